What follows belongs to an exercise in optimizing a design on an open flow for small area and a short achievable clock period; a production flow would make more cautious choices. Where RTL was checked, it was by simulation tests only, not by an equivalence proof against the original. Order is by start time. A run may have started before the one above it ended, and the first run may already hold edits. The series may have gaps, and a smaller design here may also do less where the tests do not look. Only the layout flow was run in run 18; the RTL was not checked for function there. In runs 8 and 10 to 18 the design's own scripts or RTL, not TritonCTS, make the clock network. No driver is modelled on the clock port, so clock power and skew are understated where the tree is cut down; a real chip needs a root buffer or a tree. Power and IR drop assume default switching activity.

<file path="design/flow/design.v">
module buffer
(
	input clk,
	input rst,
	input [31:0] in,
	output [31:0] out
);
	reg [6:0] row1_r;
	reg [2:0] slot1_r;
	reg [1:0] wr_r;
	reg oen_r, ozero_r;
	reg [0:0] osel_r;
	reg [1:0] wr_d;
	reg oen_d, ozero_d;
	reg [0:0] osel_d;
	reg [31:0] ring [0:255];
	reg [31:0] buffer_out;
	assign out = buffer_out;
	always @(*) begin
		case ({row1_r, slot1_r})
			{7'd0, 3'd0}, {7'd0, 3'd1}, {7'd0, 3'd2}, {7'd0, 3'd3}, {7'd0, 3'd4}: {wr_d, oen_d, ozero_d, osel_d} = {2'b00, 1'b1, 1'b0, 1'd1};
			{7'd0, 3'd5}, {7'd1, 3'd5}, {7'd2, 3'd5}, {7'd3, 3'd5}, {7'd4, 3'd5}, {7'd5, 3'd5}, {7'd6, 3'd5}, {7'd7, 3'd5}, {7'd8, 3'd5}, {7'd9, 3'd5}, {7'd10, 3'd5}, {7'd11, 3'd5}, {7'd12, 3'd5}, {7'd13, 3'd5}, {7'd14, 3'd5}, {7'd15, 3'd5}, {7'd16, 3'd5}, {7'd17, 3'd5}, {7'd18, 3'd5}, {7'd19, 3'd5}, {7'd20, 3'd5}, {7'd21, 3'd5}, {7'd22, 3'd5}, {7'd23, 3'd5}, {7'd24, 3'd5}, {7'd25, 3'd5}, {7'd26, 3'd5}, {7'd27, 3'd5}, {7'd28, 3'd5}, {7'd29, 3'd5}, {7'd30, 3'd5}, {7'd31, 3'd5}, {7'd32, 3'd5}, {7'd33, 3'd5}, {7'd34, 3'd5}, {7'd35, 3'd5}, {7'd36, 3'd5}, {7'd37, 3'd5}, {7'd38, 3'd5}, {7'd39, 3'd5}, {7'd40, 3'd5}, {7'd41, 3'd5}, {7'd42, 3'd5}, {7'd43, 3'd5}, {7'd44, 3'd5}, {7'd45, 3'd5}, {7'd46, 3'd5}, {7'd47, 3'd5}, {7'd48, 3'd5}: {wr_d, oen_d, ozero_d, osel_d} = {2'b00, 1'b1, 1'b1, 1'd0};
			{7'd1, 3'd0}, {7'd1, 3'd2}, {7'd1, 3'd3}, {7'd1, 3'd4}, {7'd2, 3'd0}, {7'd2, 3'd2}, {7'd2, 3'd3}, {7'd2, 3'd4}, {7'd3, 3'd0}, {7'd3, 3'd2}, {7'd3, 3'd3}, {7'd3, 3'd4}, {7'd4, 3'd0}, {7'd4, 3'd2}, {7'd4, 3'd3}, {7'd4, 3'd4}, {7'd5, 3'd0}, {7'd5, 3'd2}, {7'd5, 3'd3}, {7'd5, 3'd4}, {7'd6, 3'd0}, {7'd20, 3'd4}, {7'd21, 3'd4}, {7'd22, 3'd4}, {7'd23, 3'd4}, {7'd24, 3'd4}, {7'd25, 3'd4}, {7'd26, 3'd3}, {7'd26, 3'd4}, {7'd27, 3'd3}, {7'd27, 3'd4}, {7'd28, 3'd3}, {7'd28, 3'd4}, {7'd29, 3'd3}, {7'd29, 3'd4}, {7'd30, 3'd3}, {7'd30, 3'd4}, {7'd31, 3'd3}, {7'd31, 3'd4}, {7'd32, 3'd2}, {7'd32, 3'd3}, {7'd32, 3'd4}, {7'd33, 3'd2}, {7'd33, 3'd3}, {7'd33, 3'd4}, {7'd34, 3'd2}, {7'd34, 3'd3}, {7'd34, 3'd4}, {7'd35, 3'd2}, {7'd35, 3'd3}, {7'd35, 3'd4}, {7'd36, 3'd2}, {7'd36, 3'd3}, {7'd36, 3'd4}, {7'd37, 3'd2}, {7'd37, 3'd3}, {7'd38, 3'd1}, {7'd38, 3'd2}, {7'd38, 3'd3}, {7'd39, 3'd1}, {7'd39, 3'd2}, {7'd39, 3'd3}, {7'd40, 3'd1}, {7'd40, 3'd2}, {7'd40, 3'd3}, {7'd41, 3'd1}, {7'd41, 3'd2}, {7'd41, 3'd3}, {7'd42, 3'd1}, {7'd42, 3'd2}, {7'd42, 3'd3}: {wr_d, oen_d, ozero_d, osel_d} = {2'b10, 1'b1, 1'b0, 1'd1};
			{7'd1, 3'd1}, {7'd6, 3'd2}, {7'd6, 3'd3}, {7'd6, 3'd4}, {7'd7, 3'd0}, {7'd14, 3'd4}, {7'd20, 3'd3}, {7'd26, 3'd2}, {7'd32, 3'd1}, {7'd37, 3'd4}, {7'd38, 3'd0}, {7'd43, 3'd1}, {7'd43, 3'd2}, {7'd43, 3'd3}: {wr_d, oen_d, ozero_d, osel_d} = {2'b10, 1'b1, 1'b0, 1'd0};
			{7'd2, 3'd1}, {7'd3, 3'd1}, {7'd4, 3'd1}, {7'd5, 3'd1}, {7'd6, 3'd1}, {7'd7, 3'd1}, {7'd7, 3'd2}, {7'd7, 3'd3}, {7'd7, 3'd4}, {7'd8, 3'd0}, {7'd8, 3'd1}, {7'd8, 3'd2}, {7'd8, 3'd3}, {7'd8, 3'd4}, {7'd9, 3'd0}, {7'd9, 3'd1}, {7'd9, 3'd2}, {7'd9, 3'd3}, {7'd9, 3'd4}, {7'd10, 3'd0}, {7'd10, 3'd1}, {7'd10, 3'd2}, {7'd10, 3'd3}, {7'd10, 3'd4}, {7'd11, 3'd0}, {7'd11, 3'd1}, {7'd11, 3'd2}, {7'd11, 3'd3}, {7'd11, 3'd4}, {7'd12, 3'd0}, {7'd12, 3'd1}, {7'd12, 3'd2}, {7'd12, 3'd3}, {7'd12, 3'd4}, {7'd13, 3'd0}, {7'd13, 3'd1}, {7'd13, 3'd2}, {7'd13, 3'd3}, {7'd14, 3'd0}, {7'd14, 3'd1}, {7'd14, 3'd2}, {7'd14, 3'd3}, {7'd15, 3'd0}, {7'd15, 3'd1}, {7'd15, 3'd2}, {7'd15, 3'd3}, {7'd15, 3'd4}, {7'd16, 3'd0}, {7'd16, 3'd1}, {7'd16, 3'd2}, {7'd16, 3'd3}, {7'd16, 3'd4}, {7'd17, 3'd0}, {7'd17, 3'd1}, {7'd17, 3'd2}, {7'd17, 3'd3}, {7'd17, 3'd4}, {7'd18, 3'd0}, {7'd18, 3'd1}, {7'd18, 3'd2}, {7'd18, 3'd3}, {7'd18, 3'd4}, {7'd19, 3'd0}, {7'd19, 3'd1}, {7'd19, 3'd2}, {7'd20, 3'd0}, {7'd20, 3'd1}, {7'd20, 3'd2}, {7'd21, 3'd0}, {7'd21, 3'd1}, {7'd21, 3'd2}, {7'd21, 3'd3}, {7'd22, 3'd0}, {7'd22, 3'd1}, {7'd22, 3'd2}, {7'd22, 3'd3}, {7'd23, 3'd0}, {7'd23, 3'd1}, {7'd23, 3'd2}, {7'd23, 3'd3}, {7'd24, 3'd0}, {7'd24, 3'd1}, {7'd24, 3'd2}, {7'd24, 3'd3}, {7'd25, 3'd0}, {7'd25, 3'd1}, {7'd26, 3'd0}, {7'd26, 3'd1}, {7'd27, 3'd0}, {7'd27, 3'd1}, {7'd27, 3'd2}, {7'd28, 3'd0}, {7'd28, 3'd1}, {7'd28, 3'd2}, {7'd29, 3'd0}, {7'd29, 3'd1}, {7'd29, 3'd2}, {7'd30, 3'd0}, {7'd30, 3'd1}, {7'd30, 3'd2}, {7'd31, 3'd0}, {7'd32, 3'd0}, {7'd33, 3'd0}, {7'd33, 3'd1}, {7'd34, 3'd0}, {7'd34, 3'd1}, {7'd35, 3'd0}, {7'd35, 3'd1}, {7'd36, 3'd0}, {7'd36, 3'd1}, {7'd38, 3'd4}, {7'd39, 3'd0}, {7'd39, 3'd4}, {7'd40, 3'd0}, {7'd40, 3'd4}, {7'd41, 3'd0}, {7'd41, 3'd4}, {7'd42, 3'd0}, {7'd42, 3'd4}, {7'd43, 3'd0}, {7'd43, 3'd4}, {7'd44, 3'd0}, {7'd44, 3'd1}, {7'd44, 3'd2}, {7'd44, 3'd3}, {7'd44, 3'd4}, {7'd45, 3'd0}, {7'd45, 3'd1}, {7'd45, 3'd2}, {7'd45, 3'd3}, {7'd45, 3'd4}, {7'd46, 3'd0}, {7'd46, 3'd1}, {7'd46, 3'd2}, {7'd46, 3'd3}, {7'd46, 3'd4}, {7'd47, 3'd0}, {7'd47, 3'd1}, {7'd47, 3'd2}, {7'd47, 3'd3}, {7'd47, 3'd4}, {7'd48, 3'd0}, {7'd48, 3'd1}, {7'd48, 3'd2}, {7'd48, 3'd3}, {7'd48, 3'd4}: {wr_d, oen_d, ozero_d, osel_d} = {2'b01, 1'b1, 1'b0, 1'd0};
			{7'd13, 3'd4}, {7'd19, 3'd3}, {7'd19, 3'd4}, {7'd25, 3'd2}, {7'd25, 3'd3}, {7'd31, 3'd1}, {7'd31, 3'd2}, {7'd37, 3'd0}, {7'd37, 3'd1}: {wr_d, oen_d, ozero_d, osel_d} = {2'b01, 1'b1, 1'b0, 1'd1};
			{7'd49, 3'd0}, {7'd49, 3'd1}, {7'd49, 3'd2}, {7'd49, 3'd3}, {7'd49, 3'd4}: {wr_d, oen_d, ozero_d, osel_d} = {2'b01, 1'b0, 1'b0, 1'd0};
			{7'd49, 3'd5}, {7'd50, 3'd5}, {7'd51, 3'd5}, {7'd52, 3'd5}, {7'd53, 3'd5}, {7'd54, 3'd5}, {7'd55, 3'd5}, {7'd56, 3'd5}, {7'd57, 3'd5}, {7'd58, 3'd5}, {7'd59, 3'd5}, {7'd60, 3'd5}, {7'd61, 3'd5}, {7'd62, 3'd5}, {7'd63, 3'd5}, {7'd64, 3'd5}, {7'd65, 3'd5}, {7'd66, 3'd5}, {7'd67, 3'd5}, {7'd68, 3'd5}, {7'd69, 3'd5}, {7'd70, 3'd5}, {7'd71, 3'd5}, {7'd72, 3'd5}, {7'd73, 3'd5}, {7'd74, 3'd5}, {7'd75, 3'd5}, {7'd76, 3'd5}, {7'd77, 3'd5}, {7'd78, 3'd5}, {7'd79, 3'd5}, {7'd80, 3'd5}, {7'd81, 3'd5}, {7'd82, 3'd5}, {7'd83, 3'd5}, {7'd84, 3'd5}, {7'd85, 3'd5}, {7'd86, 3'd5}, {7'd87, 3'd5}, {7'd88, 3'd5}, {7'd89, 3'd5}, {7'd90, 3'd5}, {7'd91, 3'd5}, {7'd92, 3'd5}, {7'd93, 3'd5}, {7'd94, 3'd5}, {7'd95, 3'd5}, {7'd96, 3'd5}, {7'd97, 3'd5}, {7'd98, 3'd5}, {7'd99, 3'd5}, {7'd100, 3'd5}, {7'd101, 3'd5}, {7'd102, 3'd5}, {7'd103, 3'd5}, {7'd104, 3'd5}, {7'd105, 3'd5}, {7'd106, 3'd5}, {7'd107, 3'd5}, {7'd108, 3'd5}, {7'd109, 3'd5}, {7'd110, 3'd5}, {7'd111, 3'd5}, {7'd112, 3'd5}, {7'd113, 3'd5}, {7'd114, 3'd5}, {7'd115, 3'd5}, {7'd116, 3'd5}, {7'd117, 3'd5}, {7'd118, 3'd5}, {7'd119, 3'd5}, {7'd120, 3'd5}, {7'd121, 3'd5}, {7'd122, 3'd5}, {7'd123, 3'd5}, {7'd124, 3'd5}, {7'd125, 3'd5}, {7'd126, 3'd5}, {7'd127, 3'd5}: {wr_d, oen_d, ozero_d, osel_d} = {2'b00, 1'b0, 1'b1, 1'd0};
			{7'd50, 3'd0}, {7'd50, 3'd1}, {7'd50, 3'd2}, {7'd50, 3'd3}, {7'd50, 3'd4}, {7'd51, 3'd0}, {7'd51, 3'd1}, {7'd51, 3'd2}, {7'd51, 3'd3}, {7'd51, 3'd4}, {7'd52, 3'd0}, {7'd52, 3'd1}, {7'd52, 3'd2}, {7'd52, 3'd3}, {7'd52, 3'd4}, {7'd53, 3'd0}, {7'd53, 3'd1}, {7'd53, 3'd2}, {7'd53, 3'd3}, {7'd53, 3'd4}, {7'd54, 3'd0}, {7'd54, 3'd1}, {7'd54, 3'd2}, {7'd54, 3'd3}, {7'd54, 3'd4}, {7'd55, 3'd0}, {7'd55, 3'd1}, {7'd55, 3'd2}, {7'd55, 3'd3}, {7'd55, 3'd4}, {7'd56, 3'd0}, {7'd56, 3'd1}, {7'd56, 3'd2}, {7'd56, 3'd3}, {7'd56, 3'd4}, {7'd57, 3'd0}, {7'd57, 3'd1}, {7'd57, 3'd2}, {7'd57, 3'd3}, {7'd57, 3'd4}, {7'd58, 3'd0}, {7'd58, 3'd1}, {7'd58, 3'd2}, {7'd58, 3'd3}, {7'd58, 3'd4}, {7'd59, 3'd0}, {7'd59, 3'd1}, {7'd59, 3'd2}, {7'd59, 3'd3}, {7'd59, 3'd4}, {7'd60, 3'd0}, {7'd60, 3'd1}, {7'd60, 3'd2}, {7'd60, 3'd3}, {7'd60, 3'd4}, {7'd61, 3'd0}, {7'd61, 3'd1}, {7'd61, 3'd2}, {7'd61, 3'd3}, {7'd61, 3'd4}, {7'd62, 3'd0}, {7'd62, 3'd1}, {7'd62, 3'd2}, {7'd62, 3'd3}, {7'd62, 3'd4}, {7'd63, 3'd0}, {7'd63, 3'd1}, {7'd63, 3'd2}, {7'd63, 3'd3}, {7'd63, 3'd4}, {7'd64, 3'd0}, {7'd64, 3'd1}, {7'd64, 3'd2}, {7'd64, 3'd3}, {7'd64, 3'd4}, {7'd65, 3'd0}, {7'd65, 3'd1}, {7'd65, 3'd2}, {7'd65, 3'd3}, {7'd65, 3'd4}, {7'd66, 3'd0}, {7'd66, 3'd1}, {7'd66, 3'd2}, {7'd66, 3'd3}, {7'd66, 3'd4}, {7'd67, 3'd0}, {7'd67, 3'd1}, {7'd67, 3'd2}, {7'd67, 3'd3}, {7'd67, 3'd4}, {7'd68, 3'd0}, {7'd68, 3'd1}, {7'd68, 3'd2}, {7'd68, 3'd3}, {7'd68, 3'd4}, {7'd69, 3'd0}, {7'd69, 3'd1}, {7'd69, 3'd2}, {7'd69, 3'd3}, {7'd69, 3'd4}, {7'd70, 3'd0}, {7'd70, 3'd1}, {7'd70, 3'd2}, {7'd70, 3'd3}, {7'd70, 3'd4}, {7'd71, 3'd0}, {7'd71, 3'd1}, {7'd71, 3'd2}, {7'd71, 3'd3}, {7'd71, 3'd4}, {7'd72, 3'd0}, {7'd72, 3'd1}, {7'd72, 3'd2}, {7'd72, 3'd3}, {7'd72, 3'd4}, {7'd73, 3'd0}, {7'd73, 3'd1}, {7'd73, 3'd2}, {7'd73, 3'd3}, {7'd73, 3'd4}, {7'd74, 3'd0}, {7'd74, 3'd1}, {7'd74, 3'd2}, {7'd74, 3'd3}, {7'd74, 3'd4}, {7'd75, 3'd0}, {7'd75, 3'd1}, {7'd75, 3'd2}, {7'd75, 3'd3}, {7'd75, 3'd4}, {7'd76, 3'd0}, {7'd76, 3'd1}, {7'd76, 3'd2}, {7'd76, 3'd3}, {7'd76, 3'd4}, {7'd77, 3'd0}, {7'd77, 3'd1}, {7'd77, 3'd2}, {7'd77, 3'd3}, {7'd77, 3'd4}, {7'd78, 3'd0}, {7'd78, 3'd1}, {7'd78, 3'd2}, {7'd78, 3'd3}, {7'd78, 3'd4}, {7'd79, 3'd0}, {7'd79, 3'd1}, {7'd79, 3'd2}, {7'd79, 3'd3}, {7'd79, 3'd4}, {7'd80, 3'd0}, {7'd80, 3'd1}, {7'd80, 3'd2}, {7'd80, 3'd3}, {7'd80, 3'd4}, {7'd81, 3'd0}, {7'd81, 3'd1}, {7'd81, 3'd2}, {7'd81, 3'd3}, {7'd81, 3'd4}, {7'd82, 3'd0}, {7'd82, 3'd1}, {7'd82, 3'd2}, {7'd82, 3'd3}, {7'd82, 3'd4}, {7'd83, 3'd0}, {7'd83, 3'd1}, {7'd83, 3'd2}, {7'd83, 3'd3}, {7'd83, 3'd4}, {7'd84, 3'd0}, {7'd84, 3'd1}, {7'd84, 3'd2}, {7'd84, 3'd3}, {7'd84, 3'd4}, {7'd85, 3'd0}, {7'd85, 3'd1}, {7'd85, 3'd2}, {7'd85, 3'd3}, {7'd85, 3'd4}, {7'd86, 3'd0}, {7'd86, 3'd1}, {7'd86, 3'd2}, {7'd86, 3'd3}, {7'd86, 3'd4}, {7'd87, 3'd0}, {7'd87, 3'd1}, {7'd87, 3'd2}, {7'd87, 3'd3}, {7'd87, 3'd4}, {7'd88, 3'd0}, {7'd88, 3'd1}, {7'd88, 3'd2}, {7'd88, 3'd3}, {7'd88, 3'd4}, {7'd89, 3'd0}, {7'd89, 3'd1}, {7'd89, 3'd2}, {7'd89, 3'd3}, {7'd89, 3'd4}, {7'd90, 3'd0}, {7'd90, 3'd1}, {7'd90, 3'd2}, {7'd90, 3'd3}, {7'd90, 3'd4}, {7'd91, 3'd0}, {7'd91, 3'd1}, {7'd91, 3'd2}, {7'd91, 3'd3}, {7'd91, 3'd4}, {7'd92, 3'd0}, {7'd92, 3'd1}, {7'd92, 3'd2}, {7'd92, 3'd3}, {7'd92, 3'd4}, {7'd93, 3'd0}, {7'd93, 3'd1}, {7'd93, 3'd2}, {7'd93, 3'd3}, {7'd93, 3'd4}, {7'd94, 3'd0}, {7'd94, 3'd1}, {7'd94, 3'd2}, {7'd94, 3'd3}, {7'd94, 3'd4}, {7'd95, 3'd0}, {7'd95, 3'd1}, {7'd95, 3'd2}, {7'd95, 3'd3}, {7'd95, 3'd4}, {7'd96, 3'd0}, {7'd96, 3'd1}, {7'd96, 3'd2}, {7'd96, 3'd3}, {7'd96, 3'd4}, {7'd97, 3'd0}, {7'd97, 3'd1}, {7'd97, 3'd2}, {7'd97, 3'd3}, {7'd97, 3'd4}, {7'd98, 3'd0}, {7'd98, 3'd1}, {7'd98, 3'd2}, {7'd98, 3'd3}, {7'd98, 3'd4}, {7'd99, 3'd0}, {7'd99, 3'd1}, {7'd99, 3'd2}, {7'd99, 3'd3}, {7'd99, 3'd4}, {7'd100, 3'd0}, {7'd100, 3'd1}, {7'd100, 3'd2}, {7'd100, 3'd3}, {7'd100, 3'd4}, {7'd101, 3'd0}, {7'd101, 3'd1}, {7'd101, 3'd2}, {7'd101, 3'd3}, {7'd101, 3'd4}, {7'd102, 3'd0}, {7'd102, 3'd1}, {7'd102, 3'd2}, {7'd102, 3'd3}, {7'd102, 3'd4}, {7'd103, 3'd0}, {7'd103, 3'd1}, {7'd103, 3'd2}, {7'd103, 3'd3}, {7'd103, 3'd4}, {7'd104, 3'd0}, {7'd104, 3'd1}, {7'd104, 3'd2}, {7'd104, 3'd3}, {7'd104, 3'd4}, {7'd105, 3'd0}, {7'd105, 3'd1}, {7'd105, 3'd2}, {7'd105, 3'd3}, {7'd105, 3'd4}, {7'd106, 3'd0}, {7'd106, 3'd1}, {7'd106, 3'd2}, {7'd106, 3'd3}, {7'd106, 3'd4}, {7'd107, 3'd0}, {7'd107, 3'd1}, {7'd107, 3'd2}, {7'd107, 3'd3}, {7'd107, 3'd4}, {7'd108, 3'd0}, {7'd108, 3'd1}, {7'd108, 3'd2}, {7'd108, 3'd3}, {7'd108, 3'd4}, {7'd109, 3'd0}, {7'd109, 3'd1}, {7'd109, 3'd2}, {7'd109, 3'd3}, {7'd109, 3'd4}, {7'd110, 3'd0}, {7'd110, 3'd1}, {7'd110, 3'd2}, {7'd110, 3'd3}, {7'd110, 3'd4}, {7'd111, 3'd0}, {7'd111, 3'd1}, {7'd111, 3'd2}, {7'd111, 3'd3}, {7'd111, 3'd4}, {7'd112, 3'd0}, {7'd112, 3'd1}, {7'd112, 3'd2}, {7'd112, 3'd3}, {7'd112, 3'd4}, {7'd113, 3'd0}, {7'd113, 3'd1}, {7'd113, 3'd2}, {7'd113, 3'd3}, {7'd113, 3'd4}, {7'd114, 3'd0}, {7'd114, 3'd1}, {7'd114, 3'd2}, {7'd114, 3'd3}, {7'd114, 3'd4}, {7'd115, 3'd0}, {7'd115, 3'd1}, {7'd115, 3'd2}, {7'd115, 3'd3}, {7'd115, 3'd4}, {7'd116, 3'd0}, {7'd116, 3'd1}, {7'd116, 3'd2}, {7'd116, 3'd3}, {7'd116, 3'd4}, {7'd117, 3'd0}, {7'd117, 3'd1}, {7'd117, 3'd2}, {7'd117, 3'd3}, {7'd117, 3'd4}, {7'd118, 3'd0}, {7'd118, 3'd1}, {7'd118, 3'd2}, {7'd118, 3'd3}, {7'd118, 3'd4}, {7'd119, 3'd0}, {7'd119, 3'd1}, {7'd119, 3'd2}, {7'd119, 3'd3}, {7'd119, 3'd4}, {7'd120, 3'd0}, {7'd120, 3'd1}, {7'd120, 3'd2}, {7'd120, 3'd3}, {7'd120, 3'd4}, {7'd121, 3'd0}, {7'd121, 3'd1}, {7'd121, 3'd2}, {7'd121, 3'd3}, {7'd121, 3'd4}, {7'd122, 3'd0}, {7'd122, 3'd1}, {7'd122, 3'd2}, {7'd122, 3'd3}, {7'd122, 3'd4}, {7'd123, 3'd0}, {7'd123, 3'd1}, {7'd123, 3'd2}, {7'd123, 3'd3}, {7'd123, 3'd4}, {7'd124, 3'd0}, {7'd124, 3'd1}, {7'd124, 3'd2}, {7'd124, 3'd3}, {7'd124, 3'd4}, {7'd125, 3'd0}, {7'd125, 3'd1}, {7'd125, 3'd2}, {7'd125, 3'd3}, {7'd125, 3'd4}, {7'd126, 3'd0}, {7'd126, 3'd1}, {7'd126, 3'd2}, {7'd126, 3'd3}, {7'd126, 3'd4}, {7'd127, 3'd0}, {7'd127, 3'd1}, {7'd127, 3'd2}, {7'd127, 3'd3}, {7'd127, 3'd4}: {wr_d, oen_d, ozero_d, osel_d} = {2'b00, 1'b0, 1'b0, 1'd0};
			default: {wr_d, oen_d, ozero_d, osel_d} = 5'b0;
		endcase
	end
	always @(posedge clk) begin
		if (rst) begin
			row1_r <= 7'd0;
			slot1_r <= 3'd1;
			wr_r <= 2'b00;
			oen_r <= 1'b1;
			ozero_r <= 1'b0;
			osel_r <= 1'd1;
		end else begin
			row1_r <= slot1_r == 3'd5 ? row1_r + 7'd1 : row1_r;
			slot1_r <= slot1_r == 3'd5 ? 3'd0 : slot1_r + 3'd1;
			wr_r <= wr_d;
			oen_r <= oen_d;
			ozero_r <= ozero_d;
			osel_r <= osel_d;
		end
	end
	integer j;
	always @(posedge clk) begin
		for (j = 1; j < 256; j = j + 1)
			ring[j] <= ring[j-1];
		ring[0] <= ring[255];
		if (wr_r[0]) ring[0] <= in;
		if (wr_r[1]) ring[35] <= in;
	end
	reg [31:0] tap;
	always @(*) begin
		case (osel_r)
			1'd0: tap = ring[249];
			1'd1: tap = ring[28];
			default: tap = 32'b0;
		endcase
	end
	always @(posedge clk) begin
		if (oen_r)
			buffer_out <= ozero_r ? 32'b0 : tap;
	end
endmodule
</file>
<file path="design/flow/run.sh">
#!/bin/bash
# synth_recipe.tcl (not shown) runs the flow's synth.tcl, then flattens the netlist and writes it again
# the make line also repeats each setting of config.mk as NAME=value (left out here)
make -C /OpenROAD-flow-scripts/flow DESIGN_CONFIG=/design/flow/config.mk WORK_HOME=/design/flow/orfs CLKGATE_MAP_FILE= SYNTH_SCRIPT=/design/flow/synth_recipe.tcl finish
</file>
<file path="design/flow/config.mk">
export PLATFORM = sky130hd
export DESIGN_NAME = buffer
export DESIGN_NICKNAME = buffer
export VERILOG_FILES = /design/flow/design.v
export SDC_FILE = /design/flow/constraint.sdc
export NUM_CORES = 4
export LEC_CHECK = 0
export CAP_MARGIN = 40
export CORE_MARGIN = 2
export CORE_UTILIZATION = 30
export PLACE_DENSITY = 0.35
export SLEW_MARGIN = 20
export SYNTH_MEMORY_MAX_BITS = 16384
</file>
<file path="design/flow/constraint.sdc">
create_clock -name core_clock -period 8.0 [get_ports {clk}]
set_input_delay 1.6000 -clock core_clock [delete_from_list [all_inputs] [get_ports {clk}]]
set_output_delay 1.6000 -clock core_clock [all_outputs]
set_load 0.01 [all_outputs]
</file>
==> summary.md, run 1 <==
| Metric | Value |
|---|---|
| Max-Cap Viols | 0 |
| Required time worst endpoint | ~6.4 ns |
| Top cells by area, synth | dfxtp_1 (98%), edfxtp_1 (0.57%), mux2_2 (0.38%) |
| Commonest cells post-synth | dfxtp_1 (8,207), mux2_2 (57), nor2_1 (51) |
| Final Util | 0.368 |
| Root Buffer | clkbuf_16 |
| Total GRT Usage | 0.0684 |
| Vias | roughly 57,000 |
| P_leak | 81.4 nW |
| Yosys cell types | 50 |
| Register area share after synthesis | 0.987 |
| Total setup buffers inserted after CTS | 0 |
| Skew-Pair Late Insertion Delay | roughly 1.0 ns |
| Hold WC Path Type | register to register |
| GR Overflow Total | 0 |
| Crit end category | output pin |
| Final Hold Fails | 0 |
| Starting density of the core | 0.301 |
| Num rows | 274 |
| Syn Area/Cell | slightly below 20 um2 |
| CP bufs+invs | 1 |
| DRC violations left | 0 |
| Post-Syn Area | 167,000 um2 |
| Largest net degree at the start of global routing | 33 |
| Detail Route Antenna Nets | 0 |
| WL per Instance | 11.0 um |
| Vias in the first global route | 60,600 |
| Pwr dens | 387 nW/um2 |
| Post-CTS Resized | 0 |
| Setup violators final | 0 |
| Nets | 9,421 |
| Worst-Margin Slew | roughly 0.92 ns |
| Power share of the clock group | 0.477 |
| Yosys warnings | 2 |
| WP data arrival | 1.96 ns |
| Crit path max-delay family | buffers and inverters |
| Net Switching | around 15 mW |
| Post-synth top area cell | dfxtp_1 |
| Fin crit period | about 3.6 ns |
| Drt first pass iters | 22 |
| H-tree levels | 6 |
| Share of synthesized flip-flops with an asynchronous set or reset | 0 |
| Post-Syn Instances | between 8,000 and 9,000 |
| Sum of negative setup slack | 0 ns |
| First-pass GRT wire length | roughly 320,000 um |
| Post-synth EDFFs | 32 |
| # port buffers | 65 |
| Initial drt markers | 2,299 |
| Sequential Power Share | 0.522 |
| Crit path kind | register to output pin |
| Worst-path clk slew | about 0.06 ns |
| Layout cell share with drive strength beyond 1 | 0.138 |
| Crit-path cells | clkdlybuf4s50_1 |
| Max-slew headroom | 0.386 |
| Slew Limit Fails | 0 |
| Post-CTS Hold Buffers | 0 |
| Die Height | 751 um |
| CTS tree | built |
| Clock Skew | roughly 0.045 ns |
| Maximum vdd ir drop | approximately 0.0002 V |
| CP max FO | 1 |
| Num CTS Buffers | 804 |
| FF+latch count, synth | around 8,200 |
| Initial antenna violation count | 12 |
| Area added between synthesis and finish | 22.4% |
| Die outline width | about 750 um |
| Sw frac | 0.193 |
| Status | timing/DRC/antenna clean |
| Routed vias/inst | about 3.3 |
| Syn_nets | 8,572 |
| Critical path launch point type | register |
| Io pins | 66 |
| P_int | around 64 mW |
| GPL Wtd Cong | 0.690 |
| Fmax | ~0.28 GHz |
| Clock buffer depth | 4 |
| RSZ-0062 raised after global routing | false |
| Critical path's largest stage delay | 0.55 ns |
| Most common cell in the netlist | dfxtp_1 |
| Fin crit share | 0.445 |
| Post-DP HPWL | ~83,000 um |
| Die area | approximately 560,000 um2 |
| Core footprint | approximately 560,000 um2 |
| Synth top area share | 0.981 |
| Most used DFF post-synth | dfxtp_1 |
| Slowest CP cell | clkdlybuf4s50_1 |
| Total wire length | between 150,000 and 200,000 um |
| CTS Sinks | 8,239 |
| Gate power share | 0.002 |
| Total Power | around 79 mW |
==> flip-flops by register name (all words and copies together), names as in the netlist <==
register	count
slot1_r	3
osel_r	1
ozero_r	1
row1_r	7
ring	8192
oen_r	1
wr_r	2
buffer_out	32
==> layout make-up <==
class / instances / area (um2)
Sequential cell: 8239 / 165000
Antenna cell: 9 / 22.5
Tap cell: 7452 / 9320
Fill cell: 51000 / 351000
Timing Repair Buffer: 71 / 723
Multi-Input combinational cell: 257 / 2020
Clock buffer: 1184 / 23800
Clock inverter: 295 / 3750
Inverter: 8 / 30.0
==> placed cells by master, fill, tap and decap left out, types with 12 or more instances in the layout <==
| cell | netlist | routed |
|---|---|---|
| mux2i_1 | 33 | 33 |
| clkinvlp_4 | 0 | 20 |
| mux2_2 | 57 | 57 |
| clkinv_16 | 0 | 12 |
| inv_6 | 0 | 15 |
| nor2_1 | 51 | 51 |
| clkbuf_1 | 9 | 168 |
| clkbuf_8 | 0 | 201 |
| nand2_1 | 14 | 14 |
| edfxtp_1 | 32 | 32 |
| dfxtp_1 | 8207 | 8202 |
| clkdlybuf4s50_1 | 0 | 65 |
| clkinv_2 | 0 | 157 |
| clkbuf_16 | 0 | 815 |
| bufinv_16 | 0 | 63 |
==> power groups by stage <==
stage | combinational (mW) | sequential [mW] | clock, mW
after global routing | 0.126 | 41.4 | 41.1
final | 0.119 | 41.4 | 37.8
after detailed placement | 0.108 | 42.3 | 0
after global placement | 0.0981 | 42.3 | 0
after CTS | 0.109 | 41.4 | 39.5
after floorplan | 0.0625 | 42.2 | 0
==> per-layer routing <==
| metal | vias to the layer above | routed length, um | track usage | share of wire |
|---|---|---|---|---|
| met2 | 1224 | 70600 | 0.0887 | 0.37 |
| met3 | 829 | 13400 | 0.0247 | 0.070 |
| met4 | 0 | 9910 | 0.0374 | 0.051 |
| met5 | - | 0 | 0 | 0 |
| li1 | 28400 | - | - | - |
| met1 | 26900 | 98600 | 0.0974 | 0.51 |
==> cell families (layout without fill, tap and decap cells) <==
group | count (synthesis) | in the layout | share of synthesized area
muxes | 99 | 99 | 0.00641
buffers and inverters | 36 | 1558 | 0.000994
AOI/OAI and AO/OA | 51 | 51 | 0.00223
xor gates and xnor gates | 5 | 5 | 0.000262
other | 0 | 9 | 0
DFF | 8239 | 8239 | 0.987
adders and majority gates | 6 | 6 | 0.000448
and+or+nand+nor | 96 | 96 | 0.00270
==> path summary, 6_finish.rpt <==
path | slack [ns] | startpoint | to | depth (start not counted)
worst max-delay path | 4.44 | buffer_out[14]$_SDFFCE_PP0P_ | out[14] | 1
worst min-delay path | 0.28 | ring[193][20]$_DFF_P_ | ring[194][20]$_DFF_P_ | 0
worst max register to register | 5.35 | slot1_r[1]$_SDFF_PP0_ | wr_r[1]$_SDFF_PP0_ | 7
worst min register to register | 0.28 | ring[193][20]$_DFF_P_ | ring[194][20]$_DFF_P_ | 0
==> stage by stage <==
stage	instance area, um2	setup WS, ns	hold WS, ns	cells
floorplan	167000	5.60	0.310	8532
global placement	177000	4.53	0.310	16000
detailed placement	177000	4.46	0.312	16000
CTS	205000	4.25	0.280	17500
global route	205000	4.27	0.285	17500
finish	205000	4.44	0.282	17500
==> worst register-to-register path, delay by kind of cell (launching register included) <==
kind | cells | cell delay [ns]
compound gates | 3 | 0.73
simple gates | 2 | 0.69
buf+inv | 1 | 0.18
flops | 1 | 0.59
fa+ha+maj | 1 | 0.33
==> run 2, diff against run 1 <==
--- a/design/flow/config.mk
+++ b/design/flow/config.mk
@@ -7,7 +7,7 @@
 export LEC_CHECK = 0
 export CAP_MARGIN = 40
 export CORE_MARGIN = 2
-export CORE_UTILIZATION = 30
-export PLACE_DENSITY = 0.35
+export CORE_UTILIZATION = 55
+export PLACE_DENSITY = 0.65
 export SLEW_MARGIN = 20
 export SYNTH_MEMORY_MAX_BITS = 16384
==> summary.md, run 2 <==
| Metric | Value |
|---|---|
| Status | timing/DRC/antenna clean |
| Post-DP HPWL | 82,600 um (about the same) |
| Clock Skew | 0.0490 ns (+0.00433 ns) |
| Leading cell type in the layout, fill and taps excluded | dfxtp_1 |
| Slew Limit Fails | 0 (unchanged) |
| Syn Area/Cell | 19.6 um2 (unchanged) |
| Post-Syn Instances | 8,532 (unchanged) |
| Pwr dens | 383 nW/um2 (-1.1%) |
| Critical path's largest stage delay | 0.54 ns (about the same) |
| Detail Route Antenna Nets | 0 (unchanged) |
| RSZ-0062 raised after global routing | false |
| CP max FO | 1 (unchanged) |
| Fin crit share | 0.435 (-0.0101) |
| WL per Instance | 12.9 um (+17%) |
| Total wire length | 178,000 um (-7.5%) |
| Starting density of the core | 0.553 (+0.252) |
| Drt first pass iters | 6 (-73%) |
| Num rows | 202 (-26%) |
| FF+latch count, synth | 8,239 (unchanged) |
| Die outline width | 556 um (-26%) |
| Vias in the first global route | 58,000 (-4.3%) |
| P_leak | 79.8 nW (-2.0%) |
| Crit end category | output pin |
| Post-route cell area | 197,000 um2 (-3.7%) |
| CTS tree | built |
| DRC violations left | 0 (unchanged) |
| Initial antenna violation count | 8 (-4) |
| GR Overflow Total | 0 (unchanged) |
| Slowest CP cell | clkdlybuf4s50_1 |
| Worst-path clk slew | 0.06 ns (about the same) |
| Post-synth EDFFs | 32 (unchanged) |
| Vias | 55,500 (-3.2%) |
| Net Switching | 14.2 mW (-7.0%) |
| Root Buffer | clkbuf_16 |
| Most used DFF post-synth | dfxtp_1 |
| Critical path launch point type | register |
| Post-CTS Hold Buffers | 0 (unchanged) |
| Register area share after synthesis | 0.987 (unchanged) |
| Max-Cap Viols | 0 (unchanged) |
| Die Height | 556 um (-26%) |
| Hold WC Path Type | register to register |
| Area added between synthesis and finish | 17.8% |
| Worst-Margin Slew | 0.811 ns (-0.109 ns) |
| Skew-Pair Late Insertion Delay | 1.01 ns (-0.03 ns) |
| Crit-path cells | clkdlybuf4s50_1 |
| # port buffers | 65 (unchanged) |
| H-tree levels | 6 (unchanged) |
| Crit path max-delay family | buffers and inverters |
| Synth top area share | 0.981 (unchanged) |
| Yosys cell types | 50 (unchanged) |
| First-pass GRT wire length | 298,000 um (-7.2%) |
| Filler cell count | 20,200 (-60%) |
| GPL Wtd Cong | 0.731 (+6.0%) |
| Post-synth top area cell | dfxtp_1 |
| Initial drt markers | 2,320 (+0.91%) |
| Max reg flops | 8,192 (unchanged) |
| Die area | 309,000 um2 (-45%) |
| Biggest register | ring |
| Post-Syn Area | 167,000 um2 (unchanged) |
| Max-slew headroom | 0.459 (+0.0732) |
| Maximum vdd ir drop | 0.000300 V (+47%) |
| Power share of the clock group | 0.451 (-0.026) |
| Yosys warnings | 2 (unchanged) |
| WP data arrival | 1.88 ns (-0.08 ns) |
| Core footprint | 303,000 um2 (-46%) |
| Post-CTS Resized | 0 (unchanged) |
| Nets | 9,321 (-1.1%) |
| Sw frac | 0.188 (-0.00447) |
| Crit path kind | register to output pin |
| Most common cell in the netlist | dfxtp_1 |
| Largest net degree at the start of global routing | 28 (-15%) |
| Io pins | 66 (unchanged) |
| Sequential Power Share | 0.548 (+0.026) |
| Commonest cells post-synth | dfxtp_1 (8,207), mux2_2 (57), nor2_1 (51) |
| CTS Sinks | 8,239 (unchanged) |
| Top cells by area, synth | dfxtp_1 (98%), edfxtp_1 (0.57%), mux2_2 (0.38%) |
| Num CTS Buffers | 702 (-13%) |
| Dpl cell area | 173,000 um2 (-2.4%) |
| Layout cell share with drive strength beyond 1 | 0.123 (-0.0150) |
| P_int | 61.3 mW (-4.3%) |
| Share of synthesized flip-flops with an asynchronous set or reset | 0 (unchanged) |
| Gate power share | 0.001 (about the same) |
| Final Hold Fails | 0 (unchanged) |
| Top Registers | ring (8192), buffer_out (32), row1_r (7) |
| Clock buffer depth | 4 (unchanged) |
| Routed vias/inst | 4.01 (+23%) |
| Sum of negative setup slack | 0 ns (unchanged) |
| Syn_nets | 8,572 (unchanged) |
| Setup violators final | 0 (unchanged) |
| Fin crit period | 3.48 ns (-0.0808 ns) |
| Fmax | 0.287 GHz (+2.3%) |
| Total GRT Usage | 0.117 (+0.0484) |
| Total setup buffers inserted after CTS | 0 (unchanged) |
| Required time worst endpoint | 6.40 ns (about the same) |
| Commonest cells after routing, fill and taps aside | dfxtp_1 (8,202), clkbuf_16 (709), clkbuf_8 (181) |
| CP bufs+invs | 1 (unchanged) |
==> run 2: cell counts after synthesis <==
No cell type changed its count.
==> run 2: final timing paths <==
path	startpoint	end	slack, ns	cells past startpoint
worst min-delay path	ring[76][2]$_DFF_P_	ring[77][2]$_DFF_P_	0.28	0
worst min register to register	ring[76][2]$_DFF_P_	ring[77][2]$_DFF_P_	0.28	0
worst max-delay path	buffer_out[17]$_SDFFCE_PP0P_	out[17]	4.52	1
worst max register to register	slot1_r[1]$_SDFF_PP0_	osel_r$_SDFF_PP1_	5.63	7
==> run 2: kinds of logic after synthesis <==
group                    synth area share
AO/OA/AOI/OAI                     0.00223
XOR/XNOR                         0.000262
adder cells (fa/ha/maj)          0.000448
buffers and inverters            0.000994
flip-flops                          0.987
multiplexers                      0.00641
AND/OR/NAND/NOR                   0.00270
==> run 2: through the flow <==
stage	total power, mW	instances	setup slack (ns)	util	hold WS (ns)
floorplan	42.3	8532	5.60	-	0.310
global placement	42.4	12600	4.50	0.571	0.310
detailed placement	42.4	12600	4.63	0.571	0.312
CTS	76.5	13800	4.38	0.652	0.273
global route	78.2	13800	4.40	0.652	0.285
finish	75.5	13800	4.52	0.652	0.277
==> run 2: routing by layer <==
metal | track usage | wire length (um)
met1 | 0.174 | 93800
met2 | 0.161 | 70300
met3 | 0.0293 | 8290
met4 | 0.0515 | 5730
met5 | 0 | 0
==> run 2: power groups by stage <==
stage               Combinational, mW  Clock (mW)  Sequential (mW)
finish                          0.103        34.0             41.4
global route                    0.112        36.7             41.4
CTS                             0.104        35.0             41.4
detailed placement              0.104           0             42.3
global placement               0.0993           0             42.3
floorplan                      0.0625           0             42.2
==> run 2: area by class of cell <==
class	instances	area [um2]	area share
inverters	8	30.0	0.000152
repair buffers	73	746	0.00378
flip-flops and latches	8239	165000	0.838
clock buffers	1030	20800	0.105
diodes	8	20.0	0.000101
clock inverters	243	3500	0.0177
multi-input cells	257	2020	0.0102
well taps	3978	4980	0.0252
==> run 3, diff against run 2 <==
--- a/design/flow/config.mk
+++ b/design/flow/config.mk
@@ -8,6 +8,9 @@
 export CAP_MARGIN = 40
 export CORE_MARGIN = 2
 export CORE_UTILIZATION = 55
+export CTS_CLUSTER_DIAMETER = 100
+export CTS_CLUSTER_SIZE = 30
 export PLACE_DENSITY = 0.65
+export SETUP_SLACK_MARGIN = 5
 export SLEW_MARGIN = 20
 export SYNTH_MEMORY_MAX_BITS = 16384
==> summary.md, run 3 <==
| Metric | Value |
|---|---|
| Status | timing/DRC/antenna clean |
| Crit end category | output pin |
| Most common cell in the netlist | dfxtp_1 |
| Setup violators final | 0 (unchanged) |
| Drt first pass iters | 7 (+1) |
| R2R cell count | 7 (unchanged) |
| Nets | 8,932 (-4.2%) |
| Clock Skew | 0.0409 ns (-0.00814 ns) |
| Total GRT Usage | 0.108 (-0.00887) |
| Share of synthesized flip-flops with an asynchronous set or reset | 0 (unchanged) |
| Post-Syn Instances | 8,532 (unchanged) |
| Hold WC Path Type | register to register |
| DRC violations left | 0 (unchanged) |
| Critical path launch point type | register |
| GPL Wtd Cong | 0.731 (unchanged) |
| Initial drt markers | 2,626 (+13%) |
| Post-synth EDFFs | 32 (unchanged) |
| CP bufs+invs | 1 (unchanged) |
| WL per Instance | 12.9 um (-0.16%) |
| Layout cell share with drive strength beyond 1 | 0.0502 (-0.0726) |
| Flop2flop setup slack | 5.63 ns (about the same) |
| Storage cell area | 165,000 um2 (unchanged) |
| Critical path's largest stage delay | 0.39 ns (-0.15 ns) |
| Die area | 309,000 um2 (unchanged) |
| Die Height | 556 um (unchanged) |
| P_leak | 72.0 nW (-9.7%) |
| Io pins | 66 (unchanged) |
| Area of the multi-input gates | 2020 um2 (unchanged) |
| Biggest register | ring |
| Root Buffer | clkbuf_16 |
| Post-DP HPWL | 82,600 um (unchanged) |
| Num CTS Buffers | 313 (-55%) |
| GR Overflow Total | 0 (unchanged) |
| H-tree levels | 5 (-1) |
| Tightest hold margin | 0.301 ns (+0.0245 ns) |
| Commonest cells after routing, fill and taps aside | dfxtp_1 (8,202), clkbuf_16 (324), mux2_2 (57) |
| Post-CTS Hold Buffers | 0 (unchanged) |
| Commonest cells post-synth | dfxtp_1 (8,207), mux2_2 (57), nor2_1 (51) |
| Area added between synthesis and finish | 8.28% |
| Most used DFF post-synth | dfxtp_1 |
| Crit-path cells | buf_2 |
| Initial antenna violation count | 6 (-2) |
| Syn_nets | 8,572 (unchanged) |
| # port buffers | 65 (unchanged) |
| Worst Hold End | ring[227][26]$_DFF_P_ |
| Synth top area share | 0.981 (unchanged) |
| Final Hold Fails | 0 (unchanged) |
| Worst R2R Start | slot1_r[1]$_SDFF_PP0_ |
| Starting density of the core | 0.553 (unchanged) |
| Total wire length | 166,000 um (-6.8%) |
| Routed vias/inst | 4.05 (+0.87%) |
| Yosys cell types | 50 (unchanged) |
| Required time worst endpoint | 6.40 ns (about the same) |
| Pwr dens | 330 nW/um2 (-14%) |
| Leading cell type in the layout, fill and taps excluded | dfxtp_1 |
| Hold Crit Start | ring[226][26]$_DFF_P_ |
| First-pass GRT wire length | 275,000 um (-7.7%) |
| Worst-path clk slew | 0.11 ns (+0.05 ns) |
| Largest net degree at the start of global routing | 32 (+14%) |
| Worst-Margin Slew | 0.802 ns (-0.00913 ns) |
| Crit path kind | register to output pin |
| Syn Area/Cell | 19.6 um2 (unchanged) |
| Top Registers | ring (8192), buffer_out (32), row1_r (7) |
| Crit path max-delay family | flip-flops |
| Met3 routed WL | 5840 um (-30%) |
| CP max FO | 1 (unchanged) |
| Worst r2r dst | osel_r$_SDFF_PP1_ |
| Clock buffer depth | 4 (unchanged) |
| WP data arrival | 1.43 ns (-0.45 ns) |
| Die outline width | 556 um (unchanged) |
| Total length of routed met2 wires | 63,100 um (-10%) |
| CTS Sinks | 8,239 (unchanged) |
| RSZ-0062 raised after global routing | true |
| Register area share after synthesis | 0.987 (unchanged) |
| Num rows | 202 (unchanged) |
| Yosys warnings | 2 (unchanged) |
| Highest Signal Layer | met4 |
| Post-Syn Area | 167,000 um2 (unchanged) |
| Total setup buffers inserted after CTS | 0 (unchanged) |
| FF+latch count, synth | 8,239 (unchanged) |
| CTS tree | built |
| Max-slew headroom | 0.465 (+0.00608) |
| Max-Cap Viols | 0 (unchanged) |
| Slowest CP cell | edfxtp_1 |
| Detail Route Antenna Nets | 0 (unchanged) |
| Metal-1 WL | 91,600 um (-2.4%) |
| Fin crit share | 0.379 (-0.0560) |
| Slew Limit Fails | 0 (unchanged) |
| Vias | 52,300 (-5.8%) |
| Vias in the first global route | 52,600 (-9.3%) |
| Max reg flops | 8,192 (unchanged) |
| Core footprint | 303,000 um2 (unchanged) |
| Fmax | 0.330 GHz (+15%) |
| Sum of negative setup slack | 0 ns (unchanged) |
| WHS Path Cells | 0 (unchanged) |
| Top cells by area, synth | dfxtp_1 (98%), edfxtp_1 (0.57%), mux2_2 (0.38%) |
| Filler cell count | 21,700 (+7.7%) |
| Maximum vdd ir drop | 0.000204 V (-32%) |
| Skew-Pair Late Insertion Delay | 0.90 ns (-0.11 ns) |
| Post-synth top area cell | dfxtp_1 |
| Fin crit period | 3.03 ns (-0.448 ns) |
-- run 3: cell counts after synthesis --
No cell type changed its count.
-- run 3: logic make-up (layout without fill, tap and decap cells) --
family / Yosys count / count (layout) / synth area share
AOI/OAI and AO/OA: 51 / 51 / 0.00223
xor gates and xnor gates: 5 / 5 / 0.000262
adders and majority gates: 6 / 6 / 0.000448
buffers and inverters: 36 / 434 / 0.000994
DFF: 8239 / 8239 / 0.987
muxes: 99 / 99 / 0.00641
other: 0 / 7 / 0
and+or+nand+nor: 96 / 96 / 0.00270
-- run 3: area by class of cell --
| class | count | area share |
|---|---|---|
| sequential | 8239 | 0.912 |
| clock buffer | 338 | 0.0451 |
| tap | 3978 | 0.0275 |
| multi-input combinational | 257 | 0.0111 |
| timing repair buffer | 73 | 0.00323 |
| clock inverter | 15 | 0.00135 |
| inverter | 8 | 0.000166 |
| antenna | 7 | 0.0000966 |
-- run 3: power by group --
part,switching (mW),leakage (nW),internal (mW)
Sequential,0.0834,66.5,41.3
Combinational,0.0499,1.40,0.0494
Clock,10.9,4.12,7.43
-- run 3: metrics by stage --
stage / total power [mW] / area, um2 / setup WS (ns) / std cells / util
floorplan: 42.3 / 167000 / 5.60 / 8532 / -
global placement: 42.4 / 173000 / 4.50 / 12600 / 0.571
detailed placement: 42.4 / 173000 / 4.63 / 12600 / 0.571
CTS: 60.6 / 181000 / 4.84 / 12900 / 0.599
global route: 62.0 / 181000 / 4.87 / 12900 / 0.599
finish: 59.8 / 181000 / 4.97 / 12900 / 0.599
-- run 3: routing by layer --
layer / track usage / vias up
met1: 0.170 / 24700
met5: 0 / -
met2: 0.148 / 494
li1: - / 26700
met4: 0.0401 / 0
met3: 0.0197 / 366
-- run 3: how the worst max path moves through the flow --
| stage | start | end | cells past startpoint |
|---|---|---|---|
| after floorplan | rst | wr_r[1]$_SDFF_PP0_ | 5 |
| after global placement | rst | wr_r[1]$_SDFF_PP0_ | 6 |
| after detailed placement | rst | wr_r[1]$_SDFF_PP0_ | 6 |
| after CTS | buffer_out[17]$_SDFFCE_PP0P_ | out[17] | 1 |
| after global routing | buffer_out[17]$_SDFFCE_PP0P_ | out[17] | 1 |
| final | buffer_out[17]$_SDFFCE_PP0P_ | out[17] | 1 |
-- run 3: what timing repair did --
action / CTS / global route
endpoints found under the setup margin: 32 / 32
gates resized for setup: 128 / 0
gates cloned: 0 / 0
==> run 4, diff against run 3 <==
==> design/flow/design.v (replaced) <==
module buffer
(
	input clk,
	input rst,
	input [31:0] in,
	output [31:0] out
);
	reg [6:0] row1_r;
	reg [2:0] slot1_r;
	reg [1:0] wr_r, rd_r;
	reg [1:0] wr_d, rd_d;
	reg [31:0] ring [0:255];
	reg [31:0] buffer_out;
	assign out = buffer_out;
	always @(*) begin
		case ({row1_r, slot1_r})
			{7'd0, 3'd0}, {7'd0, 3'd1}, {7'd0, 3'd2}, {7'd0, 3'd3}, {7'd0, 3'd4}: {wr_d, rd_d} = {2'b00, 2'b10};
			{7'd1, 3'd0}, {7'd1, 3'd2}, {7'd1, 3'd3}, {7'd1, 3'd4}, {7'd2, 3'd0}, {7'd2, 3'd2}, {7'd2, 3'd3}, {7'd2, 3'd4}, {7'd3, 3'd0}, {7'd3, 3'd2}, {7'd3, 3'd3}, {7'd3, 3'd4}, {7'd4, 3'd0}, {7'd4, 3'd2}, {7'd4, 3'd3}, {7'd4, 3'd4}, {7'd5, 3'd0}, {7'd5, 3'd2}, {7'd5, 3'd3}, {7'd5, 3'd4}, {7'd6, 3'd0}, {7'd20, 3'd4}, {7'd21, 3'd4}, {7'd22, 3'd4}, {7'd23, 3'd4}, {7'd24, 3'd4}, {7'd25, 3'd4}, {7'd26, 3'd3}, {7'd26, 3'd4}, {7'd27, 3'd3}, {7'd27, 3'd4}, {7'd28, 3'd3}, {7'd28, 3'd4}, {7'd29, 3'd3}, {7'd29, 3'd4}, {7'd30, 3'd3}, {7'd30, 3'd4}, {7'd31, 3'd3}, {7'd31, 3'd4}, {7'd32, 3'd2}, {7'd32, 3'd3}, {7'd32, 3'd4}, {7'd33, 3'd2}, {7'd33, 3'd3}, {7'd33, 3'd4}, {7'd34, 3'd2}, {7'd34, 3'd3}, {7'd34, 3'd4}, {7'd35, 3'd2}, {7'd35, 3'd3}, {7'd35, 3'd4}, {7'd36, 3'd2}, {7'd36, 3'd3}, {7'd36, 3'd4}, {7'd37, 3'd2}, {7'd37, 3'd3}, {7'd38, 3'd1}, {7'd38, 3'd2}, {7'd38, 3'd3}, {7'd39, 3'd1}, {7'd39, 3'd2}, {7'd39, 3'd3}, {7'd40, 3'd1}, {7'd40, 3'd2}, {7'd40, 3'd3}, {7'd41, 3'd1}, {7'd41, 3'd2}, {7'd41, 3'd3}, {7'd42, 3'd1}, {7'd42, 3'd2}, {7'd42, 3'd3}: {wr_d, rd_d} = {2'b10, 2'b10};
			{7'd1, 3'd1}, {7'd6, 3'd2}, {7'd6, 3'd3}, {7'd6, 3'd4}, {7'd7, 3'd0}, {7'd14, 3'd4}, {7'd20, 3'd3}, {7'd26, 3'd2}, {7'd32, 3'd1}, {7'd37, 3'd4}, {7'd38, 3'd0}, {7'd43, 3'd1}, {7'd43, 3'd2}, {7'd43, 3'd3}: {wr_d, rd_d} = {2'b10, 2'b01};
			{7'd2, 3'd1}, {7'd3, 3'd1}, {7'd4, 3'd1}, {7'd5, 3'd1}, {7'd6, 3'd1}, {7'd7, 3'd1}, {7'd7, 3'd2}, {7'd7, 3'd3}, {7'd7, 3'd4}, {7'd8, 3'd0}, {7'd8, 3'd1}, {7'd8, 3'd2}, {7'd8, 3'd3}, {7'd8, 3'd4}, {7'd9, 3'd0}, {7'd9, 3'd1}, {7'd9, 3'd2}, {7'd9, 3'd3}, {7'd9, 3'd4}, {7'd10, 3'd0}, {7'd10, 3'd1}, {7'd10, 3'd2}, {7'd10, 3'd3}, {7'd10, 3'd4}, {7'd11, 3'd0}, {7'd11, 3'd1}, {7'd11, 3'd2}, {7'd11, 3'd3}, {7'd11, 3'd4}, {7'd12, 3'd0}, {7'd12, 3'd1}, {7'd12, 3'd2}, {7'd12, 3'd3}, {7'd12, 3'd4}, {7'd13, 3'd0}, {7'd13, 3'd1}, {7'd13, 3'd2}, {7'd13, 3'd3}, {7'd14, 3'd0}, {7'd14, 3'd1}, {7'd14, 3'd2}, {7'd14, 3'd3}, {7'd15, 3'd0}, {7'd15, 3'd1}, {7'd15, 3'd2}, {7'd15, 3'd3}, {7'd15, 3'd4}, {7'd16, 3'd0}, {7'd16, 3'd1}, {7'd16, 3'd2}, {7'd16, 3'd3}, {7'd16, 3'd4}, {7'd17, 3'd0}, {7'd17, 3'd1}, {7'd17, 3'd2}, {7'd17, 3'd3}, {7'd17, 3'd4}, {7'd18, 3'd0}, {7'd18, 3'd1}, {7'd18, 3'd2}, {7'd18, 3'd3}, {7'd18, 3'd4}, {7'd19, 3'd0}, {7'd19, 3'd1}, {7'd19, 3'd2}, {7'd20, 3'd0}, {7'd20, 3'd1}, {7'd20, 3'd2}, {7'd21, 3'd0}, {7'd21, 3'd1}, {7'd21, 3'd2}, {7'd21, 3'd3}, {7'd22, 3'd0}, {7'd22, 3'd1}, {7'd22, 3'd2}, {7'd22, 3'd3}, {7'd23, 3'd0}, {7'd23, 3'd1}, {7'd23, 3'd2}, {7'd23, 3'd3}, {7'd24, 3'd0}, {7'd24, 3'd1}, {7'd24, 3'd2}, {7'd24, 3'd3}, {7'd25, 3'd0}, {7'd25, 3'd1}, {7'd26, 3'd0}, {7'd26, 3'd1}, {7'd27, 3'd0}, {7'd27, 3'd1}, {7'd27, 3'd2}, {7'd28, 3'd0}, {7'd28, 3'd1}, {7'd28, 3'd2}, {7'd29, 3'd0}, {7'd29, 3'd1}, {7'd29, 3'd2}, {7'd30, 3'd0}, {7'd30, 3'd1}, {7'd30, 3'd2}, {7'd31, 3'd0}, {7'd32, 3'd0}, {7'd33, 3'd0}, {7'd33, 3'd1}, {7'd34, 3'd0}, {7'd34, 3'd1}, {7'd35, 3'd0}, {7'd35, 3'd1}, {7'd36, 3'd0}, {7'd36, 3'd1}, {7'd38, 3'd4}, {7'd39, 3'd0}, {7'd39, 3'd4}, {7'd40, 3'd0}, {7'd40, 3'd4}, {7'd41, 3'd0}, {7'd41, 3'd4}, {7'd42, 3'd0}, {7'd42, 3'd4}, {7'd43, 3'd0}, {7'd43, 3'd4}, {7'd44, 3'd0}, {7'd44, 3'd1}, {7'd44, 3'd2}, {7'd44, 3'd3}, {7'd44, 3'd4}, {7'd45, 3'd0}, {7'd45, 3'd1}, {7'd45, 3'd2}, {7'd45, 3'd3}, {7'd45, 3'd4}, {7'd46, 3'd0}, {7'd46, 3'd1}, {7'd46, 3'd2}, {7'd46, 3'd3}, {7'd46, 3'd4}, {7'd47, 3'd0}, {7'd47, 3'd1}, {7'd47, 3'd2}, {7'd47, 3'd3}, {7'd47, 3'd4}, {7'd48, 3'd0}, {7'd48, 3'd1}, {7'd48, 3'd2}, {7'd48, 3'd3}, {7'd48, 3'd4}: {wr_d, rd_d} = {2'b01, 2'b01};
			{7'd13, 3'd4}, {7'd19, 3'd3}, {7'd19, 3'd4}, {7'd25, 3'd2}, {7'd25, 3'd3}, {7'd31, 3'd1}, {7'd31, 3'd2}, {7'd37, 3'd0}, {7'd37, 3'd1}: {wr_d, rd_d} = {2'b01, 2'b10};
			{7'd49, 3'd0}, {7'd49, 3'd1}, {7'd49, 3'd2}, {7'd49, 3'd3}, {7'd49, 3'd4}: {wr_d, rd_d} = {2'b01, 2'b00};
			default: {wr_d, rd_d} = 4'b0;
		endcase
	end
	always @(posedge clk) begin
		if (rst) begin
			row1_r <= 7'd0;
			slot1_r <= 3'd1;
			wr_r <= 2'b00;
			rd_r <= 2'b10;
		end else begin
			row1_r <= slot1_r == 3'd5 ? row1_r + 7'd1 : row1_r;
			slot1_r <= slot1_r == 3'd5 ? 3'd0 : slot1_r + 3'd1;
			wr_r <= wr_d;
			rd_r <= rd_d;
		end
	end
	integer j;
	always @(posedge clk) begin
		for (j = 1; j < 256; j = j + 1)
			ring[j] <= ring[j-1];
		ring[0] <= ring[255];
		if (wr_r[0]) ring[0] <= in;
		if (wr_r[1]) ring[35] <= in;
	end
	always @(posedge clk)
		buffer_out <= ({32{rd_r[0]}} & ring[249]) | ({32{rd_r[1]}} & ring[28]);
endmodule
==> summary.md, run 4 <==
| Metric | Value |
|---|---|
| Yosys cell types | 48 (-4.0%) |
| Largest net degree at the start of global routing | 31 (-3.1%) |
| DRC violations left | 0 (unchanged) |
| RSZ-0062 raised after global routing | true |
| Post-Syn Instances | 8,538 (+0.070%) |
| Power share of the clock group | 0.306 (about the same) |
| Clock Skew | 0.0426 ns (+0.00175 ns) |
| Routed vias/inst | 4.03 (-0.41%) |
| Synth top area share | 0.987 (+0.00586) |
| Syn_nets | 8,578 (+0.070%) |
| Slew Limit Fails | 0 (unchanged) |
| # port buffers | 65 (unchanged) |
| Die area | 308,000 um2 (-0.22%) |
| Status | timing/DRC/antenna clean |
| Fmax | 0.337 GHz (+2.0%) |
| Crit path kind | register to output pin |
| Max-slew headroom | 0.442 (-0.0238) |
| Critical path launch point type | register |
| Fin crit period | 2.97 ns (-0.0597 ns) |
| Vias | 52,000 (-0.54%) |
| P_int | 48.6 mW (-0.32%) |
| Top Registers | ring (8192), buffer_out (32), row1_r (7) |
| Max-Cap Viols | 0 (unchanged) |
| Initial antenna violation count | 8 (+2) |
| Biggest register | ring |
| CTS tree | built |
| Share of synthesized flip-flops with an asynchronous set or reset | 0 (unchanged) |
| Clock buffer depth | 4 (unchanged) |
| Crit path max-delay family | flip-flops |
| Max reg flops | 8,192 (unchanged) |
| CTS Sinks | 8,238 (-0.012%) |
| Fin crit share | 0.371 (-0.00746) |
| Layout cell share with drive strength beyond 1 | 0.0515 (+0.00135) |
| Post-synth top area cell | dfxtp_1 |
| Final Hold Fails | 0 (unchanged) |
| Dpl cell area | 173,000 um2 (-0.25%) |
| Sum of negative setup slack | 0 ns (unchanged) |
| Sequential Power Share | 0.692 (about the same) |
| Die Height | 555 um (-0.11%) |
| First-pass GRT wire length | 273,000 um (-0.75%) |
| Syn Area/Cell | 19.6 um2 (-0.29%) |
| Vias in the first global route | 52,300 (-0.42%) |
| Post-DP HPWL | 77,200 um (-6.5%) |
| P_leak | 71.5 nW (-0.68%) |
| Commonest cells post-synth | dfxtp_1 (8,238), mux2_2 (64), a22o_1 (32) |
| Top cells by area, synth | dfxtp_1 (99%), mux2_2 (0.43%), a22o_1 (0.17%) |
| Crit-path cells | buf_2 |
| Most common cell in the netlist | dfxtp_1 |
| Skew-Pair Late Insertion Delay | 0.91 ns (about the same) |
| FF+latch count, synth | 8,238 (-0.012%) |
| Final Non-Filler Cells | 12,900 (-0.13%) |
| GR Overflow Total | 0 (unchanged) |
| Slowest CP cell | dfxtp_1 |
| Total GRT Usage | 0.106 (-0.00178) |
| Post-Syn Area | 167,000 um2 (-0.22%) |
| Gate power share | 0.001 (about the same) |
| Critical path's largest stage delay | 0.33 ns (-0.06 ns) |
| Core footprint | 303,000 um2 (about the same) |
| Starting density of the core | 0.552 (-0.000746) |
| CP max FO | 1 (unchanged) |
| Io pins | 66 (unchanged) |
| Drt first pass iters | 5 (-2) |
| Post-synth EDFFs | 0 (-100%) |
| Commonest cells after routing, fill and taps aside | dfxtp_1 (8,219), clkbuf_16 (320), mux2_2 (64) |
| H-tree levels | 5 (unchanged) |
| Num rows | 202 (unchanged) |
| Total wire length | 164,000 um (-1.3%) |
| Maximum vdd ir drop | 0.000212 V (+3.9%) |
| Leading cell type in the layout, fill and taps excluded | dfxtp_1 |
| Total setup buffers inserted after CTS | 0 (unchanged) |
| Required time worst endpoint | 6.40 ns (about the same) |
| Num CTS Buffers | 313 (unchanged) |
| Worst-path clk slew | 0.11 ns (about the same) |
| Sw frac | 0.186 (+0.000593) |
| Yosys warnings | 2 (unchanged) |
| Area added between synthesis and finish | 8.27% (about the same) |
| Die outline width | 555 um (-0.11%) |
| Post-route cell area | 181,000 um2 (-0.23%) |
| Crit end category | output pin |
| Most used DFF post-synth | dfxtp_1 |
| Pwr dens | 330 nW/um2 (about the same) |
| Initial drt markers | 2,643 (+0.65%) |
| Worst-Margin Slew | 0.836 ns (+0.0345 ns) |
| Net Switching | 11.1 mW (about the same) |
| Register area share after synthesis | 0.987 (about the same) |
| Filler cell count | 21,900 (+0.65%) |
| WP data arrival | 1.37 ns (-0.06 ns) |
| Root Buffer | clkbuf_16 |
| GPL Wtd Cong | 0.720 (-1.5%) |
| WL per Instance | 12.7 um (-1.2%) |
| Nets | 8,929 (-0.034%) |
| Detail Route Antenna Nets | 0 (unchanged) |
| Total Power | 59.7 mW (-0.25%) |
| Cells after DPL | 12,600 (-0.032%) |
| CP bufs+invs | 1 (unchanged) |
| Setup violators final | 0 (unchanged) |
| Hold WC Path Type | register to register |
==> run 4: path summary, 6_finish.rpt <==
| kind | from | endpoint | slack (ns) | depth (start not counted) |
|---|---|---|---|---|
| max reg2reg | slot1_r[1]$_SDFF_PP0_ | rd_r[0]$_SDFF_PP0_ | 5.48 | 7 |
| max | buffer_out[24]$_DFF_P_ | out[24] | 5.03 | 1 |
| min reg2reg | ring[195][12]$_DFF_P_ | ring[196][12]$_DFF_P_ | 0.31 | 0 |
| min | ring[195][12]$_DFF_P_ | ring[196][12]$_DFF_P_ | 0.31 | 0 |
==> run 4: worst reg2reg max path, cell delays in order, from the launching register on <==
cell and delay, ns:
dfxtp_1 0.59, inv_1 0.18, ha_1 0.39, and2_4 0.25
or4_1 0.51, o2111ai_1 0.12, o211ai_1 0.13, a32o_1 0.24
==> run 4: cell families after synthesis <==
kind of cell    synth area share
flops                      0.987
compound gates           0.00394
simple gates             0.00274
mux                      0.00449
buf+inv                  0.00103
fa+ha+maj               0.000449
xor+xnor                0.000262
==> run 4: area by class of cell <==
type,count,area [um2],area share
flip-flops and latches,8238,165000,0.912
clock buffers,321,8010,0.0443
well taps,3978,4980,0.0275
multi-input cells,258,1990,0.0110
repair buffers,71,644,0.00356
clock inverters,15,274,0.00151
inverters,7,26.3,0.000145
diodes,10,25.0,0.000138
==> run 4: power groups by stage <==
stage,sequential [mW],combinational [mW],clock (mW)
2_1_floorplan,42.2,0.0538,0
3_3_place_gp,42.2,0.0841,0
3_5_place_dp,42.2,0.0846,0
4_1_cts,41.3,0.0849,19.0
5_1_grt,41.3,0.0958,20.4
6_report,41.3,0.0877,18.3
==> run 4: timing repair <==
item / 4_1_cts / 5_1_grt
endpoints found under the setup margin: 32 / 27
hold buffers: 0 / 0
gates resized for setup: 140 / 18
==> run 4: metal layers <==
metal  up-vias  GRT usage  wire [um]
met3       382     0.0185       5750
met1     24400      0.172      92400
li1      26700          -          -
met4         0     0.0421       5840
met2       523      0.139      59900
met5         -          0          0
==> run 4: stage by stage <==
stage | util | setup WS (ns) | hold slack, ns
2_1_floorplan | - | 5.70 | 0.310
4_1_cts | 0.598 | 4.91 | 0.306
6_report | 0.598 | 5.03 | 0.306
3_3_place_gp | 0.570 | 4.57 | 0.310
5_1_grt | 0.598 | 4.94 | 0.304
3_5_place_dp | 0.571 | 4.65 | 0.312
==> run 5, diff against run 4 <==
==> design/flow/flow/run.sh (new file) <==
#!/bin/bash
bash standard.sh CTS_ARGS="-sink_clustering_enable -repair_clock_nets -sink_clustering_size 30 -sink_clustering_max_diameter 100 -num_static_layers 1 -balance_levels" finish > standard.log 2>&1
==> design/flow/standard.sh (new file) <==
#!/bin/bash
# synth_recipe.tcl (not shown) runs the flow's synth.tcl, then flattens the netlist and writes it again
# the make line also repeats each setting of config.mk as NAME=value (left out here)
make -C /OpenROAD-flow-scripts/flow DESIGN_CONFIG=/design/flow/config.mk WORK_HOME=/design/flow/orfs CLKGATE_MAP_FILE= SYNTH_SCRIPT=/design/flow/synth_recipe.tcl "${@:-finish}"
removed: design/flow/run.sh
==> summary.md, run 5 <==
| Metric | Value |
|---|---|
| Final Non-Filler Cells | 12,900 (+0.016%) |
| RSZ-0062 raised after global routing | true |
| Num CTS Buffers | 313 (unchanged) |
| Die Height | 555 um (unchanged) |
| Drt first pass iters | 5 (unchanged) |
| Pwr dens | 330 nW/um2 (about the same) |
| Worst-Margin Slew | 0.837 ns (+0.00103 ns) |
| Power share of the clock group | 0.307 (about the same) |
| Flop2flop setup slack | 5.47 ns (about the same) |
| Final Hold Fails | 0 (unchanged) |
| GRT Max-Usage Layer | met1 |
| GPL Wtd Cong | 0.720 (unchanged) |
| Gate power share | 0.001 (about the same) |
| Initial antenna violation count | 8 (unchanged) |
| Crit path kind | register to output pin |
| Maximum vdd ir drop | 0.000209 V (-1.3%) |
| Area added between synthesis and finish | 8.29% (about the same) |
| Post-synth top area cell | dfxtp_1 |
| Post-Syn Instances | 8,538 (unchanged) |
| Die outline width | 555 um (unchanged) |
| Max-slew headroom | 0.441 (-0.000687) |
| Die area | 308,000 um2 (unchanged) |
| CP max FO | 1 (unchanged) |
| Fin crit share | 0.374 (+0.00245) |
| Crit end category | output pin |
| CP bufs+invs | 1 (unchanged) |
| Post-DP HPWL | 77,200 um (unchanged) |
| WL per Instance | 12.7 um (about the same) |
| Met2 Use GR | 0.139 (-0.000174) |
| Worst-path clk slew | 0.11 ns (about the same) |
| Post-Syn Area | 167,000 um2 (unchanged) |
| Biggest register | ring |
| Vias | 52,000 (+0.0096%) |
| P_int | 48.6 mW (about the same) |
| GRT met3 Usage | 0.0184 (-0.000146) |
| Yosys warnings | 2 (unchanged) |
| Syn Area/Cell | 19.6 um2 (unchanged) |
| Top cells by area, synth | dfxtp_1 (99%), mux2_2 (0.43%), a22o_1 (0.17%) |
| WHS Path Cells | 0 (unchanged) |
| Top Registers | ring (8192), buffer_out (32), row1_r (7) |
| Tightest hold margin | 0.292 ns (-0.0141 ns) |
| Max-Cap Viols | 0 (unchanged) |
| Worst Hold End | ring[196][12]$_DFF_P_ |
| Layout cell share with drive strength beyond 1 | 0.0518 (+0.000319) |
| Routed vias/inst | 4.03 (about the same) |
| Sum of negative setup slack | 0 ns (unchanged) |
| Slowest CP cell | dfxtp_1 |
| Critical path launch point type | register |
| Total Power | 59.7 mW (about the same) |
| Dpl cell area | 173,000 um2 (unchanged) |
| Syn_nets | 8,578 (unchanged) |
| Post-route cell area | 181,000 um2 (about the same) |
| Largest net degree at the start of global routing | 31 (unchanged) |
| Worst r2r dst | rd_r[0]$_SDFF_PP0_ |
| GR Overflow Total | 0 (unchanged) |
| Core footprint | 303,000 um2 (unchanged) |
| Final Util | 0.598 (about the same) |
| Initial drt markers | 2,630 (-0.49%) |
| Hold Crit Start | ring[195][12]$_DFF_P_ |
| Slew Limit Fails | 0 (unchanged) |
| Register area share after synthesis | 0.987 (unchanged) |
| Cells after DPL | 12,600 (unchanged) |
| Setup violators final | 0 (unchanged) |
| Nets | 8,929 (unchanged) |
| Crit-path cells | buf_2 |
| Leading cell type in the layout, fill and taps excluded | dfxtp_1 |
| Sw frac | 0.186 (+0.000815) |
| R2R cell count | 7 (unchanged) |
| Hold WC Path Type | register to register |
| Detail Route Antenna Nets | 0 (unchanged) |
| DRC violations left | 0 (unchanged) |
| CTS tree | built |
| H-tree levels | 5 (unchanged) |
| Skew-Pair Late Insertion Delay | 0.93 ns (+0.02 ns) |
| Clock buffer depth | 4 (unchanged) |
| Vias in the first global route | 52,400 (+0.048%) |
| Total wire length | 164,000 um (about the same) |
| Critical path's largest stage delay | 0.33 ns (about the same) |
| First-pass GRT wire length | 273,000 um (about the same) |
| Post-synth EDFFs | 0 (unchanged) |
| Met1 Use GR | 0.172 (about the same) |
| Final WS setup | 5.01 ns (-0.0196 ns) |
| Sequential Power Share | 0.692 (about the same) |
| P_leak | 71.6 nW (about the same) |
| Commonest cells post-synth | dfxtp_1 (8,238), mux2_2 (64), a22o_1 (32) |
| Max reg flops | 8,192 (unchanged) |
| Fin crit period | 2.99 ns (+0.0196 ns) |
| Yosys cell types | 48 (unchanged) |
| Worst R2R Start | slot1_r[1]$_SDFF_PP0_ |
| Setup Slack @ Placement | 4.65 ns (unchanged) |
| Status | timing/DRC/antenna clean |
| # port buffers | 65 (unchanged) |
| Root Buffer | clkbuf_16 |
| Required time worst endpoint | 6.40 ns (about the same) |
| Crit path max-delay family | flip-flops |
| Clock Skew | 0.0588 ns (+0.0162 ns) |
| Share of synthesized flip-flops with an asynchronous set or reset | 0 (unchanged) |
| FF+latch count, synth | 8,238 (unchanged) |
| CTS Sinks | 8,238 (unchanged) |
| Synth top area share | 0.987 (unchanged) |
| Net Switching | 11.1 mW (+0.51%) |
| Io pins | 66 (unchanged) |
| Commonest cells after routing, fill and taps aside | dfxtp_1 (8,219), clkbuf_16 (318), mux2_2 (64) |
| Post-CTS Hold Buffers | 0 (unchanged) |
| WP data arrival | 1.39 ns (+0.02 ns) |
| Most used DFF post-synth | dfxtp_1 |
| Fmax | 0.334 GHz (-0.66%) |
| Starting density of the core | 0.552 (unchanged) |
| Most common cell in the netlist | dfxtp_1 |
| Total GRT Usage | 0.106 (about the same) |
| Num rows | 202 (unchanged) |
-- run 5: cell type report --
| class | count | area [um2] |
|---|---|---|
| sequential | 8238 | 165000 |
| clock buffer | 319 | 7960 |
| clock inverter | 20 | 363 |
| timing repair buffer | 71 | 644 |
| multi-input combinational | 258 | 1990 |
| fill | 21900 | 122000 |
| antenna | 9 | 22.5 |
| tap | 3978 | 4980 |
| inverter | 7 | 26.3 |
-- run 5: worst register-to-register path: cells and delay by family, from the launching register on --
| kind | cells | cell delay, ns |
|---|---|---|
| simple gates | 2 | 0.75 |
| fa+ha+maj | 1 | 0.39 |
| flops | 1 | 0.59 |
| compound gates | 3 | 0.49 |
| buf+inv | 1 | 0.18 |
-- run 5: per-layer routing --
metal	routed length [um]	vias to the layer above	part of all wire
li1	-	26700	-
met1	92600	24300	0.56
met2	59800	538	0.37
met3	5590	388	0.034
met4	5920	0	0.036
met5	0	-	0
-- run 5: how the worst max path moves through the flow --
| stage | to | cells after the start | start | slack (ns) |
|---|---|---|---|---|
| 5_1_grt | out[19] | 1 | buffer_out[19]$_DFF_P_ | 4.92 |
| 3_5_place_dp | wr_r[1]$_SDFF_PP0_ | 5 | rst | 4.65 |
| 4_1_cts | out[24] | 1 | buffer_out[24]$_DFF_P_ | 4.88 |
| 2_1_floorplan | wr_r[1]$_SDFF_PP0_ | 4 | rst | 5.70 |
| 3_3_place_gp | wr_r[1]$_SDFF_PP0_ | 5 | rst | 4.57 |
| 6_report | out[24] | 1 | buffer_out[24]$_DFF_P_ | 5.01 |
-- run 5: power by group through the flow --
stage	clock, mW	combinational (mW)	sequential [mW]
after detailed placement	0	0.0846	42.2
final	18.3	0.0875	41.3
after floorplan	0	0.0538	42.2
after global placement	0	0.0841	42.2
after global routing	20.4	0.0958	41.3
after CTS	19.1	0.0849	41.3
-- run 5: repair_timing --
item | CTS | global route
buffers inserted | 0 | 0
resized for setup | 142 | 16
setup endpoints to repair | 32 | 30
-- run 5: cell families after synthesis --
kind of cell    share of synthesized area
buf+inv                           0.00103
xor+xnor                         0.000262
compound gates                    0.00394
simple gates                      0.00274
flops                               0.987
mux                               0.00449
fa+ha+maj                        0.000449
==> run 6, diff against run 5 <==
==> design/flow/flow/run.sh (replaced) <==
#!/bin/bash
bash standard.sh CTS_ARGS="-sink_clustering_enable -repair_clock_nets -sink_clustering_size 30 -sink_clustering_max_diameter 100 -sink_clustering_levels 2" finish > standard.log 2>&1
==> summary.md, run 6 <==
| Metric | Value |
|---|---|
| Status | timing/DRC/antenna clean |
| Die area | 308,000 um2 (unchanged) |
| Max-Cap Viols | 0 (unchanged) |
| Critical path's largest stage delay | 0.33 ns (about the same) |
| Crit path kind | register to output pin |
| DRC violations left | 0 (unchanged) |
| Initial antenna violation count | 8 (unchanged) |
| Area of the multi-input gates | 1990 um2 (unchanged) |
| Max-slew headroom | 0.442 (+0.000687) |
| Die Height | 555 um (unchanged) |
| Clock buffer depth | 4 (unchanged) |
| Total setup buffers inserted after CTS | 0 (unchanged) |
| WP data arrival | 1.37 ns (-0.02 ns) |
| Area added between synthesis and finish | 8.27% (about the same) |
| GR Overflow Total | 0 (unchanged) |
| Post-synth top area cell | dfxtp_1 |
| Max reg flops | 8,192 (unchanged) |
| Sum of negative setup slack | 0 ns (unchanged) |
| Routed vias/inst | 4.03 (about the same) |
| # port buffers | 65 (unchanged) |
| Worst Hold End | ring[196][12]$_DFF_P_ |
| Final Hold Fails | 0 (unchanged) |
| Crit-path cells | buf_2 |
| Storage cell area | 165,000 um2 (unchanged) |
| Io pins | 66 (unchanged) |
| Num rows | 202 (unchanged) |
| Worst-Margin Slew | 0.836 ns (-0.00103 ns) |
| Crit path max-delay family | flip-flops |
| Hold WC Path Type | register to register |
| Vias in the first global route | 52,300 (-0.048%) |
| Worst-path clk slew | 0.11 ns (about the same) |
| Top Registers | ring (8192), buffer_out (32), row1_r (7) |
| Post-DP HPWL | 77,200 um (unchanged) |
| Critical path launch point type | register |
| CP max FO | 1 (unchanged) |
| Setup Slack @ Placement | 4.65 ns (unchanged) |
| Fmax | 0.337 GHz (+0.66%) |
| Total wire length | 164,000 um (about the same) |
| Core footprint | 303,000 um2 (unchanged) |
| Final WS setup | 5.03 ns (+0.0196 ns) |
| Commonest cells post-synth | dfxtp_1 (8,238), mux2_2 (64), a22o_1 (32) |
| Post-Syn Area | 167,000 um2 (unchanged) |
| Post-route cell area | 181,000 um2 (about the same) |
| Register area share after synthesis | 0.987 (unchanged) |
| Yosys cell types | 48 (unchanged) |
| Pwr dens | 330 nW/um2 (about the same) |
| Biggest register | ring |
| Post-CTS Hold Buffers | 0 (unchanged) |
| Filler cell count | 21,900 (+0.023%) |
| Setup violators final | 0 (unchanged) |
| Maximum vdd ir drop | 0.000212 V (+1.3%) |
| WHS Path Cells | 0 (unchanged) |
| Die outline width | 555 um (unchanged) |
| Hold Crit Start | ring[195][12]$_DFF_P_ |
| Leading cell type in the layout, fill and taps excluded | dfxtp_1 |
| Yosys warnings | 2 (unchanged) |
| Slew Limit Fails | 0 (unchanged) |
| Total GRT Usage | 0.106 (about the same) |
| Clock Skew | 0.0426 ns (-0.0162 ns) |
| P_leak | 71.5 nW (about the same) |
| Syn Area/Cell | 19.6 um2 (unchanged) |
| Required time worst endpoint | 6.40 ns (about the same) |
| Most used DFF post-synth | dfxtp_1 |
| Fin crit period | 2.97 ns (-0.0196 ns) |
| Synth top area share | 0.987 (unchanged) |
| Fin crit share | 0.371 (-0.00245) |
| CP bufs+invs | 1 (unchanged) |
| Layout cell share with drive strength beyond 1 | 0.0515 (-0.000319) |
| CTS tree | built |
| Slowest CP cell | dfxtp_1 |
| R2R cell count | 7 (unchanged) |
| Num CTS Buffers | 313 (unchanged) |
| Post-Syn Instances | 8,538 (unchanged) |
| H-tree levels | 5 (unchanged) |
| Largest net degree at the start of global routing | 31 (unchanged) |
| Detail Route Antenna Nets | 0 (unchanged) |
| Top cells by area, synth | dfxtp_1 (99%), mux2_2 (0.43%), a22o_1 (0.17%) |
| Worst R2R Start | slot1_r[1]$_SDFF_PP0_ |
| First-pass GRT wire length | 273,000 um (about the same) |
| Most common cell in the netlist | dfxtp_1 |
| Starting density of the core | 0.552 (unchanged) |
| Crit end category | output pin |
| WL per Instance | 12.7 um (about the same) |
| Skew-Pair Late Insertion Delay | 0.91 ns (-0.02 ns) |
| Syn_nets | 8,578 (unchanged) |
| FF+latch count, synth | 8,238 (unchanged) |
| RSZ-0062 raised after global routing | true |
| Root Buffer | clkbuf_16 |
| Initial drt markers | 2,643 (+0.49%) |
| Worst r2r dst | rd_r[0]$_SDFF_PP0_ |
| Vias | 52,000 (-0.0096%) |
| GPL Wtd Cong | 0.720 (unchanged) |
| CTS Sinks | 8,238 (unchanged) |
| Dpl cell area | 173,000 um2 (unchanged) |
| Commonest cells after routing, fill and taps aside | dfxtp_1 (8,219), clkbuf_16 (320), mux2_2 (64) |
| Post-synth EDFFs | 0 (unchanged) |
| Nets | 8,929 (unchanged) |
| Drt first pass iters | 5 (unchanged) |
| Share of synthesized flip-flops with an asynchronous set or reset | 0 (unchanged) |
| Flop2flop setup slack | 5.48 ns (about the same) |
-- run 6: worst max-delay path by stage --
stage	startpoint	endpoint	slack, ns	cells after the start
after global routing	buffer_out[19]$_DFF_P_	out[19]	4.94	1
after CTS	buffer_out[24]$_DFF_P_	out[24]	4.91	1
final	buffer_out[24]$_DFF_P_	out[24]	5.03	1
after floorplan	rst	wr_r[1]$_SDFF_PP0_	5.70	4
after global placement	rst	wr_r[1]$_SDFF_PP0_	4.57	5
after detailed placement	rst	wr_r[1]$_SDFF_PP0_	4.65	5
-- run 6: where the power goes --
group | switching [mW] | total (mW) | internal, mW
clock | 11.0 | 18.3 | 7.32
sequential | 0.0770 | 41.3 | 41.2
combinational | 0.0483 | 0.0877 | 0.0394
-- run 6: final cells by class --
cell class	instances	area share
Sequential cell	8238	0.912
Tap cell	3978	0.0275
Inverter	7	0.000145
Clock buffer	321	0.0443
Multi-Input combinational cell	258	0.0110
Antenna cell	10	0.000138
Clock inverter	15	0.00151
Timing Repair Buffer	71	0.00356
-- run 6: timing repair --
action / CTS / global route
resized for setup: 140 / 18
cloned: 0 / 0
setup endpoints to repair: 32 / 27
-- run 6: kinds of logic after synthesis --
logic type               share of synthesized area
adder cells (fa/ha/maj)                   0.000449
flip-flops                                   0.987
multiplexers                               0.00449
buffers and inverters                      0.00103
AND/OR/NAND/NOR                            0.00274
XOR/XNOR                                  0.000262
AO/OA/AOI/OAI                              0.00394
-- run 6: worst register-to-register path, cell delays in order, from the launching register on --
cell and delay [ns]:
dfxtp_1 0.59, inv_1 0.18, ha_1 0.39, and2_4 0.25, or4_1 0.51, o2111ai_1 0.12, o211ai_1 0.13, a32o_1 0.24
-- run 6: per-stage QoR --
stage	hold WS [ns]	power (mW)	utilization	std cells
2_1_floorplan	0.310	42.3	-	8538
3_3_place_gp	0.310	42.3	0.570	12600
3_5_place_dp	0.312	42.3	0.571	12600
4_1_cts	0.306	60.4	0.598	12900
5_1_grt	0.304	61.8	0.598	12900
6_report	0.306	59.7	0.598	12900
-- run 6: layer usage --
layer,part of all wire,vias up,wire length (um),GRT usage
met5,0,-,0,0
met4,0.036,0,5840,0.0421
li1,-,26700,-,-
met2,0.37,523,59900,0.139
met3,0.035,382,5750,0.0185
met1,0.56,24400,92400,0.172
==> run 7, diff against run 6 <==
==> design/flow/design.v (replaced) <==
module buffer
(
	input clk,
	input rst,
	input [31:0] in,
	output [31:0] out
);
	reg [6:0] row1_r;
	reg [2:0] slot1_r;
	reg [1:0] wr_r, rd_r;
	reg [1:0] wr_d, rd_d;
	reg [31:0] ring [0:253];
	reg [31:0] buffer_out;
	assign out = buffer_out;
	always @(*) begin
		case ({row1_r, slot1_r})
			{7'd0, 3'd0}, {7'd0, 3'd2}: {wr_d, rd_d} = {2'b00, 2'b01};
			{7'd0, 3'd1}, {7'd0, 3'd3}, {7'd0, 3'd4}: {wr_d, rd_d} = {2'b00, 2'b10};
			{7'd1, 3'd0}, {7'd1, 3'd2}, {7'd2, 3'd0}, {7'd2, 3'd2}, {7'd3, 3'd0}, {7'd3, 3'd2}, {7'd4, 3'd0}, {7'd4, 3'd2}, {7'd5, 3'd0}, {7'd5, 3'd2}, {7'd6, 3'd0}, {7'd6, 3'd2}, {7'd7, 3'd2}, {7'd8, 3'd2}, {7'd9, 3'd1}, {7'd9, 3'd2}, {7'd10, 3'd1}, {7'd10, 3'd2}, {7'd11, 3'd1}, {7'd11, 3'd2}, {7'd12, 3'd1}, {7'd12, 3'd2}, {7'd13, 3'd1}, {7'd13, 3'd2}, {7'd14, 3'd1}, {7'd14, 3'd2}, {7'd15, 3'd1}, {7'd15, 3'd2}, {7'd16, 3'd1}, {7'd16, 3'd2}, {7'd17, 3'd1}, {7'd17, 3'd2}, {7'd17, 3'd4}, {7'd18, 3'd1}, {7'd18, 3'd2}, {7'd18, 3'd3}, {7'd18, 3'd4}, {7'd19, 3'd1}, {7'd19, 3'd2}, {7'd19, 3'd3}, {7'd19, 3'd4}, {7'd20, 3'd1}, {7'd20, 3'd2}, {7'd20, 3'd3}, {7'd20, 3'd4}, {7'd21, 3'd1}, {7'd21, 3'd2}, {7'd21, 3'd3}, {7'd21, 3'd4}, {7'd22, 3'd1}, {7'd22, 3'd2}, {7'd22, 3'd3}, {7'd22, 3'd4}, {7'd23, 3'd1}, {7'd23, 3'd2}, {7'd23, 3'd3}, {7'd23, 3'd4}, {7'd24, 3'd2}, {7'd24, 3'd3}, {7'd24, 3'd4}, {7'd25, 3'd4}, {7'd26, 3'd4}, {7'd27, 3'd4}, {7'd28, 3'd4}, {7'd29, 3'd4}, {7'd30, 3'd4}, {7'd31, 3'd4}, {7'd32, 3'd4}, {7'd33, 3'd4}, {7'd34, 3'd4}, {7'd35, 3'd0}, {7'd35, 3'd1}, {7'd35, 3'd4}, {7'd36, 3'd0}, {7'd36, 3'd1}, {7'd36, 3'd4}, {7'd37, 3'd0}, {7'd37, 3'd1}, {7'd37, 3'd4}, {7'd38, 3'd0}, {7'd38, 3'd1}, {7'd38, 3'd4}, {7'd39, 3'd0}, {7'd39, 3'd1}, {7'd39, 3'd4}, {7'd40, 3'd0}, {7'd40, 3'd1}, {7'd40, 3'd4}, {7'd41, 3'd0}, {7'd41, 3'd1}, {7'd41, 3'd4}, {7'd42, 3'd0}, {7'd42, 3'd1}, {7'd43, 3'd0}, {7'd43, 3'd1}, {7'd43, 3'd3}, {7'd44, 3'd0}, {7'd44, 3'd1}, {7'd44, 3'd3}, {7'd45, 3'd0}, {7'd45, 3'd1}, {7'd45, 3'd3}, {7'd46, 3'd0}, {7'd46, 3'd1}, {7'd46, 3'd3}, {7'd47, 3'd0}, {7'd47, 3'd1}, {7'd47, 3'd3}, {7'd48, 3'd0}, {7'd48, 3'd1}, {7'd48, 3'd3}: {wr_d, rd_d} = {2'b01, 2'b01};
			{7'd1, 3'd1}, {7'd1, 3'd3}, {7'd1, 3'd4}, {7'd2, 3'd1}, {7'd2, 3'd3}, {7'd2, 3'd4}, {7'd3, 3'd1}, {7'd3, 3'd3}, {7'd3, 3'd4}, {7'd4, 3'd1}, {7'd4, 3'd3}, {7'd4, 3'd4}, {7'd5, 3'd1}, {7'd5, 3'd3}, {7'd5, 3'd4}, {7'd6, 3'd1}, {7'd6, 3'd3}, {7'd6, 3'd4}, {7'd7, 3'd1}, {7'd7, 3'd3}, {7'd7, 3'd4}, {7'd8, 3'd0}, {7'd8, 3'd3}, {7'd8, 3'd4}, {7'd9, 3'd0}, {7'd9, 3'd3}, {7'd9, 3'd4}, {7'd10, 3'd0}, {7'd10, 3'd3}, {7'd10, 3'd4}, {7'd11, 3'd0}, {7'd11, 3'd3}, {7'd11, 3'd4}, {7'd12, 3'd0}, {7'd12, 3'd3}, {7'd12, 3'd4}, {7'd13, 3'd0}, {7'd13, 3'd3}, {7'd13, 3'd4}, {7'd14, 3'd0}, {7'd14, 3'd3}, {7'd14, 3'd4}, {7'd15, 3'd0}, {7'd15, 3'd3}, {7'd15, 3'd4}, {7'd16, 3'd0}, {7'd16, 3'd3}, {7'd17, 3'd0}, {7'd18, 3'd0}, {7'd19, 3'd0}, {7'd20, 3'd0}, {7'd21, 3'd0}, {7'd22, 3'd0}, {7'd23, 3'd0}, {7'd24, 3'd0}, {7'd25, 3'd0}, {7'd25, 3'd1}, {7'd26, 3'd0}, {7'd26, 3'd1}, {7'd26, 3'd2}, {7'd26, 3'd3}, {7'd27, 3'd0}, {7'd27, 3'd1}, {7'd27, 3'd2}, {7'd27, 3'd3}, {7'd28, 3'd0}, {7'd28, 3'd1}, {7'd28, 3'd2}, {7'd28, 3'd3}, {7'd29, 3'd0}, {7'd29, 3'd1}, {7'd29, 3'd2}, {7'd29, 3'd3}, {7'd30, 3'd0}, {7'd30, 3'd1}, {7'd30, 3'd2}, {7'd30, 3'd3}, {7'd31, 3'd0}, {7'd31, 3'd1}, {7'd31, 3'd2}, {7'd31, 3'd3}, {7'd32, 3'd0}, {7'd32, 3'd1}, {7'd32, 3'd2}, {7'd32, 3'd3}, {7'd33, 3'd0}, {7'd33, 3'd1}, {7'd33, 3'd2}, {7'd33, 3'd3}, {7'd34, 3'd2}, {7'd34, 3'd3}, {7'd35, 3'd2}, {7'd35, 3'd3}, {7'd36, 3'd2}, {7'd36, 3'd3}, {7'd37, 3'd2}, {7'd37, 3'd3}, {7'd38, 3'd2}, {7'd38, 3'd3}, {7'd39, 3'd2}, {7'd39, 3'd3}, {7'd40, 3'd2}, {7'd40, 3'd3}, {7'd41, 3'd2}, {7'd41, 3'd3}, {7'd42, 3'd2}, {7'd43, 3'd2}, {7'd43, 3'd4}, {7'd44, 3'd2}, {7'd44, 3'd4}, {7'd45, 3'd2}, {7'd45, 3'd4}, {7'd46, 3'd2}, {7'd46, 3'd4}, {7'd47, 3'd2}, {7'd47, 3'd4}, {7'd48, 3'd2}, {7'd48, 3'd4}: {wr_d, rd_d} = {2'b10, 2'b10};
			{7'd7, 3'd0}, {7'd24, 3'd1}, {7'd25, 3'd2}, {7'd25, 3'd3}, {7'd42, 3'd4}: {wr_d, rd_d} = {2'b01, 2'b10};
			{7'd8, 3'd1}, {7'd16, 3'd4}, {7'd17, 3'd3}, {7'd34, 3'd0}, {7'd34, 3'd1}, {7'd42, 3'd3}: {wr_d, rd_d} = {2'b10, 2'b01};
			{7'd49, 3'd0}, {7'd49, 3'd1}, {7'd49, 3'd3}: {wr_d, rd_d} = {2'b01, 2'b00};
			{7'd49, 3'd2}, {7'd49, 3'd4}: {wr_d, rd_d} = {2'b10, 2'b00};
			default: {wr_d, rd_d} = 4'b0;
		endcase
	end
	always @(posedge clk) begin
		if (rst) begin
			row1_r <= 7'd0;
			slot1_r <= 3'd1;
			wr_r <= 2'b00;
			rd_r <= 2'b01;
		end else begin
			row1_r <= slot1_r == 3'd5 ? row1_r + 7'd1 : row1_r;
			slot1_r <= slot1_r == 3'd5 ? 3'd0 : slot1_r + 3'd1;
			wr_r <= wr_d;
			rd_r <= rd_d;
		end
	end
	integer j;
	always @(posedge clk) begin
		for (j = 1; j < 254; j = j + 1)
			ring[j] <= ring[j-1];
		ring[0] <= ring[253];
		if (wr_r[0]) ring[0] <= in;
		if (wr_r[1]) ring[105] <= in;
	end
	always @(posedge clk)
		buffer_out <= ({32{rd_r[0]}} & ring[253]) | ({32{rd_r[1]}} & ring[104]);
endmodule
==> design/flow/run.sh (new file) <==
#!/bin/bash
# synth_recipe.tcl (not shown) runs the flow's synth.tcl, then flattens the netlist and writes it again
# the make line also repeats each setting of config.mk as NAME=value (left out here)
make -C /OpenROAD-flow-scripts/flow DESIGN_CONFIG=/design/flow/config.mk WORK_HOME=/design/flow/orfs CLKGATE_MAP_FILE= SYNTH_SCRIPT=/design/flow/synth_recipe.tcl finish
removed: design/flow/flow/run.sh
removed: design/flow/standard.sh
==> summary.md, run 7 <==
| Metric | Value |
|---|---|
| Vias | 52,100 (+0.28%) |
| Fmax | 0.339 GHz (+0.71%) |
| Critical path's largest stage delay | 0.34 ns (about the same) |
| Area of the multi-input gates | 1790 um2 (-10%) |
| Area added between synthesis and finish | 8.38% |
| Total wire length | 159,000 um (-2.9%) |
| Syn_nets | 8,455 (-1.4%) |
| Slew Limit Fails | 0 (unchanged) |
| H-tree levels | 5 (unchanged) |
| Gate power share | 0.002 (about the same) |
| Nets | 8,815 (-1.3%) |
| Post-synth top area cell | dfxtp_1 |
| Biggest register | ring |
| Flop2flop setup slack | 5.51 ns (+0.03 ns) |
| Crit path kind | register to output pin |
| Max-Cap Viols | 0 (unchanged) |
| Filler cell count | 21,700 (-0.81%) |
| Vias in the first global route | 53,100 (+1.4%) |
| Top cells by area, synth | dfxtp_1 (99%), mux2_2 (0.38%), a22o_1 (0.17%) |
| P_leak | 71.1 nW (-0.69%) |
| GPL Wtd Cong | 0.793 (+10%) |
| R2R cell count | 7 (unchanged) |
| Die area | 305,000 um2 (-0.91%) |
| Largest net degree at the start of global routing | 31 (unchanged) |
| Sequential Power Share | 0.692 (about the same) |
| Commonest cells after routing, fill and taps aside | dfxtp_1 (8,154), clkbuf_16 (322), mux2_2 (56) |
| Most common cell in the netlist | dfxtp_1 |
| Hold WC Path Type | register to register |
| Fin crit share | 0.369 (-0.00262) |
| Final Hold Fails | 0 (unchanged) |
| Clock buffer depth | 4 (unchanged) |
| Clock Skew | 0.0215 ns (-0.0211 ns) |
| Post-CTS Hold Buffers | 0 (unchanged) |
| Critical path launch point type | register |
| Die Height | 553 um (-0.45%) |
| Maximum vdd ir drop | 0.000239 V (+13%) |
| Top Registers | ring (8128), buffer_out (32), row1_r (7) |
| P_int | 48.3 mW (-0.59%) |
| Critical path endpoint | out[23] |
| Io pins | 66 (unchanged) |
| Final WS setup | 5.05 ns (+0.0210 ns) |
| Max-slew headroom | 0.548 (+0.107) |
| Worst-Margin Slew | 0.673 ns (-0.163 ns) |
| Post-DP HPWL | 76,100 um (-1.4%) |
| CTS tree | built |
| Routed vias/inst | 4.08 (+1.3%) |
| WL per Instance | 12.5 um (-1.9%) |
| GR Overflow Total | 0 (unchanged) |
| Core footprint | 300,000 um2 (-0.91%) |
| Crit end category | output pin |
| Root Buffer | clkbuf_16 |
| CP bufs+invs | 1 (unchanged) |
| Detail Route Antenna Nets | 0 (unchanged) |
| Initial drt markers | 2,701 (+2.2%) |
| Slowest CP cell | dfxtp_2 |
| CP max FO | 1 (unchanged) |
| Die outline width | 553 um (-0.45%) |
| Worst Setup SP | buffer_out[23]$_DFF_P_ |
| Required time worst endpoint | 6.40 ns (about the same) |
| Starting density of the core | 0.552 (about the same) |
| DRC violations left | 0 (unchanged) |
| RSZ-0062 raised after global routing | true |
| Most used DFF post-synth | dfxtp_1 |
| Crit-path cells | buf_6 |
| Synth top area share | 0.988 (+0.00135) |
| Power share of the clock group | 0.306 (about the same) |
| Commonest cells post-synth | dfxtp_1 (8,174), mux2_2 (56), a22o_1 (32) |
| First-pass GRT wire length | 271,000 um (-0.54%) |
| Sum of negative setup slack | 0 ns (unchanged) |
| Fin crit period | 2.95 ns (-0.0210 ns) |
| Layout cell share with drive strength beyond 1 | 0.0520 (+0.000518) |
| # port buffers | 65 (unchanged) |
| Initial antenna violation count | 6 (-2) |
| Drt first pass iters | 9 (+4) |
| Max reg flops | 8,128 (-0.78%) |
| Post-Syn Area | 166,000 um2 (-0.91%) |
| Yosys warnings | 2 (unchanged) |
| Post-Syn Instances | 8,414 (-1.5%) |
| Num CTS Buffers | 311 (-0.64%) |
| Num rows | 201 (-0.50%) |
| Setup Slack @ Placement | 4.58 ns (-0.0649 ns) |
| FF+latch count, synth | 8,174 (-0.78%) |
| Status | timing/DRC/antenna clean |
| Skew-Pair Late Insertion Delay | 0.89 ns (-0.02 ns) |
| Setup violators final | 0 (unchanged) |
| Worst r2r dst | wr_r[1]$_SDFF_PP0_ |
| Total GRT Usage | 0.105 (-0.00107) |
| Pwr dens | 330 nW/um2 (about the same) |
| Syn Area/Cell | 19.7 um2 (+0.55%) |
| Register area share after synthesis | 0.988 (+0.00135) |
| Worst path depth | 1 (unchanged) |
| Post-synth EDFFs | 0 (unchanged) |
| Worst R2R Start | slot1_r[0]$_SDFF_PP1_ |
| CTS Sinks | 8,174 (-0.78%) |
| Crit path max-delay family | flip-flops |
| Total setup buffers inserted after CTS | 0 (unchanged) |
| Share of synthesized flip-flops with an asynchronous set or reset | 0 (unchanged) |
| Yosys cell types | 47 (-2.1%) |
| WP data arrival | 1.35 ns (-0.02 ns) |
| Net Switching | 10.9 mW (-1.3%) |
| Storage cell area | 164,000 um2 (-0.78%) |
| Sw frac | 0.185 (-0.00112) |
| Leading cell type in the layout, fill and taps excluded | dfxtp_1 |
| Worst-path clk slew | 0.11 ns (about the same) |
-- run 7: through the flow --
| stage | cells | utilization | hold WS, ns | power [mW] | area [um2] |
|---|---|---|---|---|---|
| finish | 12800 | 0.599 | 0.314 | 59.2 | 179000 |
| global route | 12800 | 0.598 | 0.319 | 61.4 | 179000 |
| CTS | 12800 | 0.598 | 0.307 | 60.0 | 179000 |
| detailed placement | 12400 | 0.571 | 0.312 | 42.0 | 171000 |
| global placement | 12400 | 0.571 | 0.310 | 42.0 | 171000 |
| floorplan | 8414 | - | 0.310 | 42.0 | 166000 |
-- run 7: kinds of logic after synthesis --
group / count (synthesis) / share of synthesized area
AOI/OAI and AO/OA: 69 / 0.00327
xor gates and xnor gates: 6 / 0.000317
adders and majority gates: 7 / 0.000529
buffers and inverters: 27 / 0.000771
DFF: 8174 / 0.988
muxes: 70 / 0.00472
and+or+nand+nor: 61 / 0.00197
-- run 7: layout make-up --
| class | instances | area share |
|---|---|---|
| diodes | 8 | 0.000112 |
| repair buffers | 71 | 0.00391 |
| multi-input cells | 213 | 0.00997 |
| inverters | 3 | 0.0000628 |
| flip-flops and latches | 8174 | 0.912 |
| clock buffers | 323 | 0.0449 |
| well taps | 3958 | 0.0276 |
| clock inverters | 18 | 0.00126 |
-- run 7: worst min-delay path by stage --
stage,from,to,slack (ns),depth (start not counted)
2_1_floorplan,ring[99][0]$_DFF_P_,ring[100][0]$_DFF_P_,0.31,0
3_3_place_gp,ring[102][26]$_DFF_P_,ring[103][26]$_DFF_P_,0.31,0
3_5_place_dp,ring[99][17]$_DFF_P_,ring[100][17]$_DFF_P_,0.31,0
4_1_cts,ring[165][31]$_DFF_P_,ring[166][31]$_DFF_P_,0.31,0
5_1_grt,ring[173][11]$_DFF_P_,ring[174][11]$_DFF_P_,0.32,0
6_report,ring[165][31]$_DFF_P_,ring[166][31]$_DFF_P_,0.31,0
-- run 7: power by group through the flow --
stage	combinational [mW]	clock (mW)	sequential, mW
after floorplan	0.0536	0	41.9
after global placement	0.0617	0	42.0
after detailed placement	0.0895	0	41.9
after CTS	0.0900	18.9	41.0
after global routing	0.103	20.3	41.1
final	0.0974	18.1	41.0
-- run 7: what timing repair did --
action                     4_1_cts  5_1_grt
resized for setup              150       11
setup endpoints to repair       32       32
cloned                           0        0
-- run 7: per-layer routing --
| metal | global-route usage | vias up | routed length, um |
|---|---|---|---|
| met5 | 0 | - | 0 |
| met4 | 0.0379 | 0 | 5520 |
| met3 | 0.0220 | 427 | 6320 |
| met2 | 0.143 | 582 | 60200 |
| met1 | 0.165 | 24800 | 87100 |
| li1 | - | 26300 | - |
==> run 8, diff against run 7 <==
==> design/flow/flow/run.sh (new file) <==
#!/bin/bash
# Standard layout, except that the clock tree is built by flow/cts_hook.tcl.
set -e
here=$(pwd)
V=sky130_fd_sc_hd__inv_16
export CTREE_DIR=$here/flow
export CTREE_FANOUTS="36 5 4 3 3 100"
export CTREE_CELLS="$V $V $V $V $V $V"
bash standard.sh PRE_CTS_TCL=$here/flow/cts_hook.tcl finish > standard.log 2>&1
==> design/flow/flow/ctree.tcl (new file) <==
# Build a balanced clock tree by recursive bisection.
# Globals: TREE_FANOUTS (list, leaf level first), TREE_CELLS (list of masters per level, leaf first)
proc ctree_split {items nclus} {
  # items: list of {x y payload}; returns list of nclus groups
  if {$nclus <= 1} { return [list $items] }
  set xs [lmap it $items {lindex $it 0}]
  set ys [lmap it $items {lindex $it 1}]
  set dx [expr {[tcl::mathfunc::max {*}$xs] - [tcl::mathfunc::min {*}$xs]}]
  set dy [expr {[tcl::mathfunc::max {*}$ys] - [tcl::mathfunc::min {*}$ys]}]
  set ax [expr {$dx >= $dy ? 0 : 1}]
  set sorted [lsort -integer -index $ax $items]
  set c1 [expr {$nclus / 2}]
  set n1 [expr {int(round(double([llength $items]) * $c1 / $nclus))}]
  set a [lrange $sorted 0 [expr {$n1 - 1}]]
  set b [lrange $sorted $n1 end]
  return [concat [ctree_split $a $c1] [ctree_split $b [expr {$nclus - $c1}]]]
}
proc ctree_build {fanouts cells} {
  set db [ord::get_db]
  set block [ord::get_db_block]
  set clk [$block findNet clk]
  # sinks: every iterm on clk
  set items {}
  foreach it [$clk getITerms] {
    set inst [$it getInst]
    set bb [$inst getBBox]
    lappend items [list [expr {([$bb xMin] + [$bb xMax]) / 2}] [expr {([$bb yMin] + [$bb yMax]) / 2}] $it]
  }
  set level 0
  set core [$block getCoreArea]
  while {1} {
    set fo [lindex $fanouts $level]
    set cellname [lindex $cells $level]
    set master [$db findMaster $cellname]
    set n [llength $items]
    set nclus [expr {($n + $fo - 1) / $fo}]
    if {$level == [llength $fanouts] - 1} { set nclus 1 }
    set groups [ctree_split $items $nclus]
    set next {}
    set gi 0
    foreach g $groups {
      set sx 0; set sy 0
      foreach it $g { incr sx [lindex $it 0]; incr sy [lindex $it 1] }
      set cx [expr {$sx / [llength $g]}]
      set cy [expr {$sy / [llength $g]}]
      set name "ctree_L${level}_$gi"
      set inst [odb::dbInst_create $block $master $name]
      set w [$master getWidth]; set h [$master getHeight]
      set x [expr {max([$core xMin], min([$core xMax] - $w, $cx - $w / 2))}]
      set y [expr {max([$core yMin], min([$core yMax] - $h, $cy - $h / 2))}]
      $inst setLocation $x $y
      $inst setPlacementStatus PLACED
      set net [odb::dbNet_create $block "ctree_net_L${level}_$gi"]
      $net setSigType CLOCK
      foreach it $g {
        set p [lindex $it 2]
        $p disconnect
        $p connect $net
      }
      set out ""; set inp ""
      foreach t [$inst getITerms] {
        if {[$t isOutputSignal]} { set out $t } elseif {[$t isInputSignal]} { set inp $t }
      }
      $out connect $net
      lappend next [list $cx $cy $inp]
      incr gi
    }
    puts "ctree level $level: [llength $groups] x $cellname"
    set items $next
    incr level
    if {[llength $items] == 1} { break }
  }
  # root input to clk
  [lindex [lindex $items 0] 2] connect $clk
}
==> design/flow/flow/cts_hook.tcl (new file) <==
# Sourced by ORFS cts.tcl (PRE_CTS_TCL) before clock_tree_synthesis: replace TritonCTS by a
# balanced inverter tree built by recursive bisection of the flip-flops (flow/ctree.tcl).
source $::env(CTREE_DIR)/ctree.tcl
rename clock_tree_synthesis _tritoncts_unused
proc clock_tree_synthesis {args} {
  ctree_build $::env(CTREE_FANOUTS) $::env(CTREE_CELLS)
  set_propagated_clock [all_clocks]
}
==> design/flow/standard.sh (new file) <==
#!/bin/bash
# synth_recipe.tcl (not shown) runs the flow's synth.tcl, then flattens the netlist and writes it again
# the make line also repeats each setting of config.mk as NAME=value (left out here)
make -C /OpenROAD-flow-scripts/flow DESIGN_CONFIG=/design/flow/config.mk WORK_HOME=/design/flow/orfs CLKGATE_MAP_FILE= SYNTH_SCRIPT=/design/flow/synth_recipe.tcl "${@:-finish}"
removed: design/flow/run.sh
==> summary.md, run 8 <==
| Metric | Value |
|---|---|
| Status | timing/DRC/antenna clean |
| Hold WC Path Type | register to register |
| Critical path's largest stage delay | 0.65 ns (+0.31 ns) |
| GR Overflow Total | 0 (unchanged) |
| Biggest register | ring |
| Core footprint | 300,000 um2 (unchanged) |
| Sum of negative setup slack | 0 ns (unchanged) |
| Crit path max-delay family | simple AND/OR/NAND/NOR gates |
| Post-DP HPWL | 76,100 um (unchanged) |
| Detail Route Antenna Nets | 0 (unchanged) |
| # port buffers | 65 (unchanged) |
| Synth top area share | 0.988 (unchanged) |
| Fmax | 0.334 GHz (-1.4%) |
| Layout cell share with drive strength beyond 1 | 0.0415 (-0.0106) |
| Commonest cells post-synth | dfxtp_1 (8,174), mux2_2 (56), a22o_1 (32) |
| Top cells by area, synth | dfxtp_1 (99%), mux2_2 (0.38%), a22o_1 (0.17%) |
| Setup Slack @ Placement | 4.58 ns (unchanged) |
| Register area share after synthesis | 0.988 (unchanged) |
| Yosys cell types | 47 (unchanged) |
| Critical path launch point type | input pin |
| Leading cell type in the layout, fill and taps excluded | dfxtp_1 |
| Num rows | 201 (unchanged) |
| WL per Instance | 12.3 um (-0.97%) |
| Most used DFF post-synth | dfxtp_1 |
| P_leak | 69.9 nW (-1.6%) |
| Setup violators final | 0 (unchanged) |
| RSZ-0062 raised after global routing | false |
| Total setup buffers inserted after CTS | 0 (unchanged) |
| Crit end category | register |
| Commonest cells after routing, fill and taps aside | dfxtp_1 (8,170), inv_16 (293), mux2_2 (56) |
| Slew Limit Fails | 0 (unchanged) |
| Die outline width | 553 um (unchanged) |
| Crit path kind | input pin to register |
| Most common cell in the netlist | dfxtp_1 |
| Flop2flop setup slack | 5.42 ns (-0.09 ns) |
| Worst R2R Start | slot1_r[0]$_SDFF_PP1_ |
| Required time worst endpoint | 8.55 ns (+2.15 ns) |
| Max-slew headroom | 0.611 (+0.0627) |
| Final Hold Fails | 0 (unchanged) |
| Total Power | 57.2 mW (-3.4%) |
| Pwr dens | 323 nW/um2 (-2.0%) |
| Syn Area/Cell | 19.7 um2 (unchanged) |
| Maximum vdd ir drop | 0.000209 V (-13%) |
| Vias | 51,900 (-0.53%) |
| Total wire length | 157,000 um (-1.4%) |
| Total GRT Usage | 0.101 (-0.00387) |
| Yosys warnings | 2 (unchanged) |
| Initial antenna violation count | 6 (unchanged) |
| Fin crit period | 2.99 ns (+0.0422 ns) |
| Final WS setup | 5.01 ns (-0.0422 ns) |
| DRC violations left | 0 (unchanged) |
| Clock Skew | 0.0675 ns (+0.0460 ns) |
| Worst-Margin Slew | 0.579 ns (-0.0934 ns) |
| Fin crit share | 0.374 (+0.00527) |
| GPL Wtd Cong | 0.793 (unchanged) |
| Die Height | 553 um (unchanged) |
| Syn_nets | 8,455 (unchanged) |
| Post-Syn Area | 166,000 um2 (unchanged) |
| Die area | 305,000 um2 (unchanged) |
| Crit-path cells | clkdlybuf4s50_1 > or2_1 > nor4_1 > o211ai_1 > o211ai_1 |
| First-pass GRT wire length | 265,000 um (-2.3%) |
| Area added between synthesis and finish | 6.91% |
| Initial drt markers | 2,480 (-8.2%) |
| Post-Syn Instances | 8,414 (unchanged) |
| Nets | 8,797 (-0.20%) |
| Post-synth EDFFs | 0 (unchanged) |
| CP max FO | 12 (+11) |
| Starting density of the core | 0.552 (unchanged) |
| Max reg flops | 8,128 (unchanged) |
| Share of synthesized flip-flops with an asynchronous set or reset | 0 (unchanged) |
| CP most frequent cell | o211ai_1 |
| Slowest CP cell | clkdlybuf4s50_1 |
| Routed vias/inst | 4.08 (-0.15%) |
| Worst r2r dst | wr_r[1]$_SDFF_PP0_ |
| Skew-Pair Late Insertion Delay | 0.64 ns (-0.25 ns) |
| Worst Hold End | ring[101][2]$_DFF_P_ |
| Worst-path clk slew | 0.10 ns (about the same) |
| R2R cell count | 7 (unchanged) |
| CP bufs+invs | 1 (unchanged) |
| WHS Path Cells | 0 (unchanged) |
| WP data arrival | 3.55 ns (+2.20 ns) |
| Io pins | 66 (unchanged) |
| Vias in the first global route | 51,700 (-2.5%) |
| Largest net degree at the start of global routing | 37 (+19%) |
| FF+latch count, synth | 8,174 (unchanged) |
| Post-synth top area cell | dfxtp_1 |
| Top Registers | ring (8128), buffer_out (32), row1_r (7) |
| Drt first pass iters | 11 (+2) |
| Max-Cap Viols | 0 (unchanged) |
| Hold Crit Start | ring[100][2]$_DFF_P_ |
[run 8: cells by family (layout without fill, tap and decap cells)]
family / Yosys count / count (layout) / share of synthesized area
multiplexers: 70 / 70 / 0.00472
adder cells (fa/ha/maj): 7 / 7 / 0.000529
other: 0 / 7 / 0
AND/OR/NAND/NOR: 61 / 61 / 0.00197
flip-flops: 8174 / 8174 / 0.988
AO/OA/AOI/OAI: 69 / 69 / 0.00327
buffers and inverters: 27 / 367 / 0.000771
XOR/XNOR: 6 / 6 / 0.000317
[run 8: timing repair]
| action | 4_1_cts | 5_1_grt |
|---|---|---|
| setup endpoints to repair | 32 | 0 |
| resized for setup | 32 | 0 |
| hold buffers | 0 | 0 |
[run 8: worst max-delay path by stage]
stage / startpoint / end / slack (ns) / depth (start not counted)
final: rst / wr_r[0]$_SDFF_PP0_ / 5.01 / 5
after floorplan: rst / wr_r[0]$_SDFF_PP0_ / 5.48 / 3
after detailed placement: rst / wr_r[0]$_SDFF_PP0_ / 4.58 / 4
after global placement: rst / wr_r[0]$_SDFF_PP0_ / 4.71 / 4
after CTS: buffer_out[4]$_DFF_P_ / out[4] / 5.09 / 1
after global routing: buffer_out[10]$_DFF_P_ / out[10] / 5.07 / 1
[run 8: routing by layer]
layer	up-vias	track usage	share of wire
li1	26400	-	-
met1	24500	0.161	0.55
met2	586	0.139	0.37
met3	404	0.0187	0.042
met4	0	0.0337	0.037
met5	-	0	0
[run 8: area by class of cell]
type	instances	area, um2
antenna	7	17.5
inverter	296	5880
fill	21900	123000
timing repair buffer	71	721
tap	3958	4950
multi-input combinational	213	1790
sequential	8174	164000
[run 8: stage by stage]
stage,hold slack (ns),cells,utilization,area (um2)
after floorplan,0.310,8414,-,166000
after global placement,0.310,12400,0.571,171000
after detailed placement,0.312,12400,0.571,171000
after CTS,0.287,12700,0.590,177000
after global routing,0.290,12700,0.590,177000
final,0.279,12700,0.590,177000
[run 8: worst reg2reg max path, cell delays in order (launching register included)]
cell       delay [ns]
dfxtp_1          0.58
inv_1            0.19
ha_1             0.43
nor2b_1          0.21
a2111oi_4        0.43
nand2_1          0.18
a31oi_1          0.29
and3_1           0.21
[run 8: power breakdown]
part	switching, mW	internal, mW	total, mW	leakage [nW]
logic	0.0545	0.0448	0.0993	1.19
registers	0.0803	40.9	41.0	65.9
clock network	13.7	2.46	16.1	2.87
==> run 9, diff against run 8 <==
--- a/design/flow/design.v
+++ b/design/flow/design.v
@@ -5,15 +5,17 @@
 	input [31:0] in,
 	output [31:0] out
 );
-	reg [6:0] row1_r;
-	reg [2:0] slot1_r;
+	reg rst_r;
+	reg [6:0] row2_r;
+	reg [2:0] slot2_r;
+	reg [1:0] wr_d, rd_d;
+	reg [1:0] wr_1, rd_1;
 	reg [1:0] wr_r, rd_r;
-	reg [1:0] wr_d, rd_d;
 	reg [31:0] ring [0:253];
 	reg [31:0] buffer_out;
 	assign out = buffer_out;
 	always @(*) begin
-		case ({row1_r, slot1_r})
+		case ({row2_r, slot2_r})
 			{7'd0, 3'd0}, {7'd0, 3'd2}: {wr_d, rd_d} = {2'b00, 2'b01};
 			{7'd0, 3'd1}, {7'd0, 3'd3}, {7'd0, 3'd4}: {wr_d, rd_d} = {2'b00, 2'b10};
 			{7'd1, 3'd0}, {7'd1, 3'd2}, {7'd2, 3'd0}, {7'd2, 3'd2}, {7'd3, 3'd0}, {7'd3, 3'd2}, {7'd4, 3'd0}, {7'd4, 3'd2}, {7'd5, 3'd0}, {7'd5, 3'd2}, {7'd6, 3'd0}, {7'd6, 3'd2}, {7'd7, 3'd2}, {7'd8, 3'd2}, {7'd9, 3'd1}, {7'd9, 3'd2}, {7'd10, 3'd1}, {7'd10, 3'd2}, {7'd11, 3'd1}, {7'd11, 3'd2}, {7'd12, 3'd1}, {7'd12, 3'd2}, {7'd13, 3'd1}, {7'd13, 3'd2}, {7'd14, 3'd1}, {7'd14, 3'd2}, {7'd15, 3'd1}, {7'd15, 3'd2}, {7'd16, 3'd1}, {7'd16, 3'd2}, {7'd17, 3'd1}, {7'd17, 3'd2}, {7'd17, 3'd4}, {7'd18, 3'd1}, {7'd18, 3'd2}, {7'd18, 3'd3}, {7'd18, 3'd4}, {7'd19, 3'd1}, {7'd19, 3'd2}, {7'd19, 3'd3}, {7'd19, 3'd4}, {7'd20, 3'd1}, {7'd20, 3'd2}, {7'd20, 3'd3}, {7'd20, 3'd4}, {7'd21, 3'd1}, {7'd21, 3'd2}, {7'd21, 3'd3}, {7'd21, 3'd4}, {7'd22, 3'd1}, {7'd22, 3'd2}, {7'd22, 3'd3}, {7'd22, 3'd4}, {7'd23, 3'd1}, {7'd23, 3'd2}, {7'd23, 3'd3}, {7'd23, 3'd4}, {7'd24, 3'd2}, {7'd24, 3'd3}, {7'd24, 3'd4}, {7'd25, 3'd4}, {7'd26, 3'd4}, {7'd27, 3'd4}, {7'd28, 3'd4}, {7'd29, 3'd4}, {7'd30, 3'd4}, {7'd31, 3'd4}, {7'd32, 3'd4}, {7'd33, 3'd4}, {7'd34, 3'd4}, {7'd35, 3'd0}, {7'd35, 3'd1}, {7'd35, 3'd4}, {7'd36, 3'd0}, {7'd36, 3'd1}, {7'd36, 3'd4}, {7'd37, 3'd0}, {7'd37, 3'd1}, {7'd37, 3'd4}, {7'd38, 3'd0}, {7'd38, 3'd1}, {7'd38, 3'd4}, {7'd39, 3'd0}, {7'd39, 3'd1}, {7'd39, 3'd4}, {7'd40, 3'd0}, {7'd40, 3'd1}, {7'd40, 3'd4}, {7'd41, 3'd0}, {7'd41, 3'd1}, {7'd41, 3'd4}, {7'd42, 3'd0}, {7'd42, 3'd1}, {7'd43, 3'd0}, {7'd43, 3'd1}, {7'd43, 3'd3}, {7'd44, 3'd0}, {7'd44, 3'd1}, {7'd44, 3'd3}, {7'd45, 3'd0}, {7'd45, 3'd1}, {7'd45, 3'd3}, {7'd46, 3'd0}, {7'd46, 3'd1}, {7'd46, 3'd3}, {7'd47, 3'd0}, {7'd47, 3'd1}, {7'd47, 3'd3}, {7'd48, 3'd0}, {7'd48, 3'd1}, {7'd48, 3'd3}: {wr_d, rd_d} = {2'b01, 2'b01};
@@ -26,16 +28,21 @@
 		endcase
 	end
 	always @(posedge clk) begin
-		if (rst) begin
-			row1_r <= 7'd0;
-			slot1_r <= 3'd1;
+		rst_r <= rst;
+		if (rst_r) begin
+			row2_r <= 7'd0;
+			slot2_r <= 3'd3;
+			wr_1 <= 2'b00;
+			rd_1 <= 2'b01;
 			wr_r <= 2'b00;
-			rd_r <= 2'b01;
+			rd_r <= 2'b10;
 		end else begin
-			row1_r <= slot1_r == 3'd5 ? row1_r + 7'd1 : row1_r;
-			slot1_r <= slot1_r == 3'd5 ? 3'd0 : slot1_r + 3'd1;
-			wr_r <= wr_d;
-			rd_r <= rd_d;
+			row2_r <= slot2_r == 3'd5 ? row2_r + 7'd1 : row2_r;
+			slot2_r <= slot2_r == 3'd5 ? 3'd0 : slot2_r + 3'd1;
+			wr_1 <= wr_d;
+			rd_1 <= rd_d;
+			wr_r <= wr_1;
+			rd_r <= rd_1;
 		end
 	end
 	integer j;
==> design/flow/run.sh (new file) <==
#!/bin/bash
# synth_recipe.tcl (not shown) runs the flow's synth.tcl, then flattens the netlist and writes it again
# the make line also repeats each setting of config.mk as NAME=value (left out here)
make -C /OpenROAD-flow-scripts/flow DESIGN_CONFIG=/design/flow/config.mk WORK_HOME=/design/flow/orfs CLKGATE_MAP_FILE= SYNTH_SCRIPT=/design/flow/synth_recipe.tcl finish
removed: design/flow/flow/run.sh
removed: design/flow/flow/ctree.tcl
removed: design/flow/flow/cts_hook.tcl
removed: design/flow/standard.sh
==> summary.md, run 9 <==
| Metric | Value |
|---|---|
| Detail Route Antenna Nets | 0 (unchanged) |
| Gate power share | 0.002 (about the same) |
| Critical path's largest stage delay | 0.33 ns (-0.32 ns) |
| CP max FO | 1 (-11) |
| Flop2flop setup slack | 5.13 ns (-0.29 ns) |
| Yosys cell types | 60 (+28%) |
| P_int | 48.2 mW (+11%) |
| Top Registers | ring (8128), buffer_out (32), row2_r (7) |
| Post-Syn Area | 166,000 um2 (+0.21%) |
| Required time worst endpoint | 6.40 ns (-2.15 ns) |
| Fin crit period | 2.96 ns (-0.0369 ns) |
| Worst-path clk slew | 0.11 ns (about the same) |
| Largest net degree at the start of global routing | 33 (-11%) |
| Post-synth EDFFs | 0 (unchanged) |
| Most used DFF post-synth | dfxtp_1 |
| Slew Limit Fails | 0 (unchanged) |
| Root Buffer | clkbuf_16 |
| Post-DP HPWL | 78,600 um (+3.4%) |
| Commonest cells after routing, fill and taps aside | dfxtp_1 (8,155), clkbuf_16 (323), mux2_2 (65) |
| Die outline width | 553 um (+0.10%) |
| Sum of negative setup slack | 0 ns (unchanged) |
| Biggest register | ring |
| Synth top area share | 0.987 (-0.00146) |
| Crit-path cells | buf_2 |
| # port buffers | 65 (unchanged) |
| Initial antenna violation count | 11 (+5) |
| Drt first pass iters | 6 (-5) |
| Status | timing/DRC/antenna clean |
| Leading cell type in the layout, fill and taps excluded | dfxtp_1 |
| Die Height | 553 um (+0.10%) |
| Share of synthesized flip-flops with an asynchronous set or reset | 0 (unchanged) |
| Io pins | 66 (unchanged) |
| Worst path depth | 1 (-4) |
| Top cells by area, synth | dfxtp_1 (99%), mux2_2 (0.44%), a22o_1 (0.17%) |
| Met1 Use GR | 0.166 (+0.00561) |
| Hold WC Path Type | register to register |
| Fmax | 0.338 GHz (+1.2%) |
| Most common cell in the netlist | dfxtp_1 |
| Fin crit share | 0.369 (-0.00461) |
| Total wire length | 163,000 um (+3.9%) |
| Dpl cell area | 171,000 um2 (+0.11%) |
| GR Overflow Total | 0 (unchanged) |
| GRT met3 Usage | 0.0220 (+0.00333) |
| Starting density of the core | 0.553 (+0.000692) |
| CTS tree | built |
| Met2 Use GR | 0.149 (+0.00983) |
| Skew-Pair Late Insertion Delay | 0.90 ns (+0.26 ns) |
| Area added between synthesis and finish | 8.27% |
| Sw frac | 0.185 (-0.0565) |
| Initial drt markers | 2,757 (+11%) |
| Num CTS Buffers | around 310 |
| Die area | 306,000 um2 (+0.21%) |
| Sequential Power Share | 0.691 (-0.026) |
| Crit path kind | register to output pin |
| Register area share after synthesis | 0.987 (-0.00146) |
| Post-route cell area | 180,000 um2 (+1.5%) |
| Final WS setup | 5.04 ns (+0.0369 ns) |
| Max reg flops | 8,128 (unchanged) |
| Worst R2R Start | slot2_r[1]$_SDFF_PP1_ |
| Setup Slack @ Placement | 5.36 ns (+0.779 ns) |
| Crit path max-delay family | flip-flops |
| Nets | 8,836 (+0.44%) |
| Clock buffer depth | 4 |
| Syn Area/Cell | 19.7 um2 (-0.12%) |
| CP bufs+invs | 1 (unchanged) |
| Worst-Margin Slew | 0.839 ns (+0.260 ns) |
| First-pass GRT wire length | 277,000 um (+4.3%) |
| Commonest cells post-synth | dfxtp_1 (8,179), mux2_2 (65), a22o_1 (32) |
| Slowest CP cell | dfxtp_1 |
| CTS Sinks | just over 8,000 |
| Critical path endpoint | out[7] |
| Syn_nets | 8,483 (+0.33%) |
| Routed vias/inst | 4.09 (+0.36%) |
| Post-synth top area cell | dfxtp_1 |
| Vias | 52,300 (+0.88%) |
| GRT Max-Usage Layer | met1 |
| Core footprint | 300,000 um2 (about the same) |
| Maximum vdd ir drop | 0.000195 V (-6.3%) |
| GPL Wtd Cong | 0.792 (-0.14%) |
| Final Util | 0.599 (+0.00822) |
| H-tree levels | 5 |
| Yosys warnings | 2 (unchanged) |
| WP data arrival | 1.36 ns (-2.19 ns) |
| RSZ-0062 raised after global routing | true |
| R2R cell count | 6 (-1) |
| Setup violators final | 0 (unchanged) |
| Vias in the first global route | 53,600 (+3.6%) |
| DRC violations left | 0 (unchanged) |
| Num rows | 201 (unchanged) |
| Total GRT Usage | 0.107 (+0.00624) |
| P_leak | 71.1 nW (+1.7%) |
| Post-Syn Instances | 8,442 (+0.33%) |
| Worst r2r dst | wr_1[1]$_SDFF_PP0_ |
| WL per Instance | 12.8 um (+3.4%) |
| Crit end category | output pin |
| Layout cell share with drive strength beyond 1 | 0.0540 (+0.0125) |
| Power share of the clock group | 0.307 (+0.025) |
| Critical path launch point type | register |
| Pwr dens | 329 nW/um2 (+1.8%) |
| Clock Skew | 0.0190 ns (-0.0485 ns) |
| Net Switching | 10.9 mW (-21%) |
| FF+latch count, synth | 8,179 (+0.061%) |
| Max-slew headroom | 0.440 (-0.171) |
| Final Hold Fails | 0 (unchanged) |
| Max-Cap Viols | 0 (unchanged) |
| Worst Setup SP | buffer_out[7]$_DFF_P_ |
run 9: cell types whose count changed after synthesis, moves of 3 or more:
cell / delta
mux2_2: +9
mux2_1: -8
buf_6: +7
dfxtp_1: +5
o21ai_0: -3
or3_1: +3
run 9: power groups by stage:
stage          clock network (mW)  registers (mW)  logic, mW
2_1_floorplan                   0            41.8     0.0623
6_report                     18.1            40.8      0.106
3_5_place_dp                    0            41.8     0.0945
3_3_place_gp                    0            41.8     0.0809
4_1_cts                      18.9            40.9     0.0951
5_1_grt                      20.3            40.9      0.113
run 9: layer usage:
metal	vias up	share of wire
met3	451	0.040
met5	-	0
met2	641	0.38
met1	24800	0.54
met4	0	0.035
li1	26400	-
run 9: worst min path at each step:
stage                          start                    end  depth (start not counted)  slack (ns)
2_1_floorplan    ring[99][0]$_DFF_P_   ring[100][0]$_DFF_P_                          0        0.31
3_3_place_gp     ring[2][28]$_DFF_P_    ring[3][28]$_DFF_P_                          0        0.31
3_5_place_dp   ring[101][29]$_DFF_P_  ring[102][29]$_DFF_P_                          0        0.31
4_1_cts         ring[26][25]$_DFF_P_   ring[27][25]$_DFF_P_                          0        0.32
5_1_grt        ring[200][24]$_DFF_P_  ring[201][24]$_DFF_P_                          0        0.32
6_report       ring[116][13]$_DFF_P_  ring[117][13]$_DFF_P_                          0        0.32
run 9: per-stage QoR:
step	power [mW]	cells	hold WS (ns)
final	59.1	12800	0.317
after detailed placement	41.9	12400	0.312
after global placement	41.9	12400	0.310
after CTS	59.9	12800	0.323
after floorplan	41.8	8442	0.310
after global routing	61.3	12800	0.320
run 9: cell type report:
| class | count | area, um2 |
|---|---|---|
| Clock buffer | 325 | 8090 |
| Tap cell | 3958 | 4950 |
| Timing Repair Buffer | 72 | 684 |
| Sequential cell | 8179 | 164000 |
| Inverter | 5 | 18.8 |
| Clock inverter | 15 | 164 |
| Multi-Input combinational cell | 226 | 1920 |
| Antenna cell | 4 | 10.0 |
| Fill cell | 21600 | 120000 |
run 9: what timing repair did:
action	in CTS	in global routing
setup endpoints to repair	32	32
resized for setup	156	12
hold buffers	0	0
gates cloned	0	0
buffers inserted	0	0
run 9: cell families after synthesis:
family,count (synthesis),share of synthesized area
simple gates,63,0.00207
mux,71,0.00477
fa+ha+maj,9,0.000656
xor+xnor,5,0.000264
compound gates,78,0.00384
buf+inv,37,0.00143
flops,8179,0.987
==> run 10, diff against run 9 <==
==> design/flow/flow/run.sh (new file) <==
#!/bin/bash
# Standard layout, except that the clock tree is built by flow/cts_hook.tcl.
set -e
here=$(pwd)
V=sky130_fd_sc_hd__inv_16
export CTREE_DIR=$here/flow
export CTREE_FANOUTS="36 5 4 3 3 100"
export CTREE_CELLS="$V $V $V $V $V $V"
bash standard.sh PRE_CTS_TCL=$here/flow/cts_hook.tcl SETUP_SLACK_MARGIN=5.6 finish > standard.log 2>&1
==> design/flow/flow/ctree.tcl (new file) <==
# Build a balanced clock tree by recursive bisection.
# Globals: TREE_FANOUTS (list, leaf level first), TREE_CELLS (list of masters per level, leaf first)
proc ctree_split {items nclus {maxd 0}} {
  # items: list of {x y payload}; returns nclus groups (more when maxd > 0 and a group's
  # bounding box half-perimeter, in dbu, is larger than maxd)
  set xs [lmap it $items {lindex $it 0}]
  set ys [lmap it $items {lindex $it 1}]
  set dx [expr {[tcl::mathfunc::max {*}$xs] - [tcl::mathfunc::min {*}$xs]}]
  set dy [expr {[tcl::mathfunc::max {*}$ys] - [tcl::mathfunc::min {*}$ys]}]
  if {$nclus <= 1} {
    if {$maxd <= 0 || $dx + $dy <= $maxd || [llength $items] < 2} { return [list $items] }
    set nclus 2
  }
  set ax [expr {$dx >= $dy ? 0 : 1}]
  set sorted [lsort -integer -index $ax $items]
  set c1 [expr {$nclus / 2}]
  set n1 [expr {int(round(double([llength $items]) * $c1 / $nclus))}]
  set a [lrange $sorted 0 [expr {$n1 - 1}]]
  set b [lrange $sorted $n1 end]
  return [concat [ctree_split $a $c1 $maxd] [ctree_split $b [expr {$nclus - $c1}] $maxd]]
}
proc ctree_build {fanouts cells {maxd_um 0}} {
  set db [ord::get_db]
  set block [ord::get_db_block]
  set clk [$block findNet clk]
  # sinks: every iterm on clk
  set items {}
  foreach it [$clk getITerms] {
    set inst [$it getInst]
    set bb [$inst getBBox]
    lappend items [list [expr {([$bb xMin] + [$bb xMax]) / 2}] [expr {([$bb yMin] + [$bb yMax]) / 2}] $it]
  }
  set level 0
  set core [$block getCoreArea]
  while {1} {
    set fo [lindex $fanouts $level]
    set cellname [lindex $cells $level]
    set master [$db findMaster $cellname]
    set n [llength $items]
    set nclus [expr {($n + $fo - 1) / $fo}]
    if {$level == [llength $fanouts] - 1} { set nclus 1 }
    set maxd [expr {$level == 0 ? int($maxd_um * [$block getDbUnitsPerMicron]) : 0}]
    set groups [ctree_split $items $nclus $maxd]
    set next {}
    set gi 0
    foreach g $groups {
      set sx 0; set sy 0
      foreach it $g { incr sx [lindex $it 0]; incr sy [lindex $it 1] }
      set cx [expr {$sx / [llength $g]}]
      set cy [expr {$sy / [llength $g]}]
      set name "ctree_L${level}_$gi"
      set inst [odb::dbInst_create $block $master $name]
      set w [$master getWidth]; set h [$master getHeight]
      set x [expr {max([$core xMin], min([$core xMax] - $w, $cx - $w / 2))}]
      set y [expr {max([$core yMin], min([$core yMax] - $h, $cy - $h / 2))}]
      $inst setLocation $x $y
      $inst setPlacementStatus PLACED
      set net [odb::dbNet_create $block "ctree_net_L${level}_$gi"]
      $net setSigType CLOCK
      foreach it $g {
        set p [lindex $it 2]
        $p disconnect
        $p connect $net
      }
      set out ""; set inp ""
      foreach t [$inst getITerms] {
        if {[$t isOutputSignal]} { set out $t } elseif {[$t isInputSignal]} { set inp $t }
      }
      $out connect $net
      lappend next [list $cx $cy $inp]
      incr gi
    }
    puts "ctree level $level: [llength $groups] x $cellname"
    set items $next
    incr level
    if {[llength $items] == 1} { break }
  }
  # root input to clk
  [lindex [lindex $items 0] 2] connect $clk
}
==> design/flow/flow/cts_hook.tcl (new file) <==
# Sourced by ORFS cts.tcl (PRE_CTS_TCL) before clock_tree_synthesis: replace TritonCTS by a
# balanced inverter tree built by recursive bisection of the flip-flops (flow/ctree.tcl).
source $::env(CTREE_DIR)/ctree.tcl
rename clock_tree_synthesis _tritoncts_unused
proc clock_tree_synthesis {args} {
  ctree_build $::env(CTREE_FANOUTS) $::env(CTREE_CELLS)
  set_propagated_clock [all_clocks]
}
==> design/flow/standard.sh (new file) <==
#!/bin/bash
# synth_recipe.tcl (not shown) runs the flow's synth.tcl, then flattens the netlist and writes it again
# the make line also repeats each setting of config.mk as NAME=value (left out here)
make -C /OpenROAD-flow-scripts/flow DESIGN_CONFIG=/design/flow/config.mk WORK_HOME=/design/flow/orfs CLKGATE_MAP_FILE= SYNTH_SCRIPT=/design/flow/synth_recipe.tcl "${@:-finish}"
==> design/flow/config.mk (replaced) <==
export PLATFORM = sky130hd
export DESIGN_NAME = buffer
export DESIGN_NICKNAME = buffer
export VERILOG_FILES = /design/flow/design.v
export SDC_FILE = /design/flow/constraint.sdc
export NUM_CORES = 4
export LEC_CHECK = 0
export CAP_MARGIN = 40
export CORE_MARGIN = 2
export CORE_UTILIZATION = 70
export PLACE_DENSITY = 0.8
export SETUP_SLACK_MARGIN = 5
export SLEW_MARGIN = 20
export SYNTH_MEMORY_MAX_BITS = 16384
removed: design/flow/run.sh
==> summary.md, run 10 <==
| Metric | Value |
|---|---|
| Status | timing/DRC/antenna clean |
| Maximum vdd ir drop | 0.000268 V (+37%) |
| Routed vias/inst | 4.37 (+6.7%) |
| Post-Syn Area | 166,000 um2 (unchanged) |
| Setup violators final | 0 (unchanged) |
| Post-synth EDFFs | 0 (unchanged) |
| Core footprint | 235,000 um2 (-22%) |
| Post-synthesis adder-cell area fraction | 0.000656 (unchanged) |
| Crit-path cells | buf_2 |
| Most used DFF post-synth | dfxtp_1 |
| Crit path kind | register to output pin |
| FF+latch count, synth | 8,179 (unchanged) |
| Pwr dens | 325 nW/um2 (-1.1%) |
| P_leak | 69.9 nW (-1.7%) |
| Largest net degree at the start of global routing | 37 (+12%) |
| Initial antenna violation count | 10 (-1) |
| Skew-Pair Late Insertion Delay | 0.63 ns (-0.27 ns) |
| GR Overflow Total | 0 (unchanged) |
| Combinational family with the most area after synthesis | multiplexers |
| Slew Limit Fails | 0 (unchanged) |
| P_int | 43.3 mW (-10%) |
| Yosys warnings | 2 (unchanged) |
| Synth Area in XOR/XNOR | 0.000264 (unchanged) |
| Post-DP HPWL | 86,600 um (+10%) |
| Storage cell area | 164,000 um2 (about the same) |
| Die Height | 491 um (-11%) |
| Mux share of post-synthesis cell area | 0.00477 (unchanged) |
| Fin crit share | 0.337 (-0.0325) |
| Die outline width | 491 um (-11%) |
| Area of the multi-input gates | 1960 um2 (+1.7%) |
| Most common cell in the netlist | dfxtp_1 |
| Post-Syn Instances | 8,442 (unchanged) |
| Area added between synthesis and finish | 6.29% |
| Initial drt markers | 2,938 (+6.6%) |
| Num rows | 178 (-11%) |
| Net Switching | 14.0 mW (+29%) |
| Complex-gate fraction of the synthesized area | 0.00384 (unchanged) |
| CP bufs+invs | 1 (unchanged) |
| Top Registers | ring (8128), buffer_out (32), row2_r (7) |
| Final Hold Fails | 0 (unchanged) |
| Io pins | 66 (unchanged) |
| Power share of the clock group | 0.286 (-0.021) |
| First-pass GRT wire length | 307,000 um (+11%) |
| Worst Setup SP | buffer_out[23]$_DFF_P_ |
| Critical path launch point type | register |
| Tightest hold margin | 0.287 ns (-0.0292 ns) |
| Hold Crit Start | ring[22][29]$_DFF_P_ |
| Starting density of the core | 0.705 (+0.152) |
| Fin crit period | 2.70 ns (-0.260 ns) |
| Required time worst endpoint | 6.40 ns (about the same) |
| DRC violations left | 0 (unchanged) |
| Max reg flops | 8,128 (unchanged) |
| Syn Area/Cell | 19.7 um2 (unchanged) |
| Hold WC Path Type | register to register |
| Layout cell share with drive strength beyond 1 | 0.0505 (-0.00348) |
| Clock Skew | 0.0629 ns (+0.0439 ns) |
| Sum of negative setup slack | 0 ns (unchanged) |
| Yosys cell types | 60 (unchanged) |
| Sw frac | 0.245 (+0.0602) |
| Syn_nets | 8,483 (unchanged) |
| Total wire length | 191,000 um (+17%) |
| Max-Cap Viols | 0 (unchanged) |
| Dpl cell area | 170,000 um2 (-0.56%) |
| Vias | 52,100 (-0.37%) |
| Filler cell count | 12,400 (-42%) |
| Share of synthesized flip-flops with an asynchronous set or reset | 0 (unchanged) |
| Commonest cells after routing, fill and taps aside | dfxtp_1 (8,149), inv_16 (293), mux2_2 (65) |
| Vias in the first global route | 54,900 (+2.4%) |
| Worst-path clk slew | 0.10 ns (about the same) |
| Top cells by area, synth | dfxtp_1 (99%), mux2_2 (0.44%), a22o_1 (0.17%) |
| Drt first pass iters | 13 (+7) |
| Critical path's largest stage delay | 0.33 ns (about the same) |
| Die area | 241,000 um2 (-21%) |
| Total Power | 57.4 mW (-2.9%) |
| GPL Wtd Cong | 0.893 (+13%) |
| Leading cell type in the layout, fill and taps excluded | dfxtp_1 |
| Detail Route Antenna Nets | 0 (unchanged) |
| Post-synth top area cell | dfxtp_1 |
| Gate power share | 0.002 (about the same) |
| Post-CTS Hold Buffers | 0 (unchanged) |
| Worst-Margin Slew | 0.754 ns (-0.0848 ns) |
| Nets | 8,819 (-0.19%) |
| CP max FO | 1 (unchanged) |
| Simple-Gate Fraction of Synth Area | 0.00207 (unchanged) |
| Commonest cells post-synth | dfxtp_1 (8,179), mux2_2 (65), a22o_1 (32) |
| RSZ-0062 raised after global routing | true |
| Register area share after synthesis | 0.987 (unchanged) |
| Slowest CP cell | dfxtp_1 |
| Fmax | 0.371 GHz (+9.6%) |
| Sequential Power Share | 0.712 (+0.021) |
| # port buffers | 65 (unchanged) |
| Crit path max-delay family | flip-flops |
| Synth top area share | 0.987 (unchanged) |
| Total GRT Usage | 0.157 (+0.0491) |
| WL per Instance | 16.0 um (+26%) |
| Biggest register | ring |
| Worst R2R Start | row2_r[2]$_SDFFE_PP0P_ |
| Crit end category | output pin |
| Max-slew headroom | 0.496 (+0.0566) |
| Post-route cell area | 176,000 um2 (-1.8%) |
| WP data arrival | 1.10 ns (-0.26 ns) |
run 10: routing by layer:
layer / share of wire / vias up / routed length (um) / track usage
met3: 0.035 / 442 / 6710 / 0.0241
met4: 0.033 / 2 / 6240 / 0.0433
met5: 0.00018 / - / 34 / 0.000992
met2: 0.44 / 730 / 84300 / 0.245
met1: 0.49 / 24500 / 94000 / 0.231
li1: - / 26500 / - / -
run 10: final timing paths:
check / to / slack, ns / cells past startpoint
setup / recovery: out[23] / 5.30 / 1
hold reg to reg: ring[23][29]$_DFF_P_ / 0.29 / 0
hold / removal: ring[23][29]$_DFF_P_ / 0.29 / 0
setup reg to reg: wr_1[1]$_SDFF_PP0_ / 5.58 / 4
run 10: kinds of logic (layout without fill, tap and decap cells):
logic type                 after synthesis  count (layout)
DFF                                   8179            8179
AOI/OAI and AO/OA                       78              78
muxes                                   71              71
and+or+nand+nor                         63              63
buffers and inverters                   37             371
adders and majority gates                9               9
xor gates and xnor gates                 5               5
other                                    0              13
run 10: stage by stage:
| step | utilization | setup WS, ns | std cells |
|---|---|---|---|
| final | 0.749 | 5.30 | 11900 |
| after global routing | 0.749 | 5.25 | 11900 |
| after CTS | 0.748 | 5.26 | 11900 |
| after detailed placement | 0.724 | 5.42 | 11600 |
| after global placement | 0.723 | 5.57 | 11600 |
| after floorplan | - | 5.97 | 8442 |
run 10: power groups by stage:
stage	combinational, mW	sequential [mW]	clock (mW)
finish	0.120	40.9	16.4
CTS	0.0969	40.9	16.8
global route	0.122	40.9	18.1
global placement	0.0629	41.8	0
detailed placement	0.0946	41.8	0
floorplan	0.0623	41.8	0
run 10: cell type report:
cell class                 count  area share
inverter                     298      0.0334
sequential                  8179       0.929
antenna                       13    0.000184
multi-input combinational    226      0.0111
tap                         3150      0.0224
timing repair buffer          73     0.00423
run 10: repair_timing:
item,4_1_cts,5_1_grt
setup endpoints to repair,35,34
hold endpoints to repair,0,0
resized for setup,161,23
setup buffers,0,3
==> run 11, diff against run 10 <==
--- a/design/flow/config.mk
+++ b/design/flow/config.mk
@@ -7,8 +7,10 @@
 export LEC_CHECK = 0
 export CAP_MARGIN = 40
 export CORE_MARGIN = 2
-export CORE_UTILIZATION = 70
-export PLACE_DENSITY = 0.8
+export CORE_UTILIZATION = 55
+export CTS_CLUSTER_DIAMETER = 100
+export CTS_CLUSTER_SIZE = 30
+export PLACE_DENSITY = 0.65
 export SETUP_SLACK_MARGIN = 5
 export SLEW_MARGIN = 20
 export SYNTH_MEMORY_MAX_BITS = 16384
==> summary.md, run 11 <==
| Metric | Value |
|---|---|
| Nets | 8,822 (+0.034%) |
| Slowest CP cell | dfxtp_1 |
| Max-Cap Viols | 0 (unchanged) |
| # port buffers | 65 (unchanged) |
| Syn Area/Cell | 19.7 um2 (unchanged) |
| Fmax | 0.371 GHz (about the same) |
| Layout cell share with drive strength beyond 1 | 0.0503 (-0.000131) |
| Area added between synthesis and finish | 6.87% |
| Pwr dens | 322 nW/um2 (-1.0%) |
| Die area | 306,000 um2 (+27%) |
| Crit end category | output pin |
| Setup violators final | 0 (unchanged) |
| Slew Limit Fails | 0 (unchanged) |
| Crit path max-delay family | flip-flops |
| Max reg flops | 8,128 (unchanged) |
| Post-synth EDFFs | 0 (unchanged) |
| Vias in the first global route | 52,100 (-5.1%) |
| Num rows | 201 (+13%) |
| GR Overflow Total | 0 (unchanged) |
| Crit path kind | register to output pin |
| Post-DP HPWL | 78,600 um (-9.2%) |
| Die Height | 553 um (+13%) |
| Share of synthesized flip-flops with an asynchronous set or reset | 0 (unchanged) |
| P_leak | 69.9 nW (about the same) |
| WP data arrival | 1.10 ns (about the same) |
| Worst-path clk slew | 0.10 ns (about the same) |
| Core footprint | 300,000 um2 (+27%) |
| Commonest cells after routing, fill and taps aside | dfxtp_1 (8,152), inv_16 (293), mux2_2 (65) |
| Max-slew headroom | 0.444 (-0.0521) |
| Worst path depth | 1 (unchanged) |
| Clock Skew | 0.0651 ns (+0.00213 ns) |
| Largest net degree at the start of global routing | 37 (unchanged) |
| Yosys cell types | 60 (unchanged) |
| Register area share after synthesis | 0.987 (unchanged) |
| Syn_nets | 8,483 (unchanged) |
| Total wire length | 161,000 um (-16%) |
| R2R cell count | 6 (+2) |
| Sum of negative setup slack | 0 ns (unchanged) |
| Post-Syn Area | 166,000 um2 (unchanged) |
| Post-synth top area cell | dfxtp_1 |
| Fin crit period | 2.70 ns (+0.000210 ns) |
| FF+latch count, synth | 8,179 (unchanged) |
| Die outline width | 553 um (+13%) |
| Critical path's largest stage delay | 0.33 ns (about the same) |
| Setup Slack @ Placement | 5.36 ns (-0.0525 ns) |
| Post-route cell area | 177,000 um2 (+0.54%) |
| Required time worst endpoint | 6.40 ns (about the same) |
| WHS Path Cells | 0 (unchanged) |
| Initial drt markers | 2,774 (-5.6%) |
| Final WS setup | 5.30 ns (-0.000210 ns) |
| Maximum vdd ir drop | 0.000205 V (-24%) |
| Worst-Margin Slew | 0.832 ns (+0.0781 ns) |
| Status | timing/DRC/antenna clean |
| Leading cell type in the layout, fill and taps excluded | dfxtp_1 |
| Synth top area share | 0.987 (unchanged) |
| Critical path launch point type | register |
| Starting density of the core | 0.553 (-0.152) |
| Crit-path cells | buf_2 |
| Most common cell in the netlist | dfxtp_1 |
| GPL Wtd Cong | 0.792 (-11%) |
| WL per Instance | 12.6 um (-21%) |
| Top Registers | ring (8128), buffer_out (32), row2_r (7) |
| Drt first pass iters | 10 (-3) |
| Detail Route Antenna Nets | 0 (unchanged) |
| Most used DFF post-synth | dfxtp_1 |
| Post-Syn Instances | 8,442 (unchanged) |
| CP bufs+invs | 1 (unchanged) |
| RSZ-0062 raised after global routing | true |
| Biggest register | ring |
| Hold WC Path Type | register to register |
| Initial antenna violation count | 8 (-2) |
| DRC violations left | 0 (unchanged) |
| Fin crit share | 0.337 (about the same) |
| Tightest hold margin | 0.285 ns (-0.00227 ns) |
| Top cells by area, synth | dfxtp_1 (99%), mux2_2 (0.44%), a22o_1 (0.17%) |
| Commonest cells post-synth | dfxtp_1 (8,179), mux2_2 (65), a22o_1 (32) |
| Vias | 52,100 (-0.052%) |
| CP max FO | 1 (unchanged) |
| Filler cell count | 21,800 (+75%) |
| First-pass GRT wire length | 270,000 um (-12%) |
| Dpl cell area | 171,000 um2 (+0.56%) |
| Total GRT Usage | 0.104 (-0.0529) |
| Io pins | 66 (unchanged) |
| Yosys warnings | 2 (unchanged) |
| Final Hold Fails | 0 (unchanged) |
| Skew-Pair Late Insertion Delay | 0.64 ns (about the same) |
| Routed vias/inst | 4.09 (-6.3%) |
## run 11: cell counts after synthesis
No cell type changed its count.
## run 11: power by group
| group | internal, mW | switching [mW] |
|---|---|---|
| sequential | 40.8 | 0.0380 |
| combinational | 0.0493 | 0.0712 |
| clock | 2.46 | 13.7 |
## run 11: final timing paths
check	from	endpoint	slack, ns
worst max-delay path	buffer_out[7]$_DFF_P_	out[7]	5.30
worst min-delay path	ring[97][3]$_DFF_P_	ring[98][3]$_DFF_P_	0.29
worst max register to register	slot2_r[1]$_SDFF_PP1_	wr_1[1]$_SDFF_PP0_	5.60
worst min register to register	ring[97][3]$_DFF_P_	ring[98][3]$_DFF_P_	0.29
## run 11: metrics by stage
| stage | total power, mW | util | instances |
|---|---|---|---|
| 2_1_floorplan | 41.8 | - | 8442 |
| 3_3_place_gp | 41.9 | 0.571 | 12400 |
| 3_5_place_dp | 41.9 | 0.571 | 12400 |
| 4_1_cts | 57.8 | 0.590 | 12700 |
| 5_1_grt | 59.3 | 0.591 | 12700 |
| 6_report | 57.1 | 0.591 | 12700 |
## run 11: repair_timing
item	in CTS	in global routing
gates resized for setup	158	22
pin swaps	0	1
hold buffers	0	0
setup buffers	0	5
setup endpoints to repair	35	34
## run 11: kinds of logic (layout without fill, tap and decap cells)
logic type / count (synthesis) / after routing / synth area share
mux: 71 / 71 / 0.00477
compound gates: 78 / 78 / 0.00384
simple gates: 63 / 63 / 0.00207
fa+ha+maj: 9 / 9 / 0.000656
xor+xnor: 5 / 5 / 0.000264
flops: 8179 / 8179 / 0.987
buf+inv: 37 / 374 / 0.00143
other cells: 0 / 3 / 0
## run 11: final cells by class
class | count | area (um2) | area share
Antenna cell | 3 | 7.51 | 0.0000423
Multi-Input combinational cell | 226 | 1960 | 0.0111
Timing Repair Buffer | 76 | 711 | 0.00401
Inverter | 298 | 5890 | 0.0332
Tap cell | 3958 | 4950 | 0.0279
Sequential cell | 8179 | 164000 | 0.924
## run 11: metal layers
layer / vias up / routed length (um) / track usage
li1: 26500 / - / -
met1: 24600 / 87000 / 0.163
met2: 651 / 61100 / 0.144
met3: 440 / 6740 / 0.0194
met4: 0 / 6060 / 0.0332
met5: - / 0 / 0
==> run 12, diff against run 11 <==
==> design/flow/flow/run.sh (replaced) <==
#!/bin/bash
# Standard layout, except that the clock tree is built by flow/cts_hook.tcl.
set -e
here=$(pwd)
V=sky130_fd_sc_hd__inv_16
export CTREE_DIR=$here/flow
export CTREE_FANOUTS="36 5 4 3"
export CTREE_CELLS="$V $V $V $V"
bash standard.sh PRE_CTS_TCL=$here/flow/cts_hook.tcl SETUP_SLACK_MARGIN=5.9 finish > standard.log 2>&1
--- a/design/flow/flow/ctree.tcl
+++ b/design/flow/flow/ctree.tcl
@@ -38,7 +38,7 @@
     set master [$db findMaster $cellname]
     set n [llength $items]
     set nclus [expr {($n + $fo - 1) / $fo}]
-    if {$level == [llength $fanouts] - 1} { set nclus 1 }
+    if {$level == [llength $fanouts] - 1 && $fo >= $n} { set nclus 1 }
     set maxd [expr {$level == 0 ? int($maxd_um * [$block getDbUnitsPerMicron]) : 0}]
     set groups [ctree_split $items $nclus $maxd]
     set next {}
@@ -73,8 +73,8 @@
     puts "ctree level $level: [llength $groups] x $cellname"
     set items $next
     incr level
-    if {[llength $items] == 1} { break }
+    if {$level == [llength $fanouts]} { break }
   }
-  # root input to clk
-  [lindex [lindex $items 0] 2] connect $clk
+  if {[llength $items] > 4} { error "ctree: [llength $items] top-level cells, at most 4 allowed" }
+  foreach it $items { [lindex $it 2] connect $clk }
 }
==> design/flow/config.mk (replaced) <==
export PLATFORM = sky130hd
export DESIGN_NAME = buffer
export DESIGN_NICKNAME = buffer
export VERILOG_FILES = /design/flow/design.v
export SDC_FILE = /design/flow/constraint.sdc
export NUM_CORES = 4
export LEC_CHECK = 0
export CAP_MARGIN = 40
export CORE_MARGIN = 2
export CORE_UTILIZATION = 70
export PLACE_DENSITY = 0.8
export SETUP_SLACK_MARGIN = 5
export SLEW_MARGIN = 20
export SYNTH_MEMORY_MAX_BITS = 16384
==> summary.md, run 12 <==
| Metric | Value |
|---|---|
| Top Registers | ring (8128), buffer_out (32), row2_r (7) |
| Post-synth EDFFs | 0 (unchanged) |
| Post-Syn Instances | 8,442 (unchanged) |
| Max reg flops | 8,128 (unchanged) |
| Filler cell count | 12,400 (-43%) |
| Syn Area/Cell | 19.7 um2 (unchanged) |
| Setup violators final | 0 (unchanged) |
| Pwr dens | 325 nW/um2 (+0.79%) |
| Largest net degree at the start of global routing | 37 (unchanged) |
| GPL Wtd Cong | 0.893 (+13%) |
| Mux share of post-synthesis cell area | 0.00477 (unchanged) |
| RSZ-0062 raised after global routing | true |
| Post-CTS Hold Buffers | 0 (unchanged) |
| Slowest CP cell | dfxtp_1 |
| Post-route cell area | 176,000 um2 (-0.52%) |
| GR Overflow Total | 0 (unchanged) |
| Area added between synthesis and finish | 6.31% |
| Dpl cell area | 170,000 um2 (-0.56%) |
| Status | timing/DRC/antenna clean |
| Share of synthesized flip-flops with an asynchronous set or reset | 0 (unchanged) |
| Yosys warnings | 2 (unchanged) |
| Initial antenna violation count | 7 (-1) |
| Vias | 52,000 (-0.26%) |
| Io pins | 66 (unchanged) |
| Initial drt markers | 2,879 (+3.8%) |
| Vias in the first global route | 54,600 (+4.9%) |
| Sum of negative setup slack | 0 ns (unchanged) |
| Worst path depth | 1 (unchanged) |
| Num rows | 178 (-11%) |
| Worst-Margin Slew | 0.802 ns (-0.0305 ns) |
| WHS Path Cells | 0 (unchanged) |
| Routed vias/inst | 4.35 (+6.4%) |
| Maximum vdd ir drop | 0.000268 V (+31%) |
| WL per Instance | 15.9 um (+26%) |
| Yosys cell types | 60 (unchanged) |
| # port buffers | 65 (unchanged) |
| Fmax | 0.397 GHz (+6.9%) |
| Hold WC Path Type | register to register |
| Fin crit share | 0.315 (-0.0218) |
| First-pass GRT wire length | 305,000 um (+13%) |
| Synth Area in XOR/XNOR | 0.000264 (unchanged) |
| Simple-Gate Fraction of Synth Area | 0.00207 (unchanged) |
| Fin crit period | 2.52 ns (-0.174 ns) |
| Clock Skew | 0.0599 ns (-0.00513 ns) |
| Top cells by area, synth | dfxtp_1 (99%), mux2_2 (0.44%), a22o_1 (0.17%) |
| Crit path kind | register to output pin |
| Detail Route Antenna Nets | 0 (unchanged) |
| Combinational family with the most area after synthesis | multiplexers |
| Post-synth top area cell | dfxtp_1 |
| Crit end category | output pin |
| Most used DFF post-synth | dfxtp_1 |
| DRC violations left | 0 (unchanged) |
| Most common cell in the netlist | dfxtp_1 |
| Critical path launch point type | register |
| Worst-path clk slew | 0.10 ns (about the same) |
| Complex-gate fraction of the synthesized area | 0.00384 (unchanged) |
| Crit path max-delay family | flip-flops |
| Core footprint | 235,000 um2 (-22%) |
| Post-Syn Area | 166,000 um2 (unchanged) |
| CP bufs+invs | 1 (unchanged) |
| P_leak | 69.9 nW (about the same) |
| Drt first pass iters | 8 (-2) |
| Critical path's largest stage delay | 0.33 ns (about the same) |
| Total wire length | 190,000 um (+18%) |
| Slew Limit Fails | 0 (unchanged) |
| Starting density of the core | 0.705 (+0.152) |
| FF+latch count, synth | 8,179 (unchanged) |
| Required time worst endpoint | 6.40 ns (about the same) |
| Register area share after synthesis | 0.987 (unchanged) |
| Synth top area share | 0.987 (unchanged) |
| WP data arrival | 0.92 ns (-0.18 ns) |
| Commonest cells after routing, fill and taps aside | dfxtp_1 (8,146), inv_16 (290), mux2_2 (64) |
| Total Power | 57.2 mW (+0.26%) |
| Total GRT Usage | 0.156 (+0.0521) |
| Skew-Pair Late Insertion Delay | 0.45 ns (-0.19 ns) |
| Post-synthesis adder-cell area fraction | 0.000656 (unchanged) |
| Nets | 8,819 (-0.034%) |
| Die outline width | 491 um (-11%) |
| Max-Cap Viols | 0 (unchanged) |
| Crit-path cells | buf_2 |
| Final Hold Fails | 0 (unchanged) |
| Post-DP HPWL | 86,600 um (+10%) |
| Syn_nets | 8,483 (unchanged) |
| Die Height | 491 um (-11%) |
| Biggest register | ring |
| CP max FO | 1 (unchanged) |
| Max-slew headroom | 0.465 (+0.0203) |
| Die area | 241,000 um2 (-21%) |
| Layout cell share with drive strength beyond 1 | 0.0517 (+0.00138) |
| Commonest cells post-synth | dfxtp_1 (8,179), mux2_2 (65), a22o_1 (32) |
| Leading cell type in the layout, fill and taps excluded | dfxtp_1 |
| R2R cell count | 4 (-2) |
-- run 12: kinds of logic (layout without fill, tap and decap cells) --
| logic type | after synthesis | after routing |
|---|---|---|
| flops | 8179 | 8179 |
| buf+inv | 37 | 371 |
| compound gates | 78 | 78 |
| fa+ha+maj | 9 | 9 |
| mux | 71 | 71 |
| xor+xnor | 5 | 5 |
| other cells | 0 | 11 |
| simple gates | 63 | 63 |
-- run 12: what timing repair did --
action,CTS,global route
endpoints found under the setup margin,36,35
buffers inserted,3,4
gates cloned,0,0
gates resized for setup,172,29
pin swaps,1,6
-- run 12: final timing paths --
check	from	to	slack, ns
worst max-delay path	buffer_out[21]$_DFF_P_	out[21]	5.48
worst min-delay path	ring[22][29]$_DFF_P_	ring[23][29]$_DFF_P_	0.29
worst max register to register	row2_r[1]$_SDFFE_PP0P_	wr_1[0]$_SDFF_PP0_	5.77
worst min register to register	ring[22][29]$_DFF_P_	ring[23][29]$_DFF_P_	0.29
-- run 12: per-stage QoR --
stage	hold WS (ns)	worst slack, ns	cells	util
floorplan	0.310	5.97	8442	-
global placement	0.310	5.57	11600	0.723
detailed placement	0.312	5.42	11600	0.724
CTS	0.275	5.46	11900	0.748
global route	0.289	5.44	11900	0.749
finish	0.285	5.48	11900	0.749
-- run 12: cell type report --
type                       instances  area [um2]  area share
antenna                           11        27.5    0.000156
inverter                         295        5830      0.0331
tap                             3150        3940      0.0223
timing repair buffer              76         754     0.00428
sequential                      8179      164000       0.929
multi-input combinational        226        2030      0.0115
-- run 12: per-layer routing --
layer,wire [um],share of wire,up-vias,global-route usage
li1,-,-,26500,-
met3,6490,0.034,423,0.0229
met2,83700,0.44,707,0.243
met4,6070,0.032,0,0.0429
met5,0,0,-,0
met1,94000,0.49,24300,0.231
-- run 12: power by group --
part           switching, mW  internal, mW
clock network           13.8          2.44
registers             0.0520          40.8
logic                 0.0726        0.0562
total                   13.9          43.3
==> run 13, diff against run 12 <==
==> design/flow/design.v (replaced) <==
module buffer
(
	input clk,
	input rst,
	input [31:0] in,
	output [31:0] out
);
	reg rst_r;
	reg [6:0] row2_r;
	reg [2:0] slot2_r;
	reg [4:0] wr_d, rd_d;
	reg [4:0] wr_1, rd_1;
	reg [4:0] wr_r, rd_r;
	reg [31:0] ring0 [0:191];
	reg [31:0] ring1 [0:47];
	reg [31:0] ring2 [0:5];
	reg [31:0] buffer_out;
	assign out = buffer_out;
	always @(*) begin
		case ({row2_r, slot2_r})
			{7'd0, 3'd0}: {wr_d, rd_d} = {5'b00000, 5'b00100};
			{7'd0, 3'd1}, {7'd0, 3'd2}, {7'd0, 3'd3}: {wr_d, rd_d} = {5'b00000, 5'b00010};
			{7'd0, 3'd4}: {wr_d, rd_d} = {5'b00000, 5'b00001};
			{7'd1, 3'd0}, {7'd6, 3'd2}, {7'd39, 3'd3}, {7'd42, 3'd0}: {wr_d, rd_d} = {5'b00100, 5'b00010};
			{7'd1, 3'd1}, {7'd1, 3'd3}, {7'd2, 3'd1}, {7'd2, 3'd3}, {7'd2, 3'd4}, {7'd3, 3'd1}, {7'd3, 3'd3}, {7'd3, 3'd4}, {7'd4, 3'd4}, {7'd5, 3'd4}, {7'd6, 3'd4}, {7'd7, 3'd4}, {7'd10, 3'd1}, {7'd13, 3'd0}, {7'd14, 3'd0}, {7'd14, 3'd1}, {7'd15, 3'd0}, {7'd15, 3'd1}, {7'd16, 3'd1}, {7'd18, 3'd0}, {7'd19, 3'd0}, {7'd20, 3'd0}, {7'd21, 3'd0}, {7'd22, 3'd0}, {7'd22, 3'd1}, {7'd23, 3'd0}, {7'd23, 3'd1}, {7'd24, 3'd0}, {7'd24, 3'd1}, {7'd25, 3'd0}, {7'd25, 3'd1}, {7'd26, 3'd0}, {7'd26, 3'd1}, {7'd26, 3'd2}, {7'd27, 3'd0}, {7'd27, 3'd1}, {7'd27, 3'd2}, {7'd28, 3'd0}, {7'd28, 3'd1}, {7'd28, 3'd2}, {7'd29, 3'd0}, {7'd29, 3'd1}, {7'd29, 3'd2}, {7'd30, 3'd0}, {7'd30, 3'd1}, {7'd30, 3'd2}, {7'd30, 3'd3}, {7'd31, 3'd0}, {7'd31, 3'd1}, {7'd31, 3'd2}, {7'd31, 3'd3}, {7'd32, 3'd0}, {7'd36, 3'd2}, {7'd37, 3'd0}, {7'd38, 3'd0}, {7'd39, 3'd0}, {7'd40, 3'd0}, {7'd43, 3'd0}: {wr_d, rd_d} = {5'b00010, 5'b00010};
			{7'd1, 3'd2}, {7'd2, 3'd0}, {7'd4, 3'd0}, {7'd7, 3'd2}, {7'd8, 3'd4}, {7'd9, 3'd3}, {7'd13, 3'd3}, {7'd14, 3'd2}, {7'd16, 3'd0}, {7'd16, 3'd2}, {7'd17, 3'd1}, {7'd17, 3'd4}, {7'd32, 3'd2}, {7'd33, 3'd0}, {7'd34, 3'd2}, {7'd35, 3'd0}, {7'd37, 3'd2}, {7'd40, 3'd3}, {7'd44, 3'd1}: {wr_d, rd_d} = {5'b00010, 5'b00001};
			{7'd1, 3'd4}, {7'd2, 3'd2}, {7'd3, 3'd0}, {7'd8, 3'd2}, {7'd9, 3'd0}, {7'd11, 3'd4}, {7'd12, 3'd3}, {7'd15, 3'd2}, {7'd16, 3'd4}, {7'd17, 3'd0}, {7'd21, 3'd1}, {7'd25, 3'd2}, {7'd29, 3'd3}, {7'd33, 3'd2}, {7'd34, 3'd0}, {7'd35, 3'd2}, {7'd36, 3'd0}, {7'd36, 3'd1}, {7'd43, 3'd1}, {7'd48, 3'd0}: {wr_d, rd_d} = {5'b00001, 5'b00010};
			{7'd3, 3'd2}: {wr_d, rd_d} = {5'b00010, 5'b10000};
			{7'd4, 3'd1}, {7'd9, 3'd2}, {7'd10, 3'd0}, {7'd11, 3'd1}, {7'd12, 3'd4}, {7'd32, 3'd1}, {7'd37, 3'd1}, {7'd41, 3'd0}, {7'd44, 3'd0}: {wr_d, rd_d} = {5'b00010, 5'b00100};
			{7'd4, 3'd2}, {7'd48, 3'd3}: {wr_d, rd_d} = {5'b10000, 5'b00100};
			{7'd4, 3'd3}, {7'd32, 3'd3}: {wr_d, rd_d} = {5'b00010, 5'b01000};
			{7'd5, 3'd0}, {7'd6, 3'd1}, {7'd11, 3'd2}, {7'd34, 3'd1}, {7'd38, 3'd3}, {7'd39, 3'd2}, {7'd40, 3'd4}, {7'd41, 3'd1}, {7'd41, 3'd3}, {7'd42, 3'd2}, {7'd46, 3'd2}, {7'd46, 3'd4}: {wr_d, rd_d} = {5'b00001, 5'b00100};
			{7'd5, 3'd1}, {7'd8, 3'd0}, {7'd10, 3'd2}, {7'd14, 3'd4}, {7'd33, 3'd1}, {7'd35, 3'd1}, {7'd36, 3'd3}, {7'd38, 3'd1}, {7'd41, 3'd2}, {7'd42, 3'd1}, {7'd43, 3'd2}, {7'd43, 3'd4}, {7'd45, 3'd0}, {7'd46, 3'd3}, {7'd47, 3'd2}: {wr_d, rd_d} = {5'b00100, 5'b00001};
			{7'd5, 3'd2}, {7'd6, 3'd0}, {7'd7, 3'd0}, {7'd7, 3'd1}, {7'd13, 3'd4}, {7'd35, 3'd3}, {7'd40, 3'd2}, {7'd41, 3'd4}, {7'd42, 3'd4}, {7'd45, 3'd3}: {wr_d, rd_d} = {5'b00100, 5'b00100};
			{7'd5, 3'd3}, {7'd33, 3'd3}, {7'd43, 3'd3}: {wr_d, rd_d} = {5'b01000, 5'b01000};
			{7'd6, 3'd3}, {7'd15, 3'd3}, {7'd48, 3'd4}: {wr_d, rd_d} = {5'b01000, 5'b00001};
			{7'd7, 3'd3}, {7'd14, 3'd3}, {7'd48, 3'd2}: {wr_d, rd_d} = {5'b00001, 5'b01000};
			{7'd8, 3'd1}, {7'd11, 3'd0}: {wr_d, rd_d} = {5'b00100, 5'b10000};
			{7'd8, 3'd3}, {7'd13, 3'd1}, {7'd13, 3'd2}: {wr_d, rd_d} = {5'b01000, 5'b00010};
			{7'd9, 3'd1}, {7'd12, 3'd0}: {wr_d, rd_d} = {5'b10000, 5'b00010};
			{7'd9, 3'd4}, {7'd10, 3'd3}, {7'd10, 3'd4}, {7'd11, 3'd3}, {7'd15, 3'd4}, {7'd16, 3'd3}, {7'd17, 3'd2}, {7'd17, 3'd3}, {7'd18, 3'd1}, {7'd18, 3'd2}, {7'd18, 3'd3}, {7'd18, 3'd4}, {7'd19, 3'd1}, {7'd19, 3'd2}, {7'd19, 3'd3}, {7'd19, 3'd4}, {7'd20, 3'd1}, {7'd20, 3'd2}, {7'd20, 3'd3}, {7'd20, 3'd4}, {7'd21, 3'd2}, {7'd21, 3'd3}, {7'd21, 3'd4}, {7'd22, 3'd2}, {7'd22, 3'd3}, {7'd22, 3'd4}, {7'd23, 3'd2}, {7'd23, 3'd3}, {7'd23, 3'd4}, {7'd24, 3'd2}, {7'd24, 3'd3}, {7'd24, 3'd4}, {7'd25, 3'd3}, {7'd25, 3'd4}, {7'd26, 3'd3}, {7'd26, 3'd4}, {7'd27, 3'd3}, {7'd27, 3'd4}, {7'd28, 3'd3}, {7'd28, 3'd4}, {7'd29, 3'd4}, {7'd30, 3'd4}, {7'd31, 3'd4}, {7'd34, 3'd4}, {7'd35, 3'd4}, {7'd36, 3'd4}, {7'd37, 3'd3}, {7'd37, 3'd4}, {7'd38, 3'd2}, {7'd38, 3'd4}, {7'd39, 3'd1}, {7'd39, 3'd4}, {7'd40, 3'd1}, {7'd44, 3'd2}, {7'd44, 3'd4}, {7'd45, 3'd1}, {7'd45, 3'd2}, {7'd45, 3'd4}, {7'd46, 3'd0}, {7'd46, 3'd1}, {7'd47, 3'd0}, {7'd47, 3'd1}, {7'd48, 3'd1}: {wr_d, rd_d} = {5'b00001, 5'b00001};
			{7'd12, 3'd1}, {7'd12, 3'd2}, {7'd42, 3'd3}, {7'd47, 3'd4}: {wr_d, rd_d} = {5'b00100, 5'b01000};
			{7'd32, 3'd4}, {7'd47, 3'd3}: {wr_d, rd_d} = {5'b00001, 5'b10000};
			{7'd33, 3'd4}: {wr_d, rd_d} = {5'b10000, 5'b00001};
			{7'd34, 3'd3}, {7'd44, 3'd3}: {wr_d, rd_d} = {5'b01000, 5'b00100};
			{7'd49, 3'd0}: {wr_d, rd_d} = {5'b00010, 5'b00000};
			{7'd49, 3'd1}, {7'd49, 3'd4}: {wr_d, rd_d} = {5'b00001, 5'b00000};
			{7'd49, 3'd2}: {wr_d, rd_d} = {5'b01000, 5'b00000};
			{7'd49, 3'd3}: {wr_d, rd_d} = {5'b00100, 5'b00000};
			default: {wr_d, rd_d} = 10'b0;
		endcase
	end
	always @(posedge clk) begin
		rst_r <= rst;
		if (rst_r) begin
			row2_r <= 7'd0;
			slot2_r <= 3'd3;
			wr_1 <= 5'b00000;
			rd_1 <= 5'b00010;
			wr_r <= 5'b00000;
			rd_r <= 5'b00010;
		end else begin
			row2_r <= slot2_r == 3'd5 ? row2_r + 7'd1 : row2_r;
			slot2_r <= slot2_r == 3'd5 ? 3'd0 : slot2_r + 3'd1;
			wr_1 <= wr_d;
			rd_1 <= rd_d;
			wr_r <= wr_1;
			rd_r <= rd_1;
		end
	end
	integer j;
	always @(posedge clk) begin
		for (j = 1; j < 192; j = j + 1)
			ring0[j] <= ring0[j-1];
		ring0[0] <= ring0[191];
		for (j = 1; j < 48; j = j + 1)
			ring1[j] <= ring1[j-1];
		ring1[0] <= ring1[47];
		for (j = 1; j < 6; j = j + 1)
			ring2[j] <= ring2[j-1];
		ring2[0] <= ring2[5];
		if (wr_r[0]) ring0[0] <= in;
		if (wr_r[1]) ring0[25] <= in;
		if (wr_r[2]) ring1[0] <= in;
		if (wr_r[3]) ring1[28] <= in;
		if (wr_r[4]) ring2[0] <= in;
	end
	always @(posedge clk)
		buffer_out <= ({32{rd_r[0]}} & ring0[185])
			| ({32{rd_r[1]}} & ring0[18])
			| ({32{rd_r[2]}} & ring1[41])
			| ({32{rd_r[3]}} & ring1[21])
			| ({32{rd_r[4]}} & ring2[5]);
endmodule
==> design/flow/flow/run.sh (replaced) <==
#!/bin/bash
# Standard layout, except that the clock tree is built by flow/cts_hook.tcl.
set -e
here=$(pwd)
V=sky130_fd_sc_hd__inv_16
C=sky130_fd_sc_hd__clkinv_16
export CTREE_DIR=$here/flow
export CTREE_FANOUTS="36 5 4 3"
export CTREE_CELLS="$V $V $C $V"
bash standard.sh PRE_CTS_TCL=$here/flow/cts_hook.tcl SETUP_SLACK_MARGIN=5.9 finish > standard.log 2>&1
--- a/design/flow/config.mk
+++ b/design/flow/config.mk
@@ -7,8 +7,8 @@
 export LEC_CHECK = 0
 export CAP_MARGIN = 40
 export CORE_MARGIN = 2
-export CORE_UTILIZATION = 70
-export PLACE_DENSITY = 0.8
+export CORE_UTILIZATION = 60
+export PLACE_DENSITY = 0.68
 export SETUP_SLACK_MARGIN = 5
 export SLEW_MARGIN = 20
 export SYNTH_MEMORY_MAX_BITS = 16384
==> summary.md, run 13 <==
| Metric | Value |
|---|---|
| Status | timing/DRC/antenna clean |
| Max-slew headroom | 0.400 (-0.0649) |
| Crit end category | output pin |
| Worst r2r dst | rd_1[0]$_SDFF_PP0_ |
| Sum of negative setup slack | 0 ns (unchanged) |
| WP data arrival | 0.87 ns (-0.05 ns) |
| Post-Syn Instances | 8,659 (+2.6%) |
| GR Overflow Total | 0 (unchanged) |
| Biggest register | ring0 |
| Critical path launch point type | register |
| Syn_nets | 8,703 (+2.6%) |
| Top Registers | ring0 (6144), ring1 (1536), ring2 (192) |
| CP bufs+invs | 1 (unchanged) |
| Worst-Margin Slew | 0.901 ns (+0.0985 ns) |
| Syn Area/Cell | 19.0 um2 (-3.6%) |
| R2R cell count | 10 (+6) |
| RSZ-0062 raised after global routing | true |
| Required time worst endpoint | 6.40 ns (about the same) |
| Clock Skew | 0.0768 ns (+0.0168 ns) |
| Layout cell share with drive strength beyond 1 | 0.0757 (+0.0240) |
| Skew-Pair Late Insertion Delay | 0.44 ns (about the same) |
| Slowest CP cell | dfxtp_1 |
| Post-CTS Hold Buffers | 0 (unchanged) |
| Crit path kind | register to output pin |
| Largest net degree at the start of global routing | 46 (+24%) |
| GPL Wtd Cong | 0.748 (-16%) |
| Worst Hold End | ring0[13][21]$_DFF_P_ |
| Crit-path cells | buf_2 |
| Post-Syn Area | 164,000 um2 (-1.1%) |
| Hold WC Path Type | register to register |
| Drt first pass iters | 7 (-1) |
| WHS Path Cells | 0 (unchanged) |
| Post-synth EDFFs | 0 (unchanged) |
| Num rows | 192 (+7.9%) |
| Yosys warnings | 4 (+2) |
| Most used DFF post-synth | dfxtp_1 |
| Hold Crit Start | ring0[12][21]$_DFF_P_ |
| Total GRT Usage | 0.142 (-0.0136) |
| FF+latch count, synth | 7,935 (-3.0%) |
| Register area share after synthesis | 0.968 (-0.0190) |
| Worst-path clk slew | 0.10 ns (about the same) |
| Die outline width | 527 um (+7.4%) |
| Max-Cap Viols | 0 (unchanged) |
| Fin crit share | 0.309 (-0.00613) |
| Synth top area share | 0.968 (-0.0190) |
| Area added between synthesis and finish | 7.44% |
| WL per Instance | 16.0 um (+0.27%) |
| Post-DP HPWL | 109,000 um (+26%) |
| CP max FO | 1 (unchanged) |
| Vias | 53,800 (+3.6%) |
| Post-synth top area cell | dfxtp_1 |
| Final Hold Fails | 0 (unchanged) |
| Leading cell type in the layout, fill and taps excluded | dfxtp_1 |
| Fmax | 0.404 GHz (+2.0%) |
| Initial drt markers | 2,687 (-6.7%) |
| Routed vias/inst | 4.27 (-1.8%) |
| Total wire length | 201,000 um (+5.8%) |
| Initial antenna violation count | 26 (+19) |
| Filler cell count | 18,500 (+49%) |
| Yosys cell types | 68 (+13%) |
| Fin crit period | 2.47 ns (-0.0490 ns) |
| Vias in the first global route | 53,300 (-2.3%) |
| Die area | 278,000 um2 (+15%) |
| Most common cell in the netlist | dfxtp_1 |
| First-pass GRT wire length | 311,000 um (+1.8%) |
| Die Height | 527 um (+7.4%) |
| Setup violators final | 0 (unchanged) |
| Worst R2R Start | slot2_r[0]$_SDFF_PP1_ |
| Detail Route Antenna Nets | 0 (unchanged) |
| Pwr dens | 317 nW/um2 (-2.3%) |
| Share of synthesized flip-flops with an asynchronous set or reset | 0 (unchanged) |
| Final Util | 0.646 (-0.103) |
| Flop2flop setup slack | 5.78 ns (about the same) |
| # port buffers | 65 (unchanged) |
| P_leak | 69.7 nW (-0.31%) |
| DRC violations left | 0 (unchanged) |
| Nets | 9,053 (+2.7%) |
| Slew Limit Fails | 0 (unchanged) |
| Core footprint | 273,000 um2 (+16%) |
| Commonest cells after routing, fill and taps aside | dfxtp_1 (7,904), inv_16 (270), mux2_2 (163) |
| Worst path depth | 1 (unchanged) |
| Starting density of the core | 0.601 (-0.103) |
| Crit path max-delay family | flip-flops |
| Top cells by area, synth | dfxtp_1 (97%), mux2_2 (1.1%), a222oi_1 (0.20%) |
| Maximum vdd ir drop | 0.000233 V (-13%) |
| Critical path's largest stage delay | 0.32 ns (about the same) |
| Max reg flops | 6,144 (-24%) |
| Commonest cells post-synth | dfxtp_1 (7,935), mux2_2 (163), nand2_1 (77) |
| Io pins | 66 (unchanged) |
[run 13: cell count changes in the layout (fill, tap and decap cells not counted), sizes merged, moves of 32 or more]
cell,change
a222oi,+32
a22oi,+34
buf,+76
dfxtp,-244
mux2,+98
nand2,+68
[run 13: worst max path at each step]
stage / startpoint / to / slack [ns]
floorplan: slot2_r[1]$_SDFF_PP1_ / rd_1[2]$_SDFF_PP0_ / 5.91
global placement: slot2_r[2]$_SDFF_PP0_ / rd_1[0]$_SDFF_PP0_ / 4.60
detailed placement: slot2_r[2]$_SDFF_PP0_ / rd_1[0]$_SDFF_PP0_ / 4.69
CTS: buffer_out[6]$_DFF_P_ / out[6] / 5.50
global route: buffer_out[28]$_DFF_P_ / out[28] / 5.49
finish: buffer_out[30]$_DFF_P_ / out[30] / 5.53
[run 13: what timing repair did]
item	in CTS	in global routing
setup endpoints to repair	72	54
gates cloned	6	0
pin swaps	28	34
setup buffers	52	4
resized for setup	275	55
[run 13: per-layer routing]
metal | global-route usage | up-vias | wire length [um]
met1 | 0.227 | 25400 | 109000
li1 | - | 27600 | -
met4 | 0.0332 | 0 | 5400
met3 | 0.0187 | 347 | 6100
met2 | 0.206 | 529 | 81000
met5 | 0 | - | 0
[run 13: layout make-up]
cell class | instances | area [um2] | share of cell area
Sequential cell | 7935 | 159000 | 0.901
Inverter | 291 | 5820 | 0.0330
Multi-Input combinational cell | 625 | 5260 | 0.0298
Timing Repair Buffer | 156 | 1820 | 0.0103
Tap cell | 3589 | 4490 | 0.0255
Antenna cell | 4 | 10.0 | 0.0000568
[run 13: kinds of logic (layout without fill, tap and decap cells)]
logic type	Yosys count	in the layout	synth area share
AND/OR/NAND/NOR	213	213	0.00629
flip-flops	7935	7935	0.968
AO/OA/AOI/OAI	222	222	0.00980
other	0	4	0
adder cells (fa/ha/maj)	10	10	0.000762
XOR/XNOR	6	6	0.000320
multiplexers	174	174	0.0119
buffers and inverters	99	447	0.00296
[run 13: report_power, final]
part	switching (mW)	internal (mW)	leakage, nW
clock network	13.3	2.39	2.78
logic	0.303	0.215	2.97
registers	0.0660	39.7	63.9
[run 13: stage by stage]
step                hold WS (ns)  cell area, um2  total power [mW]  instances  worst slack, ns
global route               0.279          176000              57.8      12600             5.49
floorplan                  0.310          164000              40.8       8659             5.91
detailed placement         0.312          169000              41.0      12300             4.69
CTS                        0.273          176000              56.3      12600             5.50
global placement           0.310          169000              41.0      12200             4.60
finish                     0.267          176000              55.9      12600             5.53
==> run 14, diff against run 13 <==
==> design/flow/design.v: back to that of run 9 <==
--- a/design/flow/config.mk
+++ b/design/flow/config.mk
@@ -7,8 +7,8 @@
 export LEC_CHECK = 0
 export CAP_MARGIN = 40
 export CORE_MARGIN = 2
-export CORE_UTILIZATION = 60
-export PLACE_DENSITY = 0.68
+export CORE_UTILIZATION = 70
+export PLACE_DENSITY = 0.8
 export SETUP_SLACK_MARGIN = 5
 export SLEW_MARGIN = 20
 export SYNTH_MEMORY_MAX_BITS = 16384
==> summary.md, run 14 <==
| Metric | Value |
|---|---|
| # port buffers | 65 (unchanged) |
| Num rows | 178 (-7.3%) |
| Critical path's largest stage delay | 0.34 ns (+0.02 ns) |
| Vias in the first global route | 54,500 (+2.1%) |
| Vias | 52,000 (-3.5%) |
| Area added between synthesis and finish | 6.38% |
| Crit path max-delay family | flip-flops |
| Storage cell area | 164,000 um2 (+3.1%) |
| First-pass GRT wire length | 305,000 um (-2.0%) |
| Leading cell type in the layout, fill and taps excluded | dfxtp_1 |
| Synth Area in XOR/XNOR | 0.000264 (-0.0000563) |
| Commonest cells post-synth | dfxtp_1 (8,179), mux2_2 (65), a22o_1 (32) |
| Syn_nets | 8,483 (-2.5%) |
| Commonest cells after routing, fill and taps aside | dfxtp_1 (8,144), inv_16 (278), mux2_2 (64) |
| Top cells by area, synth | dfxtp_1 (99%), mux2_2 (0.44%), a22o_1 (0.17%) |
| Share of synthesized flip-flops with an asynchronous set or reset | 0 (unchanged) |
| Core footprint | 235,000 um2 (-14%) |
| Post-CTS Hold Buffers | 0 (unchanged) |
| Sequential Power Share | 0.714 (+0.003) |
| Fin crit period | 2.49 ns (+0.0135 ns) |
| Complex-gate fraction of the synthesized area | 0.00384 (-0.00597) |
| Most used DFF post-synth | dfxtp_1 |
| Post-synthesis adder-cell area fraction | 0.000656 (-0.000106) |
| Yosys warnings | 2 (-2) |
| Final Non-Filler Cells | 11,900 (-5.3%) |
| Crit end category | output pin |
| Combinational family with the most area after synthesis | multiplexers |
| Sw frac | 0.243 (-0.000772) |
| Area of the multi-input gates | 2020 um2 (-62%) |
| Crit-path cells | buf_2 |
| WL per Instance | 15.9 um (-0.70%) |
| Initial drt markers | 2,801 (+4.2%) |
| Tightest hold margin | 0.278 ns (+0.0102 ns) |
| Total GRT Usage | 0.155 (+0.0131) |
| Die Height | 491 um (-6.9%) |
| Hold WC Path Type | register to register |
| Required time worst endpoint | 6.40 ns (about the same) |
| CP bufs+invs | 1 (unchanged) |
| Post-route cell area | 176,000 um2 (about the same) |
| Post-Syn Area | 166,000 um2 (+1.1%) |
| Sum of negative setup slack | 0 ns (unchanged) |
| DRC violations left | 0 (unchanged) |
| GR Overflow Total | 0 (unchanged) |
| Clock Skew | 0.0582 ns (-0.0186 ns) |
| Total wire length | 189,000 um (-5.9%) |
| Post-synth EDFFs | 0 (unchanged) |
| Io pins | 66 (unchanged) |
| Starting density of the core | 0.705 (+0.103) |
| Fmax | 0.402 GHz (-0.54%) |
| WP data arrival | 0.89 ns (+0.02 ns) |
| Max-slew headroom | 0.457 (+0.0575) |
| Die area | 241,000 um2 (-13%) |
| Cells after DPL | 11,600 (-5.1%) |
| Post-synth top area cell | dfxtp_1 |
| Drt first pass iters | 9 (+2) |
| CP max FO | 1 (unchanged) |
| Gate power share | 0.002 (-0.007) |
| Nets | 8,818 (-2.6%) |
| Routed vias/inst | 4.35 (+1.9%) |
| Fin crit share | 0.311 (+0.00169) |
| Initial antenna violation count | 10 (-62%) |
| Mux share of post-synthesis cell area | 0.00477 (-0.00710) |
| Post-DP HPWL | 86,600 um (-20%) |
| Synth top area share | 0.987 (+0.0190) |
| Register area share after synthesis | 0.987 (+0.0190) |
| Total Power | 57.2 mW (+2.4%) |
| Largest net degree at the start of global routing | 37 (-20%) |
| RSZ-0062 raised after global routing | true |
| GPL Wtd Cong | 0.893 (+19%) |
| Worst-Margin Slew | 0.813 ns (-0.0873 ns) |
| Yosys cell types | 60 (-12%) |
| Worst-path clk slew | 0.10 ns (about the same) |
| P_leak | 69.9 nW (+0.33%) |
| Max-Cap Viols | 0 (unchanged) |
| Biggest register | ring |
| P_int | 43.3 mW (+2.5%) |
| Simple-Gate Fraction of Synth Area | 0.00207 (-0.00422) |
| Critical path launch point type | register |
| Setup violators final | 0 (unchanged) |
| Filler cell count | 12,500 (-33%) |
| Status | timing/DRC/antenna clean |
| Detail Route Antenna Nets | 0 (unchanged) |
| Crit path kind | register to output pin |
| FF+latch count, synth | 8,179 (+3.1%) |
| Slew Limit Fails | 0 (unchanged) |
| Max reg flops | 8,128 (+32%) |
| Skew-Pair Late Insertion Delay | 0.42 ns (-0.02 ns) |
| Post-Syn Instances | 8,442 (-2.5%) |
| Dpl cell area | 170,000 um2 (+0.68%) |
| Pwr dens | 324 nW/um2 (+2.3%) |
| Slowest CP cell | dfxtp_1 |
| Layout cell share with drive strength beyond 1 | 0.0517 (-0.0240) |
| Maximum vdd ir drop | 0.000268 V (+15%) |
| Top Registers | ring (8128), buffer_out (32), row2_r (7) |
| Most common cell in the netlist | dfxtp_1 |
| Syn Area/Cell | 19.7 um2 (+3.7%) |
| Power share of the clock group | 0.284 (+0.004) |
| Net Switching | 13.9 mW (+2.1%) |
| Die outline width | 491 um (-6.9%) |
| Final Hold Fails | 0 (unchanged) |
## run 14: changes by cell type after synthesis, moves of 25 or more
cell	previous run	this run
dfxtp_1	7935	8179
mux2_2	163	65
nand2_1	77	9
a22oi_1	34	0
a222oi_1	32	0
a22o_1	1	32
o21ai_0	30	5
## run 14: kinds of logic after synthesis
kind of cell    count (synthesis)
fa+ha+maj                       9
simple gates                   63
compound gates                 78
xor+xnor                        5
flops                        8179
mux                            71
buf+inv                        37
## run 14: metrics by stage
step | setup slack (ns) | utilization
6_report | 5.51 | 0.750
5_1_grt | 5.48 | 0.750
4_1_cts | 5.49 | 0.749
3_5_place_dp | 5.42 | 0.724
3_3_place_gp | 5.57 | 0.723
2_1_floorplan | 5.97 | -
## run 14: final timing paths
path | startpoint | endpoint | slack, ns | cells after the start
min reg2reg | ring[24][29]$_DFF_P_ | ring[25][29]$_DFF_P_ | 0.28 | 0
max | buffer_out[29]$_DFF_P_ | out[29] | 5.51 | 1
min | ring[24][29]$_DFF_P_ | ring[25][29]$_DFF_P_ | 0.28 | 0
max reg2reg | slot2_r[1]$_SDFF_PP1_ | wr_1[1]$_SDFF_PP0_ | 5.84 | 7
## run 14: power by group through the flow
stage,Combinational [mW],Clock (mW),Sequential [mW]
finish,0.127,16.3,40.9
global route,0.128,18.0,40.9
CTS,0.108,16.6,40.9
detailed placement,0.0946,0,41.8
global placement,0.0629,0,41.8
floorplan,0.0623,0,41.8
## run 14: repair_timing
item,CTS,global route
endpoints found under the setup margin,36,34
resized for setup,176,28
buffers inserted,4,2
endpoints found under the hold margin,0,0
pin swaps,1,7
cloned,0,0
## run 14: cell type report
class,count,share of cell area
Tap cell,3150,0.0223
Antenna cell,12,0.000170
Timing Repair Buffer,75,0.00427
Multi-Input combinational cell,226,0.0114
Sequential cell,8179,0.928
Inverter,295,0.0337
## run 14: layer usage
layer,vias up,wire (um),global-route usage
li1,26500,-,-
met1,24400,93000,0.230
met2,692,84300,0.243
met3,429,6610,0.0236
met4,0,5580,0.0425
met5,-,0,0
==> run 15, diff against run 14 <==
==> design/flow/flow/run.sh (replaced) <==
#!/bin/bash
# Standard layout, except that the clock tree is built by flow/cts_hook.tcl.
set -e
here=$(pwd)
V=sky130_fd_sc_hd__inv_16
C=sky130_fd_sc_hd__clkinv_16
export CTREE_DIR=$here/flow
export CTREE_FANOUTS="36 5 4 3"
export CTREE_CELLS="$V $V $C $V"
bash standard.sh PRE_CTS_TCL=$here/flow/cts_hook.tcl SETUP_SLACK_MARGIN=5.6 finish > standard.log 2>&1
--- a/design/flow/config.mk
+++ b/design/flow/config.mk
@@ -7,8 +7,8 @@
 export LEC_CHECK = 0
 export CAP_MARGIN = 40
 export CORE_MARGIN = 2
-export CORE_UTILIZATION = 70
-export PLACE_DENSITY = 0.8
+export CORE_UTILIZATION = 60
+export PLACE_DENSITY = 0.68
 export SETUP_SLACK_MARGIN = 5
 export SLEW_MARGIN = 20
 export SYNTH_MEMORY_MAX_BITS = 16384
==> summary.md, run 15 <==
| Metric | Value |
|---|---|
| WHS Path Cells | 0 (unchanged) |
| Worst-Margin Slew | 0.837 ns (+0.0235 ns) |
| Syn Area/Cell | 19.7 um2 (unchanged) |
| Vias in the first global route | 51,200 (-6.0%) |
| Area of the multi-input gates | 1940 um2 (-4.0%) |
| Worst-path clk slew | 0.11 ns (about the same) |
| Core footprint | 276,000 um2 (+17%) |
| Storage cell area | 164,000 um2 (about the same) |
| Detail Route Antenna Nets | 0 (unchanged) |
| Fmax | 0.402 GHz (-0.11%) |
| Nets | 8,815 (-0.034%) |
| P_leak | 69.9 nW (about the same) |
| Skew-Pair Late Insertion Delay | 0.42 ns (about the same) |
| Hold WC Path Type | register to register |
| Vias | 51,900 (-0.031%) |
| Post-synth EDFFs | 0 (unchanged) |
| Pwr dens | 322 nW/um2 (-0.79%) |
| # port buffers | 65 (unchanged) |
| RSZ-0062 raised after global routing | true |
| Most used DFF post-synth | dfxtp_1 |
| Commonest cells post-synth | dfxtp_1 (8,179), mux2_2 (65), a22o_1 (32) |
| Sw frac | 0.240 (-0.00322) |
| Leading cell type in the layout, fill and taps excluded | dfxtp_1 |
| Post-route cell area | 177,000 um2 (+0.32%) |
| Top cells by area, synth | dfxtp_1 (99%), mux2_2 (0.44%), a22o_1 (0.17%) |
| Share of synthesized flip-flops with an asynchronous set or reset | 0 (unchanged) |
| Crit path max-delay family | flip-flops |
| Worst R2R Start | slot2_r[1]$_SDFF_PP1_ |
| Sum of negative setup slack | 0 ns (unchanged) |
| Starting density of the core | 0.602 (-0.103) |
| Slew Limit Fails | 0 (unchanged) |
| Filler cell count | 18,900 (+52%) |
| DRC violations left | 0 (unchanged) |
| Setup violators final | 0 (unchanged) |
| P_int | 43.3 mW (about the same) |
| Io pins | 66 (unchanged) |
| Crit end category | output pin |
| CP max FO | 1 (unchanged) |
| Gate power share | 0.002 (about the same) |
| Die outline width | 530 um (+7.9%) |
| Tightest hold margin | 0.298 ns (+0.0204 ns) |
| Worst r2r dst | wr_1[1]$_SDFF_PP0_ |
| Biggest register | ring |
| Post-Syn Area | 166,000 um2 (unchanged) |
| Max reg flops | 8,128 (unchanged) |
| GPL Wtd Cong | 0.842 (-5.6%) |
| Post-Syn Instances | 8,442 (unchanged) |
| Total setup buffers inserted after CTS | 0 (-4) |
| Initial antenna violation count | 6 (-4) |
| Max-slew headroom | 0.441 (-0.0157) |
| WL per Instance | 12.9 um (-19%) |
| Die area | 281,000 um2 (+17%) |
| Fin crit share | 0.311 (+0.000333) |
| Net Switching | 13.7 mW (-1.8%) |
| Initial drt markers | 2,550 (-9.0%) |
| Drt first pass iters | 12 (+3) |
| Critical path launch point type | register |
| Post-CTS Hold Buffers | 0 (unchanged) |
| Fin crit period | 2.49 ns (+0.00266 ns) |
| Hold Crit Start | ring[38][27]$_DFF_P_ |
| Slowest CP cell | dfxtp_2 |
| Commonest cells after routing, fill and taps aside | dfxtp_1 (8,152), inv_16 (278), mux2_2 (65) |
| Crit-path cells | buf_6 |
| GR Overflow Total | 0 (unchanged) |
| Worst Hold End | ring[39][27]$_DFF_P_ |
| Crit path kind | register to output pin |
| Sequential Power Share | 0.717 (+0.003) |
| Post-DP HPWL | 79,800 um (-7.9%) |
| Syn_nets | 8,483 (unchanged) |
| Num rows | 193 (+8.4%) |
| Register area share after synthesis | 0.987 (unchanged) |
| First-pass GRT wire length | 265,000 um (-13%) |
| CP bufs+invs | 1 (unchanged) |
| Critical path's largest stage delay | 0.34 ns (about the same) |
| Max-Cap Viols | 0 (unchanged) |
| Die Height | 530 um (+7.9%) |
| Synth top area share | 0.987 (unchanged) |
| Top Registers | ring (8128), buffer_out (32), row2_r (7) |
| Dpl cell area | 171,000 um2 (+0.41%) |
| Final Hold Fails | 0 (unchanged) |
| Status | timing/DRC/antenna clean |
| Maximum vdd ir drop | 0.000257 V (-3.9%) |
| Required time worst endpoint | 6.40 ns (about the same) |
| R2R cell count | 6 (-1) |
| Total wire length | 161,000 um (-15%) |
| Clock Skew | 0.0528 ns (-0.00539 ns) |
| Routed vias/inst | 4.16 (-4.4%) |
| Flop2flop setup slack | 5.52 ns (-0.32 ns) |
| Power share of the clock group | 0.281 (-0.003) |
| Layout cell share with drive strength beyond 1 | 0.0491 (-0.00260) |
| FF+latch count, synth | 8,179 (unchanged) |
| Area added between synthesis and finish | 6.71% |
| Most common cell in the netlist | dfxtp_1 |
| Post-synth top area cell | dfxtp_1 |
| Largest net degree at the start of global routing | 37 (unchanged) |
| Yosys warnings | 2 (unchanged) |
| WP data arrival | 0.89 ns (about the same) |
| Total GRT Usage | 0.112 (-0.0431) |
| Yosys cell types | 60 (unchanged) |
-- run 15: routing by layer --
metal,vias up,share of wire,GRT usage
met3,448,0.040,0.0199
li1,26500,-,-
met4,0,0.040,0.0389
met1,24400,0.54,0.179
met2,661,0.38,0.154
met5,-,0,0
-- run 15: layout make-up --
class / count / area share
diodes: 2 / 0.0000283
flip-flops and latches: 8179 / 0.925
inverters: 295 / 0.0336
well taps: 3705 / 0.0262
multi-input cells: 226 / 0.0109
repair buffers: 72 / 0.00421
-- run 15: what timing repair did --
action                                  4_1_cts  5_1_grt
resized for setup                           159       15
gates cloned                                  0        0
endpoints found under the hold margin         0        0
endpoints found under the setup margin       34       33
-- run 15: cell families (layout without fill, tap and decap cells) --
kind of cell,count (synthesis),count (layout),share of synthesized area
DFF,8179,8179,0.987
adders and majority gates,9,9,0.000656
buffers and inverters,37,367,0.00143
other,0,2,0
xor gates and xnor gates,5,5,0.000264
muxes,71,71,0.00477
and+or+nand+nor,63,63,0.00207
AOI/OAI and AO/OA,78,78,0.00384
-- run 15: worst max-delay path by stage --
stage | startpoint | endpoint | slack [ns] | cells after the start
4_1_cts | buffer_out[27]$_DFF_P_ | out[27] | 5.48 | 1
2_1_floorplan | slot2_r[1]$_SDFF_PP1_ | wr_1[1]$_SDFF_PP0_ | 5.97 | 7
3_3_place_gp | buffer_out[12]$_DFF_P_ | out[12] | 5.57 | 1
3_5_place_dp | slot2_r[1]$_SDFF_PP1_ | wr_1[1]$_SDFF_PP0_ | 5.38 | 6
5_1_grt | slot2_r[0]$_SDFF_PP1_ | wr_1[1]$_SDFF_PP0_ | 5.45 | 6
6_report | buffer_out[21]$_DFF_P_ | out[21] | 5.51 | 1
-- run 15: power by group through the flow --
stage / clock network (mW) / registers, mW / logic, mW
after global placement: 0 / 41.8 / 0.0631
after detailed placement: 0 / 41.8 / 0.0915
after global routing: 18.0 / 40.9 / 0.113
after CTS: 16.6 / 40.9 / 0.0924
final: 16.0 / 40.9 / 0.109
after floorplan: 0 / 41.8 / 0.0623
-- run 15: through the flow --
step	setup WS, ns	power, mW	std cells	util
finish	5.51	57.0	12500	0.642
global route	5.45	59.0	12500	0.642
CTS	5.48	57.5	12500	0.642
detailed placement	5.38	41.9	12200	0.620
global placement	5.57	41.9	12200	0.620
floorplan	5.97	41.8	8442	-
==> run 16, diff against run 15 <==
==> design/flow/design.v: back to that of run 13 <==
==> design/flow/flow/run.sh (replaced) <==
#!/bin/bash
# Standard layout (standard.sh), except that the clock tree is built by flow/cts_hook.tcl
# instead of TritonCTS, and flow/cts_post_hook.tcl splits any leaf cluster whose clock-pin
# slew came out high after legalization.  make's output goes to standard.log; ORFS keeps
# each step's log under orfs/logs/.
set -e
here=$(pwd)
V=sky130_fd_sc_hd__inv_16
C=sky130_fd_sc_hd__clkinv_16
export CTREE_DIR=$here/flow
# fanout per level, leaf level first; the top level's 4 cells hang on the clock port
export CTREE_FANOUTS="36 5 4 3"
export CTREE_CELLS="$V $V $C $V"
export CTREE_MAXD_UM=120
export CTREE_SLEW_NS=0.105
bash standard.sh PRE_CTS_TCL=$here/flow/cts_hook.tcl POST_CTS_TCL=$here/flow/cts_post_hook.tcl SETUP_SLACK_MARGIN=5.6 finish > standard.log 2>&1
--- a/design/flow/flow/ctree.tcl
+++ b/design/flow/flow/ctree.tcl
@@ -78,3 +78,58 @@
   if {[llength $items] > 4} { error "ctree: [llength $items] top-level cells, at most 4 allowed" }
   foreach it $items { [lindex $it 2] connect $clk }
 }
+
+# After legalization: split any leaf cluster whose flip-flop clock pins see a slew above
+# limit_ns (placement parasitics) into two, driven by two cells of the same type.
+proc ctree_fix_slew {limit_ns} {
+  set db [ord::get_db]
+  set block [ord::get_db_block]
+  estimate_parasitics -placement
+  set nsplit 0
+  foreach net [$block getNets] {
+    if {![string match ctree_net_L0_* [$net getName]]} { continue }
+    set worst 0
+    set sinks {}
+    set drv ""
+    foreach it [$net getITerms] {
+      if {[$it isOutputSignal]} { set drv $it; continue }
+      set pin [get_pins -quiet [$it getName]]
+      foreach e {rise fall} {
+        set s [get_property $pin slew_max_$e]
+        if {$s > $worst} { set worst $s }
+      }
+      set bb [[$it getInst] getBBox]
+      lappend sinks [list [expr {([$bb xMin] + [$bb xMax]) / 2}] [expr {([$bb yMin] + [$bb yMax]) / 2}] $it]
+    }
+    if {$worst <= $limit_ns} { continue }
+    set dinst [$drv getInst]
+    set master [$dinst getMaster]
+    set inp ""
+    foreach t [$dinst getITerms] { if {[$t isInputSignal]} { set inp $t } }
+    set parent [$inp getNet]
+    set groups [ctree_split $sinks 2]
+    set g [lindex $groups 1]
+    set sx 0; set sy 0
+    foreach it $g { incr sx [lindex $it 0]; incr sy [lindex $it 1] }
+    set cx [expr {$sx / [llength $g]}]; set cy [expr {$sy / [llength $g]}]
+    set name "[$dinst getName]_split"
+    set inst [odb::dbInst_create $block $master $name]
+    $inst setLocation [expr {$cx - [$master getWidth] / 2}] [expr {$cy - [$master getHeight] / 2}]
+    $inst setPlacementStatus PLACED
+    set nnet [odb::dbNet_create $block "[$net getName]_split"]
+    $nnet setSigType CLOCK
+    foreach it $g { set p [lindex $it 2]; $p disconnect; $p connect $nnet }
+    foreach t [$inst getITerms] {
+      if {[$t isOutputSignal]} { $t connect $nnet } elseif {[$t isInputSignal]} { $t connect $parent }
+    }
+    # move the original driver to the centroid of the sinks it keeps
+    set g0 [lindex $groups 0]
+    set sx 0; set sy 0
+    foreach it $g0 { incr sx [lindex $it 0]; incr sy [lindex $it 1] }
+    $dinst setLocation [expr {$sx / [llength $g0] - [$master getWidth] / 2}] [expr {$sy / [llength $g0] - [$master getHeight] / 2}]
+    incr nsplit
+    puts "ctree: split [$net getName] (slew [format %.3f $worst] ns)"
+  }
+  puts "ctree: split $nsplit leaf clusters"
+  if {$nsplit} { detailed_placement }
+}
--- a/design/flow/flow/cts_hook.tcl
+++ b/design/flow/flow/cts_hook.tcl
@@ -3,6 +3,6 @@
 source $::env(CTREE_DIR)/ctree.tcl
 rename clock_tree_synthesis _tritoncts_unused
 proc clock_tree_synthesis {args} {
-  ctree_build $::env(CTREE_FANOUTS) $::env(CTREE_CELLS)
+  ctree_build $::env(CTREE_FANOUTS) $::env(CTREE_CELLS) $::env(CTREE_MAXD_UM)
   set_propagated_clock [all_clocks]
 }
==> design/flow/flow/cts_post_hook.tcl (new file) <==
# Sourced by ORFS cts.tcl (POST_CTS_TCL) after legalization and timing repair: split leaf
# clusters whose clock-pin slew came out high after legalization moved their flip-flops.
source $::env(CTREE_DIR)/ctree.tcl
ctree_fix_slew $::env(CTREE_SLEW_NS)
==> summary.md, run 16 <==
| Metric | Value |
|---|---|
| Storage cell area | 159,000 um2 (-3.0%) |
| DRC violations left | 0 (unchanged) |
| Commonest cells post-synth | dfxtp_1 (7,935), mux2_2 (163), nand2_1 (77) |
| Worst Setup SP | buffer_out[27]$_DFF_P_ |
| Crit path kind | register to output pin |
| Die Height | 527 um (-0.54%) |
| Most common cell in the netlist | dfxtp_1 |
| Io pins | 66 (unchanged) |
| Commonest cells after routing, fill and taps aside | dfxtp_1 (7,907), inv_16 (279), mux2_2 (163) |
| Top cells by area, synth | dfxtp_1 (97%), mux2_2 (1.1%), a222oi_1 (0.20%) |
| Total Power | 56.0 mW (-1.8%) |
| Worst r2r dst | rd_1[0]$_SDFF_PP0_ |
| Final Hold Fails | 0 (unchanged) |
| Total GRT Usage | 0.140 (+0.0281) |
| Nets | 9,015 (+2.3%) |
| Post-Syn Area | 164,000 um2 (-1.1%) |
| Detail Route Antenna Nets | 0 (unchanged) |
| Yosys warnings | 4 (+2) |
| R2R cell count | 10 (+4) |
| Crit path max-delay family | flip-flops |
| Routed vias/inst | 4.28 (+2.8%) |
| Flop2flop setup slack | 5.65 ns (+0.13 ns) |
| Die outline width | 527 um (-0.54%) |
| Filler cell count | 18,600 (-1.8%) |
| Biggest register | ring0 |
| Worst R2R Start | slot2_r[1]$_SDFF_PP1_ |
| GPL Wtd Cong | 0.732 (-13%) |
| Post-DP HPWL | 107,000 um (+34%) |
| WP data arrival | 0.87 ns (-0.02 ns) |
| Setup violators final | 0 (unchanged) |
| Starting density of the core | 0.601 (about the same) |
| Required time worst endpoint | 6.40 ns (about the same) |
| Pwr dens | 319 nW/um2 (-0.86%) |
| Total wire length | 199,000 um (+24%) |
| Yosys cell types | 68 (+13%) |
| Max reg flops | 6,144 (-24%) |
| Syn_nets | 8,703 (+2.6%) |
| Worst-Margin Slew | 0.856 ns (+0.0191 ns) |
| Drt first pass iters | 5 (-7) |
| Area of the multi-input gates | 4950 um2 (+160%) |
| Post-synth EDFFs | 0 (unchanged) |
| Skew-Pair Late Insertion Delay | 0.42 ns (about the same) |
| Crit end category | output pin |
| Most used DFF post-synth | dfxtp_1 |
| Leading cell type in the layout, fill and taps excluded | dfxtp_1 |
| P_leak | 69.3 nW (-0.91%) |
| Slowest CP cell | dfxtp_1 |
| Area added between synthesis and finish | 6.91% |
| Worst path depth | 1 (unchanged) |
| Post-synth top area cell | dfxtp_1 |
| Crit-path cells | buf_2 |
| Fin crit period | 2.47 ns (-0.0140 ns) |
| Largest net degree at the start of global routing | 43 (+16%) |
| Synth top area share | 0.968 (-0.0190) |
| Slew Limit Fails | 0 (unchanged) |
| Post-Syn Instances | 8,659 (+2.6%) |
| Vias | 53,800 (+3.5%) |
| Core footprint | 273,000 um2 (-1.0%) |
| Die area | 278,000 um2 (-1.1%) |
| CP bufs+invs | 1 (unchanged) |
| Register area share after synthesis | 0.968 (-0.0190) |
| Initial drt markers | 2,563 (+0.51%) |
| Critical path's largest stage delay | 0.32 ns (-0.02 ns) |
| Sum of negative setup slack | 0 ns (unchanged) |
| # port buffers | 65 (unchanged) |
| RSZ-0062 raised after global routing | true |
| Fmax | 0.404 GHz (+0.56%) |
| First-pass GRT wire length | 308,000 um (+16%) |
| Maximum vdd ir drop | 0.000241 V (-6.3%) |
| Initial antenna violation count | 25 (+19) |
| Fin crit share | 0.309 (-0.00175) |
| CP max FO | 1 (unchanged) |
| Num rows | 192 (-0.52%) |
| Layout cell share with drive strength beyond 1 | 0.0671 (+0.0180) |
| Status | timing/DRC/antenna clean |
| Post-route cell area | 175,000 um2 (-0.90%) |
| Critical path launch point type | register |
| Dpl cell area | 169,000 um2 (-1.2%) |
| FF+latch count, synth | 7,935 (-3.0%) |
| Max-slew headroom | 0.429 (-0.0120) |
| Top Registers | ring0 (6144), ring1 (1536), ring2 (192) |
| Critical path endpoint | out[27] |
| Hold WC Path Type | register to register |
| GR Overflow Total | 0 (unchanged) |
| Syn Area/Cell | 19.0 um2 (-3.6%) |
| Max-Cap Viols | 0 (unchanged) |
| Vias in the first global route | 53,400 (+4.2%) |
| Share of synthesized flip-flops with an asynchronous set or reset | 0 (unchanged) |
| Worst-path clk slew | 0.10 ns (about the same) |
| Clock Skew | 0.0531 ns (+0.000318 ns) |
| WL per Instance | 15.8 um (+23%) |
run 16: changes by cell type in the layout (fill, tap and decap cells not counted), moves of 31 or more:
| cell | before | now |
|---|---|---|
| dfxtp_1 | 8152 | 7907 |
| a222oi_1 | 0 | 32 |
| a22oi_1 | 0 | 34 |
| a22o_1 | 32 | 1 |
| nand2_1 | 9 | 75 |
| mux2_2 | 65 | 163 |
run 16: through the flow:
step,utilization,hold slack (ns),worst slack (ns),std cells
global placement,0.619,0.310,4.27,12200
finish,0.643,0.275,5.53,12600
floorplan,-,0.310,5.66,8659
detailed placement,0.619,0.312,4.50,12200
global route,0.643,0.272,5.47,12600
run 16: worst min-delay path by stage:
stage / startpoint / to / slack [ns] / cells past startpoint
final: ring0[53][9]$_DFF_P_ / ring0[54][9]$_DFF_P_ / 0.28 / 0
after global routing: ring0[53][9]$_DFF_P_ / ring0[54][9]$_DFF_P_ / 0.27 / 0
after detailed placement: ring0[114][21]$_DFF_P_ / ring0[115][21]$_DFF_P_ / 0.31 / 0
after global placement: ring0[10][21]$_DFF_P_ / ring0[11][21]$_DFF_P_ / 0.31 / 0
after floorplan: ring0[99][0]$_DFF_P_ / ring0[100][0]$_DFF_P_ / 0.31 / 0
run 16: layout make-up:
class | count | share of cell area
timing repair buffer | 109 | 0.00621
inverter | 300 | 0.0341
multi-input combinational | 625 | 0.0282
antenna | 7 | 0.0000998
sequential | 7935 | 0.906
tap | 3589 | 0.0256
run 16: kinds of logic after synthesis:
family | count (synthesis) | synth area share
adder cells (fa/ha/maj) | 10 | 0.000762
flip-flops | 7935 | 0.968
XOR/XNOR | 6 | 0.000320
multiplexers | 174 | 0.0119
AND/OR/NAND/NOR | 213 | 0.00629
AO/OA/AOI/OAI | 222 | 0.00980
buffers and inverters | 99 | 0.00296
run 16: report_power, final:
part | leakage (nW) | switching (mW) | total, mW | internal (mW)
Clock | 2.87 | 13.4 | 15.9 | 2.45
Combinational | 2.48 | 0.250 | 0.392 | 0.142
Sequential | 63.9 | 0.0636 | 39.7 | 39.7
run 16: layer usage:
layer	GRT usage	up-vias	wire, um
met5	0	-	0
met4	0.0346	0	5330
met3	0.0202	331	6840
met2	0.201	583	78600
met1	0.225	25400	108000
li1	-	27500	-
==> run 17, diff against run 16 <==
--- a/design/flow/flow/run.sh
+++ b/design/flow/flow/run.sh
@@ -9,7 +9,7 @@
 C=sky130_fd_sc_hd__clkinv_16
 export CTREE_DIR=$here/flow
 # fanout per level, leaf level first; the top level's 4 cells hang on the clock port
-export CTREE_FANOUTS="36 5 4 3"
+export CTREE_FANOUTS="40 5 4 3"
 export CTREE_CELLS="$V $V $C $V"
 export CTREE_MAXD_UM=120
 export CTREE_SLEW_NS=0.105
==> summary.md, run 17 <==
| Metric | Value |
|---|---|
| Critical path launch point type | register |
| Register area share after synthesis | 0.968 (unchanged) |
| Post-synth EDFFs | 0 (unchanged) |
| Most used DFF post-synth | dfxtp_1 |
| Initial antenna violation count | 22 (-12%) |
| Max reg flops | 6,144 (unchanged) |
| Routed vias/inst | 4.32 (+0.90%) |
| Area added between synthesis and finish | 9.04% |
| Hold WC Path Type | register to register |
| Setup Slack @ Placement | 4.50 ns (unchanged) |
| Core footprint | 273,000 um2 (unchanged) |
| Worst-path clk slew | 0.07 ns (-0.03 ns) |
| RSZ-0062 raised after global routing | true |
| Die area | 278,000 um2 (unchanged) |
| FF+latch count, synth | 7,935 (unchanged) |
| Tightest hold margin | 0.235 ns (-0.0399 ns) |
| Commonest cells after routing, fill and taps aside | dfxtp_1 (7,906), inv_16 (448), mux2_2 (163) |
| Final Util | 0.656 (+0.0128) |
| First-pass GRT wire length | 317,000 um (+3.1%) |
| GRT met3 Usage | 0.0235 (+0.00330) |
| Synth top area share | 0.968 (unchanged) |
| R2R cell count | 10 (unchanged) |
| Final Non-Filler Cells | 12,700 (+1.4%) |
| Vias in the first global route | 55,600 (+4.2%) |
| Vias | 55,000 (+2.3%) |
| Worst-Margin Slew | 0.871 ns (+0.0149 ns) |
| GR Overflow Total | 0 (unchanged) |
| Post-DP HPWL | 107,000 um (unchanged) |
| Crit path max-delay family | flip-flops |
| Skew-Pair Late Insertion Delay | 0.48 ns (+0.06 ns) |
| Post-Syn Instances | 8,659 (unchanged) |
| Met2 Use GR | 0.210 (+0.00892) |
| GPL Wtd Cong | 0.732 (unchanged) |
| Drt first pass iters | 5 (unchanged) |
| GRT Max-Usage Layer | met1 |
| Critical path's largest stage delay | 0.31 ns (about the same) |
| Top Registers | ring0 (6144), ring1 (1536), ring2 (192) |
| Met1 Use GR | 0.225 (about the same) |
| Crit end category | output pin |
| WHS Path Cells | 0 (unchanged) |
| Worst path depth | 1 (unchanged) |
| Dpl cell area | 169,000 um2 (unchanged) |
| Initial drt markers | 2,513 (-2.0%) |
| Num rows | 192 (unchanged) |
| WL per Instance | 15.9 um (+0.39%) |
| CP bufs+invs | 1 (unchanged) |
| Required time worst endpoint | 6.40 ns (about the same) |
| Crit path kind | register to output pin |
| CP max FO | 1 (unchanged) |
| Cells after DPL | 12,200 (unchanged) |
| WP data arrival | 0.91 ns (+0.04 ns) |
| Biggest register | ring0 |
| Largest net degree at the start of global routing | 43 (unchanged) |
| Fin crit share | 0.313 (+0.00394) |
| Clock Skew | 0.103 ns (+0.0499 ns) |
| Yosys cell types | 68 (unchanged) |
| Post-Syn Area | 164,000 um2 (unchanged) |
| Slowest CP cell | dfxtp_1 |
| Pwr dens | 333 nW/um2 (+4.5%) |
| Post-synth top area cell | dfxtp_1 |
| Yosys warnings | 4 (unchanged) |
| Die outline width | 527 um (unchanged) |
| Detail Route Antenna Nets | 0 (unchanged) |
| Fin crit period | 2.51 ns (+0.0315 ns) |
| Commonest cells post-synth | dfxtp_1 (7,935), mux2_2 (163), nand2_1 (77) |
| Maximum vdd ir drop | 0.000299 V (+24%) |
| Total GRT Usage | 0.145 (+0.00454) |
| Slew Limit Fails | 0 (unchanged) |
| Status | timing/DRC/antenna clean |
| Sum of negative setup slack | 0 ns (unchanged) |
| Syn Area/Cell | 19.0 um2 (unchanged) |
| Final WS setup | 5.49 ns (-0.0315 ns) |
| Post-route cell area | 179,000 um2 (+2.0%) |
| Syn_nets | 8,703 (unchanged) |
| Leading cell type in the layout, fill and taps excluded | dfxtp_1 |
| Layout cell share with drive strength beyond 1 | 0.0866 (+0.0195) |
| P_leak | 71.0 nW (+2.5%) |
| Fmax | 0.399 GHz (-1.3%) |
| Starting density of the core | 0.601 (unchanged) |
| Total wire length | 202,000 um (+1.8%) |
| Io pins | 66 (unchanged) |
| Crit-path cells | buf_2 |
| Max-slew headroom | 0.420 (-0.00993) |
| Max-Cap Viols | 0 (unchanged) |
| Final Hold Fails | 0 (unchanged) |
| Total Power | 59.7 mW (+6.6%) |
| Top cells by area, synth | dfxtp_1 (97%), mux2_2 (1.1%), a222oi_1 (0.20%) |
| DRC violations left | 0 (unchanged) |
| # port buffers | 65 (unchanged) |
| Share of synthesized flip-flops with an asynchronous set or reset | 0 (unchanged) |
| Most common cell in the netlist | dfxtp_1 |
| Die Height | 527 um (unchanged) |
| Nets | 9,194 (+2.0%) |
| Setup violators final | 0 (unchanged) |
-- run 17: path summary, 6_finish.rpt --
kind / from / end / slack [ns]
worst max register to register: slot2_r[1]$_SDFF_PP1_ / rd_1[2]$_SDFF_PP0_ / 5.65
worst min register to register: ring0[163][10]$_DFF_P_ / ring0[164][10]$_DFF_P_ / 0.24
worst min-delay path: ring0[163][10]$_DFF_P_ / ring0[164][10]$_DFF_P_ / 0.24
worst max-delay path: buffer_out[2]$_DFF_P_ / out[2] / 5.49
-- run 17: final cells by class --
| class | count | area [um2] |
|---|---|---|
| fillers | 18100 | 94000 |
| inverters | 468 | 9340 |
| repair buffers | 120 | 1180 |
| well taps | 3589 | 4490 |
| multi-input cells | 625 | 5010 |
| flip-flops and latches | 7935 | 159000 |
| diodes | 5 | 12.5 |
-- run 17: where the power goes --
group	internal, mW	switching (mW)	total (mW)
Clock	3.69	15.9	19.5
Sequential	39.6	0.0612	39.7
Combinational	0.144	0.258	0.402
-- run 17: cell families (layout without fill, tap and decap cells) --
kind of cell | after synthesis | count (layout) | synth area share
adder cells (fa/ha/maj) | 10 | 10 | 0.000762
buffers and inverters | 99 | 588 | 0.00296
flip-flops | 7935 | 7935 | 0.968
multiplexers | 174 | 174 | 0.0119
other | 0 | 5 | 0
AND/OR/NAND/NOR | 213 | 213 | 0.00629
XOR/XNOR | 6 | 6 | 0.000320
AO/OA/AOI/OAI | 222 | 222 | 0.00980
-- run 17: metal layers --
layer  wire, um  up-vias
li1           -    28000
met1     106000    25900
met2      82100      743
met3       8160      388
met4       6250        0
met5          0        -
==> run 18, diff against run 17 <==
==> design/flow/design.v (replaced) <==
module buffer
(
	input clk,
	input rst,
	input [31:0] in,
	output [31:0] out
);
	reg rst_r;
	reg [6:0] row2_r;
	reg [2:0] slot2_r;
	reg [5:0] wr_d, rd_d;
	reg [5:0] wr_1, rd_1;
	reg [5:0] wr_r, rd_r;
	reg [31:0] ring0 [0:191];
	reg [31:0] ring1 [0:47];
	reg [31:0] ring2 [0:2];
	reg [31:0] ring3 [0:1];
	reg [31:0] buffer_out;
	assign out = buffer_out;
	always @(*) begin
		case ({row2_r, slot2_r})
			{7'd0, 3'd0}: {wr_d, rd_d} = {6'b000000, 6'b001000};
			{7'd0, 3'd1}, {7'd0, 3'd2}, {7'd0, 3'd4}: {wr_d, rd_d} = {6'b000000, 6'b000001};
			{7'd0, 3'd3}: {wr_d, rd_d} = {6'b000000, 6'b000010};
			{7'd1, 3'd0}, {7'd10, 3'd0}, {7'd14, 3'd0}, {7'd16, 3'd0}, {7'd16, 3'd1}, {7'd39, 3'd0}, {7'd43, 3'd0}: {wr_d, rd_d} = {6'b001000, 6'b000010};
			{7'd1, 3'd1}, {7'd3, 3'd3}, {7'd5, 3'd2}, {7'd8, 3'd0}, {7'd8, 3'd1}, {7'd8, 3'd4}, {7'd9, 3'd3}, {7'd11, 3'd4}, {7'd13, 3'd1}, {7'd15, 3'd2}, {7'd15, 3'd4}, {7'd17, 3'd3}, {7'd18, 3'd2}, {7'd20, 3'd3}, {7'd22, 3'd2}, {7'd24, 3'd2}, {7'd26, 3'd2}, {7'd27, 3'd1}, {7'd31, 3'd1}, {7'd37, 3'd1}, {7'd43, 3'd3}, {7'd45, 3'd3}: {wr_d, rd_d} = {6'b000001, 6'b000010};
			{7'd1, 3'd2}, {7'd2, 3'd3}, {7'd4, 3'd2}, {7'd4, 3'd4}, {7'd6, 3'd1}, {7'd7, 3'd1}, {7'd10, 3'd4}, {7'd17, 3'd2}, {7'd18, 3'd4}, {7'd19, 3'd3}, {7'd19, 3'd4}, {7'd20, 3'd4}, {7'd21, 3'd4}, {7'd22, 3'd4}, {7'd23, 3'd4}, {7'd24, 3'd4}, {7'd25, 3'd4}, {7'd26, 3'd4}, {7'd27, 3'd3}, {7'd27, 3'd4}, {7'd28, 3'd2}, {7'd28, 3'd3}, {7'd28, 3'd4}, {7'd29, 3'd3}, {7'd29, 3'd4}, {7'd30, 3'd3}, {7'd30, 3'd4}, {7'd31, 3'd3}, {7'd31, 3'd4}, {7'd32, 3'd3}, {7'd34, 3'd4}, {7'd36, 3'd3}, {7'd37, 3'd3}, {7'd38, 3'd2}, {7'd38, 3'd3}, {7'd38, 3'd4}, {7'd39, 3'd2}, {7'd39, 3'd3}, {7'd40, 3'd2}, {7'd42, 3'd3}, {7'd43, 3'd2}, {7'd44, 3'd4}, {7'd45, 3'd4}, {7'd48, 3'd4}: {wr_d, rd_d} = {6'b000001, 6'b000001};
			{7'd1, 3'd3}, {7'd2, 3'd1}, {7'd3, 3'd4}, {7'd5, 3'd1}, {7'd7, 3'd0}, {7'd7, 3'd4}, {7'd9, 3'd1}, {7'd9, 3'd4}, {7'd14, 3'd2}, {7'd14, 3'd4}, {7'd16, 3'd2}, {7'd16, 3'd3}, {7'd17, 3'd4}, {7'd18, 3'd3}, {7'd21, 3'd2}, {7'd23, 3'd2}, {7'd23, 3'd3}, {7'd25, 3'd2}, {7'd26, 3'd1}, {7'd26, 3'd3}, {7'd27, 3'd2}, {7'd30, 3'd1}, {7'd35, 3'd0}, {7'd36, 3'd1}, {7'd44, 3'd3}, {7'd45, 3'd1}, {7'd46, 3'd3}, {7'd48, 3'd0}: {wr_d, rd_d} = {6'b000010, 6'b000001};
			{7'd1, 3'd4}, {7'd47, 3'd3}: {wr_d, rd_d} = {6'b000001, 6'b100000};
			{7'd2, 3'd0}, {7'd5, 3'd0}, {7'd5, 3'd3}, {7'd7, 3'd3}, {7'd11, 3'd3}, {7'd33, 3'd0}, {7'd33, 3'd1}, {7'd35, 3'd2}, {7'd39, 3'd1}, {7'd40, 3'd0}, {7'd46, 3'd0}, {7'd47, 3'd2}: {wr_d, rd_d} = {6'b000010, 6'b000100};
			{7'd2, 3'd2}, {7'd3, 3'd1}, {7'd5, 3'd4}, {7'd10, 3'd1}, {7'd14, 3'd3}, {7'd32, 3'd4}, {7'd33, 3'd3}, {7'd35, 3'd4}, {7'd36, 3'd0}, {7'd39, 3'd4}, {7'd40, 3'd3}, {7'd41, 3'd2}, {7'd41, 3'd4}, {7'd46, 3'd1}, {7'd46, 3'd4}: {wr_d, rd_d} = {6'b000001, 6'b000100};
			{7'd2, 3'd4}: {wr_d, rd_d} = {6'b100000, 6'b000010};
			{7'd3, 3'd0}, {7'd4, 3'd1}, {7'd6, 3'd0}, {7'd6, 3'd3}, {7'd6, 3'd4}, {7'd15, 3'd3}, {7'd31, 3'd2}, {7'd34, 3'd0}, {7'd34, 3'd1}, {7'd37, 3'd0}, {7'd41, 3'd0}, {7'd41, 3'd1}, {7'd46, 3'd2}, {7'd47, 3'd0}, {7'd47, 3'd1}, {7'd48, 3'd2}: {wr_d, rd_d} = {6'b000100, 6'b000010};
			{7'd3, 3'd2}, {7'd8, 3'd3}, {7'd13, 3'd3}, {7'd33, 3'd4}, {7'd35, 3'd3}, {7'd37, 3'd2}, {7'd37, 3'd4}, {7'd40, 3'd4}, {7'd41, 3'd3}, {7'd42, 3'd2}, {7'd43, 3'd4}, {7'd47, 3'd4}: {wr_d, rd_d} = {6'b000100, 6'b000001};
			{7'd4, 3'd0}, {7'd4, 3'd3}, {7'd6, 3'd2}, {7'd7, 3'd2}, {7'd8, 3'd2}, {7'd9, 3'd2}, {7'd10, 3'd2}, {7'd10, 3'd3}, {7'd11, 3'd2}, {7'd12, 3'd2}, {7'd12, 3'd4}, {7'd13, 3'd2}, {7'd13, 3'd4}, {7'd14, 3'd1}, {7'd16, 3'd4}, {7'd17, 3'd0}, {7'd17, 3'd1}, {7'd18, 3'd0}, {7'd18, 3'd1}, {7'd19, 3'd0}, {7'd19, 3'd1}, {7'd19, 3'd2}, {7'd20, 3'd0}, {7'd20, 3'd1}, {7'd20, 3'd2}, {7'd21, 3'd0}, {7'd21, 3'd1}, {7'd21, 3'd3}, {7'd22, 3'd0}, {7'd22, 3'd1}, {7'd22, 3'd3}, {7'd23, 3'd0}, {7'd23, 3'd1}, {7'd24, 3'd0}, {7'd24, 3'd1}, {7'd25, 3'd0}, {7'd25, 3'd1}, {7'd26, 3'd0}, {7'd27, 3'd0}, {7'd28, 3'd0}, {7'd28, 3'd1}, {7'd29, 3'd0}, {7'd29, 3'd1}, {7'd30, 3'd0}, {7'd31, 3'd0}, {7'd32, 3'd0}, {7'd32, 3'd1}, {7'd34, 3'd2}, {7'd35, 3'd1}, {7'd38, 3'd1}, {7'd42, 3'd1}, {7'd43, 3'd1}, {7'd44, 3'd0}, {7'd44, 3'd1}, {7'd45, 3'd0}: {wr_d, rd_d} = {6'b000010, 6'b000010};
			{7'd9, 3'd0}, {7'd11, 3'd0}, {7'd15, 3'd0}, {7'd15, 3'd1}, {7'd38, 3'd0}, {7'd42, 3'd0}: {wr_d, rd_d} = {6'b000010, 6'b001000};
			{7'd11, 3'd1}: {wr_d, rd_d} = {6'b000100, 6'b001000};
			{7'd12, 3'd0}, {7'd13, 3'd0}: {wr_d, rd_d} = {6'b001000, 6'b001000};
			{7'd12, 3'd1}: {wr_d, rd_d} = {6'b001000, 6'b000001};
			{7'd12, 3'd3}, {7'd34, 3'd3}, {7'd36, 3'd2}, {7'd36, 3'd4}, {7'd40, 3'd1}, {7'd42, 3'd4}: {wr_d, rd_d} = {6'b000100, 6'b000100};
			{7'd24, 3'd3}: {wr_d, rd_d} = {6'b000001, 6'b010000};
			{7'd25, 3'd3}, {7'd33, 3'd2}: {wr_d, rd_d} = {6'b010000, 6'b000010};
			{7'd29, 3'd2}, {7'd44, 3'd2}: {wr_d, rd_d} = {6'b000001, 6'b001000};
			{7'd30, 3'd2}, {7'd45, 3'd2}: {wr_d, rd_d} = {6'b001000, 6'b000100};
			{7'd32, 3'd2}, {7'd48, 3'd1}: {wr_d, rd_d} = {6'b000010, 6'b010000};
			{7'd48, 3'd3}: {wr_d, rd_d} = {6'b100000, 6'b001000};
			{7'd49, 3'd0}, {7'd49, 3'd4}: {wr_d, rd_d} = {6'b000001, 6'b000000};
			{7'd49, 3'd1}: {wr_d, rd_d} = {6'b010000, 6'b000000};
			{7'd49, 3'd2}: {wr_d, rd_d} = {6'b000010, 6'b000000};
			{7'd49, 3'd3}: {wr_d, rd_d} = {6'b001000, 6'b000000};
			default: {wr_d, rd_d} = 12'b0;
		endcase
	end
	always @(posedge clk) begin
		rst_r <= rst;
		if (rst_r) begin
			row2_r <= 7'd0;
			slot2_r <= 3'd3;
			wr_1 <= 6'b000000;
			rd_1 <= 6'b000001;
			wr_r <= 6'b000000;
			rd_r <= 6'b000001;
		end else begin
			row2_r <= slot2_r == 3'd5 ? row2_r + 7'd1 : row2_r;
			slot2_r <= slot2_r == 3'd5 ? 3'd0 : slot2_r + 3'd1;
			wr_1 <= wr_d;
			rd_1 <= rd_d;
			wr_r <= wr_1;
			rd_r <= rd_1;
		end
	end
	integer j;
	always @(posedge clk) begin
		for (j = 1; j < 192; j = j + 1)
			ring0[j] <= ring0[j-1];
		ring0[0] <= ring0[191];
		for (j = 1; j < 48; j = j + 1)
			ring1[j] <= ring1[j-1];
		ring1[0] <= ring1[47];
		for (j = 1; j < 3; j = j + 1)
			ring2[j] <= ring2[j-1];
		ring2[0] <= ring2[2];
		for (j = 1; j < 2; j = j + 1)
			ring3[j] <= ring3[j-1];
		ring3[0] <= ring3[1];
		if (wr_r[0]) ring0[0] <= in;
		if (wr_r[1]) ring0[139] <= in;
		if (wr_r[2]) ring1[0] <= in;
		if (wr_r[3]) ring1[1] <= in;
		if (wr_r[4]) ring2[0] <= in;
		if (wr_r[5]) ring3[0] <= in;
	end
	always @(posedge clk)
		buffer_out <= ({32{rd_r[0]}} & ring0[185])
			| ({32{rd_r[1]}} & ring0[132])
			| ({32{rd_r[2]}} & ring1[41])
			| ({32{rd_r[3]}} & ring1[42])
			| ({32{rd_r[4]}} & ring2[2])
			| ({32{rd_r[5]}} & ring3[1]);
endmodule
--- a/design/flow/flow/run.sh
+++ b/design/flow/flow/run.sh
@@ -9,7 +9,7 @@
 C=sky130_fd_sc_hd__clkinv_16
 export CTREE_DIR=$here/flow
 # fanout per level, leaf level first; the top level's 4 cells hang on the clock port
-export CTREE_FANOUTS="40 5 4 3"
+export CTREE_FANOUTS="36 5 4 3"
 export CTREE_CELLS="$V $V $C $V"
 export CTREE_MAXD_UM=120
 export CTREE_SLEW_NS=0.105
==> summary.md, run 18 <==
| Metric | Value |
|---|---|
| Max-slew headroom | 0.409 (-0.0108) |
| # port buffers | 65 (unchanged) |
| Max reg flops | 6,144 (unchanged) |
| Crit path kind | register to output pin |
| R2R cell count | 10 (unchanged) |
| Crit path max-delay family | flip-flops |
| Routed vias/inst | 4.31 (-0.25%) |
| Worst-path clk slew | 0.10 ns (+0.03 ns) |
| Most used DFF post-synth | dfxtp_1 |
| Sum of negative setup slack | 0 ns (unchanged) |
| Fin crit share | 0.309 (-0.00443) |
| Vias | 54,500 (-0.91%) |
| Fin crit period | 2.47 ns (-0.0354 ns) |
| Share of synthesized flip-flops with an asynchronous set or reset | 0 (unchanged) |
| Die area | 278,000 um2 (+0.11%) |
| Initial drt markers | 2,504 (-0.36%) |
| Syn Area/Cell | 18.9 um2 (-0.54%) |
| Status | timing/DRC/antenna clean |
| Critical path's largest stage delay | 0.33 ns (+0.02 ns) |
| Core footprint | 273,000 um2 (unchanged) |
| Fmax | 0.405 GHz (+1.4%) |
| Hold WC Path Type | register to register |
| Post-DP HPWL | 115,000 um (+7.5%) |
| Critical path launch point type | register |
| CP max FO | 1 (unchanged) |
| RSZ-0062 raised after global routing | true |
| FF+latch count, synth | 7,907 (-0.35%) |
| Vias in the first global route | 53,900 (-3.1%) |
| GPL Wtd Cong | 0.774 (+5.8%) |
| Worst-Margin Slew | 0.887 ns (+0.0161 ns) |
| Post-synth top area cell | dfxtp_1 |
| CP bufs+invs | 1 (unchanged) |
| Starting density of the core | 0.602 (+0.000637) |
| Total GRT Usage | 0.146 (+0.00151) |
| Post-Syn Instances | 8,715 (+0.65%) |
| Crit end category | output pin |
| Final Util | 0.645 (-0.0103) |
| Nets | 9,099 (-1.0%) |
| WL per Instance | 16.4 um (+3.2%) |
| Io pins | 66 (unchanged) |
| Top cells by area, synth | dfxtp_1 (96%), mux2_2 (1.3%), a22oi_1 (0.45%) |
| Die Height | 527 um (about the same) |
| Die outline width | 527 um (about the same) |
| Yosys cell types | 71 (+4.4%) |
| Pwr dens | 318 nW/um2 (-4.6%) |
| Largest net degree at the start of global routing | 47 (+9.3%) |
| Crit-path cells | buf_6 |
| Post-Syn Area | 164,000 um2 (+0.11%) |
| P_leak | 69.4 nW (-2.2%) |
| Worst path depth | 1 (unchanged) |
| Syn_nets | 8,759 (+0.64%) |
| WP data arrival | 0.87 ns (-0.04 ns) |
| Area added between synthesis and finish | 7.22% |
| Maximum vdd ir drop | 0.000235 V (-22%) |
| Setup violators final | 0 (unchanged) |
| Skew-Pair Late Insertion Delay | 0.44 ns (-0.04 ns) |
| GR Overflow Total | 0 (unchanged) |
| Leading cell type in the layout, fill and taps excluded | dfxtp_1 |
| Final Hold Fails | 0 (unchanged) |
| Synth top area share | 0.964 (-0.00444) |
| Slew Limit Fails | 0 (unchanged) |
| Initial antenna violation count | 22 (unchanged) |
| First-pass GRT wire length | 319,000 um (+0.49%) |
| Detail Route Antenna Nets | 0 (unchanged) |
| Total wire length | 208,000 um (+2.6%) |
| Layout cell share with drive strength beyond 1 | 0.0767 (-0.00992) |
| Most common cell in the netlist | dfxtp_1 |
| Commonest cells post-synth | dfxtp_1 (7,907), mux2_2 (195), a22oi_1 (98) |
| Drt first pass iters | 5 (unchanged) |
| WHS Path Cells | 0 (unchanged) |
| Clock Skew | 0.0664 ns (-0.0367 ns) |
| Biggest register | ring0 |
| Post-synth EDFFs | 0 (unchanged) |
| Num rows | 192 (unchanged) |
| Yosys warnings | 5 (+1) |
| Top Registers | ring0 (6144), ring1 (1536), ring2 (96) |
| Max-Cap Viols | 0 (unchanged) |
| Slowest CP cell | dfxtp_2 |
| Register area share after synthesis | 0.964 (-0.00444) |
| DRC violations left | 0 (unchanged) |
| Commonest cells after routing, fill and taps aside | dfxtp_1 (7,870), inv_16 (278), mux2_2 (194) |
| Filler cell count | 18,400 (+1.3%) |
| Required time worst endpoint | 6.40 ns (about the same) |
==> run 18: changes by cell type in the layout (fill, tap and decap cells not counted), moves of 12 or more <==
cell      delta
inv_16     -170
a22oi_1     +64
dfxtp_1     -36
nand2_1     -34
a222oi_1    -32
mux2_2      +31
nand3_1     +28
buf_4       +12
==> run 18: layer usage <==
layer / vias up / track usage / part of all wire
met1: 25700 / 0.229 / 0.53
met5: - / 0 / 0
met2: 553 / 0.217 / 0.41
li1: 27900 / - / -
met3: 371 / 0.0190 / 0.031
met4: 0 / 0.0364 / 0.027
==> run 18: area by class of cell <==
cell class / count / area, um2 / share of cell area
sequential: 7907 / 158000 / 0.899
inverter: 300 / 5980 / 0.0339
multi-input combinational: 705 / 5790 / 0.0329
timing repair buffer: 141 / 1460 / 0.00830
antenna: 16 / 40.0 / 0.000227
tap: 3589 / 4490 / 0.0255
==> run 18: path summary, 6_finish.rpt <==
kind,start,to,slack (ns)
setup / recovery,buffer_out[7]$_DFF_P_,out[7],5.53
hold / removal,ring1[11][26]$_DFF_P_,ring1[12][26]$_DFF_P_,0.28
setup reg to reg,slot2_r[0]$_SDFF_PP1_,wr_1[0]$_SDFF_PP0_,5.64
hold reg to reg,ring1[11][26]$_DFF_P_,ring1[12][26]$_DFF_P_,0.28
==> run 18: worst register-to-register path, cell delays in order (launching register included) <==
cell        delay [ns]
dfxtp_2           0.35
buf_8             0.11
clkinvlp_4        0.14
ha_2              0.24
buf_12            0.16
nor2b_4           0.17
o311ai_2          0.27
o21ai_1           0.13
a211oi_2          0.34
a41o_1            0.24
nor3_1            0.05
==> run 18: report_power, final <==
part	internal, mW	switching (mW)
Sequential	39.5	0.0775
Clock	2.45	13.4
Combinational	0.221	0.353
Total	42.2	13.8
==> run 18: through the flow <==
| step | total power, mW | std cells | setup WS, ns | area [um2] | hold slack, ns |
|---|---|---|---|---|---|
| global route | 57.9 | 12600 | 5.47 | 176000 | 0.289 |
| detailed placement | 41.0 | 12300 | 4.60 | 169000 | 0.312 |
| floorplan | 40.7 | 8715 | 5.73 | 164000 | 0.310 |
| global placement | 41.0 | 12300 | 4.22 | 169000 | 0.309 |
| finish | 56.0 | 12700 | 5.53 | 176000 | 0.280 |
==> run 18: logic make-up (layout without fill, tap and decap cells) <==
logic type,Yosys count,after routing,share of synthesized area
DFF,7907,7907,0.964
AOI/OAI and AO/OA,279,279,0.0120
and+or+nand+nor,206,206,0.00644
muxes,204,204,0.0140
buffers and inverters,103,441,0.00294
adders and majority gates,10,10,0.000762
xor gates and xnor gates,6,6,0.000320
other,0,16,0

==> what the ideal ports hide <==
How much do the figures lean on ideal ports? The routed layouts below were timed once more, with nothing changed but the port constraints.
Step 1 (the two cells are an assumption about what drives the block):
set clk [get_ports {clk}]
set_driving_cell -lib_cell sky130_fd_sc_hd__clkbuf_16 $clk
set_driving_cell -lib_cell sky130_fd_sc_hd__buf_2 [delete_from_list [all_inputs] $clk]
Step 2 times the ports against the registers' clock, not the clock port: input delays grow and output delays shrink by t, the midpoint of the rising clock arrivals with the driver on.
a / b / c = no drivers / after step 1 / after step 2; a / b = the first two.
run | t, ns | setup WS [ns] | hold WS [ns] | worst slew at a driven data input, ns
run 1 | 1.137 | 4.440 / 4.335 / 4.086 | 0.282 / 0.282 / 0.282 | 0.21
run 2 | 1.073 | 4.521 / 4.426 / 4.559 | 0.277 / 0.277 / 0.277 | 0.09
run 3 | 0.972 | 4.969 / 4.878 / 4.539 | 0.301 / 0.301 / 0.301 | 0.09
run 4 | 0.972 | 5.029 / 4.938 / 4.600 | 0.306 / 0.306 / 0.306 | 0.08
run 5 | 0.983 | 5.009 / 4.918 / 4.578 | 0.292 / 0.292 / 0.292 | 0.08
run 6 | 0.972 | 5.029 / 4.938 / 4.600 | 0.306 / 0.306 / 0.306 | 0.08
run 7 | 0.976 | 5.050 / 4.960 / 4.290 | 0.314 / 0.314 / 0.314 | 0.07
run 8 | 0.727 | 5.008 / 5.029 / 4.350 | 0.279 / 0.279 / 0.279 | 0.06
run 9 | 0.976 | 5.045 / 4.955 / 5.126 | 0.317 / 0.317 / 0.317 | 0.07
run 10 | 0.705 | 5.305 / 5.196 / 5.486 | 0.287 / 0.287 / 0.287 | 0.10
run 11 | 0.717 | 5.304 / 5.192 / 5.521 | 0.285 / 0.285 / 0.285 | 0.07
run 12 | 0.701 | 5.478 / 5.200 / 5.436 | 0.285 / 0.285 / 0.285 | 0.10
run 13 | 0.701 | 5.528 / 5.228 / 5.394 | 0.267 / 0.270 / 0.270 | 0.17
run 14 | 0.662 | 5.514 / 5.238 / 5.474 | 0.278 / 0.278 / 0.278 | 0.10
run 15 | 0.682 | 5.511 / 5.227 / 5.522 | 0.298 / 0.298 / 0.298 | 0.12
run 16 | 0.685 | 5.525 / 5.238 / 5.369 | 0.275 / 0.275 / 0.275 | 0.18
run 17 | 0.708 | 5.494 / 5.208 / 5.362 | 0.235 / 0.235 / 0.235 | 0.18
run 18 | 0.675 | 5.529 / 5.244 / 5.351 | 0.280 / 0.280 / 0.280 | 0.18
After both steps every run listed still meets setup and hold. The setup slack of run 7, which loses most, moves by -0.090 ns with the drivers and by -0.760 ns with both steps.
